Context: an optimization exercise on an open-source flow, tuned for small area, a short achievable clock period and few clock cycles. The choices shown serve that exercise and are no tape-out recipe. At most, simulation tests tie the RTL to the original design; equivalence was not proved. Runs are listed by start time; runs that overlapped did not see each other's results, and the first one shown may already differ from the original design. Not every run is shown, and edits may drop behaviour that the tests do not exercise. For runs 2 to 5, 12, 14 to 16 and 19, only the layout was checked, not whether the RTL still works.

File: config.mk
export PLATFORM = sky130hd
export DESIGN_NAME = TPU
export DESIGN_NICKNAME = TPU
export VERILOG_FILES = /design/flow/design.v
export SDC_FILE = /design/flow/constraint.sdc
export NUM_CORES = 4
export LEC_CHECK = 0
export CAP_MARGIN = 20
export CORE_MARGIN = 2
export CORE_UTILIZATION = 40
export SLEW_MARGIN = 20
File: constraint.sdc
create_clock -name core_clock -period 10.0 [get_ports {clk}]
set_input_delay 2.0000 -clock core_clock [delete_from_list [all_inputs] [get_ports {clk}]]
set_output_delay 2.0000 -clock core_clock [all_outputs]
set_load 0.01 [all_outputs]
File: design.v
module block(inp_north, inp_west, clk, rst, outp_south, outp_east, result);
	input [7:0] inp_north, inp_west;
	output reg [7:0] outp_south, outp_east;
	input clk, rst;
	output reg [31:0] result;
	wire [31:0] multi;
	always @(posedge rst or posedge clk) begin
		if(rst) begin
			result <= 0;
			outp_east <= 0;
			outp_south <= 0;
		end
		else begin
			result <= result + multi;
			outp_east <= inp_west;
			outp_south <= inp_north;
		end
	end
	assign multi = inp_north*inp_west;
endmodule
module systolic_array
#(  parameter ADDR_BITS=16, 
	parameter DATA_BITS=32,
	parameter DATAC_BITS=128,
	parameter S0 = 3'b000,
	parameter S1 = 3'b001,
	parameter S2 = 3'b010,
	parameter S3 = 3'b011,
	parameter S4 = 3'b100,
	parameter S5 = 3'b101,
	parameter S6 = 3'b110
)
(
	input clk,
	input sa_rst_n,
	output  wire [2:0] 			 	    state_SA_o,
	input busy,
	output done,
	output [7:0] inp_north0_o,
	output [7:0] inp_north1_o,
	output [7:0] inp_north2_o,
	output [7:0] inp_north3_o,
	output [7:0] inp_west0_o, 
	output [7:0] inp_west4_o, 
	output [7:0] inp_west8_o, 
	output [7:0] inp_west12_o,
	output [31:0] result0_o,
	input [DATA_BITS-1:0] local_buffer_A0,
	input [DATA_BITS-1:0] local_buffer_A1,
	input [DATA_BITS-1:0] local_buffer_A2,
	input [DATA_BITS-1:0] local_buffer_A3,
	input [DATA_BITS-1:0] local_buffer_B0,
	input [DATA_BITS-1:0] local_buffer_B1,
	input [DATA_BITS-1:0] local_buffer_B2,
	input [DATA_BITS-1:0] local_buffer_B3,
	output [DATAC_BITS-1:0] local_buffer_C0,
	output [DATAC_BITS-1:0] local_buffer_C1,
	output [DATAC_BITS-1:0] local_buffer_C2,
	output [DATAC_BITS-1:0] local_buffer_C3
);
	reg [3:0] count;
	reg [2:0] 							state;
	reg	done_temp;
	assign state_SA_o = state;
	assign result0_o = result7;
	wire [7:0] inp_north0, inp_north1, inp_north2, inp_north3;
	wire [7:0] inp_west0, inp_west4, inp_west8, inp_west12;
	wire [7:0] outp_south0, outp_south1, outp_south2, outp_south3, outp_south4, outp_south5, outp_south6, outp_south7, outp_south8, outp_south9, outp_south10, outp_south11, outp_south12, outp_south13, outp_south14, outp_south15;
	wire [7:0] outp_east0, outp_east1, outp_east2, outp_east3, outp_east4, outp_east5, outp_east6, outp_east7, outp_east8, outp_east9, outp_east10, outp_east11, outp_east12, outp_east13, outp_east14, outp_east15;
	wire [31:0] result0, result1, result2, result3, result4, result5, result6, result7, result8, result9, result10, result11, result12, result13, result14, result15;
	assign inp_north0_o = inp_north0;
	assign inp_north1_o = inp_north1;
	assign inp_north2_o = inp_north2;
	assign inp_north3_o = inp_north3;
	assign inp_west0_o = inp_west0;
	assign inp_west4_o = inp_west4;
	assign inp_west8_o = inp_west8;
	assign inp_west12_o = inp_west12;
	wire rst;
	assign rst = ~sa_rst_n;
	block P0 (inp_north0, inp_west0, clk, rst, outp_south0, outp_east0, result0);
	block P1 (inp_north1, outp_east0, clk, rst, outp_south1, outp_east1, result1);
	block P2 (inp_north2, outp_east1, clk, rst, outp_south2, outp_east2, result2);
	block P3 (inp_north3, outp_east2, clk, rst, outp_south3, outp_east3, result3);
	block P4 (outp_south0, inp_west4, clk, rst, outp_south4, outp_east4, result4);
	block P5 (outp_south1, outp_east4, clk, rst, outp_south5, outp_east5, result5);
	block P6 (outp_south2, outp_east5, clk, rst, outp_south6, outp_east6, result6);
	block P7 (outp_south3, outp_east6, clk, rst, outp_south7, outp_east7, result7);
	block P8 (outp_south4, inp_west8, clk, rst, outp_south8, outp_east8, result8);
	block P9 (outp_south5, outp_east8, clk, rst, outp_south9, outp_east9, result9);
	block P10 (outp_south6, outp_east9, clk, rst, outp_south10, outp_east10, result10);
	block P11 (outp_south7, outp_east10, clk, rst, outp_south11, outp_east11, result11);
	block P12 (outp_south8, inp_west12, clk, rst, outp_south12, outp_east12, result12);
	block P13 (outp_south9, outp_east12, clk, rst, outp_south13, outp_east13, result13);
	block P14 (outp_south10, outp_east13, clk, rst, outp_south14, outp_east14, result14);
	block P15 (outp_south11, outp_east14, clk, rst, outp_south15, outp_east15, result15);
	always@(negedge clk) begin
		if (!sa_rst_n) begin
			state <= S0;
		end else begin
			case(state)
				S0: begin
					if (sa_rst_n) begin
						state <= S1;
					end
					else begin
						state <= S0;
					end
				end
				S1: begin
					if (count == (7+4)) begin
						state <= S2;
					end
					else begin
						state <= S1;
					end
				end
				S2: begin
					state <= S0;
				end
				default: begin 
					state <= S0;
				end
			endcase
		end
	end
integer addr_n0, addr_n1, addr_n2, addr_n3;
integer addr_w0, addr_w4, addr_w8, addr_w12;
	always @(posedge clk) begin
		case(state)
			S0: begin 
				addr_n0 <= 0;
				addr_n1 <= -1;
				addr_n2 <= -2;
				addr_n3 <= -3;
				addr_w0 <= 0;
				addr_w4 <= -1;
				addr_w8 <= -2;
				addr_w12 <= -3;
				count <= 0;
				done_temp <= 0;
				local_buffer_A[0] <= local_buffer_A0;
				local_buffer_A[1] <= local_buffer_A1;
				local_buffer_A[2] <= local_buffer_A2;
				local_buffer_A[3] <= local_buffer_A3;
				local_buffer_B[0] <= local_buffer_B0;
				local_buffer_B[1] <= local_buffer_B1;
				local_buffer_B[2] <= local_buffer_B2;
				local_buffer_B[3] <= local_buffer_B3;
			end
			S1: begin 
				addr_n0 <= addr_n0 + 1;
				addr_n1 <= addr_n1 + 1;
				addr_n2 <= addr_n2 + 1;
				addr_n3 <= addr_n3 + 1;
				addr_w0 <= addr_w0 + 1;
				addr_w4 <= addr_w4 + 1;
				addr_w8 <= addr_w8 + 1;
				addr_w12 <= addr_w12 + 1;
				count <= count + 1;
				done_temp <= 0;
			end
			S2: begin 
				count <= 0;
				done_temp <= 1;
				local_buffer_C[0] <= {result0, result1, result2, result3};
				local_buffer_C[1] <= {result4, result5, result6, result7};
				local_buffer_C[2] <= {result8, result9, result10, result11};
				local_buffer_C[3] <= {result12, result13, result14, result15};
            end
			default: begin 
				addr_n0 <= 0;
				addr_n1 <= -1;
				addr_n2 <= -2;
				addr_n3 <= -3;
				addr_w0 <= 0;
				addr_w4 <= -1;
				addr_w8 <= -2;
				addr_w12 <= -3;
				count <= 0;
				done_temp <= 0;
            end
		endcase
	end
    reg [31:0]local_buffer_A[3:0];
    reg [31:0]local_buffer_B[3:0];
	reg [127:0]local_buffer_C[3:0];
	assign local_buffer_C0 = local_buffer_C[0];
	assign local_buffer_C1 = local_buffer_C[1];
	assign local_buffer_C2 = local_buffer_C[2];
	assign local_buffer_C3 = local_buffer_C[3];
	reg [7:0] inp_north0_temp, inp_north1_temp, inp_north2_temp, inp_north3_temp;
	reg [7:0] inp_west0_temp, inp_west4_temp, inp_west8_temp, inp_west12_temp;
	always @(*) begin
		if(addr_n0 >= 0 && addr_n0 < 4) begin
			case (addr_n0)
				0: inp_north0_temp <= local_buffer_B[0][31:24];
				1: inp_north0_temp <= local_buffer_B[1][31:24];
				2: inp_north0_temp <= local_buffer_B[2][31:24];
				3: inp_north0_temp <= local_buffer_B[3][31:24];
				default: inp_north0_temp <= 8'b0;
			endcase
		end 
		else begin
			inp_north0_temp <= 8'b0;
		end 
		if(addr_n1 >= 0 && addr_n1 < 4) begin
			case (addr_n1)
				0: inp_north1_temp <= local_buffer_B[0][23:16];
				1: inp_north1_temp <= local_buffer_B[1][23:16];
				2: inp_north1_temp <= local_buffer_B[2][23:16];
				3: inp_north1_temp <= local_buffer_B[3][23:16];
				default: inp_north1_temp <= 8'b0;
			endcase
		end else begin
			inp_north1_temp <= 8'b0;
		end
		if(addr_n2 >= 0 && addr_n2 < 4) begin
			case (addr_n2)
				0: inp_north2_temp <= local_buffer_B[0][15:8];
				1: inp_north2_temp <= local_buffer_B[1][15:8];
				2: inp_north2_temp <= local_buffer_B[2][15:8];
				3: inp_north2_temp <= local_buffer_B[3][15:8];
				default: inp_north2_temp <= 8'b0;
			endcase
		end else begin
			inp_north2_temp <= 8'b0;
		end
		if(addr_n3 >= 0 && addr_n3 < 4) begin
			case(addr_n3)
				0: inp_north3_temp <= local_buffer_B[0][7:0];
				1: inp_north3_temp <= local_buffer_B[1][7:0];
				2: inp_north3_temp <= local_buffer_B[2][7:0];
				3: inp_north3_temp <= local_buffer_B[3][7:0];
				default: inp_north3_temp <= 8'b0;
			endcase
		end else begin
			inp_north3_temp <= 8'b0;
		end
		if(addr_w0 >= 0 && addr_w0 < 4) begin
			case (addr_w0)
				0: inp_west0_temp <= local_buffer_A[0][31:24];
				1: inp_west0_temp <= local_buffer_A[1][31:24];
				2: inp_west0_temp <= local_buffer_A[2][31:24];
				3: inp_west0_temp <= local_buffer_A[3][31:24];
				default: inp_west0_temp <= 8'b0;
			endcase
		end else begin
			inp_west0_temp <= 8'b0;
		end
		if(addr_w4 >= 0 && addr_w4 < 4) begin
			case (addr_w4)
				0: inp_west4_temp <= local_buffer_A[0][23:16];
				1: inp_west4_temp <= local_buffer_A[1][23:16];
				2: inp_west4_temp <= local_buffer_A[2][23:16];
				3: inp_west4_temp <= local_buffer_A[3][23:16];
				default: inp_west4_temp <= 8'b0;
			endcase
		end else begin
			inp_west4_temp <= 8'b0;
		end
		if(addr_w8 >= 0 && addr_w8 < 4) begin
			case (addr_w8)
				0: inp_west8_temp <= local_buffer_A[0][15:8];
				1: inp_west8_temp <= local_buffer_A[1][15:8];
				2: inp_west8_temp <= local_buffer_A[2][15:8];
				3: inp_west8_temp <= local_buffer_A[3][15:8];
				default: inp_west8_temp <= 8'b0;
			endcase
		end else begin
			inp_west8_temp <= 8'b0;
		end
		if(addr_w12 >= 0 && addr_w12 < 4) begin
			case (addr_w12)
				0: inp_west12_temp <= local_buffer_A[0][7:0];
				1: inp_west12_temp <= local_buffer_A[1][7:0];
				2: inp_west12_temp <= local_buffer_A[2][7:0];
				3: inp_west12_temp <= local_buffer_A[3][7:0];
				default: inp_west12_temp <= 8'b0;
			endcase
		end else begin
			inp_west12_temp <= 8'b0;
		end
	end
    assign inp_north0 = inp_north0_temp;
    assign inp_north1 = inp_north1_temp;
    assign inp_north2 = inp_north2_temp;
    assign inp_north3 = inp_north3_temp;
    assign inp_west0 = inp_west0_temp;
    assign inp_west4 = inp_west4_temp;
    assign inp_west8 = inp_west8_temp;
    assign inp_west12 = inp_west12_temp;
	assign done = done_temp;
endmodule
module TPU_fsm
#(  parameter ADDR_BITS=16, 
	parameter DATA_BITS=32,
	parameter DATAC_BITS=128,
	parameter S0 = 4'b0000,
	parameter S1 = 4'b0001,
	parameter S2 = 4'b0010,
	parameter S3 = 4'b0011,
	parameter S4 = 4'b0100,
	parameter S5 = 4'b0101,
	parameter S6 = 4'b0110,
	parameter S7 = 4'b0111,
	parameter S8 = 4'b1000,
	parameter S9 = 4'b1001
)
(
	input   wire                     	clk,
	input   wire                     	rst_n,
	output  wire [3:0] 			 	    state_TPU_o,
    input            					in_valid,
	input								done,
    input [7:0]      					K,
    input [7:0]     					M,
    input [7:0]      					N,
    output     							busy,
    output      						sa_rst_n,
	output      						A_wr_en,
	output [15:0]    					A_index,
	input  [31:0]    					A_data_out,
	output      						B_wr_en,
	output [15:0]    					B_index,
	input  [31:0]    					B_data_out,
	output      						C_wr_en,
    output  [ADDR_BITS-1:0]    			C_index,
    output  [DATAC_BITS-1:0]    		C_data_in,
	output [DATA_BITS-1:0] local_buffer_A0,
	output [DATA_BITS-1:0] local_buffer_A1,
	output [DATA_BITS-1:0] local_buffer_A2,
	output [DATA_BITS-1:0] local_buffer_A3,
	output [DATA_BITS-1:0] local_buffer_B0,
	output [DATA_BITS-1:0] local_buffer_B1,
	output [DATA_BITS-1:0] local_buffer_B2,
	output [DATA_BITS-1:0] local_buffer_B3,
	input [DATAC_BITS-1:0] local_buffer_C0,
	input [DATAC_BITS-1:0] local_buffer_C1,
	input [DATAC_BITS-1:0] local_buffer_C2,
	input [DATAC_BITS-1:0] local_buffer_C3
);
	reg [15:0]				 			i, j;
	integer								t;
	reg [3:0] 							state;
	assign state_TPU_o = state;
	reg A_wr_en_temp;
	reg B_wr_en_temp;
	reg C_wr_en_temp;
	reg busy_temp;
	reg sa_rst_n_temp;
	reg [DATAC_BITS-1:0] result[3:0];
	wire [DATAC_BITS-1:0] result_temp[3:0];
	assign result_temp[0] = local_buffer_C0;
	assign result_temp[1] = local_buffer_C1;
	assign result_temp[2] = local_buffer_C2;
	reg [7:0]    K_reg;
	reg [7:0]    M_reg;
	reg [7:0]    N_reg;
	assign result_temp[3] = local_buffer_C3;
	reg [5:0] check_Koffset_times;
	reg [5:0] check_Moffset_times;
	reg [5:0] check_Noffset_times;
	reg [5:0] Koffset_times;
	reg [5:0] Moffset_times;
	reg [5:0] Noffset_times;
	reg [7:0] Koffset;
	reg [7:0] Moffset;
	reg [7:0] Noffset;
	reg [ADDR_BITS-1:0] Moffset_index_o;
	reg [ADDR_BITS-1:0] Noffset_index_o;
always @(posedge clk) begin
		if(in_valid) begin
			K_reg <= K;
			M_reg <= M;
			N_reg <= N;
			check_Koffset_times <= (K==4) ? 0 : (K>>2);
			check_Moffset_times <= (M==4) ? 0 : (M>>2);
			check_Noffset_times <= (N==4) ? 0 : (N>>2);
		end
end
	assign A_wr_en = A_wr_en_temp;
	assign B_wr_en = B_wr_en_temp;
	assign C_wr_en = C_wr_en_temp;
	assign busy = busy_temp;	
	assign sa_rst_n = sa_rst_n_temp;
	reg [ADDR_BITS-1:0]    			A_index_temp;
	reg [ADDR_BITS-1:0]    			B_index_temp;
	reg [ADDR_BITS-1:0]    			C_index_temp;
	reg [DATAC_BITS-1:0]			C_data_in_temp;
	assign	A_index = A_index_temp;
	assign	B_index = B_index_temp;
	assign	C_index = C_index_temp;
	assign 	C_data_in = C_data_in_temp;
	reg [DATA_BITS-1:0]	local_buffer_A[3:0];
	reg [DATA_BITS-1:0]	local_buffer_B[3:0];
	assign local_buffer_A0 = local_buffer_A[0];
	assign local_buffer_A1 = local_buffer_A[1];
	assign local_buffer_A2 = local_buffer_A[2];
	assign local_buffer_A3 = local_buffer_A[3];
	assign local_buffer_B0 = local_buffer_B[0];
	assign local_buffer_B1 = local_buffer_B[1];
	assign local_buffer_B2 = local_buffer_B[2];
	assign local_buffer_B3 = local_buffer_B[3];
	always@(negedge clk) begin
		if (!rst_n) begin
			state <= S0;
		end else begin
			case(state)
				S0: begin
					if (in_valid) begin
						state <= S1;
					end
					else begin
						state <= S0;
					end
				end
				S1: begin
					if (i == 4) begin
						state <= S3;
					end
					else begin
						state <= S2;
					end
				end
				S2: begin
					state <= S1;
				end
				S3: begin
					if (done) begin
						state <= S6;
					end
					else begin
						state <= S3;
					end
				end
				S4: begin
					if (j == 4) begin
						if (Moffset_times == check_Moffset_times) begin
							if (Noffset_times == check_Noffset_times) begin
								state <= S0;
							end
							else begin
								state <= S9;
							end
						end	
						else begin
							state <= S8;
						end
					end
					else begin
						state <= S5;
					end
				end
				S5: begin
					state <= S4;
				end
				S6: begin
					if(Koffset_times == check_Koffset_times) begin
						state <= S4;
					end
					else begin
						state <= S7;
					end
				end
				S7: begin
					state <= S1;
				end
				S8: begin
					state <= S1;
				end
				S9: begin
					state <= S1;
				end
				default: begin 
					state <= S0;
				end
			endcase
		end
	end
	always @(posedge clk) begin
		case(state)
			S0: begin
				A_wr_en_temp <= 1'b0;
				B_wr_en_temp <= 1'b0;
				C_wr_en_temp <= 1'b0;
				busy_temp <= 1'b0;
				sa_rst_n_temp <= 1'b0;
				i=0;
				j=0;
				for (t = 0; t <4; t = t + 1)
					result[t] <= 128'b0;
				Koffset_times <= 0;
				Koffset <= 0;
				Moffset_times <= 0;
				Moffset <= 0;
				Moffset_index_o <= 0;
				Noffset_times <= 0;
				Noffset <= 0;
				Noffset_index_o <= 0;
			end
			S1: begin
				A_wr_en_temp <= 1'b0;
				B_wr_en_temp <= 1'b0;
				C_wr_en_temp <= 1'b0;
				busy_temp <= 1'b1;
				sa_rst_n_temp <= 1'b0;
				A_index_temp <= i + Koffset + Moffset;
				B_index_temp <= i + Koffset + Noffset;
			end
			S2: begin
				A_wr_en_temp <= 1'b0;
				B_wr_en_temp <= 1'b0;
				C_wr_en_temp <= 1'b0;
				busy_temp <= 1'b1;
				sa_rst_n_temp <= 1'b0;
				if ( A_index_temp < K_reg * (Moffset_times+1)) begin
					local_buffer_A[i] <= A_data_out;
					local_buffer_B[i] <= B_data_out;
				end
				else begin
					local_buffer_A[i] <= 32'b0;
					local_buffer_B[i] <= 32'b0;
				end
				i <= i + 1;
			end
			S3: begin
				A_wr_en_temp <= 1'b0;
				B_wr_en_temp <= 1'b0;
				C_wr_en_temp <= 1'b0;
				busy_temp <= 1'b1;
				sa_rst_n_temp <= 1'b1;
			end
			S4: begin
				A_wr_en_temp <= 1'b0;
				B_wr_en_temp <= 1'b0;
				C_wr_en_temp <= 1'b1;
				busy_temp <= 1'b1;
				sa_rst_n_temp <= 1'b1;
				C_index_temp = j + Moffset_index_o + Noffset_index_o;
			end
			S5: begin
				A_wr_en_temp <= 1'b0;
				B_wr_en_temp <= 1'b0;
				C_wr_en_temp <= 1'b1;
				busy_temp <= 1'b1;
				sa_rst_n_temp <= 1'b1;
				C_data_in_temp <= result[j];
				j <= j + 1;
			end
			S6: begin
				A_wr_en_temp <= 1'b0;
				B_wr_en_temp <= 1'b0;
				C_wr_en_temp <= 1'b0;
				busy_temp <= 1'b1;
				sa_rst_n_temp <= 1'b0;
				for (t = 0; t < 4; t = t + 1)
					result[t] <= result[t] + result_temp[t];
			end
			S7: begin
				A_wr_en_temp <= 1'b0;
				B_wr_en_temp <= 1'b0;
				C_wr_en_temp <= 1'b0;
				busy_temp <= 1'b1;
				sa_rst_n_temp <= 1'b0;
				Koffset_times <= Koffset_times + 1;
				Koffset <= Koffset + 4;
				i <= 0;
			end
			S8: begin
				A_wr_en_temp <= 1'b0;
				B_wr_en_temp <= 1'b0;
				C_wr_en_temp <= 1'b0;
				busy_temp <= 1'b1;
				sa_rst_n_temp <= 1'b0;
				i=0;
				j=0;
				for (t = 0; t <4; t = t + 1)
					result[t] <= 128'b0;
				Koffset_times <= 0;
				Koffset <= 0;
				Moffset_times <= Moffset_times + 1;
				Moffset <= Moffset + K_reg;
				Moffset_index_o <= Moffset_index_o + 4;
			end
			S9: begin
				A_wr_en_temp <= 1'b0;
				B_wr_en_temp <= 1'b0;
				C_wr_en_temp <= 1'b0;
				busy_temp <= 1'b1;
				sa_rst_n_temp <= 1'b0;
				i=0;
				j=0;
				for (t = 0; t <4; t = t + 1)
					result[t] <= 128'b0;
				Koffset_times <= 0;
				Koffset <= 0;
				Moffset_times <= 0;
				Moffset <= 0;
				Moffset_index_o <= 0;
				Noffset_times <= Noffset_times + 1;
				Noffset <= Noffset + K_reg;
				Noffset_index_o <= Noffset_index_o + M_reg;
			end
		endcase
	end
endmodule
module TPU
#(  parameter ADDR_BITS=16, 
	parameter DATA_BITS=32,
	parameter DATAC_BITS=128
)(
    clk,
    rst_n,
    in_valid,
    K,
    M,
    N,
    busy,
    A_index,
    A_data_out,
    B_index,
    B_data_out,
    C_wr_en,
    C_index,
    C_data_in
);
input clk;
input rst_n;
input            in_valid;
input [7:0]      K;
input [7:0]      M;
input [7:0]      N;
output           busy;
output [15:0]    A_index;
input  [31:0]    A_data_out;
output [15:0]    B_index;
input  [31:0]    B_data_out;
output           C_wr_en;
output [15:0]    C_index;
output [127:0]   C_data_in;
wire done;
wire sa_rst_n;
wire [DATA_BITS-1:0]	local_buffer_A0;
wire [DATA_BITS-1:0]	local_buffer_A1;
wire [DATA_BITS-1:0]	local_buffer_A2;
wire [DATA_BITS-1:0]	local_buffer_A3;
wire [DATA_BITS-1:0]	local_buffer_B0;
wire [DATA_BITS-1:0]	local_buffer_B1;
wire [DATA_BITS-1:0]	local_buffer_B2;
wire [DATA_BITS-1:0]	local_buffer_B3;
wire [DATAC_BITS-1:0]	local_buffer_C0;
wire [DATAC_BITS-1:0]	local_buffer_C1;
wire [DATAC_BITS-1:0]	local_buffer_C2;
wire [DATAC_BITS-1:0]	local_buffer_C3;
TPU_fsm TPU_fsm1(
    .clk(clk),
	.rst_n(rst_n),
	.state_TPU_o(),
    .in_valid(in_valid),
    .done(done),
    .K(K),
    .M(M),
    .N(N),
    .busy(busy),
    .sa_rst_n(sa_rst_n),
	.A_wr_en(),
	.A_index(A_index),
	.A_data_out(A_data_out),
	.B_wr_en(),
	.B_index(B_index),
	.B_data_out(B_data_out),
	.C_wr_en(C_wr_en),
    .C_index(C_index),
    .C_data_in(C_data_in),
	.local_buffer_A0(local_buffer_A0),
	.local_buffer_A1(local_buffer_A1),
	.local_buffer_A2(local_buffer_A2),
	.local_buffer_A3(local_buffer_A3),
	.local_buffer_B0(local_buffer_B0),
	.local_buffer_B1(local_buffer_B1),
	.local_buffer_B2(local_buffer_B2),
	.local_buffer_B3(local_buffer_B3),
	.local_buffer_C0(local_buffer_C0),
	.local_buffer_C1(local_buffer_C1),
	.local_buffer_C2(local_buffer_C2),
	.local_buffer_C3(local_buffer_C3)
);
systolic_array systolic_array1(
	.clk(clk),
	.sa_rst_n(sa_rst_n),
    .state_SA_o(),
    .busy(busy),
	.done(done),
	.inp_north0_o(),
	.inp_north1_o(),
	.inp_north2_o(),
	.inp_north3_o(),
	.inp_west0_o(), 
	.inp_west4_o(), 
	.inp_west8_o(), 
	.inp_west12_o(),
    .result0_o(),
	.local_buffer_A0(local_buffer_A0),
	.local_buffer_A1(local_buffer_A1),
	.local_buffer_A2(local_buffer_A2),
	.local_buffer_A3(local_buffer_A3),
	.local_buffer_B0(local_buffer_B0),
	.local_buffer_B1(local_buffer_B1),
	.local_buffer_B2(local_buffer_B2),
	.local_buffer_B3(local_buffer_B3),
	.local_buffer_C0(local_buffer_C0),
	.local_buffer_C1(local_buffer_C1),
	.local_buffer_C2(local_buffer_C2),
	.local_buffer_C3(local_buffer_C3)
);
endmodule
File: run.sh
#!/bin/bash
# synth_recipe.tcl (not shown) runs the flow's synth.tcl, then flattens the netlist and writes it again
# the make line also repeats each setting of config.mk as NAME=value (left out here)
make -C /OpenROAD-flow-scripts/flow DESIGN_CONFIG=/design/flow/config.mk WORK_HOME=/design/flow/orfs CLKGATE_MAP_FILE= SYNTH_SCRIPT=/design/flow/synth_recipe.tcl finish
==> results of run 1 <==
==> layout make-up <==
class | count | area [µm²] | area share
repair buffers | 409 | 3990 | 0.0200
flip-flops and latches | 2822 | 81100 | 0.406
clock inverters | 181 | 2040 | 0.0102
inverters | 1857 | 6990 | 0.0350
diodes | 45 | 113 | 0.000564
well taps | 5928 | 7420 | 0.0372
clock buffers | 427 | 9030 | 0.0453
multi-input cells | 11600 | 88900 | 0.445
==> metrics by stage <==
step	hold WS (ns)	utilization	area, µm²	worst slack, ns
2_1_floorplan	0.352	-	179000	-11.91
3_3_place_gp	0.285	0.424	188000	1.75
3_5_place_dp	0.286	0.424	188000	1.70
4_1_cts	0.289	0.448	199000	1.70
5_1_grt	0.329	0.449	200000	1.04
6_report	0.269	0.449	200000	1.70
==> cells in the final DEF, fill, tap and decap left out, drive strengths merged, types with 229 or more instances in the layout <==
cell | netlist | layout
nor2b | 231 | 231
o21bai | 229 | 229
nand4 | 329 | 329
a21o | 282 | 282
nand2 | 1440 | 1440
nand3 | 313 | 313
nor2 | 1391 | 1391
ha | 1323 | 1323
dfrtp | 704 | 704
xor2 | 453 | 453
xnor2 | 688 | 688
fa | 853 | 853
and2 | 549 | 549
clkdlybuf4s50 | 0 | 268
clkbuf | 446 | 429
edfxtp | 2107 | 2107
a21oi | 1040 | 1040
o21ai | 683 | 683
inv | 1858 | 1879
==> synth_stat cells (229+ instances only) <==
library cell	n
edfxtp_1	2107
ha_1	1323
a21oi_1	1037
nand3_1	313
nand4_1	329
fa_1	853
dfrtp_1	704
clkbuf_1	445
o21ai_0	667
o21bai_1	229
xnor2_1	688
nand2_1	1439
a21o_1	282
and2_1	549
nor2_1	1391
xor2_1	453
inv_1	1857
nor2b_1	231
==> path summary, 6_finish.rpt <==
| kind | to | slack [ns] | cells after the start |
|---|---|---|---|
| setup / recovery | systolic_array1.P12.result[31] | 1.70 | 27 |
| hold / removal | systolic_array1.P3.result[2] | 0.27 | 1 |
| setup reg to reg | systolic_array1.P12.result[31] | 1.70 | 27 |
| hold reg to reg | systolic_array1.P3.result[2] | 0.27 | 1 |
| max in group asynchronous | systolic_array1.P0.result[14] | 6.27 | 5 |
| min in group core_clock | systolic_array1.local_buffer_A[1][30] | 0.40 | 0 |
==> metal layers <==
layer	vias up	track usage	part of all wire
met4	2	0.0812	0.041
li1	58900	-	-
met1	61800	0.321	0.46
met5	-	0	0.000026
met2	3357	0.338	0.44
met3	720	0.0263	0.056
==> kinds of logic (layout without fill, tap and decap cells) <==
family | Yosys count | in the layout | share of synthesized area
AOI/OAI and AO/OA | 3079 | 3079 | 0.110
xor gates and xnor gates | 1141 | 1141 | 0.0560
adders and majority gates | 2176 | 2176 | 0.188
buffers and inverters | 2326 | 2874 | 0.0489
DFF | 2822 | 2822 | 0.454
muxes | 132 | 132 | 0.00740
other | 0 | 45 | 0
and+or+nand+nor | 5084 | 5084 | 0.136
==> critical path, stage by stage, from the launching register on <==
cell and delay [ns]:
edfxtp_1 0.49, nor4_1 0.40, nand4_1 0.17, nor2_1 0.41
and2_1 0.37, a22oi_1 0.15, nand2_1 0.46, nand2_1 0.15
fa_1 0.52, inv_1 0.05, fa_1 0.49, inv_1 0.05
fa_1 0.48, fa_1 0.49, inv_1 0.04, ha_1 0.31
o21ai_0 0.12, a21boi_0 0.15, o21ai_0 0.27, a21boi_0 0.17
o21ai_0 0.26, a21boi_0 0.16, o21ai_0 0.26, a21boi_0 0.32
o41a_1 0.44, a31oi_1 0.64, nor3b_1 0.14, xor2_1 0.18
==> impl_metrics.yaml, run 1 <==
status:
  status: "timing/DRC/antenna clean"
critical_path:
  critPathLaunchType: "flop"
  cp_data_arrival_time_ns: 9.11
  critPathKind: "flop to flop"
  endpoint_kind: "flop"
  crit_required_ns: 10.81
  path_max_fanout: 9
  crit_start: "systolic_array1.addr_w12[19]"
  reg2reg_from: "systolic_array1.addr_w12[19]"
logic_synthesis:
  ys_ff_latch: 2822
  synth_edf_count: 2107
  yosys-top-cells-area: "edfxtp_1 (35%), dfrtp_1 (9.9%), fa_1 (9.6%), ha_1 (9.3%), inv_1 (3.9%)"
  synth_seq_area_share: 0.454
  yosys_warnings: 7
  ys.flop_type: "edfxtp_1"
  netlist_instances: 16800
  synth_top_area_frac: 0.354
  syn_area_um2: 179000
  synth.distinct_cells: 98
  avgSynthCellArea_um2: 10.7
  synth_top_cell_by_area: "edfxtp_1"
  synthArstFlopShare: 0.249
sta:
  maxSlewHeadroom: 0.131
  fmax_mhz: 120
  fin_skew_ns: 0.0715
  rsz0062_at_grt: "false"
  final.setup.tns_ns: 0
  min_period_over_period: 0.830
  period_needed_ns: 8.30
  setup_viol: 0
  worstMarginPinSlew_ns: 1.27
  slew_violations: 0
  hold_violations: 0
place:
  gp_congestion: 0.987
  dpl.hpwl_mm: 395
  port_buffers: 268
  place_inst: 22600
grt:
  grt_usage: 0.220
  grt_pass1_vias: 124000
  grt_max_degree: 145
  grt_first_pass_wirelength_mm: 765
  grt_overflow: 0
  antenna_found_initial: 39
floorplanning:
  fp.dieW_um: 672
  die_area_um2: 452000
  coreArea_um2: 445000
  ioPinCount: 269
  die_y_um: 672
  initial_core_util: 0.402
  rows: 245
drt:
  drt_wl_total_mm: 506
  via_per_inst: 5.36
  drt-initial-drc-count: 11400
  vias: 125000
  drc_errors: 0
  dr.pass1.iters: 9
  wire_per_inst_um: 21.7
  final_antenna_net_count: 0
layout:
  top_regs: "TPU_fsm1.result (512), systolic_array1.local_buffer_C (512)"
  drive_gt1_frac: 0.0449
  nNetsFinal: 19300
  fin_cells: 23300
  area_growth_pct: 11.8
  fillers: 41500
clock_network:
  cts.path.max_buffers: 4
  clock-root-buffer: "clkbuf_16"
  clk_latency_ns: 0.98
  cts_resized: 0
  postCtsHoldBufs: 0
  postCtsSetupRepairBufs: 0
  clkSlewWorstSetupHoldPaths_ns: 0.06
  cts_tree: "yes"
  numCtsBuffers: 327
  cts_sinks: 2822
  htreeDepth: 5
flow_run:
  drv_cap: 0
hold_path:
  min_path_type: "flop to async pin"
Testbench counts, summed over its fixed seeds: cycles 150,754.
Power of run 1 is not shown: the default activity estimate is doubtful for this run.
==> run 2, diff against run 1 <==
==> design.v (replaced) <==
module block (
	input             clk,
	input      [7:0]  a,
	input      [7:0]  b,
	input             first,
	output reg [20:0] acc
);
	reg [15:0] p;
	always @(posedge clk) begin
		p   <= a * b;
		acc <= (first ? 21'd0 : acc) + {5'd0, p};
	end
endmodule
module systolic_array (
	input          clk,
	input  [31:0]  a_word,      
	input  [31:0]  b_word,      
	input  [3:0]   first,       
	output [83:0]  row0,
	output [83:0]  row1,
	output [83:0]  row2,
	output [83:0]  row3
);
	reg [31:0] b1, b2, b3;
	reg [7:0]  a1_0;
	reg [7:0]  a2_0, a2_1;
	reg [7:0]  a3_0, a3_1, a3_2;
	always @(posedge clk) begin
		b1 <= b_word;
		b2 <= b1;
		b3 <= b2;
		a1_0 <= a_word[23:16];
		a2_0 <= a_word[15:8];
		a2_1 <= a2_0;
		a3_0 <= a_word[7:0];
		a3_1 <= a3_0;
		a3_2 <= a3_1;
	end
	wire [7:0]  ar [0:3];
	wire [31:0] br [0:3];
	assign ar[0] = a_word[31:24];
	assign ar[1] = a1_0;
	assign ar[2] = a2_1;
	assign ar[3] = a3_2;
	assign br[0] = b_word;
	assign br[1] = b1;
	assign br[2] = b2;
	assign br[3] = b3;
	wire [83:0] rows [0:3];
	genvar r, c;
	generate
		for (r = 0; r < 4; r = r + 1) begin : g_row
			for (c = 0; c < 4; c = c + 1) begin : g_col
				block P (
					.clk(clk),
					.a(ar[r]),
					.b(br[r][31-8*c -: 8]),
					.first(first[r]),
					.acc(rows[r][83-21*c -: 21])
				);
			end
		end
	endgenerate
	assign row0 = rows[0];
	assign row1 = rows[1];
	assign row2 = rows[2];
	assign row3 = rows[3];
endmodule
module TPU_fsm (
	input             clk,
	input             rst_n,
	input             in_valid,
	input      [7:0]  K,
	input      [7:0]  M,
	input      [7:0]  N,
	output reg        busy,
	output reg [7:0]  A_idx,
	output reg [7:0]  B_idx,
	output reg        fetch_v,      
	output     [3:0]  first_row,    
	output     [3:0]  wr_row,       
	output reg [7:0]  C_idx
);
	reg        act;
	reg [4:0]  k, Km1, Kpm1;
	reg [2:0]  mb, nb, MBm1, NBm1;
	reg [5:0]  Kr, Mr;
	reg [7:0]  abase, bbase;
	reg [5:0]  first_c;    
	reg [6:0]  last_c;
	reg [7:0]  fin_c;
	wire start    = in_valid & ~busy;
	wire tile_end = (k == Kpm1);
	wire mb_end   = (mb == MBm1);
	wire nb_end   = (nb == NBm1);
	reg [4:0]  k_n;
	reg [2:0]  mb_n, nb_n;
	reg [7:0]  a_n, b_n, abase_n, bbase_n;
	always @(*) begin
		k_n = k + 5'd1;
		mb_n = mb;
		nb_n = nb;
		a_n = A_idx + 8'd1;
		b_n = B_idx + 8'd1;
		abase_n = abase;
		bbase_n = bbase;
		if (tile_end) begin
			k_n = 5'd0;
			if (!mb_end) begin
				mb_n = mb + 3'd1;
				abase_n = abase + {2'b0, Kr};
				a_n = abase_n;
				b_n = bbase;
			end else begin
				mb_n = 3'd0;
				nb_n = nb + 3'd1;
				abase_n = 8'd0;
				a_n = 8'd0;
				bbase_n = bbase + {2'b0, Kr};
				b_n = bbase_n;
			end
		end
	end
	wire last_n = (k_n == Km1);
	wire fin_n  = last_n & (mb_n == MBm1) & (nb_n == NBm1);
	wire [4:0] Kin_m1 = K[4:0] - 5'd1;
	always @(posedge clk) begin
		if (!rst_n) begin
			act <= 1'b0;
			busy <= 1'b0;
			fetch_v <= 1'b0;
			first_c[0] <= 1'b0;
			last_c[0] <= 1'b0;
			fin_c[0] <= 1'b0;
		end else if (start) begin
			act <= 1'b1;
			busy <= 1'b1;
			k <= 5'd0;
			mb <= 3'd0;
			nb <= 3'd0;
			Km1 <= Kin_m1;
			Kpm1 <= (K < 8'd4) ? 5'd3 : Kin_m1;
			MBm1 <= (M - 8'd1) >> 2;
			NBm1 <= (N - 8'd1) >> 2;
			Kr <= K[5:0];
			Mr <= M[5:0];
			abase <= 8'd0;
			bbase <= 8'd0;
			A_idx <= 8'd0;
			B_idx <= 8'd0;
			fetch_v <= 1'b1;
			first_c[0] <= 1'b1;
			last_c[0] <= (K == 8'd1);
			fin_c[0] <= (K == 8'd1) & (M <= 8'd4) & (N <= 8'd4);
		end else begin
			if (fin_c[7])
				busy <= 1'b0;
			if (act) begin
				if (tile_end & mb_end & nb_end) begin
					act <= 1'b0;
					fetch_v <= 1'b0;
					first_c[0] <= 1'b0;
					last_c[0] <= 1'b0;
					fin_c[0] <= 1'b0;
				end else begin
					k <= k_n;
					mb <= mb_n;
					nb <= nb_n;
					abase <= abase_n;
					bbase <= bbase_n;
					A_idx <= a_n;
					B_idx <= b_n;
					fetch_v <= (k_n <= Km1);
					first_c[0] <= (k_n == 5'd0);
					last_c[0] <= last_n;
					fin_c[0] <= fin_n;
				end
			end else begin
				fetch_v <= 1'b0;
				first_c[0] <= 1'b0;
				last_c[0] <= 1'b0;
				fin_c[0] <= 1'b0;
			end
		end
	end
	always @(posedge clk) begin
		if (!rst_n) begin
			last_c[6:1] <= 6'd0;
			fin_c[7:1] <= 7'd0;
		end else begin
			last_c[6:1] <= last_c[5:0];
			fin_c[7:1] <= fin_c[6:0];
		end
		first_c[5:1] <= first_c[4:0];
	end
	assign first_row = first_c[5:2];
	assign wr_row    = last_c[6:3];
	reg [7:0] cbn, cbnb;
	reg [2:0] wmb;
	always @(posedge clk) begin
		if (start) begin
			cbn <= 8'd0;
			cbnb <= 8'd0;
			wmb <= 3'd0;
		end else if (last_c[3]) begin
			if (wmb == MBm1) begin
				wmb <= 3'd0;
				cbnb <= cbnb + {2'b0, Mr};
				cbn <= cbnb + {2'b0, Mr};
			end else begin
				wmb <= wmb + 3'd1;
				cbn <= cbn + 8'd4;
			end
		end
		C_idx <= last_c[3] ? cbn : C_idx + 8'd1;
	end
endmodule
module TPU (
	clk,
	rst_n,
	in_valid,
	K,
	M,
	N,
	busy,
	A_index,
	A_data_out,
	B_index,
	B_data_out,
	C_wr_en,
	C_index,
	C_data_in
);
input            clk;
input            rst_n;
input            in_valid;
input  [7:0]     K;
input  [7:0]     M;
input  [7:0]     N;
output           busy;
output [15:0]    A_index;
input  [31:0]    A_data_out;
output [15:0]    B_index;
input  [31:0]    B_data_out;
output reg       C_wr_en;
output [15:0]    C_index;
output [127:0]   C_data_in;
wire [7:0] A_idx, B_idx, C_idx;
wire       fetch_v;
wire [3:0] first_row, wr_row;
TPU_fsm ctrl (
	.clk(clk),
	.rst_n(rst_n),
	.in_valid(in_valid),
	.K(K),
	.M(M),
	.N(N),
	.busy(busy),
	.A_idx(A_idx),
	.B_idx(B_idx),
	.fetch_v(fetch_v),
	.first_row(first_row),
	.wr_row(wr_row),
	.C_idx(C_idx)
);
assign A_index = {8'd0, A_idx};
assign B_index = {8'd0, B_idx};
assign C_index = {8'd0, C_idx};
reg [31:0] a_word, b_word;
always @(posedge clk) begin
	a_word <= fetch_v ? A_data_out : 32'd0;
	b_word <= B_data_out;
end
wire [83:0] row0, row1, row2, row3;
systolic_array sa (
	.clk(clk),
	.a_word(a_word),
	.b_word(b_word),
	.first(first_row),
	.row0(row0),
	.row1(row1),
	.row2(row2),
	.row3(row3)
);
reg [83:0] c_row;
always @(posedge clk) begin
	if (!rst_n)
		C_wr_en <= 1'b0;
	else
		C_wr_en <= |wr_row;
	c_row <= ({84{wr_row[0]}} & row0) | ({84{wr_row[1]}} & row1) |
	         ({84{wr_row[2]}} & row2) | ({84{wr_row[3]}} & row3);
end
assign C_data_in = {11'd0, c_row[83:63], 11'd0, c_row[62:42],
                    11'd0, c_row[41:21], 11'd0, c_row[20:0]};
endmodule
==> run 2 against run 1 <==
Cell count decreased by 55%. First-iteration DRC count down 72%. Critical path depth shrank 11. Sequential share of layout area down 15 points. Via count down 57%. Largest cell class unchanged.
==> impl_metrics.yaml, run 2 <==
status:
  status: "timing/DRC/antenna clean"
logic_synthesis:
  synth_edf_count: 71
  synth_top_area_frac: 0.253
  synth_simple_gate_area_share: 0.176
  synth_xor_area_frac: 0.0594
  syn_area_um2: 74000
  synth_compound_area_frac: 0.107
  netlist_instances: 7808
  ys.flop_type: "dfxtp_1"
  synthMuxAreaShare: 0.00240
  synth_top_family_by_area: "adder cells"
  synth_seq_area_share: 0.282
  ys_ff_latch: 1007
  synthMostInstantiatedCell: "inv_1"
  synth.distinct_cells: 86
  yosys_warnings: 4
  synthArstFlopShare: 0
  synthTopCellsByCount: "inv_1 (975), dfxtp_1 (936), and2_1 (893)"
  avgSynthCellArea_um2: 9.48
  synth_top_cell_by_area: "dfxtp_1"
  yosys-top-cells-area: "dfxtp_1 (25%), fa_1 (16%), ha_1 (15%), and2_1 (7.6%), inv_1 (4.9%)"
  synth_fa_ha_area_frac: 0.307
drt:
  final_antenna_net_count: 0
  drt-initial-drc-count: 3203
  dr.pass1.iters: 5
  wire_per_inst_um: 17.7
  drt_wl_total_mm: 187
  drc_errors: 0
  via_per_inst: 5.05
  vias: 53300
sta:
  worstMarginPinSlew_ns: 0.831
  setup_viol: 0
  fmax_mhz: 187
  min_period_over_period: 0.534
  maxSlewHeadroom: 0.446
  slew_violations: 0
  hold_violations: 0
  fin_ws_ns: 4.66
  period_needed_ns: 5.34
  rsz0062_at_grt: "false"
  fin_skew_ns: 0.0734
  final.setup.tns_ns: 0
clock_network:
  clkSlewWorstSetupHoldPaths_ns: 0.06
  cts_resized: 0
  clock-root-buffer: "clkbuf_16"
  postCtsSetupRepairBufs: 0
  cts_sinks: 1007
  numCtsBuffers: 117
  htreeDepth: 3
  cts.path.max_buffers: 3
  clk_latency_ns: 0.80
  postCtsHoldBufs: 0
  cts_tree: "yes"
critical_path:
  path_max_fanout: 17
  r2r_cells: 16
  crit_start: "sa.a1_0[5]"
  r2r_setup_slack_ns: 4.66
  critPathLaunchType: "flop"
  cp_data_arrival_time_ns: 6.03
  reg2reg_from: "sa.a1_0[5]"
  crit_required_ns: 10.69
  endpoint_kind: "flop"
  critPathKind: "flop to flop"
  r2r-end: "sa.g_row[1].g_col[3].P.p[15]"
layout:
  largest_reg_flops: 336
  drive_gt1_frac: 0.0398
  area_growth_pct: 11.9
  mostFrequentLayoutCells: "inv_1 (975), dfxtp_1 (925), and2_1 (893), ha_1 (865), fa_1 (595)"
  fillers: 17600
  layout_commonest_cell: "inv_1"
  top_regs: "sa.g_row.g_col.P.acc (336), sa.g_row.g_col.P.p (256), c_row (84)"
  fin_area_um2: 82800
  nNetsFinal: 9525
  top_register: "sa.g_row.g_col.P.acc"
grt:
  busiest_layer: "met2"
  grt_pass1_vias: 54500
  grt_usage: 0.200
  grt_first_pass_wirelength_mm: 298
  antenna_found_initial: 7
  grt.met2_usage: 0.329
  grt_max_degree: 66
  grt_overflow: 0
  use_met1: 0.274
  gr-usage-met3: 0.0240
place:
  place_ws_ns: 4.60
  placed_cell_area_um2: 78500
  port_buffers: 200
  gp_congestion: 0.876
  dpl.hpwl_mm: 143
hold_path:
  min_path_type: "flop to flop"
  holdPathStages: 0
  min_to: "sa.a2_0[5]"
  min_from: "a_word[13]"
floorplanning:
  ioPinCount: 269
  die_area_um2: 188000
  rows: 157
  fp.dieW_um: 434
  coreArea_um2: 183000
  die_y_um: 434
  initial_core_util: 0.403
flow_run:
  drv_cap: 0
==> run 2: how the worst max path moves through the flow <==
stage,endpoint,slack (ns),cells past startpoint
floorplan,sa.g_row[1].g_col[2].P.p[15],5.41,16
global placement,sa.g_row[2].g_col[1].P.p[15],4.70,16
detailed placement,sa.g_row[1].g_col[3].P.p[15],4.60,16
CTS,sa.g_row[1].g_col[3].P.p[15],4.61,16
global route,sa.g_row[1].g_col[3].P.p[15],4.34,16
finish,sa.g_row[1].g_col[3].P.p[15],4.66,16
==> run 2: cells by family after synthesis <==
logic type	Yosys count
flip-flops	1007
AND/OR/NAND/NOR	2385
buffers and inverters	1244
other	1
multiplexers	17
XOR/XNOR	502
adder cells (fa/ha/maj)	1460
AO/OA/AOI/OAI	1192
==> run 2: metal layers <==
layer	wire (µm)	vias up
li1	-	25800
met1	85600	26200
met2	86700	1090
met3	8860	242
met4	5810	0
met5	0	-
==> run 2: final cells by class <==
class,instances,area (µm²),share of cell area
clock buffers,171,3490,0.0421
flip-flops and latches,1007,20900,0.253
multi-input cells,5624,48400,0.585
repair buffers,248,2370,0.0286
clock inverters,49,800,0.00966
well taps,2464,3080,0.0372
diodes,7,17.5,0.000212
inverters,976,3660,0.0443
==> run 2: stage by stage <==
stage	hold WS [ns]	std cells	utilization
final	0.323	10500	0.451
after CTS	0.325	10500	0.451
after global routing	0.328	10500	0.451
after detailed placement	0.312	10300	0.428
after floorplan	0.310	7875	-
after global placement	0.313	10300	0.428
==> run 2: critical path, stage by stage (launching register included) <==
cell and delay [ns]:
dfxtp_1 0.76, buf_4 0.33, and2_1 0.19, fa_1 0.45
fa_1 0.53, fa_1 0.50, inv_1 0.05, fa_1 0.47
inv_1 0.04, ha_1 0.32, or3_1 0.37, o21ai_0 0.08
a21oi_1 0.07, and4_1 0.21, a2111oi_1 0.57, a21oi_1 0.16
xnor2_1 0.16
Power of run 2 is not shown: the default activity estimate is doubtful for this run.
==> run 3, diff against run 2 <==
--- a/design.v
+++ b/design.v
@@ -7,7 +7,236 @@
 );
-	reg [15:0] p;
-	always @(posedge clk) begin
-		p   <= a * b;
-		acc <= (first ? 21'd0 : acc) + {5'd0, p};
-	end
+	wire [63:0] pp;
+	wire [20:0] ai = first ? 21'd0 : acc;
+	genvar i;
+	generate for (i = 0; i < 64; i = i + 1) begin : g_pp
+		assign pp[i] = a[i / 8] & b[i % 8];
+	end endgenerate
+	wire s0;
+	wire c0;
+	wire s1;
+	wire c1;
+	wire s2;
+	wire c2;
+	wire s3;
+	wire c3;
+	wire s4;
+	wire c4;
+	wire s5;
+	wire c5;
+	wire s6;
+	wire c6;
+	wire s7;
+	wire c7;
+	wire s8;
+	wire c8;
+	wire s9;
+	wire c9;
+	wire s10;
+	wire c10;
+	wire s11;
+	wire c11;
+	wire s12;
+	wire c12;
+	wire s13;
+	wire c13;
+	wire s14;
+	wire c14;
+	wire s15;
+	wire c15;
+	wire s16;
+	wire c16;
+	wire s17;
+	wire c17;
+	wire s18;
+	wire c18;
+	wire s19;
+	wire c19;
+	wire s20;
+	wire c20;
+	wire s21;
+	wire c21;
+	wire s22;
+	wire c22;
+	wire s23;
+	wire c23;
+	wire s24;
+	wire c24;
+	wire s25;
+	wire c25;
+	wire s26;
+	wire c26;
+	wire s27;
+	wire c27;
+	wire s28;
+	wire c28;
+	wire s29;
+	wire c29;
+	wire s30;
+	wire c30;
+	wire s31;
+	wire c31;
+	wire s32;
+	wire c32;
+	wire s33;
+	wire c33;
+	wire s34;
+	wire c34;
+	wire s35;
+	wire c35;
+	wire s36;
+	wire c36;
+	wire s37;
+	wire c37;
+	wire s38;
+	wire c38;
+	wire s39;
+	wire c39;
+	wire s40;
+	wire c40;
+	wire s41;
+	wire c41;
+	wire s42;
+	wire c42;
+	wire s43;
+	wire c43;
+	wire s44;
+	wire c44;
+	wire s45;
+	wire c45;
+	wire s46;
+	wire c46;
+	wire s47;
+	wire c47;
+	wire s48;
+	wire c48;
+	wire s49;
+	wire c49;
+	wire s50;
+	wire c50;
+	wire s51;
+	wire c51;
+	wire s52;
+	wire c52;
+	wire s53;
+	wire c53;
+	wire s54;
+	wire c54;
+	wire s55;
+	wire c55;
+	assign s0 = pp[5] ^ pp[12];
+	assign c0 = pp[5] & pp[12];
+	assign s1 = pp[6] ^ pp[13] ^ pp[20];
+	assign c1 = (pp[6] & pp[13]) | (pp[6] & pp[20]) | (pp[13] & pp[20]);
+	assign s2 = pp[27] ^ pp[34];
+	assign c2 = pp[27] & pp[34];
+	assign s3 = pp[7] ^ pp[14] ^ pp[21];
+	assign c3 = (pp[7] & pp[14]) | (pp[7] & pp[21]) | (pp[14] & pp[21]);
+	assign s4 = pp[28] ^ pp[35] ^ pp[42];
+	assign c4 = (pp[28] & pp[35]) | (pp[28] & pp[42]) | (pp[35] & pp[42]);
+	assign s5 = pp[49] ^ pp[56];
+	assign c5 = pp[49] & pp[56];
+	assign s6 = pp[15] ^ pp[22] ^ pp[29];
+	assign c6 = (pp[15] & pp[22]) | (pp[15] & pp[29]) | (pp[22] & pp[29]);
+	assign s7 = pp[36] ^ pp[43] ^ pp[50];
+	assign c7 = (pp[36] & pp[43]) | (pp[36] & pp[50]) | (pp[43] & pp[50]);
+	assign s8 = pp[57] ^ ai[8];
+	assign c8 = pp[57] & ai[8];
+	assign s9 = pp[23] ^ pp[30] ^ pp[37];
+	assign c9 = (pp[23] & pp[30]) | (pp[23] & pp[37]) | (pp[30] & pp[37]);
+	assign s10 = pp[44] ^ pp[51] ^ pp[58];
+	assign c10 = (pp[44] & pp[51]) | (pp[44] & pp[58]) | (pp[51] & pp[58]);
+	assign s11 = pp[31] ^ pp[38] ^ pp[45];
+	assign c11 = (pp[31] & pp[38]) | (pp[31] & pp[45]) | (pp[38] & pp[45]);
+	assign s12 = pp[3] ^ pp[10];
+	assign c12 = pp[3] & pp[10];
+	assign s13 = pp[4] ^ pp[11] ^ pp[18];
+	assign c13 = (pp[4] & pp[11]) | (pp[4] & pp[18]) | (pp[11] & pp[18]);
+	assign s14 = pp[25] ^ pp[32];
+	assign c14 = pp[25] & pp[32];
+	assign s15 = pp[19] ^ pp[26] ^ pp[33];
+	assign c15 = (pp[19] & pp[26]) | (pp[19] & pp[33]) | (pp[26] & pp[33]);
+	assign s16 = pp[40] ^ ai[5] ^ s0;
+	assign c16 = (pp[40] & ai[5]) | (pp[40] & s0) | (ai[5] & s0);
+	assign s17 = pp[41] ^ pp[48] ^ ai[6];
+	assign c17 = (pp[41] & pp[48]) | (pp[41] & ai[6]) | (pp[48] & ai[6]);
+	assign s18 = s1 ^ s2 ^ c0;
+	assign c18 = (s1 & s2) | (s1 & c0) | (s2 & c0);
+	assign s19 = ai[7] ^ s3 ^ s4;
+	assign c19 = (ai[7] & s3) | (ai[7] & s4) | (s3 & s4);
+	assign s20 = s5 ^ c1 ^ c2;
+	assign c20 = (s5 & c1) | (s5 & c2) | (c1 & c2);
+	assign s21 = s6 ^ s7 ^ s8;
+	assign c21 = (s6 & s7) | (s6 & s8) | (s7 & s8);
+	assign s22 = c3 ^ c4 ^ c5;
+	assign c22 = (c3 & c4) | (c3 & c5) | (c4 & c5);
+	assign s23 = ai[9] ^ s9 ^ s10;
+	assign c23 = (ai[9] & s9) | (ai[9] & s10) | (s9 & s10);
+	assign s24 = c6 ^ c7 ^ c8;
+	assign c24 = (c6 & c7) | (c6 & c8) | (c7 & c8);
+	assign s25 = pp[52] ^ pp[59] ^ ai[10];
+	assign c25 = (pp[52] & pp[59]) | (pp[52] & ai[10]) | (pp[59] & ai[10]);
+	assign s26 = s11 ^ c9 ^ c10;
+	assign c26 = (s11 & c9) | (s11 & c10) | (c9 & c10);
+	assign s27 = pp[39] ^ pp[46] ^ pp[53];
+	assign c27 = (pp[39] & pp[46]) | (pp[39] & pp[53]) | (pp[46] & pp[53]);
+	assign s28 = pp[60] ^ ai[11] ^ c11;
+	assign c28 = (pp[60] & ai[11]) | (pp[60] & c11) | (ai[11] & c11);
+	assign s29 = pp[47] ^ pp[54] ^ pp[61];
+	assign c29 = (pp[47] & pp[54]) | (pp[47] & pp[61]) | (pp[54] & pp[61]);
+	assign s30 = pp[2] ^ pp[9];
+	assign c30 = pp[2] & pp[9];
+	assign s31 = pp[17] ^ pp[24] ^ ai[3];
+	assign c31 = (pp[17] & pp[24]) | (pp[17] & ai[3]) | (pp[24] & ai[3]);
+	assign s32 = ai[4] ^ s13 ^ s14;
+	assign c32 = (ai[4] & s13) | (ai[4] & s14) | (s13 & s14);
+	assign s33 = s15 ^ s16 ^ c13;
+	assign c33 = (s15 & s16) | (s15 & c13) | (s16 & c13);
+	assign s34 = s17 ^ s18 ^ c15;
+	assign c34 = (s17 & s18) | (s17 & c15) | (s18 & c15);
+	assign s35 = s19 ^ s20 ^ c17;
+	assign c35 = (s19 & s20) | (s19 & c17) | (s20 & c17);
+	assign s36 = s21 ^ s22 ^ c19;
+	assign c36 = (s21 & s22) | (s21 & c19) | (s22 & c19);
+	assign s37 = s23 ^ s24 ^ c21;
+	assign c37 = (s23 & s24) | (s23 & c21) | (s24 & c21);
+	assign s38 = s25 ^ s26 ^ c23;
+	assign c38 = (s25 & s26) | (s25 & c23) | (s26 & c23);
+	assign s39 = s27 ^ s28 ^ c25;
+	assign c39 = (s27 & s28) | (s27 & c25) | (s28 & c25);
+	assign s40 = ai[12] ^ s29 ^ c27;
+	assign c40 = (ai[12] & s29) | (ai[12] & c27) | (s29 & c27);
+	assign s41 = pp[55] ^ pp[62] ^ ai[13];
+	assign c41 = (pp[55] & pp[62]) | (pp[55] & ai[13]) | (pp[62] & ai[13]);
+	assign s42 = pp[1] ^ pp[8];
+	assign c42 = pp[1] & pp[8];
+	assign s43 = pp[16] ^ ai[2] ^ s30;
+	assign c43 = (pp[16] & ai[2]) | (pp[16] & s30) | (ai[2] & s30);
+	assign s44 = s12 ^ s31 ^ c30;
+	assign c44 = (s12 & s31) | (s12 & c30) | (s31 & c30);
+	assign s45 = c12 ^ s32 ^ c31;
+	assign c45 = (c12 & s32) | (c12 & c31) | (s32 & c31);
+	assign s46 = c14 ^ s33 ^ c32;
+	assign c46 = (c14 & s33) | (c14 & c32) | (s33 & c32);
+	assign s47 = c16 ^ s34 ^ c33;
+	assign c47 = (c16 & s34) | (c16 & c33) | (s34 & c33);
+	assign s48 = c18 ^ s35 ^ c34;
+	assign c48 = (c18 & s35) | (c18 & c34) | (s35 & c34);
+	assign s49 = c20 ^ s36 ^ c35;
+	assign c49 = (c20 & s36) | (c20 & c35) | (s36 & c35);
+	assign s50 = c22 ^ s37 ^ c36;
+	assign c50 = (c22 & s37) | (c22 & c36) | (s37 & c36);
+	assign s51 = c24 ^ s38 ^ c37;
+	assign c51 = (c24 & s38) | (c24 & c37) | (s38 & c37);
+	assign s52 = c26 ^ s39 ^ c38;
+	assign c52 = (c26 & s39) | (c26 & c38) | (s39 & c38);
+	assign s53 = c28 ^ s40 ^ c39;
+	assign c53 = (c28 & s40) | (c28 & c39) | (s40 & c39);
+	assign s54 = c29 ^ s41 ^ c40;
+	assign c54 = (c29 & s41) | (c29 & c40) | (s41 & c40);
+	assign s55 = pp[63] ^ ai[14] ^ c41;
+	assign c55 = (pp[63] & ai[14]) | (pp[63] & c41) | (ai[14] & c41);
+	wire [20:0] x = {ai[20], ai[19], ai[18], ai[17], ai[16], ai[15], s55, s54, s53, s52, s51, s50, s49, s48, s47, s46, s45, s44, s43, ai[1], pp[0]};
+	wire [20:0] y = {1'b0, 1'b0, 1'b0, 1'b0, 1'b0, c55, c54, c53, c52, c51, c50, c49, c48, c47, c46, c45, c44, c43, c42, s42, ai[0]};
+	always @(posedge clk)
+		acc <= x + y;
 endmodule
@@ -88,5 +317,5 @@
 	reg [7:0]  abase, bbase;
-	reg [5:0]  first_c;    
-	reg [6:0]  last_c;
-	reg [7:0]  fin_c;
+	reg [4:0]  first_c;    
+	reg [5:0]  last_c;
+	reg [6:0]  fin_c;
 	wire start    = in_valid & ~busy;
@@ -155,3 +384,3 @@
 		end else begin
-			if (fin_c[7])
+			if (fin_c[6])
 				busy <= 1'b0;
@@ -187,12 +416,12 @@
 		if (!rst_n) begin
-			last_c[6:1] <= 6'd0;
-			fin_c[7:1] <= 7'd0;
+			last_c[5:1] <= 5'd0;
+			fin_c[6:1] <= 6'd0;
 		end else begin
-			last_c[6:1] <= last_c[5:0];
-			fin_c[7:1] <= fin_c[6:0];
+			last_c[5:1] <= last_c[4:0];
+			fin_c[6:1] <= fin_c[5:0];
 		end
-		first_c[5:1] <= first_c[4:0];
+		first_c[4:1] <= first_c[3:0];
 	end
-	assign first_row = first_c[5:2];
-	assign wr_row    = last_c[6:3];
+	assign first_row = first_c[4:1];
+	assign wr_row    = last_c[5:2];
 	reg [7:0] cbn, cbnb;
@@ -204,3 +433,3 @@
 			wmb <= 3'd0;
-		end else if (last_c[3]) begin
+		end else if (last_c[2]) begin
 			if (wmb == MBm1) begin
@@ -214,3 +443,3 @@
 		end
-		C_idx <= last_c[3] ? cbn : C_idx + 8'd1;
+		C_idx <= last_c[2] ? cbn : C_idx + 8'd1;
 	end
--- a/config.mk
+++ b/config.mk
@@ -7,2 +7,3 @@
 export LEC_CHECK = 0
+export ABC_CLOCK_PERIOD_IN_PS = 3000
 export CAP_MARGIN = 20
@@ -10,2 +11,3 @@
 export CORE_UTILIZATION = 40
+export SETUP_SLACK_MARGIN = 5
 export SLEW_MARGIN = 20
==> run 3 against run 2 <==
Clock skew is 0.019 ns lower. Routed wire length is 11% lower. Register-to-register slack better by 0.52 ns. Final area is 17% lower. Clock-buffer cell count is 46 lower. Worst hold slack worse by 0.0099 ns. Cell count is 17% lower. Highest routed layer unchanged. Flip-flop and latch count is 259 lower. Synthesized area is 18% lower.
==> impl_metrics.yaml, run 3 <==
clock_network:
  cts_tree: "yes"
  htreeDepth: 3
  cts.path.max_buffers: 3
  clock-root-buffer: "clkbuf_16"
  clkSlewWorstSetupHoldPaths_ns: 0.06
  postCtsHoldBufs: 0
  numCtsBuffers: 91
  cts_sinks: 748
  clk_latency_ns: 0.74
grt:
  grt_usage: 0.212
  grt_first_pass_wirelength_mm: 260
  grt_max_degree: 67
  grt_overflow: 0
  antenna_found_initial: 6
  grt_pass1_vias: 46100
critical_path:
  crit_required_ns: 10.57
  cp_cell_sequence: "buf_12 -> and2_1 -> fa_1 -> fa_1 -> inv_1 -> fa_1 -> fa_1 -> inv_1 -> ha_1 -> and3_1 -> a31o_2 -> a221o_1 -> nand3_2 -> a21oi_1 -> mux2_4"
  path_max_fanout: 24
  critPathLaunchType: "flop"
  cp_data_arrival_time_ns: 5.40
  critPathKind: "flop to flop"
  crit_top_cell: "fa_1"
  worst_path_max_delay_cell: "fa_1"
  crit_path_max_incr_delay_ns: 0.55
  crit_family: "adder cells"
  cp.buffers_inverters: 3
  endpoint_kind: "flop"
sta:
  maxSlewHeadroom: 0.364
  hold_violations: 0
  fin_skew_ns: 0.0541
  worstMarginPinSlew_ns: 0.954
  fmax_mhz: 207
  setup_viol: 0
  slew_violations: 0
  min_period_over_period: 0.482
  period_needed_ns: 4.82
  rsz0062_at_grt: "true"
  final.setup.tns_ns: 0
layout:
  mostFrequentLayoutCells: "inv_1 (840), fa_1 (787), nand2_1 (728), dfxtp_1 (638), and2_1 (609)"
  top_regs: "sa.g_row.g_col.P.acc (336), c_row (84)"
  layout_commonest_cell: "inv_1"
  top_register: "sa.g_row.g_col.P.acc"
  fin_area_um2: 69000
  nNetsFinal: 7902
  largest_reg_flops: 336
  fillers: 14500
  area_growth_pct: 13.2
  drive_gt1_frac: 0.0475
place:
  placed_cell_area_um2: 64900
  dpl.hpwl_mm: 121
  port_buffers: 200
  gp_congestion: 0.862
drt:
  wire_per_inst_um: 19.0
  dr.pass1.iters: 5
  via_per_inst: 5.14
  drt_wl_total_mm: 166
  final_antenna_net_count: 0
  drt-initial-drc-count: 2772
  drc_errors: 0
  vias: 44800
floorplanning:
  rows: 143
  coreArea_um2: 152000
  die_y_um: 394
  ioPinCount: 269
  initial_core_util: 0.402
  fp.dieW_um: 394
  die_area_um2: 156000
logic_synthesis:
  synth_top_area_frac: 0.258
  yosys_warnings: 4
  synth_seq_area_share: 0.257
  synthArstFlopShare: 0
  synthMostInstantiatedCell: "inv_1"
  ys_ff_latch: 748
  ys.flop_type: "dfxtp_1"
  yosys-top-cells-area: "fa_1 (26%), dfxtp_1 (22%), ha_1 (8.6%), and2_1 (6.3%), inv_1 (5.2%)"
  synth_edf_count: 71
  synth.distinct_cells: 82
  synth_top_cell_by_area: "fa_1"
  avgSynthCellArea_um2: 9.45
  synthTopCellsByCount: "inv_1 (841), fa_1 (787), nand2_1 (728)"
  netlist_instances: 6451
  syn_area_um2: 61000
status:
  status: "timing/DRC/antenna clean"
flow_run:
  drv_cap: 0
hold_path:
  min_path_type: "flop to flop"
run 3: what timing repair did:
action / CTS / global route
pin swaps: 2 / 10
setup endpoints to repair: 85 / 81
buffers inserted: 1 / 7
cloned: 1 / 8
resized for setup: 58 / 113
run 3: final cells by class:
cell class                 count  area, µm²  area share
inverter                     842       3160      0.0458
timing repair buffer         264       3020      0.0438
antenna                        4       10.0    0.000145
tap                         2030       2540      0.0368
sequential                   748      15800       0.228
multi-input combinational   4660      41300       0.598
clock buffer                 125       2690      0.0390
clock inverter                41        522     0.00756
run 3: metal layers:
layer,wire (µm),GRT usage,part of all wire,vias up
li1,-,-,-,20800
met1,79700,0.316,0.48,22600
met2,71600,0.318,0.43,1181
met3,11100,0.0338,0.067,202
met4,3560,0.0508,0.021,0
met5,0,0,0,-
run 3: final timing paths:
check              from                              to  slack (ns)  cells after the start
max reg2reg  sa.a3_2[1]  sa.g_row[3].g_col[0].P.acc[20]        5.18                     15
max          sa.a3_2[1]  sa.g_row[3].g_col[0].P.acc[20]        5.18                     15
min          a_word[13]                      sa.a2_0[5]        0.31                      0
min reg2reg  a_word[13]                      sa.a2_0[5]        0.31                      0
run 3: cells by family after synthesis:
family	synth area share
buf+inv	0.0726
mux	0.00242
fa+ha+maj	0.344
compound gates	0.0978
simple gates	0.178
xor+xnor	0.0478
other cells	0.0000615
flops	0.257
run 3: metrics by stage:
stage | utilization | setup slack (ns) | std cells | hold WS, ns
after global placement | 0.428 | 4.50 | 8527 | 0.310
final | 0.455 | 5.18 | 8714 | 0.313
after global routing | 0.455 | 4.91 | 8710 | 0.330
after CTS | 0.451 | 4.96 | 8695 | 0.309
after floorplan | - | 5.08 | 6518 | 0.310
after detailed placement | 0.428 | 4.42 | 8527 | 0.312
Power of run 3 is not shown: the default activity estimate is doubtful for this run.
==> run 4, diff against run 3 <==
==> design.v (replaced) <==
module block (
	input             clk,
	input      [7:0]  a,
	input      [7:0]  b,
	input             first,
	output reg [20:0] s,
	output reg [20:0] c
);
	wire [63:0] pp;
	wire [20:0] si = first ? 21'd0 : s;
	wire [20:0] ci = first ? 21'd0 : c;
	genvar i;
	generate for (i = 0; i < 64; i = i + 1) begin : g_pp
		assign pp[i] = a[i / 8] & b[i % 8];
	end endgenerate
	wire ts0;
	wire tc0;
	wire ts1;
	wire tc1;
	wire ts2;
	wire tc2;
	wire ts3;
	wire tc3;
	wire ts4;
	wire tc4;
	wire ts5;
	wire tc5;
	wire ts6;
	wire tc6;
	wire ts7;
	wire tc7;
	wire ts8;
	wire tc8;
	wire ts9;
	wire tc9;
	wire ts10;
	wire tc10;
	wire ts11;
	wire tc11;
	wire ts12;
	wire tc12;
	wire ts13;
	wire tc13;
	wire ts14;
	wire tc14;
	wire ts15;
	wire tc15;
	wire ts16;
	wire tc16;
	wire ts17;
	wire tc17;
	wire ts18;
	wire tc18;
	wire ts19;
	wire tc19;
	wire ts20;
	wire tc20;
	wire ts21;
	wire tc21;
	wire ts22;
	wire tc22;
	wire ts23;
	wire tc23;
	wire ts24;
	wire tc24;
	wire ts25;
	wire tc25;
	wire ts26;
	wire tc26;
	wire ts27;
	wire tc27;
	wire ts28;
	wire tc28;
	wire ts29;
	wire tc29;
	wire ts30;
	wire tc30;
	wire ts31;
	wire tc31;
	wire ts32;
	wire tc32;
	wire ts33;
	wire tc33;
	wire ts34;
	wire tc34;
	wire ts35;
	wire tc35;
	wire ts36;
	wire tc36;
	wire ts37;
	wire tc37;
	wire ts38;
	wire tc38;
	wire ts39;
	wire tc39;
	wire ts40;
	wire tc40;
	wire ts41;
	wire tc41;
	wire ts42;
	wire tc42;
	wire ts43;
	wire tc43;
	wire ts44;
	wire tc44;
	wire ts45;
	wire tc45;
	wire ts46;
	wire tc46;
	wire ts47;
	wire tc47;
	wire ts48;
	wire tc48;
	wire ts49;
	wire tc49;
	wire ts50;
	wire tc50;
	wire ts51;
	wire tc51;
	wire ts52;
	wire tc52;
	wire ts53;
	wire tc53;
	wire ts54;
	wire tc54;
	wire ts55;
	wire tc55;
	wire ts56;
	wire tc56;
	wire ts57;
	wire tc57;
	wire ts58;
	wire tc58;
	wire ts59;
	wire tc59;
	wire ts60;
	wire tc60;
	wire ts61;
	wire tc61;
	wire ts62;
	wire tc62;
	wire ts63;
	wire tc63;
	wire ts64;
	wire tc64;
	wire ts65;
	wire tc65;
	wire ts66;
	wire tc66;
	wire ts67;
	wire tc67;
	wire ts68;
	wire tc68;
	wire ts69;
	wire tc69;
	wire ts70;
	wire tc70;
	wire ts71;
	wire tc71;
	wire ts72;
	wire tc72;
	wire ts73;
	wire tc73;
	wire ts74;
	wire tc74;
	wire ts75;
	wire tc75;
	wire ts76;
	wire tc76;
	assign ts0 = pp[7] ^ pp[14];
	assign tc0 = pp[7] & pp[14];
	assign ts1 = pp[15] ^ pp[22];
	assign tc1 = pp[15] & pp[22];
	assign ts2 = pp[4] ^ pp[11];
	assign tc2 = pp[4] & pp[11];
	assign ts3 = pp[5] ^ pp[12] ^ pp[19];
	assign tc3 = (pp[5] & pp[12]) | (pp[5] & pp[19]) | (pp[12] & pp[19]);
	assign ts4 = pp[26] ^ pp[33];
	assign tc4 = pp[26] & pp[33];
	assign ts5 = pp[6] ^ pp[13] ^ pp[20];
	assign tc5 = (pp[6] & pp[13]) | (pp[6] & pp[20]) | (pp[13] & pp[20]);
	assign ts6 = pp[27] ^ pp[34] ^ pp[41];
	assign tc6 = (pp[27] & pp[34]) | (pp[27] & pp[41]) | (pp[34] & pp[41]);
	assign ts7 = pp[48] ^ si[6];
	assign tc7 = pp[48] & si[6];
	assign ts8 = pp[21] ^ pp[28] ^ pp[35];
	assign tc8 = (pp[21] & pp[28]) | (pp[21] & pp[35]) | (pp[28] & pp[35]);
	assign ts9 = pp[42] ^ pp[49] ^ pp[56];
	assign tc9 = (pp[42] & pp[49]) | (pp[42] & pp[56]) | (pp[49] & pp[56]);
	assign ts10 = si[7] ^ ci[7] ^ ts0;
	assign tc10 = (si[7] & ci[7]) | (si[7] & ts0) | (ci[7] & ts0);
	assign ts11 = pp[29] ^ pp[36] ^ pp[43];
	assign tc11 = (pp[29] & pp[36]) | (pp[29] & pp[43]) | (pp[36] & pp[43]);
	assign ts12 = pp[50] ^ pp[57] ^ si[8];
	assign tc12 = (pp[50] & pp[57]) | (pp[50] & si[8]) | (pp[57] & si[8]);
	assign ts13 = ci[8] ^ ts1 ^ tc0;
	assign tc13 = (ci[8] & ts1) | (ci[8] & tc0) | (ts1 & tc0);
	assign ts14 = pp[23] ^ pp[30] ^ pp[37];
	assign tc14 = (pp[23] & pp[30]) | (pp[23] & pp[37]) | (pp[30] & pp[37]);
	assign ts15 = pp[44] ^ pp[51] ^ pp[58];
	assign tc15 = (pp[44] & pp[51]) | (pp[44] & pp[58]) | (pp[51] & pp[58]);
	assign ts16 = si[9] ^ ci[9] ^ tc1;
	assign tc16 = (si[9] & ci[9]) | (si[9] & tc1) | (ci[9] & tc1);
	assign ts17 = pp[31] ^ pp[38] ^ pp[45];
	assign tc17 = (pp[31] & pp[38]) | (pp[31] & pp[45]) | (pp[38] & pp[45]);
	assign ts18 = pp[52] ^ pp[59] ^ si[10];
	assign tc18 = (pp[52] & pp[59]) | (pp[52] & si[10]) | (pp[59] & si[10]);
	assign ts19 = pp[39] ^ pp[46] ^ pp[53];
	assign tc19 = (pp[39] & pp[46]) | (pp[39] & pp[53]) | (pp[46] & pp[53]);
	assign ts20 = pp[2] ^ pp[9];
	assign tc20 = pp[2] & pp[9];
	assign ts21 = pp[3] ^ pp[10] ^ pp[17];
	assign tc21 = (pp[3] & pp[10]) | (pp[3] & pp[17]) | (pp[10] & pp[17]);
	assign ts22 = pp[24] ^ si[3];
	assign tc22 = pp[24] & si[3];
	assign ts23 = pp[18] ^ pp[25] ^ pp[32];
	assign tc23 = (pp[18] & pp[25]) | (pp[18] & pp[32]) | (pp[25] & pp[32]);
	assign ts24 = si[4] ^ ci[4] ^ ts2;
	assign tc24 = (si[4] & ci[4]) | (si[4] & ts2) | (ci[4] & ts2);
	assign ts25 = pp[40] ^ si[5] ^ ci[5];
	assign tc25 = (pp[40] & si[5]) | (pp[40] & ci[5]) | (si[5] & ci[5]);
	assign ts26 = ts3 ^ ts4 ^ tc2;
	assign tc26 = (ts3 & ts4) | (ts3 & tc2) | (ts4 & tc2);
	assign ts27 = ci[6] ^ ts5 ^ ts6;
	assign tc27 = (ci[6] & ts5) | (ci[6] & ts6) | (ts5 & ts6);
	assign ts28 = ts7 ^ tc3 ^ tc4;
	assign tc28 = (ts7 & tc3) | (ts7 & tc4) | (tc3 & tc4);
	assign ts29 = ts8 ^ ts9 ^ ts10;
	assign tc29 = (ts8 & ts9) | (ts8 & ts10) | (ts9 & ts10);
	assign ts30 = tc5 ^ tc6 ^ tc7;
	assign tc30 = (tc5 & tc6) | (tc5 & tc7) | (tc6 & tc7);
	assign ts31 = ts11 ^ ts12 ^ ts13;
	assign tc31 = (ts11 & ts12) | (ts11 & ts13) | (ts12 & ts13);
	assign ts32 = tc8 ^ tc9 ^ tc10;
	assign tc32 = (tc8 & tc9) | (tc8 & tc10) | (tc9 & tc10);
	assign ts33 = ts14 ^ ts15 ^ ts16;
	assign tc33 = (ts14 & ts15) | (ts14 & ts16) | (ts15 & ts16);
	assign ts34 = tc11 ^ tc12 ^ tc13;
	assign tc34 = (tc11 & tc12) | (tc11 & tc13) | (tc12 & tc13);
	assign ts35 = ci[10] ^ ts17 ^ ts18;
	assign tc35 = (ci[10] & ts17) | (ci[10] & ts18) | (ts17 & ts18);
	assign ts36 = tc14 ^ tc15 ^ tc16;
	assign tc36 = (tc14 & tc15) | (tc14 & tc16) | (tc15 & tc16);
	assign ts37 = pp[60] ^ si[11] ^ ci[11];
	assign tc37 = (pp[60] & si[11]) | (pp[60] & ci[11]) | (si[11] & ci[11]);
	assign ts38 = ts19 ^ tc17 ^ tc18;
	assign tc38 = (ts19 & tc17) | (ts19 & tc18) | (tc17 & tc18);
	assign ts39 = pp[47] ^ pp[54] ^ pp[61];
	assign tc39 = (pp[47] & pp[54]) | (pp[47] & pp[61]) | (pp[54] & pp[61]);
	assign ts40 = si[12] ^ ci[12] ^ tc19;
	assign tc40 = (si[12] & ci[12]) | (si[12] & tc19) | (ci[12] & tc19);
	assign ts41 = pp[55] ^ pp[62] ^ si[13];
	assign tc41 = (pp[55] & pp[62]) | (pp[55] & si[13]) | (pp[62] & si[13]);
	assign ts42 = pp[1] ^ pp[8];
	assign tc42 = pp[1] & pp[8];
	assign ts43 = pp[16] ^ si[2] ^ ci[2];
	assign tc43 = (pp[16] & si[2]) | (pp[16] & ci[2]) | (si[2] & ci[2]);
	assign ts44 = ci[3] ^ ts21 ^ ts22;
	assign tc44 = (ci[3] & ts21) | (ci[3] & ts22) | (ts21 & ts22);
	assign ts45 = ts23 ^ ts24 ^ tc21;
	assign tc45 = (ts23 & ts24) | (ts23 & tc21) | (ts24 & tc21);
	assign ts46 = ts25 ^ ts26 ^ tc23;
	assign tc46 = (ts25 & ts26) | (ts25 & tc23) | (ts26 & tc23);
	assign ts47 = ts27 ^ ts28 ^ tc25;
	assign tc47 = (ts27 & ts28) | (ts27 & tc25) | (ts28 & tc25);
	assign ts48 = ts29 ^ ts30 ^ tc27;
	assign tc48 = (ts29 & ts30) | (ts29 & tc27) | (ts30 & tc27);
	assign ts49 = ts31 ^ ts32 ^ tc29;
	assign tc49 = (ts31 & ts32) | (ts31 & tc29) | (ts32 & tc29);
	assign ts50 = ts33 ^ ts34 ^ tc31;
	assign tc50 = (ts33 & ts34) | (ts33 & tc31) | (ts34 & tc31);
	assign ts51 = ts35 ^ ts36 ^ tc33;
	assign tc51 = (ts35 & ts36) | (ts35 & tc33) | (ts36 & tc33);
	assign ts52 = ts37 ^ ts38 ^ tc35;
	assign tc52 = (ts37 & ts38) | (ts37 & tc35) | (ts38 & tc35);
	assign ts53 = ts39 ^ ts40 ^ tc37;
	assign tc53 = (ts39 & ts40) | (ts39 & tc37) | (ts40 & tc37);
	assign ts54 = ci[13] ^ ts41 ^ tc39;
	assign tc54 = (ci[13] & ts41) | (ci[13] & tc39) | (ts41 & tc39);
	assign ts55 = pp[63] ^ si[14] ^ ci[14];
	assign tc55 = (pp[63] & si[14]) | (pp[63] & ci[14]) | (si[14] & ci[14]);
	assign ts56 = pp[0] ^ si[0];
	assign tc56 = pp[0] & si[0];
	assign ts57 = si[1] ^ ci[1] ^ ts42;
	assign tc57 = (si[1] & ci[1]) | (si[1] & ts42) | (ci[1] & ts42);
	assign ts58 = ts20 ^ ts43 ^ tc42;
	assign tc58 = (ts20 & ts43) | (ts20 & tc42) | (ts43 & tc42);
	assign ts59 = tc20 ^ ts44 ^ tc43;
	assign tc59 = (tc20 & ts44) | (tc20 & tc43) | (ts44 & tc43);
	assign ts60 = tc22 ^ ts45 ^ tc44;
	assign tc60 = (tc22 & ts45) | (tc22 & tc44) | (ts45 & tc44);
	assign ts61 = tc24 ^ ts46 ^ tc45;
	assign tc61 = (tc24 & ts46) | (tc24 & tc45) | (ts46 & tc45);
	assign ts62 = tc26 ^ ts47 ^ tc46;
	assign tc62 = (tc26 & ts47) | (tc26 & tc46) | (ts47 & tc46);
	assign ts63 = tc28 ^ ts48 ^ tc47;
	assign tc63 = (tc28 & ts48) | (tc28 & tc47) | (ts48 & tc47);
	assign ts64 = tc30 ^ ts49 ^ tc48;
	assign tc64 = (tc30 & ts49) | (tc30 & tc48) | (ts49 & tc48);
	assign ts65 = tc32 ^ ts50 ^ tc49;
	assign tc65 = (tc32 & ts50) | (tc32 & tc49) | (ts50 & tc49);
	assign ts66 = tc34 ^ ts51 ^ tc50;
	assign tc66 = (tc34 & ts51) | (tc34 & tc50) | (ts51 & tc50);
	assign ts67 = tc36 ^ ts52 ^ tc51;
	assign tc67 = (tc36 & ts52) | (tc36 & tc51) | (ts52 & tc51);
	assign ts68 = tc38 ^ ts53 ^ tc52;
	assign tc68 = (tc38 & ts53) | (tc38 & tc52) | (ts53 & tc52);
	assign ts69 = tc40 ^ ts54 ^ tc53;
	assign tc69 = (tc40 & ts54) | (tc40 & tc53) | (ts54 & tc53);
	assign ts70 = tc41 ^ ts55 ^ tc54;
	assign tc70 = (tc41 & ts55) | (tc41 & tc54) | (ts55 & tc54);
	assign ts71 = si[15] ^ ci[15] ^ tc55;
	assign tc71 = (si[15] & ci[15]) | (si[15] & tc55) | (ci[15] & tc55);
	assign ts72 = si[16] ^ ci[16];
	assign tc72 = si[16] & ci[16];
	assign ts73 = si[17] ^ ci[17];
	assign tc73 = si[17] & ci[17];
	assign ts74 = si[18] ^ ci[18];
	assign tc74 = si[18] & ci[18];
	assign ts75 = si[19] ^ ci[19];
	assign tc75 = si[19] & ci[19];
	assign ts76 = si[20] ^ ci[20];
	assign tc76 = si[20] & ci[20];
	always @(posedge clk) begin
		s <= {ts76, ts75, ts74, ts73, ts72, ts71, ts70, ts69, ts68, ts67, ts66, ts65, ts64, ts63, ts62, ts61, ts60, ts59, ts58, ts57, ci[0]};
		c <= {tc75, tc74, tc73, tc72, tc71, tc70, tc69, tc68, tc67, tc66, tc65, tc64, tc63, tc62, tc61, tc60, tc59, tc58, tc57, tc56, ts56};
	end
endmodule
module systolic_array (
	input          clk,
	input  [31:0]  a_word,      
	input  [31:0]  b_word,      
	input  [3:0]   first,       
	output [167:0] row0,        
	output [167:0] row1,
	output [167:0] row2,
	output [167:0] row3
);
	reg [31:0] b1, b2, b3;
	reg [7:0]  a1_0;
	reg [7:0]  a2_0, a2_1;
	reg [7:0]  a3_0, a3_1, a3_2;
	always @(posedge clk) begin
		b1 <= b_word;
		b2 <= b1;
		b3 <= b2;
		a1_0 <= a_word[23:16];
		a2_0 <= a_word[15:8];
		a2_1 <= a2_0;
		a3_0 <= a_word[7:0];
		a3_1 <= a3_0;
		a3_2 <= a3_1;
	end
	wire [7:0]  ar [0:3];
	wire [31:0] br [0:3];
	assign ar[0] = a_word[31:24];
	assign ar[1] = a1_0;
	assign ar[2] = a2_1;
	assign ar[3] = a3_2;
	assign br[0] = b_word;
	assign br[1] = b1;
	assign br[2] = b2;
	assign br[3] = b3;
	wire [83:0] rs [0:3];
	wire [83:0] rc [0:3];
	genvar r, c;
	generate
		for (r = 0; r < 4; r = r + 1) begin : g_row
			for (c = 0; c < 4; c = c + 1) begin : g_col
				block P (
					.clk(clk),
					.a(ar[r]),
					.b(br[r][31-8*c -: 8]),
					.first(first[r]),
					.s(rs[r][83-21*c -: 21]),
					.c(rc[r][83-21*c -: 21])
				);
			end
		end
	endgenerate
	assign row0 = {rs[0], rc[0]};
	assign row1 = {rs[1], rc[1]};
	assign row2 = {rs[2], rc[2]};
	assign row3 = {rs[3], rc[3]};
endmodule
module TPU_fsm (
	input             clk,
	input             rst_n,
	input             in_valid,
	input      [7:0]  K,
	input      [7:0]  M,
	input      [7:0]  N,
	output reg        busy,
	output reg [7:0]  A_idx,
	output reg [7:0]  B_idx,
	output reg        fetch_v,      
	output     [3:0]  first_row,    
	output     [3:0]  wr_row,       
	output reg [7:0]  C_idx
);
	reg        act;
	reg [4:0]  k, Km1, Kpm1;
	reg [2:0]  mb, nb, MBm1, NBm1;
	reg [5:0]  Kr, Mr;
	reg [7:0]  abase, bbase;
	reg [4:0]  first_c;    
	reg [5:0]  last_c;
	reg [6:0]  fin_c;
	wire start    = in_valid & ~busy;
	wire tile_end = (k == Kpm1);
	wire mb_end   = (mb == MBm1);
	wire nb_end   = (nb == NBm1);
	reg [4:0]  k_n;
	reg [2:0]  mb_n, nb_n;
	reg [7:0]  a_n, b_n, abase_n, bbase_n;
	always @(*) begin
		k_n = k + 5'd1;
		mb_n = mb;
		nb_n = nb;
		a_n = A_idx + 8'd1;
		b_n = B_idx + 8'd1;
		abase_n = abase;
		bbase_n = bbase;
		if (tile_end) begin
			k_n = 5'd0;
			if (!mb_end) begin
				mb_n = mb + 3'd1;
				abase_n = abase + {2'b0, Kr};
				a_n = abase_n;
				b_n = bbase;
			end else begin
				mb_n = 3'd0;
				nb_n = nb + 3'd1;
				abase_n = 8'd0;
				a_n = 8'd0;
				bbase_n = bbase + {2'b0, Kr};
				b_n = bbase_n;
			end
		end
	end
	wire last_n = (k_n == Km1);
	wire fin_n  = last_n & (mb_n == MBm1) & (nb_n == NBm1);
	wire [4:0] Kin_m1 = K[4:0] - 5'd1;
	always @(posedge clk) begin
		if (!rst_n) begin
			act <= 1'b0;
			busy <= 1'b0;
			fetch_v <= 1'b0;
			first_c[0] <= 1'b0;
			last_c[0] <= 1'b0;
			fin_c[0] <= 1'b0;
		end else if (start) begin
			act <= 1'b1;
			busy <= 1'b1;
			k <= 5'd0;
			mb <= 3'd0;
			nb <= 3'd0;
			Km1 <= Kin_m1;
			Kpm1 <= (K < 8'd4) ? 5'd3 : Kin_m1;
			MBm1 <= (M - 8'd1) >> 2;
			NBm1 <= (N - 8'd1) >> 2;
			Kr <= K[5:0];
			Mr <= M[5:0];
			abase <= 8'd0;
			bbase <= 8'd0;
			A_idx <= 8'd0;
			B_idx <= 8'd0;
			fetch_v <= 1'b1;
			first_c[0] <= 1'b1;
			last_c[0] <= (K == 8'd1);
			fin_c[0] <= (K == 8'd1) & (M <= 8'd4) & (N <= 8'd4);
		end else begin
			if (fin_c[6])
				busy <= 1'b0;
			if (act) begin
				if (tile_end & mb_end & nb_end) begin
					act <= 1'b0;
					fetch_v <= 1'b0;
					first_c[0] <= 1'b0;
					last_c[0] <= 1'b0;
					fin_c[0] <= 1'b0;
				end else begin
					k <= k_n;
					mb <= mb_n;
					nb <= nb_n;
					abase <= abase_n;
					bbase <= bbase_n;
					A_idx <= a_n;
					B_idx <= b_n;
					fetch_v <= (k_n <= Km1);
					first_c[0] <= (k_n == 5'd0);
					last_c[0] <= last_n;
					fin_c[0] <= fin_n;
				end
			end else begin
				fetch_v <= 1'b0;
				first_c[0] <= 1'b0;
				last_c[0] <= 1'b0;
				fin_c[0] <= 1'b0;
			end
		end
	end
	always @(posedge clk) begin
		if (!rst_n) begin
			last_c[5:1] <= 5'd0;
			fin_c[6:1] <= 6'd0;
		end else begin
			last_c[5:1] <= last_c[4:0];
			fin_c[6:1] <= fin_c[5:0];
		end
		first_c[4:1] <= first_c[3:0];
	end
	assign first_row = first_c[4:1];
	assign wr_row    = last_c[5:2];
	reg [7:0] cbn, cbnb;
	reg [2:0] wmb;
	always @(posedge clk) begin
		if (start) begin
			cbn <= 8'd0;
			cbnb <= 8'd0;
			wmb <= 3'd0;
		end else if (last_c[2]) begin
			if (wmb == MBm1) begin
				wmb <= 3'd0;
				cbnb <= cbnb + {2'b0, Mr};
				cbn <= cbnb + {2'b0, Mr};
			end else begin
				wmb <= wmb + 3'd1;
				cbn <= cbn + 8'd4;
			end
		end
		C_idx <= last_c[2] ? cbn : C_idx + 8'd1;
	end
endmodule
module TPU (
	clk,
	rst_n,
	in_valid,
	K,
	M,
	N,
	busy,
	A_index,
	A_data_out,
	B_index,
	B_data_out,
	C_wr_en,
	C_index,
	C_data_in
);
input            clk;
input            rst_n;
input            in_valid;
input  [7:0]     K;
input  [7:0]     M;
input  [7:0]     N;
output           busy;
output [15:0]    A_index;
input  [31:0]    A_data_out;
output [15:0]    B_index;
input  [31:0]    B_data_out;
output reg       C_wr_en;
output [15:0]    C_index;
output [127:0]   C_data_in;
wire [7:0] A_idx, B_idx, C_idx;
wire       fetch_v;
wire [3:0] first_row, wr_row;
TPU_fsm ctrl (
	.clk(clk),
	.rst_n(rst_n),
	.in_valid(in_valid),
	.K(K),
	.M(M),
	.N(N),
	.busy(busy),
	.A_idx(A_idx),
	.B_idx(B_idx),
	.fetch_v(fetch_v),
	.first_row(first_row),
	.wr_row(wr_row),
	.C_idx(C_idx)
);
assign A_index = {8'd0, A_idx};
assign B_index = {8'd0, B_idx};
assign C_index = {8'd0, C_idx};
reg [31:0] a_word, b_word;
always @(posedge clk) begin
	a_word <= fetch_v ? A_data_out : 32'd0;
	b_word <= B_data_out;
end
wire [167:0] row0, row1, row2, row3;
systolic_array sa (
	.clk(clk),
	.a_word(a_word),
	.b_word(b_word),
	.first(first_row),
	.row0(row0),
	.row1(row1),
	.row2(row2),
	.row3(row3)
);
wire [167:0] sel = ({168{wr_row[0]}} & row0) | ({168{wr_row[1]}} & row1) |
                   ({168{wr_row[2]}} & row2) | ({168{wr_row[3]}} & row3);
reg [83:0] c_row;
always @(posedge clk) begin
	if (!rst_n)
		C_wr_en <= 1'b0;
	else
		C_wr_en <= |wr_row;
	c_row[83:63] <= sel[167:147] + sel[83:63];
	c_row[62:42] <= sel[146:126] + sel[62:42];
	c_row[41:21] <= sel[125:105] + sel[41:21];
	c_row[20:0]  <= sel[104:84]  + sel[20:0];
end
assign C_data_in = {11'd0, c_row[83:63], 11'd0, c_row[62:42],
                    11'd0, c_row[41:21], 11'd0, c_row[20:0]};
endmodule
==> run 4 against run 3 <==
Still clean on timing, DRC and antenna. Sequential share of layout area rose by 5.7 points. Register-to-register slack improved by 0.09 ns. Non-clock buffer count fell by 11. Maximum frequency rose by 1.9%. Via count rose by 3.6%. Clock-buffer cell count rose by 47. Worst hold slack improved by 0.0032 ns. Worst setup slack improved by 0.088 ns. Critical path depth did not move. Synthesized area rose by 15%. Flip-flop and latch count rose by 336. Critical endpoint is now c_row[62].
==> impl_metrics.yaml, run 4 <==
grt:
  grt_overflow: 0
  grt_first_pass_wirelength_mm: 296
  grt_pass1_vias: 50000
  antenna_found_initial: 19
  grt_usage: 0.215
  grt_max_degree: 89
logic_synthesis:
  synthMostInstantiatedCell: "inv_1"
  synth_seq_area_share: 0.320
  ys.flop_type: "dfxtp_1"
  yosys_warnings: 4
  yosys-top-cells-area: "fa_1 (29%), dfxtp_1 (29%), and2_1 (6.5%), inv_1 (5.8%), ha_1 (5.7%)"
  synth_edf_count: 71
  synth_top_cell_by_area: "fa_1"
  syn_area_um2: 70100
  ys_ff_latch: 1084
  synthTopCellsByCount: "inv_1 (1,076), fa_1 (1,015), dfxtp_1 (1,013)"
  synth.distinct_cells: 66
  avgSynthCellArea_um2: 10.3
  synthArstFlopShare: 0
  netlist_instances: 6800
  synth_top_area_frac: 0.290
layout:
  fillers: 16300
  top_regs: "sa.g_row.g_col.P.c (336), sa.g_row.g_col.P.s (336), c_row (84)"
  area_growth_pct: 12.4
  layout_commonest_cell: "inv_1"
  nNetsFinal: 8343
  post-route-util: 0.453
  mostFrequentLayoutCells: "inv_1 (1,076), fa_1 (1,015), dfxtp_1 (993), and2_1 (730), nand2_1 (558)"
  drive_gt1_frac: 0.0430
  fin_cells: 9346
drt:
  wire_per_inst_um: 20.2
  dr.pass1.iters: 6
  drt-initial-drc-count: 3120
  via_per_inst: 4.96
  drc_errors: 0
  vias: 46400
  final_antenna_net_count: 0
  drt_wl_total_mm: 189
critical_path:
  path_max_fanout: 83
  crit_required_ns: 10.70
  worst_path_max_delay_cell: "buf_4"
  critPathKind: "flop to flop"
  critPathLaunchType: "flop"
  cp_cell_sequence: "buf_12 -> buf_4 -> a22oi_1 -> nand2_1 -> ha_1 -> inv_1 -> fa_1 -> nor2b_1 -> o21ai_0 -> a21boi_0 -> o211ai_1 -> a2111o_1 -> nand4_1 -> a2111oi_0 -> a211oi_1"
  endpoint_kind: "flop"
  reg2reg_from: "ctrl.last_c[3]"
  r2r_setup_slack_ns: 5.27
  r2r_cells: 15
  r2r-end: "c_row[62]"
  cp_data_arrival_time_ns: 5.43
  crit_path_max_incr_delay_ns: 0.78
clock_network:
  postCtsHoldBufs: 0
  cts.path.max_buffers: 3
  postCtsSetupRepairBufs: 0
  cts_resized: 0
  clock-root-buffer: "clkbuf_16"
  numCtsBuffers: 131
  htreeDepth: 4
  cts_sinks: 1084
  clk_latency_ns: 0.80
  cts_tree: "yes"
  clkSlewWorstSetupHoldPaths_ns: 0.06
hold_path:
  min_path_type: "flop to flop"
  min_from: "a_word[8]"
  holdPathStages: 0
  min_to: "sa.a2_0[0]"
sta:
  maxSlewHeadroom: 0.235
  fin_skew_ns: 0.0393
  hold_ws_ns: 0.317
  min_period_over_period: 0.473
  final.setup.tns_ns: 0
  setup_viol: 0
  hold_violations: 0
  period_needed_ns: 4.73
  rsz0062_at_grt: "false"
  fmax_mhz: 211
  worstMarginPinSlew_ns: 1.15
  slew_violations: 0
floorplanning:
  ioPinCount: 269
  fp.dieW_um: 423
  coreArea_um2: 174000
  die_area_um2: 179000
  rows: 153
  die_y_um: 423
  initial_core_util: 0.403
flow_run:
  drv_cap: 0
place:
  dpl.hpwl_mm: 136
  gp_congestion: 0.877
  place_inst: 9106
  port_buffers: 200
status:
  status: "timing/DRC/antenna clean"
run 4: final cells by class:
| type | count | area [µm²] | share of cell area |
|---|---|---|---|
| Antenna cell | 5 | 12.5 | 0.000159 |
| Clock buffer | 172 | 3660 | 0.0465 |
| Clock inverter | 61 | 913 | 0.0116 |
| Inverter | 1076 | 4040 | 0.0513 |
| Multi-Input combinational cell | 4370 | 42400 | 0.538 |
| Sequential cell | 1084 | 22500 | 0.285 |
| Tap cell | 2325 | 2910 | 0.0369 |
| Timing Repair Buffer | 253 | 2420 | 0.0308 |
run 4: layer usage:
| metal | vias up | track usage | routed length [µm] |
|---|---|---|---|
| li1 | 21000 | - | - |
| met1 | 23800 | 0.294 | 84100 |
| met2 | 1302 | 0.348 | 88000 |
| met3 | 290 | 0.0343 | 11000 |
| met4 | 8 | 0.0724 | 5820 |
| met5 | - | 0 | 60 |
run 4: how the worst max path moves through the flow:
stage                     cells past startpoint       endpoint           start  slack [ns]
final                                        15      c_row[62]  ctrl.last_c[3]        5.27
after global routing                         15      c_row[62]  ctrl.last_c[3]        5.01
after CTS                                    14      c_row[62]  ctrl.last_c[3]        5.10
after detailed placement                     14      c_row[62]  ctrl.last_c[3]        5.16
after global placement                       14      c_row[62]  ctrl.last_c[3]        5.14
after floorplan                               2  ctrl.abase[0]           rst_n        6.27
run 4: worst max-delay path: cells and delay by family (launching register included):
family,cells,cell delay [ns]
simple gates,3,0.41
compound gates,7,1.67
fa+ha+maj,2,0.59
buf+inv,3,1.17
flops,1,0.70
run 4: kinds of logic after synthesis:
kind of cell | Yosys count | share of synthesized area
and+or+nand+nor | 2191 | 0.171
xor gates and xnor gates | 153 | 0.0191
DFF | 1084 | 0.320
buffers and inverters | 1413 | 0.0794
muxes | 14 | 0.00204
AOI/OAI and AO/OA | 608 | 0.0619
other | 1 | 0.0000535
adders and majority gates | 1336 | 0.347
run 4: metrics by stage:
stage | instance area, µm² | setup slack, ns
3_3_place_gp | 74200 | 5.14
4_1_cts | 78700 | 5.10
5_1_grt | 78800 | 5.01
2_1_floorplan | 70300 | 6.27
6_report | 78800 | 5.27
3_5_place_dp | 74200 | 5.16
Power of run 4 is not shown: the default activity estimate is doubtful for this run.
==> run 5, diff against run 4 <==
--- a/design.v
+++ b/design.v
@@ -169,156 +169,79 @@
 	wire tc76;
-	assign ts0 = pp[7] ^ pp[14];
-	assign tc0 = pp[7] & pp[14];
-	assign ts1 = pp[15] ^ pp[22];
-	assign tc1 = pp[15] & pp[22];
-	assign ts2 = pp[4] ^ pp[11];
-	assign tc2 = pp[4] & pp[11];
-	assign ts3 = pp[5] ^ pp[12] ^ pp[19];
-	assign tc3 = (pp[5] & pp[12]) | (pp[5] & pp[19]) | (pp[12] & pp[19]);
-	assign ts4 = pp[26] ^ pp[33];
-	assign tc4 = pp[26] & pp[33];
-	assign ts5 = pp[6] ^ pp[13] ^ pp[20];
-	assign tc5 = (pp[6] & pp[13]) | (pp[6] & pp[20]) | (pp[13] & pp[20]);
-	assign ts6 = pp[27] ^ pp[34] ^ pp[41];
-	assign tc6 = (pp[27] & pp[34]) | (pp[27] & pp[41]) | (pp[34] & pp[41]);
-	assign ts7 = pp[48] ^ si[6];
-	assign tc7 = pp[48] & si[6];
-	assign ts8 = pp[21] ^ pp[28] ^ pp[35];
-	assign tc8 = (pp[21] & pp[28]) | (pp[21] & pp[35]) | (pp[28] & pp[35]);
-	assign ts9 = pp[42] ^ pp[49] ^ pp[56];
-	assign tc9 = (pp[42] & pp[49]) | (pp[42] & pp[56]) | (pp[49] & pp[56]);
-	assign ts10 = si[7] ^ ci[7] ^ ts0;
-	assign tc10 = (si[7] & ci[7]) | (si[7] & ts0) | (ci[7] & ts0);
-	assign ts11 = pp[29] ^ pp[36] ^ pp[43];
-	assign tc11 = (pp[29] & pp[36]) | (pp[29] & pp[43]) | (pp[36] & pp[43]);
-	assign ts12 = pp[50] ^ pp[57] ^ si[8];
-	assign tc12 = (pp[50] & pp[57]) | (pp[50] & si[8]) | (pp[57] & si[8]);
-	assign ts13 = ci[8] ^ ts1 ^ tc0;
-	assign tc13 = (ci[8] & ts1) | (ci[8] & tc0) | (ts1 & tc0);
-	assign ts14 = pp[23] ^ pp[30] ^ pp[37];
-	assign tc14 = (pp[23] & pp[30]) | (pp[23] & pp[37]) | (pp[30] & pp[37]);
-	assign ts15 = pp[44] ^ pp[51] ^ pp[58];
-	assign tc15 = (pp[44] & pp[51]) | (pp[44] & pp[58]) | (pp[51] & pp[58]);
-	assign ts16 = si[9] ^ ci[9] ^ tc1;
-	assign tc16 = (si[9] & ci[9]) | (si[9] & tc1) | (ci[9] & tc1);
-	assign ts17 = pp[31] ^ pp[38] ^ pp[45];
-	assign tc17 = (pp[31] & pp[38]) | (pp[31] & pp[45]) | (pp[38] & pp[45]);
-	assign ts18 = pp[52] ^ pp[59] ^ si[10];
-	assign tc18 = (pp[52] & pp[59]) | (pp[52] & si[10]) | (pp[59] & si[10]);
-	assign ts19 = pp[39] ^ pp[46] ^ pp[53];
-	assign tc19 = (pp[39] & pp[46]) | (pp[39] & pp[53]) | (pp[46] & pp[53]);
-	assign ts20 = pp[2] ^ pp[9];
-	assign tc20 = pp[2] & pp[9];
-	assign ts21 = pp[3] ^ pp[10] ^ pp[17];
-	assign tc21 = (pp[3] & pp[10]) | (pp[3] & pp[17]) | (pp[10] & pp[17]);
-	assign ts22 = pp[24] ^ si[3];
-	assign tc22 = pp[24] & si[3];
-	assign ts23 = pp[18] ^ pp[25] ^ pp[32];
-	assign tc23 = (pp[18] & pp[25]) | (pp[18] & pp[32]) | (pp[25] & pp[32]);
-	assign ts24 = si[4] ^ ci[4] ^ ts2;
-	assign tc24 = (si[4] & ci[4]) | (si[4] & ts2) | (ci[4] & ts2);
-	assign ts25 = pp[40] ^ si[5] ^ ci[5];
-	assign tc25 = (pp[40] & si[5]) | (pp[40] & ci[5]) | (si[5] & ci[5]);
-	assign ts26 = ts3 ^ ts4 ^ tc2;
-	assign tc26 = (ts3 & ts4) | (ts3 & tc2) | (ts4 & tc2);
-	assign ts27 = ci[6] ^ ts5 ^ ts6;
-	assign tc27 = (ci[6] & ts5) | (ci[6] & ts6) | (ts5 & ts6);
-	assign ts28 = ts7 ^ tc3 ^ tc4;
-	assign tc28 = (ts7 & tc3) | (ts7 & tc4) | (tc3 & tc4);
-	assign ts29 = ts8 ^ ts9 ^ ts10;
-	assign tc29 = (ts8 & ts9) | (ts8 & ts10) | (ts9 & ts10);
-	assign ts30 = tc5 ^ tc6 ^ tc7;
-	assign tc30 = (tc5 & tc6) | (tc5 & tc7) | (tc6 & tc7);
-	assign ts31 = ts11 ^ ts12 ^ ts13;
-	assign tc31 = (ts11 & ts12) | (ts11 & ts13) | (ts12 & ts13);
-	assign ts32 = tc8 ^ tc9 ^ tc10;
-	assign tc32 = (tc8 & tc9) | (tc8 & tc10) | (tc9 & tc10);
-	assign ts33 = ts14 ^ ts15 ^ ts16;
-	assign tc33 = (ts14 & ts15) | (ts14 & ts16) | (ts15 & ts16);
-	assign ts34 = tc11 ^ tc12 ^ tc13;
-	assign tc34 = (tc11 & tc12) | (tc11 & tc13) | (tc12 & tc13);
-	assign ts35 = ci[10] ^ ts17 ^ ts18;
-	assign tc35 = (ci[10] & ts17) | (ci[10] & ts18) | (ts17 & ts18);
-	assign ts36 = tc14 ^ tc15 ^ tc16;
-	assign tc36 = (tc14 & tc15) | (tc14 & tc16) | (tc15 & tc16);
-	assign ts37 = pp[60] ^ si[11] ^ ci[11];
-	assign tc37 = (pp[60] & si[11]) | (pp[60] & ci[11]) | (si[11] & ci[11]);
-	assign ts38 = ts19 ^ tc17 ^ tc18;
-	assign tc38 = (ts19 & tc17) | (ts19 & tc18) | (tc17 & tc18);
-	assign ts39 = pp[47] ^ pp[54] ^ pp[61];
-	assign tc39 = (pp[47] & pp[54]) | (pp[47] & pp[61]) | (pp[54] & pp[61]);
-	assign ts40 = si[12] ^ ci[12] ^ tc19;
-	assign tc40 = (si[12] & ci[12]) | (si[12] & tc19) | (ci[12] & tc19);
-	assign ts41 = pp[55] ^ pp[62] ^ si[13];
-	assign tc41 = (pp[55] & pp[62]) | (pp[55] & si[13]) | (pp[62] & si[13]);
-	assign ts42 = pp[1] ^ pp[8];
-	assign tc42 = pp[1] & pp[8];
-	assign ts43 = pp[16] ^ si[2] ^ ci[2];
-	assign tc43 = (pp[16] & si[2]) | (pp[16] & ci[2]) | (si[2] & ci[2]);
-	assign ts44 = ci[3] ^ ts21 ^ ts22;
-	assign tc44 = (ci[3] & ts21) | (ci[3] & ts22) | (ts21 & ts22);
-	assign ts45 = ts23 ^ ts24 ^ tc21;
-	assign tc45 = (ts23 & ts24) | (ts23 & tc21) | (ts24 & tc21);
-	assign ts46 = ts25 ^ ts26 ^ tc23;
-	assign tc46 = (ts25 & ts26) | (ts25 & tc23) | (ts26 & tc23);
-	assign ts47 = ts27 ^ ts28 ^ tc25;
-	assign tc47 = (ts27 & ts28) | (ts27 & tc25) | (ts28 & tc25);
-	assign ts48 = ts29 ^ ts30 ^ tc27;
-	assign tc48 = (ts29 & ts30) | (ts29 & tc27) | (ts30 & tc27);
-	assign ts49 = ts31 ^ ts32 ^ tc29;
-	assign tc49 = (ts31 & ts32) | (ts31 & tc29) | (ts32 & tc29);
-	assign ts50 = ts33 ^ ts34 ^ tc31;
-	assign tc50 = (ts33 & ts34) | (ts33 & tc31) | (ts34 & tc31);
-	assign ts51 = ts35 ^ ts36 ^ tc33;
-	assign tc51 = (ts35 & ts36) | (ts35 & tc33) | (ts36 & tc33);
-	assign ts52 = ts37 ^ ts38 ^ tc35;
-	assign tc52 = (ts37 & ts38) | (ts37 & tc35) | (ts38 & tc35);
-	assign ts53 = ts39 ^ ts40 ^ tc37;
-	assign tc53 = (ts39 & ts40) | (ts39 & tc37) | (ts40 & tc37);
-	assign ts54 = ci[13] ^ ts41 ^ tc39;
-	assign tc54 = (ci[13] & ts41) | (ci[13] & tc39) | (ts41 & tc39);
-	assign ts55 = pp[63] ^ si[14] ^ ci[14];
-	assign tc55 = (pp[63] & si[14]) | (pp[63] & ci[14]) | (si[14] & ci[14]);
-	assign ts56 = pp[0] ^ si[0];
-	assign tc56 = pp[0] & si[0];
-	assign ts57 = si[1] ^ ci[1] ^ ts42;
-	assign tc57 = (si[1] & ci[1]) | (si[1] & ts42) | (ci[1] & ts42);
-	assign ts58 = ts20 ^ ts43 ^ tc42;
-	assign tc58 = (ts20 & ts43) | (ts20 & tc42) | (ts43 & tc42);
-	assign ts59 = tc20 ^ ts44 ^ tc43;
-	assign tc59 = (tc20 & ts44) | (tc20 & tc43) | (ts44 & tc43);
-	assign ts60 = tc22 ^ ts45 ^ tc44;
-	assign tc60 = (tc22 & ts45) | (tc22 & tc44) | (ts45 & tc44);
-	assign ts61 = tc24 ^ ts46 ^ tc45;
-	assign tc61 = (tc24 & ts46) | (tc24 & tc45) | (ts46 & tc45);
-	assign ts62 = tc26 ^ ts47 ^ tc46;
-	assign tc62 = (tc26 & ts47) | (tc26 & tc46) | (ts47 & tc46);
-	assign ts63 = tc28 ^ ts48 ^ tc47;
-	assign tc63 = (tc28 & ts48) | (tc28 & tc47) | (ts48 & tc47);
-	assign ts64 = tc30 ^ ts49 ^ tc48;
-	assign tc64 = (tc30 & ts49) | (tc30 & tc48) | (ts49 & tc48);
-	assign ts65 = tc32 ^ ts50 ^ tc49;
-	assign tc65 = (tc32 & ts50) | (tc32 & tc49) | (ts50 & tc49);
-	assign ts66 = tc34 ^ ts51 ^ tc50;
-	assign tc66 = (tc34 & ts51) | (tc34 & tc50) | (ts51 & tc50);
-	assign ts67 = tc36 ^ ts52 ^ tc51;
-	assign tc67 = (tc36 & ts52) | (tc36 & tc51) | (ts52 & tc51);
-	assign ts68 = tc38 ^ ts53 ^ tc52;
-	assign tc68 = (tc38 & ts53) | (tc38 & tc52) | (ts53 & tc52);
-	assign ts69 = tc40 ^ ts54 ^ tc53;
-	assign tc69 = (tc40 & ts54) | (tc40 & tc53) | (ts54 & tc53);
-	assign ts70 = tc41 ^ ts55 ^ tc54;
-	assign tc70 = (tc41 & ts55) | (tc41 & tc54) | (ts55 & tc54);
-	assign ts71 = si[15] ^ ci[15] ^ tc55;
-	assign tc71 = (si[15] & ci[15]) | (si[15] & tc55) | (ci[15] & tc55);
-	assign ts72 = si[16] ^ ci[16];
-	assign tc72 = si[16] & ci[16];
-	assign ts73 = si[17] ^ ci[17];
-	assign tc73 = si[17] & ci[17];
-	assign ts74 = si[18] ^ ci[18];
-	assign tc74 = si[18] & ci[18];
-	assign ts75 = si[19] ^ ci[19];
-	assign tc75 = si[19] & ci[19];
-	assign ts76 = si[20] ^ ci[20];
-	assign tc76 = si[20] & ci[20];
+	ha hts0 (pp[7], pp[14], ts0, tc0);
+	ha hts1 (pp[15], pp[22], ts1, tc1);
+	ha hts2 (pp[4], pp[11], ts2, tc2);
+	fa fts3 (pp[5], pp[12], pp[19], ts3, tc3);
+	ha hts4 (pp[26], pp[33], ts4, tc4);
+	fa fts5 (pp[6], pp[13], pp[20], ts5, tc5);
+	fa fts6 (pp[27], pp[34], pp[41], ts6, tc6);
+	ha hts7 (pp[48], si[6], ts7, tc7);
+	fa fts8 (pp[21], pp[28], pp[35], ts8, tc8);
+	fa fts9 (pp[42], pp[49], pp[56], ts9, tc9);
+	fa fts10 (si[7], ci[7], ts0, ts10, tc10);
+	fa fts11 (pp[29], pp[36], pp[43], ts11, tc11);
+	fa fts12 (pp[50], pp[57], si[8], ts12, tc12);
+	fa fts13 (ci[8], ts1, tc0, ts13, tc13);
+	fa fts14 (pp[23], pp[30], pp[37], ts14, tc14);
+	fa fts15 (pp[44], pp[51], pp[58], ts15, tc15);
+	fa fts16 (si[9], ci[9], tc1, ts16, tc16);
+	fa fts17 (pp[31], pp[38], pp[45], ts17, tc17);
+	fa fts18 (pp[52], pp[59], si[10], ts18, tc18);
+	fa fts19 (pp[39], pp[46], pp[53], ts19, tc19);
+	ha hts20 (pp[2], pp[9], ts20, tc20);
+	fa fts21 (pp[3], pp[10], pp[17], ts21, tc21);
+	ha hts22 (pp[24], si[3], ts22, tc22);
+	fa fts23 (pp[18], pp[25], pp[32], ts23, tc23);
+	fa fts24 (si[4], ci[4], ts2, ts24, tc24);
+	fa fts25 (pp[40], si[5], ci[5], ts25, tc25);
+	fa fts26 (ts3, ts4, tc2, ts26, tc26);
+	fa fts27 (ci[6], ts5, ts6, ts27, tc27);
+	fa fts28 (ts7, tc3, tc4, ts28, tc28);
+	fa fts29 (ts8, ts9, ts10, ts29, tc29);
+	fa fts30 (tc5, tc6, tc7, ts30, tc30);
+	fa fts31 (ts11, ts12, ts13, ts31, tc31);
+	fa fts32 (tc8, tc9, tc10, ts32, tc32);
+	fa fts33 (ts14, ts15, ts16, ts33, tc33);
+	fa fts34 (tc11, tc12, tc13, ts34, tc34);
+	fa fts35 (ci[10], ts17, ts18, ts35, tc35);
+	fa fts36 (tc14, tc15, tc16, ts36, tc36);
+	fa fts37 (pp[60], si[11], ci[11], ts37, tc37);
+	fa fts38 (ts19, tc17, tc18, ts38, tc38);
+	fa fts39 (pp[47], pp[54], pp[61], ts39, tc39);
+	fa fts40 (si[12], ci[12], tc19, ts40, tc40);
+	fa fts41 (pp[55], pp[62], si[13], ts41, tc41);
+	ha hts42 (pp[1], pp[8], ts42, tc42);
+	fa fts43 (pp[16], si[2], ci[2], ts43, tc43);
+	fa fts44 (ci[3], ts21, ts22, ts44, tc44);
+	fa fts45 (ts23, ts24, tc21, ts45, tc45);
+	fa fts46 (ts25, ts26, tc23, ts46, tc46);
+	fa fts47 (ts27, ts28, tc25, ts47, tc47);
+	fa fts48 (ts29, ts30, tc27, ts48, tc48);
+	fa fts49 (ts31, ts32, tc29, ts49, tc49);
+	fa fts50 (ts33, ts34, tc31, ts50, tc50);
+	fa fts51 (ts35, ts36, tc33, ts51, tc51);
+	fa fts52 (ts37, ts38, tc35, ts52, tc52);
+	fa fts53 (ts39, ts40, tc37, ts53, tc53);
+	fa fts54 (ci[13], ts41, tc39, ts54, tc54);
+	fa fts55 (pp[63], si[14], ci[14], ts55, tc55);
+	ha hts56 (pp[0], si[0], ts56, tc56);
+	fa fts57 (si[1], ci[1], ts42, ts57, tc57);
+	fa fts58 (ts20, ts43, tc42, ts58, tc58);
+	fa fts59 (tc20, ts44, tc43, ts59, tc59);
+	fa fts60 (tc22, ts45, tc44, ts60, tc60);
+	fa fts61 (tc24, ts46, tc45, ts61, tc61);
+	fa fts62 (tc26, ts47, tc46, ts62, tc62);
+	fa fts63 (tc28, ts48, tc47, ts63, tc63);
+	fa fts64 (tc30, ts49, tc48, ts64, tc64);
+	fa fts65 (tc32, ts50, tc49, ts65, tc65);
+	fa fts66 (tc34, ts51, tc50, ts66, tc66);
+	fa fts67 (tc36, ts52, tc51, ts67, tc67);
+	fa fts68 (tc38, ts53, tc52, ts68, tc68);
+	fa fts69 (tc40, ts54, tc53, ts69, tc69);
+	fa fts70 (tc41, ts55, tc54, ts70, tc70);
+	fa fts71 (si[15], ci[15], tc55, ts71, tc71);
+	ha hts72 (si[16], ci[16], ts72, tc72);
+	ha hts73 (si[17], ci[17], ts73, tc73);
+	ha hts74 (si[18], ci[18], ts74, tc74);
+	ha hts75 (si[19], ci[19], ts75, tc75);
+	ha hts76 (si[20], ci[20], ts76, tc76);
 	always @(posedge clk) begin
@@ -328,2 +251,10 @@
 endmodule
+module fa (input a, input b, input c, output s, output co);
+	assign s = a ^ b ^ c;
+	assign co = (a & b) | (a & c) | (b & c);
+endmodule
+module ha (input a, input b, output s, output co);
+	assign s = a ^ b;
+	assign co = a & b;
+endmodule
 module systolic_array (
--- a/config.mk
+++ b/config.mk
@@ -13 +13,3 @@
 export SLEW_MARGIN = 20
+export SYNTH_HIERARCHICAL = 1
+export SYNTH_MINIMUM_KEEP_SIZE = 0
==> run 5 against run 4 <==
Non-clock buffer count unchanged. Worst hold slack better by 0.0065 ns. Final area down 3.2%.
==> impl_metrics.yaml, run 5 <==
status:
  status: "timing/DRC/antenna clean"
place:
  dpl.hpwl_mm: 127
  gp_congestion: 0.864
  port_buffers: 200
layout:
  top_regs: "sa.g_row.g_col.P.c (336), sa.g_row.g_col.P.s (336), c_row (84)"
  drive_gt1_frac: 0.0539
  layout_commonest_cell: "and2_1"
  area_growth_pct: 12.8
  mostFrequentLayoutCells: "and2_1 (1,074), fa_1 (1,015), dfxtp_1 (1,002), nor2b_1 (681), ha_1 (337)"
  nNetsFinal: 7406
logic_synthesis:
  synthArstFlopShare: 0
  synth_top_family_by_area: "adder cells"
  synth.distinct_cells: 84
  synth_fa_ha_area_frac: 0.363
  ys_ff_latch: 1084
  ys.flop_type: "dfxtp_1"
  yosys_warnings: 10
  synth_top_area_frac: 0.301
  synth_top_cell_by_area: "fa_1"
  synthTopCellsByCount: "and2_1 (1,074), fa_1 (1,015), dfxtp_1 (1,013)"
  syn_area_um2: 67600
  synthMuxAreaShare: 0.00122
  synthMostInstantiatedCell: "and2_1"
  synth_simple_gate_area_share: 0.193
  synth_seq_area_share: 0.332
  yosys-top-cells-area: "fa_1 (30%), dfxtp_1 (30%), and2_1 (9.9%), nor2b_1 (6.3%), ha_1 (6.2%)"
  netlist_instances: 5762
  synth_compound_area_frac: 0.0707
  synth_xor_area_frac: 0.0176
  synth_edf_count: 71
  avgSynthCellArea_um2: 11.7
critical_path:
  critPathKind: "flop to flop"
  endpoint_kind: "flop"
  path_max_fanout: 84
  critPathLaunchType: "flop"
  crit_required_ns: 10.64
  cp_data_arrival_time_ns: 5.13
floorplanning:
  ioPinCount: 269
  fp.dieW_um: 415
  die_area_um2: 172000
  coreArea_um2: 167000
  rows: 150
  initial_core_util: 0.404
  die_y_um: 415
sta:
  worstMarginPinSlew_ns: 1.16
  fmax_mhz: 223
  rsz0062_at_grt: "false"
  period_needed_ns: 4.49
  hold_violations: 0
  maxSlewHeadroom: 0.224
  setup_viol: 0
  slew_violations: 0
  min_period_over_period: 0.449
  final.setup.tns_ns: 0
  fin_skew_ns: 0.0349
grt:
  grt_first_pass_wirelength_mm: 282
  grt_pass1_vias: 47400
  grt_overflow: 0
  grt_max_degree: 87
  antenna_found_initial: 7
  grt_usage: 0.211
clock_network:
  cts_tree: "yes"
  clock-root-buffer: "clkbuf_16"
  postCtsSetupRepairBufs: 0
  cts_sinks: 1084
  clk_latency_ns: 0.79
  numCtsBuffers: 131
  cts_resized: 0
  cts.path.max_buffers: 3
  clkSlewWorstSetupHoldPaths_ns: 0.06
  postCtsHoldBufs: 0
  htreeDepth: 4
drt:
  drc_errors: 0
  final_antenna_net_count: 0
  wire_per_inst_um: 21.6
  dr.pass1.iters: 5
  via_per_inst: 5.13
  drt-initial-drc-count: 2543
  vias: 42400
  drt_wl_total_mm: 179
flow_run:
  drv_cap: 0
hold_path:
  min_path_type: "flop to flop"
==> run 5: metrics by stage <==
stage          cell area, µm²  instances  utilization  setup WS (ns)  hold WS, ns
2_1_floorplan           67800       5829            -           6.10        0.310
3_3_place_gp            71700       8033        0.428           5.39        0.310
3_5_place_dp            71700       8033        0.428           5.33        0.312
4_1_cts                 76200       8267        0.455           5.50        0.324
5_1_grt                 76200       8269        0.455           5.22        0.326
6_report                76200       8277        0.455           5.51        0.323
==> run 5: worst max-delay path: stages, from the launching register on <==
cell,delay [ns]
dfxtp_4,0.60
buf_4,0.57
buf_4,0.83
nor2b_1,0.16
fa_1,0.59
fa_1,0.45
fa_1,0.59
fa_1,0.43
==> run 5: final cells by class <==
cell class	count	area [µm²]
sequential	1084	22400
inverter	47	176
fill	15400	91200
multi-input combinational	4446	43900
antenna	9	22.5
clock buffer	176	3850
timing repair buffer	253	2430
tap	2204	2760
clock inverter	58	644
==> run 5: worst paths after layout <==
path	startpoint	depth (start not counted)	end	slack (ns)
worst max-delay path	ctrl.first_c[2]	7	sa.g_row[1].g_col[2].P.s[9]	5.51
worst min-delay path	a_word[7]	0	sa.a3_0[7]	0.32
worst max register to register	ctrl.first_c[2]	7	sa.g_row[1].g_col[2].P.s[9]	5.51
worst min register to register	a_word[7]	0	sa.a3_0[7]	0.32
==> run 5: cell families after synthesis <==
| kind of cell | after synthesis |
|---|---|
| simple gates | 2219 |
| mux | 8 |
| xor+xnor | 136 |
| compound gates | 663 |
| flops | 1084 |
| other cells | 1 |
| buf+inv | 299 |
| fa+ha+maj | 1352 |
==> run 5: Yosys stat by module (local to each module, per instance) <==
module          times used  flip-flops and latches
fa                    1008                       0
TPU                      1                     149
block                   16                      42
TPU_fsm                  1                     119
ha                     224                       0
systolic_array           1                     144
==> run 5: metal layers <==
| metal | track usage | wire (µm) | up-vias |
|---|---|---|---|
| met1 | 0.282 | 79000 | 22000 |
| met3 | 0.0302 | 7700 | 242 |
| met5 | 0 | 0 | - |
| li1 | - | - | 19200 |
| met2 | 0.352 | 86700 | 970 |
| met4 | 0.0734 | 5630 | 0 |
Power of run 5 is not shown: the default activity estimate is doubtful for this run.
==> run 6, diff against run 5 <==
--- a/design.v
+++ b/design.v
@@ -4,3 +4,3 @@
 	input      [7:0]  b,
-	input             first,
+	input             first_in,   
 	output reg [20:0] s,
@@ -8,2 +8,5 @@
 );
+	reg first;   
+	always @(posedge clk)
+		first <= first_in;
 	wire [63:0] pp;
@@ -304,3 +307,3 @@
 					.b(br[r][31-8*c -: 8]),
-					.first(first[r]),
+					.first_in(first[r]),
 					.s(rs[r][83-21*c -: 21]),
@@ -336,3 +339,3 @@
 	reg [7:0]  abase, bbase;
-	reg [4:0]  first_c;    
+	reg [3:0]  first_c;    
 	reg [5:0]  last_c;
@@ -441,5 +444,5 @@
 		end
-		first_c[4:1] <= first_c[3:0];
+		first_c[3:1] <= first_c[2:0];
 	end
-	assign first_row = first_c[4:1];
+	assign first_row = first_c[3:0];
 	assign wr_row    = last_c[5:2];
==> flow/run.sh (new file) <==
#!/bin/bash
set -euo pipefail
MARGIN=$(cat flow/margin.txt)
bash standard.sh SETUP_SLACK_MARGIN=$MARGIN finish > standard.log 2>&1
==> flow/margin.txt (new file) <==
7.0
==> standard.sh (new file) <==
#!/bin/bash
# synth_recipe.tcl (not shown) runs the flow's synth.tcl, then flattens the netlist and writes it again
# the make line also repeats each setting of config.mk as NAME=value (left out here)
make -C /OpenROAD-flow-scripts/flow DESIGN_CONFIG=/design/flow/config.mk WORK_HOME=/design/flow/orfs CLKGATE_MAP_FILE= SYNTH_SCRIPT=/design/flow/synth_recipe.tcl "${@:-finish}"
--- a/config.mk
+++ b/config.mk
@@ -7,3 +7,2 @@
 export LEC_CHECK = 0
-export ABC_CLOCK_PERIOD_IN_PS = 3000
 export CAP_MARGIN = 20
@@ -11,3 +10,2 @@
 export CORE_UTILIZATION = 40
-export SETUP_SLACK_MARGIN = 5
 export SLEW_MARGIN = 20
removed: run.sh
==> run 6 against run 5 <==
Worst hold slack worse by 0.0027 ns. Clock skew is 0.00076 ns lower. Flip-flop and latch count up 15. Non-clock buffer count is 234 higher. Cell count increased by 3.3%. Clock-buffer cell count unchanged. Maximum frequency up 31%. Critical path depth decreased by 6. Routed wire length is 18% higher. Synthesized cell count about the same. Global-route usage rose by 2.2 points. Critical path type is now flop to primary output. Highest routed layer unchanged.
==> impl_metrics.yaml, run 6 <==
status:
  status: "timing/DRC/antenna clean"
drt:
  drt_wl_total_mm: 212
  dr.pass1.iters: 5
  drc_errors: 0
  via_per_inst: 5.29
  drt-initial-drc-count: 3376
  wire_per_inst_um: 24.8
  vias: 45200
  final_antenna_net_count: 0
floorplanning:
  coreArea_um2: 169000
  die_y_um: 416
  die_area_um2: 173000
  rows: 151
  ioPinCount: 269
  initial_core_util: 0.402
  fp.dieW_um: 416
sta:
  maxSlewHeadroom: 0.382
  hold_ws_ns: 0.320
  fin_skew_ns: 0.0342
  rsz0062_at_grt: "true"
  worstMarginPinSlew_ns: 0.926
  fmax_mhz: 291
  hold_violations: 0
  slew_violations: 0
  min_period_over_period: 0.344
  setup_viol: 0
  period_needed_ns: 3.44
  final.setup.tns_ns: 0
logic_synthesis:
  synthTopCellsByCount: "and2_1 (1,073), dfxtp_1 (1,028), fa_1 (1,015)"
  synth_top_cell_by_area: "dfxtp_1"
  synth_top_area_frac: 0.303
  ys.flop_type: "dfxtp_1"
  avgSynthCellArea_um2: 11.8
  synthMostInstantiatedCell: "and2_1"
  syn_area_um2: 67900
  yosys-top-cells-area: "dfxtp_1 (30%), fa_1 (30%), and2_1 (9.9%), nor2b_1 (6.3%), ha_1 (6.2%)"
  yosys_warnings: 10
  synth_simple_gate_area_share: 0.192
  ys_ff_latch: 1099
  synth_compound_area_frac: 0.0709
  synth.distinct_cells: 91
  synth_seq_area_share: 0.335
  synth_top_family_by_area: "adder cells"
  netlist_instances: 5760
  synth_fa_ha_area_frac: 0.362
  synth_xor_area_frac: 0.0180
  synthArstFlopShare: 0
  synthMuxAreaShare: 0.00120
  synth_edf_count: 71
place:
  gp_congestion: 0.872
  dpl.hpwl_mm: 130
  port_buffers: 200
  place_inst: 8055
clock_network:
  numCtsBuffers: 132
  clkSlewWorstSetupHoldPaths_ns: 0.06
  clock-root-buffer: "clkbuf_16"
  htreeDepth: 4
  cts_sinks: 1099
  cts_tree: "yes"
  cts.path.max_buffers: 3
  clk_latency_ns: 0.80
critical_path:
  endpoint_kind: "primary output"
  crit_required_ns: 8.00
  cp.buffers_inverters: 1
  cp_cell_sequence: "buf_2"
  critPathLaunchType: "flop"
  crit_family: "flip-flops"
  crit_path_max_incr_delay_ns: 0.47
  worst_path_max_delay_cell: "edfxtp_1"
  path_max_fanout: 3
  cp_data_arrival_time_ns: 1.44
  reg2reg_from: "a_word[26]"
  crit_start: "ctrl.A_idx[6]"
  critPathKind: "flop to primary output"
grt:
  grt_first_pass_wirelength_mm: 304
  antenna_found_initial: 22
  grt_max_degree: 47
  grt_overflow: 0
  grt_pass1_vias: 48300
  grt_usage: 0.234
hold_path:
  min_from: "a_word[21]"
  min_path_type: "flop to flop"
flow_run:
  drv_cap: 0
layout:
  area_growth_pct: 21.6
  layout_commonest_cell: "and2_1"
  mostFrequentLayoutCells: "and2_1 (1,002), fa_1 (933), dfxtp_1 (895), nor2b_1 (683), ha_1 (267)"
  fin_cells: 8552
  drive_gt1_frac: 0.187
  top_regs: "sa.g_row.g_col.P.c (336), sa.g_row.g_col.P.s (336), c_row (84)"
  nNetsFinal: 7648
[run 6: path summary, 6_finish.rpt]
check	end	slack, ns	cells past startpoint
hold reg to reg	sa.a1_0[5]	0.32	0
setup / recovery	A_index[6]	6.56	1
hold / removal	sa.a1_0[5]	0.32	0
setup reg to reg	sa.g_row[0].g_col[2].P.s[8]	6.84	8
[run 6: area by class of cell]
class / count / area, µm²
timing repair inverter: 2 / 15.0
clock buffer: 176 / 3790
timing repair buffer: 487 / 6130
multi-input combinational: 4437 / 45800
tap: 2218 / 2780
fill: 14900 / 86400
clock inverter: 62 / 739
antenna: 25 / 62.6
inverter: 46 / 180
sequential: 1099 / 23000
[run 6: per-layer routing]
metal  global-route usage  vias up  part of all wire
met5                    0        -                 0
li1                     -    19800                 -
met1                0.311    23400              0.41
met2                0.379     1694              0.47
met4               0.0894        0             0.040
met3               0.0428      366             0.075
[run 6: cell families (layout without fill, tap and decap cells)]
logic type / Yosys count / count (layout)
adders and majority gates: 1352 / 1352
muxes: 8 / 8
DFF: 1099 / 1099
other: 1 / 93
xor gates and xnor gates: 138 / 138
buffers and inverters: 291 / 773
AOI/OAI and AO/OA: 662 / 662
and+or+nand+nor: 2209 / 2209
[run 6: through the flow]
step / util / setup WS, ns / area, µm²
2_1_floorplan: - / 6.84 / 68300
3_3_place_gp: 0.427 / 5.68 / 72100
3_5_place_dp: 0.427 / 5.58 / 72100
4_1_cts: 0.473 / 6.49 / 80000
5_1_grt: 0.488 / 6.53 / 82400
6_report: 0.488 / 6.56 / 82500
[run 6: modules after synthesis, one instance, submodules excluded]
module | cells | times used
TPU | 1341 | 1
TPU_fsm | 595 | 1
block | 153 | 16
fa | 1 | 1008
ha | 1 | 224
systolic_array | 144 | 1
[run 6: what timing repair did]
action	in CTS	in global routing
gates cloned	25	15
endpoints found under the setup margin	479	354
hold buffers	0	0
pin swaps	218	262
buffers inserted	121	73
gates resized for setup	899	372
Testbench counts for the RTL of run 6, summed over its fixed seeds: cycles 19,071.
Power of run 6 is not shown: the default activity estimate is doubtful for this run.
==> run 7, diff against run 6 <==
==> flow/margin.txt (replaced) <==
6.5
==> run 7 against run 6 <==
Still clean. Worst setup slack got worse by 0.00081 ns. Critical path depth unchanged. Global-route usage shrank 2.1 points. Cell count fell by 2.5%. Flip-flop and latch count stayed put. Worst hold slack got worse by 0.0071 ns. Core utilization decreased by 3.3 points. Largest cell class unchanged.
==> impl_metrics.yaml, run 7 <==
clock_network:
  cts_tree: "yes"
  cts_sinks: 1099
  clk_latency_ns: 0.78
  cts.path.max_buffers: 3
  numCtsBuffers: 133
  clkSlewWorstSetupHoldPaths_ns: 0.06
  clock-root-buffer: "clkbuf_16"
  htreeDepth: 4
drt:
  wire_per_inst_um: 21.8
  vias: 43100
  drt_wl_total_mm: 182
  final_antenna_net_count: 0
  dr.pass1.iters: 7
  via_per_inst: 5.17
  drt-initial-drc-count: 2804
  drc_errors: 0
grt:
  antenna_found_initial: 17
  grt_overflow: 0
  grt_first_pass_wirelength_mm: 283
  grt_usage: 0.213
  grt_max_degree: 97
  grt_pass1_vias: 47700
critical_path:
  critPathLaunchType: "flop"
  crit_family: "flip-flops"
  endpoint_kind: "primary output"
  r2r-end: "sa.g_row[3].g_col[1].P.s[10]"
  cp_data_arrival_time_ns: 1.44
  crit_start: "ctrl.A_idx[0]"
  path_max_fanout: 4
  crit_required_ns: 8.00
  r2r_setup_slack_ns: 6.57
  r2r_cells: 5
  worst_path_max_delay_cell: "edfxtp_1"
  reg2reg_from: "sa.a3_2[4]"
  cp_cell_sequence: "buf_2"
  cp.buffers_inverters: 1
  critPathKind: "flop to primary output"
  crit_path_max_incr_delay_ns: 0.48
logic_synthesis:
  synth_edf_count: 71
  synth_xor_area_frac: 0.0180
  syn_area_um2: 67900
  synth_top_family_by_area: "adder cells"
  ys_ff_latch: 1099
  synthArstFlopShare: 0
  synthMuxAreaShare: 0.00120
  netlist_instances: 5760
  synth_simple_gate_area_share: 0.192
  synth_fa_ha_area_frac: 0.362
  synth_seq_area_share: 0.335
  synthMostInstantiatedCell: "and2_1"
  synth_compound_area_frac: 0.0709
  synth_top_area_frac: 0.303
  synth_top_cell_by_area: "dfxtp_1"
  avgSynthCellArea_um2: 11.8
  yosys-top-cells-area: "dfxtp_1 (30%), fa_1 (30%), and2_1 (9.9%), nor2b_1 (6.3%), ha_1 (6.2%)"
  synthTopCellsByCount: "and2_1 (1,073), dfxtp_1 (1,028), fa_1 (1,015)"
  synth.distinct_cells: 91
  yosys_warnings: 10
  ys.flop_type: "dfxtp_1"
sta:
  rsz0062_at_grt: "true"
  setup_viol: 0
  final.setup.tns_ns: 0
  min_period_over_period: 0.344
  fmax_mhz: 291
  fin_skew_ns: 0.0306
  maxSlewHeadroom: 0.337
  fin_ws_ns: 6.56
  slew_violations: 0
  worstMarginPinSlew_ns: 0.995
  hold_violations: 0
  period_needed_ns: 3.44
hold_path:
  min_path_type: "flop to flop"
  min_to: "sa.a2_1[6]"
  min_from: "sa.a2_0[6]"
  holdPathStages: 0
flow_run:
  drv_cap: 0
floorplanning:
  die_area_um2: 173000
  initial_core_util: 0.402
  fp.dieW_um: 416
  ioPinCount: 269
  die_y_um: 416
  coreArea_um2: 169000
  rows: 151
layout:
  drive_gt1_frac: 0.0665
  mostFrequentLayoutCells: "and2_1 (1,073), fa_1 (1,013), dfxtp_1 (1,010), nor2b_1 (683), ha_1 (337)"
  area_growth_pct: 13.4
  layout_commonest_cell: "and2_1"
  top_regs: "sa.g_row.g_col.P.c (336), sa.g_row.g_col.P.s (336), c_row (84)"
  nNetsFinal: 7448
place:
  place_ws_ns: 5.00
  gp_congestion: 0.867
  port_buffers: 200
  dpl.hpwl_mm: 128
status:
  status: "timing/DRC/antenna clean"
[run 7: cell counts after synthesis]
No cell type changed its count.
[run 7: per-stage QoR]
stage / instance area [µm²] / instances / util / hold WS [ns]
after detailed placement: 72000 / 8056 / 0.426 / 0.312
after global routing: 76900 / 8325 / 0.456 / 0.321
after global placement: 72000 / 8056 / 0.426 / 0.310
after CTS: 76700 / 8313 / 0.454 / 0.309
after floorplan: 68100 / 5827 / - / 0.310
final: 77000 / 8334 / 0.456 / 0.313
[run 7: kinds of logic (layout without fill, tap and decap cells)]
logic type	Yosys count	in the layout
and+or+nand+nor	2209	2211
adders and majority gates	1352	1352
DFF	1099	1099
AOI/OAI and AO/OA	662	662
buffers and inverters	291	569
xor gates and xnor gates	138	138
muxes	8	8
other	1	77
[run 7: worst max-delay path by stage]
stage,end,cells past startpoint
4_1_cts,ctrl.Kpm1[2],4
6_report,A_index[0],1
2_1_floorplan,ctrl.abase[0],3
5_1_grt,c_row[81],13
3_5_place_dp,ctrl.Kr[5],4
3_3_place_gp,ctrl.Kr[4],4
[run 7: area by class of cell]
type                       count  area (µm²)
tap                         2218        2780
antenna                        9        22.5
sequential                  1099       22800
timing repair inverter         1        7.51
fill                       15600       91900
inverter                      46         180
clock buffer                 179        3810
clock inverter                58         777
timing repair buffer         285        2630
multi-input combinational   4439       44000
[run 7: what timing repair did]
action                     4_1_cts  5_1_grt
setup endpoints to repair      262       76
pin swaps                        1        5
gates resized for setup        221       22
cloned                           2        2
hold buffers                     0        0
setup buffers                   18       10
[run 7: modules after synthesis (local to each module, per instance)]
| module | cell area (µm²) | flip-flops and latches | cells | copies in the design |
|---|---|---|---|---|
| block | 1540 | 43 | 153 | 16 |
| fa | 20.0 | 0 | 1 | 1008 |
| TPU_fsm | 6170 | 118 | 595 | 1 |
| TPU | 11100 | 149 | 1341 | 1 |
| systolic_array | 2880 | 144 | 144 | 1 |
| ha | 12.5 | 0 | 1 | 224 |
[run 7: worst register-to-register path, cell delays in order, from the launching register on]
cell	delay [ns]
dfxtp_2	0.96
and2_1	0.31
fa_1	0.45
fa_1	0.51
fa_1	0.63
fa_1	0.45
[run 7: layer usage]
layer  vias to the layer above  wire length, µm  track usage
met5                         -                0            0
met4                         0             5500       0.0692
met3                       285             9600       0.0317
met2                      1236            87200        0.352
met1                     22200            79400        0.287
li1                      19300                -            -
Power of run 7 is not shown: the default activity estimate is doubtful for this run.
==> run 8, diff against run 7 <==
--- a/design.v
+++ b/design.v
@@ -12,7 +12,7 @@
 	wire [63:0] pp;
-	wire [20:0] si = first ? 21'd0 : s;
-	wire [20:0] ci = first ? 21'd0 : c;
+	wire [20:0] si = first ? 21'h1fffff : s;
+	wire [20:0] ci = first ? 21'h1fffff : c;
 	genvar i;
 	generate for (i = 0; i < 64; i = i + 1) begin : g_pp
-		assign pp[i] = a[i / 8] & b[i % 8];
+		assign pp[i] = ~(a[i / 8] & b[i % 8]);
 	end endgenerate
@@ -172,10 +172,10 @@
 	wire tc76;
-	ha hts0 (pp[7], pp[14], ts0, tc0);
-	ha hts1 (pp[15], pp[22], ts1, tc1);
-	ha hts2 (pp[4], pp[11], ts2, tc2);
+	half_adder_n hts0 (pp[7], pp[14], ts0, tc0);
+	half_adder_n hts1 (pp[15], pp[22], ts1, tc1);
+	half_adder_n hts2 (pp[4], pp[11], ts2, tc2);
 	fa fts3 (pp[5], pp[12], pp[19], ts3, tc3);
-	ha hts4 (pp[26], pp[33], ts4, tc4);
+	half_adder_n hts4 (pp[26], pp[33], ts4, tc4);
 	fa fts5 (pp[6], pp[13], pp[20], ts5, tc5);
 	fa fts6 (pp[27], pp[34], pp[41], ts6, tc6);
-	ha hts7 (pp[48], si[6], ts7, tc7);
+	half_adder_n hts7 (pp[48], si[6], ts7, tc7);
 	fa fts8 (pp[21], pp[28], pp[35], ts8, tc8);
@@ -192,5 +192,5 @@
 	fa fts19 (pp[39], pp[46], pp[53], ts19, tc19);
-	ha hts20 (pp[2], pp[9], ts20, tc20);
+	half_adder_n hts20 (pp[2], pp[9], ts20, tc20);
 	fa fts21 (pp[3], pp[10], pp[17], ts21, tc21);
-	ha hts22 (pp[24], si[3], ts22, tc22);
+	half_adder_n hts22 (pp[24], si[3], ts22, tc22);
 	fa fts23 (pp[18], pp[25], pp[32], ts23, tc23);
@@ -214,3 +214,3 @@
 	fa fts41 (pp[55], pp[62], si[13], ts41, tc41);
-	ha hts42 (pp[1], pp[8], ts42, tc42);
+	half_adder_n hts42 (pp[1], pp[8], ts42, tc42);
 	fa fts43 (pp[16], si[2], ci[2], ts43, tc43);
@@ -228,3 +228,3 @@
 	fa fts55 (pp[63], si[14], ci[14], ts55, tc55);
-	ha hts56 (pp[0], si[0], ts56, tc56);
+	half_adder_n hts56 (pp[0], si[0], ts56, tc56);
 	fa fts57 (si[1], ci[1], ts42, ts57, tc57);
@@ -244,7 +244,7 @@
 	fa fts71 (si[15], ci[15], tc55, ts71, tc71);
-	ha hts72 (si[16], ci[16], ts72, tc72);
-	ha hts73 (si[17], ci[17], ts73, tc73);
-	ha hts74 (si[18], ci[18], ts74, tc74);
-	ha hts75 (si[19], ci[19], ts75, tc75);
-	ha hts76 (si[20], ci[20], ts76, tc76);
+	half_adder_n hts72 (si[16], ci[16], ts72, tc72);
+	half_adder_n hts73 (si[17], ci[17], ts73, tc73);
+	half_adder_n hts74 (si[18], ci[18], ts74, tc74);
+	half_adder_n hts75 (si[19], ci[19], ts75, tc75);
+	half_adder_n hts76 (si[20], ci[20], ts76, tc76);
 	always @(posedge clk) begin
@@ -258,5 +258,11 @@
 endmodule
-module ha (input a, input b, output s, output co);
-	assign s = a ^ b;
-	assign co = a & b;
+module half_adder_n (input a, input b, output s, output co);
+	gate_xnor gx (a, b, s);
+	gate_or go (a, b, co);
+endmodule
+module gate_xnor (input a, input b, output y);
+	assign y = ~(a ^ b);
+endmodule
+module gate_or (input a, input b, output y);
+	assign y = a | b;
 endmodule
@@ -377,2 +383,3 @@
 	wire [4:0] Kin_m1 = K[4:0] - 5'd1;
+	wire final_fetch = tile_end & mb_end & nb_end;
 	always @(posedge clk) begin
@@ -385,5 +392,29 @@
 			fin_c[0] <= 1'b0;
-		end else if (start) begin
-			act <= 1'b1;
-			busy <= 1'b1;
+		end else begin
+			if (start)
+				busy <= 1'b1;
+			else if (fin_c[6])
+				busy <= 1'b0;
+			if (start) begin
+				act <= 1'b1;
+				fetch_v <= 1'b1;
+				first_c[0] <= 1'b1;
+				last_c[0] <= (K == 8'd1);
+				fin_c[0] <= (K == 8'd1) & (M <= 8'd4) & (N <= 8'd4);
+			end else if (act & ~final_fetch) begin
+				fetch_v <= (k_n <= Km1);
+				first_c[0] <= (k_n == 5'd0);
+				last_c[0] <= last_n;
+				fin_c[0] <= fin_n;
+			end else begin
+				act <= 1'b0;
+				fetch_v <= 1'b0;
+				first_c[0] <= 1'b0;
+				last_c[0] <= 1'b0;
+				fin_c[0] <= 1'b0;
+			end
+		end
+	end
+	always @(posedge clk) begin
+		if (!busy) begin
 			k <= 5'd0;
@@ -391,2 +422,6 @@
 			nb <= 3'd0;
+			abase <= 8'd0;
+			bbase <= 8'd0;
+			A_idx <= 8'd0;
+			B_idx <= 8'd0;
 			Km1 <= Kin_m1;
@@ -397,39 +432,10 @@
 			Mr <= M[5:0];
-			abase <= 8'd0;
-			bbase <= 8'd0;
-			A_idx <= 8'd0;
-			B_idx <= 8'd0;
-			fetch_v <= 1'b1;
-			first_c[0] <= 1'b1;
-			last_c[0] <= (K == 8'd1);
-			fin_c[0] <= (K == 8'd1) & (M <= 8'd4) & (N <= 8'd4);
-		end else begin
-			if (fin_c[6])
-				busy <= 1'b0;
-			if (act) begin
-				if (tile_end & mb_end & nb_end) begin
-					act <= 1'b0;
-					fetch_v <= 1'b0;
-					first_c[0] <= 1'b0;
-					last_c[0] <= 1'b0;
-					fin_c[0] <= 1'b0;
-				end else begin
-					k <= k_n;
-					mb <= mb_n;
-					nb <= nb_n;
-					abase <= abase_n;
-					bbase <= bbase_n;
-					A_idx <= a_n;
-					B_idx <= b_n;
-					fetch_v <= (k_n <= Km1);
-					first_c[0] <= (k_n == 5'd0);
-					last_c[0] <= last_n;
-					fin_c[0] <= fin_n;
-				end
-			end else begin
-				fetch_v <= 1'b0;
-				first_c[0] <= 1'b0;
-				last_c[0] <= 1'b0;
-				fin_c[0] <= 1'b0;
-			end
+		end else if (act & ~final_fetch) begin
+			k <= k_n;
+			mb <= mb_n;
+			nb <= nb_n;
+			abase <= abase_n;
+			bbase <= bbase_n;
+			A_idx <= a_n;
+			B_idx <= b_n;
 		end
@@ -451,3 +457,3 @@
 	always @(posedge clk) begin
-		if (start) begin
+		if (!busy) begin
 			cbn <= 8'd0;
@@ -543,6 +549,6 @@
 		C_wr_en <= |wr_row;
-	c_row[83:63] <= sel[167:147] + sel[83:63];
-	c_row[62:42] <= sel[146:126] + sel[62:42];
-	c_row[41:21] <= sel[125:105] + sel[41:21];
-	c_row[20:0]  <= sel[104:84]  + sel[20:0];
+	c_row[83:63] <= ~sel[167:147] + ~sel[83:63];
+	c_row[62:42] <= ~sel[146:126] + ~sel[62:42];
+	c_row[41:21] <= ~sel[125:105] + ~sel[41:21];
+	c_row[20:0]  <= ~sel[104:84]  + ~sel[20:0];
 end
==> flow/margin.txt (replaced) <==
6.2
--- a/config.mk
+++ b/config.mk
@@ -10,2 +10,4 @@
 export CORE_UTILIZATION = 40
+export CTS_CLUSTER_DIAMETER = 100
+export CTS_CLUSTER_SIZE = 20
 export SLEW_MARGIN = 20
==> run 8 against run 7 <==
Register-to-register slack lost 0.20 ns. Synthesized cell count grew 6.1%. Non-clock buffer count shrank 19. Routed wire length shrank 2.3%. Die area shrank 1.9%. Cell count shrank 1.2%. Synthesized area shrank 1.9%. Clock-buffer cell count shrank 101. Sequential share of layout area grew 1.6 points.
==> impl_metrics.yaml, run 8 <==
layout:
  area_growth_pct: 7.70
  nNetsFinal: 7232
  layout_commonest_cell: "nand2_1"
  fillers: 15500
  top_regs: "sa.g_row.g_col.P.c (336), sa.g_row.g_col.P.s (336), c_row (84)"
  mostFrequentLayoutCells: "nand2_1 (1,136), dfxtp_1 (1,039), fa_1 (1,015), or2_1 (881), xnor2_1 (300)"
  post-route-util: 0.434
  drive_gt1_frac: 0.0363
logic_synthesis:
  yosys_warnings: 10
  netlist_instances: 6113
  avgSynthCellArea_um2: 10.9
  syn_area_um2: 66500
hold_path:
  min_path_type: "flop to flop"
critical_path:
  crit_path_max_incr_delay_ns: 0.71
  cp_data_arrival_time_ns: 1.75
  worst_path_max_delay_cell: "clkdlybuf4s50_1"
  critPathKind: "flop to primary output"
  cp.buffers_inverters: 1
  critPathLaunchType: "flop"
  endpoint_kind: "primary output"
  path_max_fanout: 1
  crit_family: "buffers and inverters"
  crit_required_ns: 8.00
  cp_cell_sequence: "clkdlybuf4s50_1"
sta:
  fmax_mhz: 267
  fin_skew_ns: 0.0428
  slew_violations: 0
  period_needed_ns: 3.75
  min_period_over_period: 0.375
  hold_violations: 0
  maxSlewHeadroom: 0.191
  final.setup.tns_ns: 0
  hold_ws_ns: 0.314
  setup_viol: 0
  rsz0062_at_grt: "true"
  fin_ws_ns: 6.25
  worstMarginPinSlew_ns: 1.21
clock_network:
  cts_sinks: 1099
  clkSlewWorstSetupHoldPaths_ns: 0.09
  numCtsBuffers: 69
  cts.path.max_buffers: 3
  htreeDepth: 3
  clock-root-buffer: "clkbuf_16"
  clk_latency_ns: 0.72
  postCtsHoldBufs: 0
  cts_tree: "yes"
place:
  gp_congestion: 0.878
  place_ws_ns: 5.50
  dpl.hpwl_mm: 127
  port_buffers: 200
grt:
  grt_overflow: 0
  grt_first_pass_wirelength_mm: 275
  grt_usage: 0.211
  antenna_found_initial: 12
  grt_pass1_vias: 46300
  grt_max_degree: 96
drt:
  drt-initial-drc-count: 2972
  drc_errors: 0
  drt_wl_total_mm: 177
  final_antenna_net_count: 0
  vias: 43100
  dr.pass1.iters: 7
  wire_per_inst_um: 21.6
  via_per_inst: 5.24
floorplanning:
  ioPinCount: 269
  fp.dieW_um: 412
  rows: 149
  coreArea_um2: 165000
  initial_core_util: 0.403
  die_y_um: 412
  die_area_um2: 170000
flow_run:
  drv_cap: 0
status:
  status: "timing/DRC/antenna clean"
-- run 8: worst paths after layout --
| path | from | to | slack [ns] | cells after the start |
|---|---|---|---|---|
| hold reg to reg | a_word[16] | sa.a1_0[0] | 0.31 | 0 |
| hold / removal | a_word[16] | sa.a1_0[0] | 0.31 | 0 |
| setup / recovery | c_row[24] | C_data_in[35] | 6.25 | 1 |
| setup reg to reg | ctrl.last_c[5] | c_row[83] | 6.37 | 10 |
-- run 8: final cells by class --
| cell class | instances | area (µm²) | area share |
|---|---|---|---|
| tap | 2189 | 2740 | 0.0382 |
| clock inverter | 17 | 244 | 0.00341 |
| multi-input combinational | 4536 | 41700 | 0.582 |
| clock buffer | 78 | 1790 | 0.0250 |
| timing repair buffer | 266 | 2690 | 0.0375 |
| antenna | 5 | 12.5 | 0.000175 |
| sequential | 1099 | 22300 | 0.312 |
| inverter | 41 | 154 | 0.00215 |
-- run 8: timing repair --
item,CTS,global route
resized for setup,28,18
cloned,0,1
pin swaps,0,1
buffers inserted,4,4
setup endpoints to repair,63,28
-- run 8: routing by layer --
layer / vias to the layer above / wire length [µm] / global-route usage
li1: 19300 / - / -
met2: 1384 / 81100 / 0.333
met1: 22100 / 79400 / 0.293
met5: - / 72 / 0
met3: 259 / 12000 / 0.0437
met4: 10 / 4810 / 0.0575
-- run 8: through the flow --
step / std cells / instance area [µm²]
after floorplan: 6180 / 66800
after global placement: 8122 / 69300
after detailed placement: 8122 / 69300
after CTS: 8221 / 71500
after global routing: 8227 / 71600
final: 8231 / 71700
Testbench counts for the RTL of run 8, summed over its fixed seeds: cycles 19,071.
Power of run 8 is not shown: the default activity estimate is doubtful for this run.
==> run 9, diff against run 8 <==
==> flow/margin.txt (replaced) <==
6.5
==> run 9 against run 8 <==
Core utilization is 0.079 points higher. Synthesized cell count unchanged. Clock-buffer cell count up 1. Still clean on timing, DRC and antenna. First-iteration DRC count up 3.7%. Largest cell class unchanged. Critical path type unchanged. Cell count about the same.
==> impl_metrics.yaml, run 9 <==
status:
  status: "timing/DRC/antenna clean"
place:
  gp_congestion: 0.871
  dpl.hpwl_mm: 126
  port_buffers: 200
layout:
  top_regs: "sa.g_row.g_col.P.c (336), sa.g_row.g_col.P.s (336), c_row (84)"
  drive_gt1_frac: 0.0430
  area_growth_pct: 7.89
  post-route-util: 0.435
  fillers: 15500
  mostFrequentLayoutCells: "nand2_1 (1,136), dfxtp_1 (1,021), fa_1 (1,015), or2_1 (881), xnor2_1 (300)"
  layout_commonest_cell: "nand2_1"
  nNetsFinal: 7244
sta:
  rsz0062_at_grt: "false"
  hold_violations: 0
  min_period_over_period: 0.345
  slew_violations: 0
  setup_viol: 0
  period_needed_ns: 3.45
  fmax_mhz: 290
  maxSlewHeadroom: 0.342
  fin_skew_ns: 0.0373
  final.setup.tns_ns: 0
  worstMarginPinSlew_ns: 0.984
logic_synthesis:
  netlist_instances: 6113
  yosys_warnings: 10
  avgSynthCellArea_um2: 10.9
  syn_area_um2: 66500
hold_path:
  min_path_type: "flop to flop"
grt:
  grt.met2_usage: 0.335
  grt_usage: 0.211
  grt_overflow: 0
  grt_max_degree: 58
  grt_pass1_vias: 46300
  busiest_layer: "met2"
  grt_first_pass_wirelength_mm: 276
  use_met1: 0.294
  gr-usage-met3: 0.0459
  antenna_found_initial: 7
critical_path:
  endpoint: "C_data_in[33]"
  worst_path_max_delay_cell: "dlygate4sd2_1"
  critPathLaunchType: "flop"
  r2r-end: "sa.g_row[1].g_col[3].P.s[9]"
  crit_path_max_incr_delay_ns: 0.43
  r2r_cells: 7
  endpoint_kind: "primary output"
  cp_cell_sequence: "dlygate4sd2_1"
  crit_family: "buffers and inverters"
  crit_required_ns: 8.00
  cp.buffers_inverters: 1
  crit_start: "c_row[22]"
  path_max_fanout: 1
  cp_data_arrival_time_ns: 1.45
  reg2reg_from: "sa.a1_0[2]"
  critPathKind: "flop to primary output"
  path_depth: 1
  r2r_setup_slack_ns: 6.61
drt:
  dr.pass1.iters: 6
  drc_errors: 0
  final_antenna_net_count: 0
  vias: 43200
  wire_per_inst_um: 21.5
  via_per_inst: 5.25
  drt-initial-drc-count: 3082
  drt_wl_total_mm: 177
flow_run:
  drv_cap: 0
floorplanning:
  ioPinCount: 269
  initial_core_util: 0.403
  fp.dieW_um: 412
  rows: 149
  coreArea_um2: 165000
  die_area_um2: 170000
  die_y_um: 412
clock_network:
  clk_latency_ns: 0.71
  cts.path.max_buffers: 3
  clkSlewWorstSetupHoldPaths_ns: 0.09
  cts_sinks: 1099
  clock-root-buffer: "clkbuf_16"
  numCtsBuffers: 69
  cts_tree: "yes"
  htreeDepth: 3
run 9: stage by stage:
stage               setup WS (ns)  hold slack [ns]  instance area, µm²  instances
floorplan                    6.49            0.310               66800       6180
global placement             5.48            0.310               69300       8121
detailed placement           5.49            0.312               69300       8121
CTS                          6.48            0.315               71600       8227
global route                 6.50            0.306               71800       8234
finish                       6.55            0.313               71800       8237
run 9: worst min-delay path by stage:
| stage | slack (ns) | from | endpoint | cells after the start |
|---|---|---|---|---|
| 2_1_floorplan | 0.31 | a_word[16] | sa.a1_0[0] | 0 |
| 3_3_place_gp | 0.31 | sa.a3_1[6] | sa.a3_2[6] | 0 |
| 3_5_place_dp | 0.31 | a_word[20] | sa.a1_0[4] | 0 |
| 4_1_cts | 0.32 | sa.a2_0[7] | sa.a2_1[7] | 0 |
| 5_1_grt | 0.31 | sa.a2_0[7] | sa.a2_1[7] | 0 |
| 6_report | 0.31 | sa.a2_0[7] | sa.a2_1[7] | 0 |
run 9: worst reg2reg max path: cells and delay by family (launching register included):
kind          cells  cell delay [ns]
fa+ha+maj         4             1.93
buf+inv           1             0.51
flops             1             0.32
simple gates      2             0.54
run 9: cell type report:
class,count,area (µm²),area share
diodes,3,7.51,0.000105
clock buffers,79,1850,0.0258
clock inverters,12,153,0.00213
inverters,41,154,0.00214
multi-input cells,4536,41700,0.581
flip-flops and latches,1099,22400,0.312
well taps,2189,2740,0.0382
repair buffers,278,2780,0.0388
run 9: repair_timing:
action	CTS	global route
gates resized for setup	183	26
hold buffers	0	0
setup endpoints to repair	190	41
setup buffers	11	5
cloned	4	2
pin swaps	0	2
run 9: routing by layer:
layer / routed length, µm / share of wire
met3: 12400 / 0.070
met4: 3710 / 0.021
met1: 79400 / 0.45
met5: 77 / 0.00043
met2: 81800 / 0.46
Power of run 9 is not shown: the default activity estimate is doubtful for this run.
==> run 10, diff against run 9 <==
==> flow/run.sh (replaced) <==
#!/bin/bash
set -euo pipefail
MARGIN=$(cat flow/margin.txt)
bash standard.sh SETUP_SLACK_MARGIN=$MARGIN \
  "BUFFER_PORTS_ARGS=-inputs -outputs -buffer_cell sky130_fd_sc_hd__buf_2" \
  finish > standard.log 2>&1
==> flow/margin.txt (replaced) <==
7.0
==> run 10 against run 9 <==
Still clean. Synthesized area did not move. Die area did not move. Global-route usage rose by 1.9 points. Non-clock buffer count rose by 298. Cell count rose by 3.7%. Critical path depth did not move. Core utilization rose by 3.5 points. Critical path type unchanged. Highest routed layer unchanged.
==> impl_metrics.yaml, run 10 <==
sta:
  hold_violations: 0
  final.setup.tns_ns: 0
  rsz0062_at_grt: "true"
  period_needed_ns: 3.26
  maxSlewHeadroom: 0.414
  setup_viol: 0
  fin_ws_ns: 6.74
  fmax_mhz: 307
  fin_skew_ns: 0.0441
  slew_violations: 0
  worstMarginPinSlew_ns: 0.879
  min_period_over_period: 0.326
critical_path:
  path_max_fanout: 1
  critPathKind: "flop to primary output"
  cp_data_arrival_time_ns: 1.26
  crit_family: "flip-flops"
  crit_required_ns: 8.00
  critPathLaunchType: "flop"
  endpoint_kind: "primary output"
  cp_cell_sequence: "buf_6"
  worst_path_max_delay_cell: "dfxtp_4"
  cp.buffers_inverters: 1
  crit_path_max_incr_delay_ns: 0.44
flow_run:
  drv_cap: 0
place:
  place_ws_ns: 5.49
  place_inst: 8116
  port_buffers: 200
  dpl.hpwl_mm: 125
  placed_cell_area_um2: 68300
  gp_congestion: 0.861
layout:
  fin_cells: 8544
  area_growth_pct: 16.6
  top_regs: "sa.g_row.g_col.P.c (336), sa.g_row.g_col.P.s (336), c_row (84)"
  drive_gt1_frac: 0.183
  nNetsFinal: 7541
  fillers: 14800
  mostFrequentLayoutCells: "nand2_1 (1,080), fa_1 (972), dfxtp_1 (895), or2_1 (869), xnor2_1 (270)"
  layout_commonest_cell: "nand2_1"
  fin_area_um2: 77600
floorplanning:
  coreArea_um2: 165000
  initial_core_util: 0.403
  die_area_um2: 170000
  fp.dieW_um: 412
  die_y_um: 412
  ioPinCount: 269
  rows: 149
logic_synthesis:
  syn_area_um2: 66500
  avgSynthCellArea_um2: 10.9
  yosys_warnings: 10
  netlist_instances: 6113
grt:
  grt_usage: 0.230
  grt_pass1_vias: 47500
  grt_max_degree: 75
  grt_first_pass_wirelength_mm: 295
  grt_overflow: 0
  antenna_found_initial: 12
hold_path:
  min_path_type: "flop to flop"
clock_network:
  clkSlewWorstSetupHoldPaths_ns: 0.09
  numCtsBuffers: 68
  cts_sinks: 1099
  postCtsHoldBufs: 0
  cts_tree: "yes"
  cts.path.max_buffers: 3
  clk_latency_ns: 0.71
  htreeDepth: 3
  clock-root-buffer: "clkbuf_16"
drt:
  dr.pass1.iters: 6
  drc_errors: 0
  drt-initial-drc-count: 3820
  final_antenna_net_count: 0
  via_per_inst: 5.40
  drt_wl_total_mm: 210
  vias: 46100
  wire_per_inst_um: 24.6
status:
  status: "timing/DRC/antenna clean"
[run 10: changes by cell type in the layout (fill, tap and decap cells not counted), sizes merged, moves of 3 or more]
cell	previous run	this run
clkdlybuf4s15	4	0
bufinv	0	3
buf	73	542
diode	3	7
dlygate4sd2	100	0
bufbuf	4	10
clkbuf	85	107
clkdlybuf4s50	90	0
[run 10: layout make-up]
type,count,area [µm²],area share
Timing Repair Buffer,576,6710,0.0864
Antenna cell,7,17.5,0.000226
Inverter,41,154,0.00198
Clock inverter,13,198,0.00255
Sequential cell,1099,22600,0.292
Clock buffer,83,1850,0.0239
Tap cell,2189,2740,0.0353
Multi-Input combinational cell,4536,43300,0.558
[run 10: through the flow]
stage / hold slack (ns) / util
after floorplan: 0.310 / -
after global placement: 0.310 / 0.414
after detailed placement: 0.312 / 0.414
after CTS: 0.328 / 0.451
after global routing: 0.332 / 0.470
final: 0.327 / 0.470
[run 10: worst reg2reg max path: stages, from the launching register on]
cell and delay [ns]:
dfxtp_4 0.41, buf_12 0.17, clkbuf_16 0.18, a22o_1 0.23, a221oi_2 0.25, ha_2 0.34
and3_4 0.23, nand3_1 0.12, o21ai_4 0.24, o41ai_4 0.10, buf_4 0.16, or2_1 0.25
a311oi_2 0.27, xor2_1 0.16
[run 10: path summary, 6_finish.rpt]
check                 start            end  slack [ns]  cells past startpoint
max               c_row[27]  C_data_in[38]        6.74                      1
min               a_word[3]     sa.a3_0[3]        0.33                      0
max reg2reg  ctrl.last_c[2]      c_row[16]        6.85                     13
min reg2reg       a_word[3]     sa.a3_0[3]        0.33                      0
[run 10: metal layers]
metal,global-route usage,part of all wire,up-vias
met5,0,0.00042,-
met4,0.0752,0.043,14
met3,0.0617,0.099,426
met2,0.362,0.45,2012
met1,0.309,0.41,23700
li1,-,-,20000
[run 10: what timing repair did]
action / CTS / global route
setup endpoints to repair: 478 / 297
buffers inserted: 148 / 126
hold endpoints to repair: 0 / 0
pin swaps: 129 / 354
resized for setup: 482 / 339
gates cloned: 25 / 26
Power of run 10 is not shown: the default activity estimate is doubtful for this run.
==> run 11, diff against run 10 <==
==> flow/margin.txt (replaced) <==
6.65
==> run 11 against run 10 <==
Still clean on timing, DRC and antenna. Maximum frequency shrank 2.4%. Clock skew shrank 0.0079 ns. First-iteration DRC count shrank 17%. Critical endpoint is now c_row[20]. Synthesized area is the same.
==> impl_metrics.yaml, run 11 <==
status:
  status: "timing/DRC/antenna clean"
grt:
  grt_max_degree: 80
  grt_first_pass_wirelength_mm: 276
  antenna_found_initial: 11
  grt_overflow: 0
  grt_pass1_vias: 46000
  grt_usage: 0.212
sta:
  final.setup.tns_ns: 0
  rsz0062_at_grt: "true"
  hold_violations: 0
  period_needed_ns: 3.34
  worstMarginPinSlew_ns: 0.946
  hold_ws_ns: 0.325
  maxSlewHeadroom: 0.368
  fmax_mhz: 299
  slew_violations: 0
  min_period_over_period: 0.334
  setup_viol: 0
  fin_skew_ns: 0.0362
layout:
  top_regs: "sa.g_row.g_col.P.c (336), sa.g_row.g_col.P.s (336), c_row (84)"
  drive_gt1_frac: 0.0749
  nNetsFinal: 7259
  post-route-util: 0.431
  fin_cells: 8254
  layout_commonest_cell: "nand2_1"
  area_growth_pct: 6.81
  mostFrequentLayoutCells: "nand2_1 (1,136), dfxtp_1 (1,031), fa_1 (1,014), or2_1 (881), xnor2_1 (300)"
drt:
  drt_wl_total_mm: 180
  drc_errors: 0
  dr.pass1.iters: 6
  vias: 43400
  wl_met1_mm: 78.8
  highest-signal-layer: "met5"
  wire_per_inst_um: 21.8
  wl_met3_mm: 13.0
  drt-initial-drc-count: 3189
  via_per_inst: 5.26
  met2WireLength_mm: 82.6
  final_antenna_net_count: 0
hold_path:
  min_path_type: "flop to flop"
  min_from: "sa.a2_0[6]"
  holdPathStages: 0
  min_to: "sa.a2_1[6]"
clock_network:
  postCtsHoldBufs: 0
  clkSlewWorstSetupHoldPaths_ns: 0.09
  cts.path.max_buffers: 3
  clk_latency_ns: 0.72
  htreeDepth: 3
  cts_tree: "yes"
  numCtsBuffers: 68
  cts_sinks: 1099
  clock-root-buffer: "clkbuf_16"
floorplanning:
  coreArea_um2: 165000
  ioPinCount: 269
  die_y_um: 412
  initial_core_util: 0.403
  fp.dieW_um: 412
  rows: 149
  die_area_um2: 170000
critical_path:
  reg2reg_from: "ctrl.last_c[2]"
  critPathKind: "flop to flop"
  r2r-end: "c_row[20]"
  crit_path_max_incr_delay_ns: 0.48
  r2r_cells: 13
  cp_data_arrival_time_ns: 3.90
  critPathLaunchType: "flop"
  r2r_setup_slack_ns: 6.66
  path_max_fanout: 17
  cp_cell_sequence: "buf_12 -> buf_16 -> a22o_1 -> a221oi_1 -> ha_1 -> fa_2 -> a21oi_2 -> a2bb2oi_4 -> o21ai_2 -> o41ai_4 -> o31ai_2 -> nor4_1 -> nor4bb_2"
  worst_path_max_delay_cell: "dfxtp_4"
  crit_required_ns: 10.56
  endpoint_kind: "flop"
logic_synthesis:
  yosys_warnings: 10
  avgSynthCellArea_um2: 10.9
  syn_area_um2: 66500
  netlist_instances: 6113
place:
  gp_congestion: 0.876
  dpl.hpwl_mm: 126
  port_buffers: 200
  place_inst: 8123
flow_run:
  drv_cap: 0
run 11: stage by stage:
| stage | cell area [µm²] | setup WS, ns |
|---|---|---|
| floorplan | 66800 | 6.64 |
| global placement | 68300 | 5.68 |
| detailed placement | 68300 | 5.62 |
| CTS | 70700 | 6.63 |
| finish | 71100 | 6.66 |
| global route | 71100 | 6.56 |
run 11: cell type report:
type                    count  area, µm²
diodes                      3       7.51
clock buffers              77       1760
clock inverters            15        161
fillers                 15500      93900
inverters                  41        154
multi-input cells        4536      41700
flip-flops and latches   1099      22400
well taps                2189       2740
repair buffers            294       2160
run 11: metal layers:
layer | vias to the layer above | track usage
li1 | 19300 | -
met1 | 22400 | 0.291
met2 | 1417 | 0.334
met3 | 291 | 0.0458
met4 | 16 | 0.0633
met5 | - | 0
run 11: worst max-delay path by stage:
stage                               from   endpoint  slack (ns)
after floorplan           ctrl.last_c[2]  c_row[39]        6.64
after global placement    ctrl.last_c[3]  c_row[16]        5.68
after detailed placement  ctrl.last_c[3]  c_row[20]        5.62
after CTS                 ctrl.last_c[2]  c_row[20]        6.63
after global routing      ctrl.last_c[2]  c_row[20]        6.56
final                     ctrl.last_c[2]  c_row[20]        6.66
run 11: repair_timing:
item | 4_1_cts | 5_1_grt
setup buffers | 17 | 10
pin swaps | 0 | 6
setup endpoints to repair | 151 | 94
cloned | 3 | 6
gates resized for setup | 55 | 29
run 11: critical path, delay by kind of cell, from the launching register on:
| family | cells | cell delay (ns) |
|---|---|---|
| DFF | 1 | 0.48 |
| and+or+nand+nor | 2 | 0.40 |
| AOI/OAI and AO/OA | 7 | 1.32 |
| buffers and inverters | 2 | 0.30 |
| adders and majority gates | 2 | 0.67 |
Power of run 11 is not shown: the default activity estimate is doubtful for this run.
==> run 12, diff against run 11 <==
--- a/design.v
+++ b/design.v
@@ -5,4 +5,4 @@
 	input             first_in,   
-	output reg [20:0] s,
-	output reg [20:0] c
+	output reg [20:0] acc,        
+	output reg [2:0]  cr          
 );
@@ -12,4 +12,4 @@
 	wire [63:0] pp;
-	wire [20:0] si = first ? 21'h1fffff : s;
-	wire [20:0] ci = first ? 21'h1fffff : c;
+	wire [20:0] ai = first ? 21'h1fffff : acc;
+	wire [2:0]  ri = first ? 3'h7 : cr;
 	genvar i;
@@ -144,110 +144,79 @@
 	wire tc62;
-	wire ts63;
-	wire tc63;
-	wire ts64;
-	wire tc64;
-	wire ts65;
-	wire tc65;
-	wire ts66;
-	wire tc66;
-	wire ts67;
-	wire tc67;
-	wire ts68;
-	wire tc68;
-	wire ts69;
-	wire tc69;
-	wire ts70;
-	wire tc70;
-	wire ts71;
-	wire tc71;
-	wire ts72;
-	wire tc72;
-	wire ts73;
-	wire tc73;
-	wire ts74;
-	wire tc74;
-	wire ts75;
-	wire tc75;
-	wire ts76;
-	wire tc76;
-	half_adder_n hts0 (pp[7], pp[14], ts0, tc0);
-	half_adder_n hts1 (pp[15], pp[22], ts1, tc1);
-	half_adder_n hts2 (pp[4], pp[11], ts2, tc2);
-	fa fts3 (pp[5], pp[12], pp[19], ts3, tc3);
-	half_adder_n hts4 (pp[26], pp[33], ts4, tc4);
-	fa fts5 (pp[6], pp[13], pp[20], ts5, tc5);
-	fa fts6 (pp[27], pp[34], pp[41], ts6, tc6);
-	half_adder_n hts7 (pp[48], si[6], ts7, tc7);
-	fa fts8 (pp[21], pp[28], pp[35], ts8, tc8);
-	fa fts9 (pp[42], pp[49], pp[56], ts9, tc9);
-	fa fts10 (si[7], ci[7], ts0, ts10, tc10);
-	fa fts11 (pp[29], pp[36], pp[43], ts11, tc11);
-	fa fts12 (pp[50], pp[57], si[8], ts12, tc12);
-	fa fts13 (ci[8], ts1, tc0, ts13, tc13);
-	fa fts14 (pp[23], pp[30], pp[37], ts14, tc14);
-	fa fts15 (pp[44], pp[51], pp[58], ts15, tc15);
-	fa fts16 (si[9], ci[9], tc1, ts16, tc16);
-	fa fts17 (pp[31], pp[38], pp[45], ts17, tc17);
-	fa fts18 (pp[52], pp[59], si[10], ts18, tc18);
-	fa fts19 (pp[39], pp[46], pp[53], ts19, tc19);
-	half_adder_n hts20 (pp[2], pp[9], ts20, tc20);
-	fa fts21 (pp[3], pp[10], pp[17], ts21, tc21);
-	half_adder_n hts22 (pp[24], si[3], ts22, tc22);
-	fa fts23 (pp[18], pp[25], pp[32], ts23, tc23);
-	fa fts24 (si[4], ci[4], ts2, ts24, tc24);
-	fa fts25 (pp[40], si[5], ci[5], ts25, tc25);
-	fa fts26 (ts3, ts4, tc2, ts26, tc26);
-	fa fts27 (ci[6], ts5, ts6, ts27, tc27);
-	fa fts28 (ts7, tc3, tc4, ts28, tc28);
-	fa fts29 (ts8, ts9, ts10, ts29, tc29);
-	fa fts30 (tc5, tc6, tc7, ts30, tc30);
-	fa fts31 (ts11, ts12, ts13, ts31, tc31);
-	fa fts32 (tc8, tc9, tc10, ts32, tc32);
-	fa fts33 (ts14, ts15, ts16, ts33, tc33);
-	fa fts34 (tc11, tc12, tc13, ts34, tc34);
-	fa fts35 (ci[10], ts17, ts18, ts35, tc35);
-	fa fts36 (tc14, tc15, tc16, ts36, tc36);
-	fa fts37 (pp[60], si[11], ci[11], ts37, tc37);
-	fa fts38 (ts19, tc17, tc18, ts38, tc38);
-	fa fts39 (pp[47], pp[54], pp[61], ts39, tc39);
-	fa fts40 (si[12], ci[12], tc19, ts40, tc40);
-	fa fts41 (pp[55], pp[62], si[13], ts41, tc41);
-	half_adder_n hts42 (pp[1], pp[8], ts42, tc42);
-	fa fts43 (pp[16], si[2], ci[2], ts43, tc43);
-	fa fts44 (ci[3], ts21, ts22, ts44, tc44);
-	fa fts45 (ts23, ts24, tc21, ts45, tc45);
-	fa fts46 (ts25, ts26, tc23, ts46, tc46);
-	fa fts47 (ts27, ts28, tc25, ts47, tc47);
-	fa fts48 (ts29, ts30, tc27, ts48, tc48);
-	fa fts49 (ts31, ts32, tc29, ts49, tc49);
-	fa fts50 (ts33, ts34, tc31, ts50, tc50);
-	fa fts51 (ts35, ts36, tc33, ts51, tc51);
-	fa fts52 (ts37, ts38, tc35, ts52, tc52);
-	fa fts53 (ts39, ts40, tc37, ts53, tc53);
-	fa fts54 (ci[13], ts41, tc39, ts54, tc54);
-	fa fts55 (pp[63], si[14], ci[14], ts55, tc55);
-	half_adder_n hts56 (pp[0], si[0], ts56, tc56);
-	fa fts57 (si[1], ci[1], ts42, ts57, tc57);
-	fa fts58 (ts20, ts43, tc42, ts58, tc58);
-	fa fts59 (tc20, ts44, tc43, ts59, tc59);
-	fa fts60 (tc22, ts45, tc44, ts60, tc60);
-	fa fts61 (tc24, ts46, tc45, ts61, tc61);
-	fa fts62 (tc26, ts47, tc46, ts62, tc62);
-	fa fts63 (tc28, ts48, tc47, ts63, tc63);
-	fa fts64 (tc30, ts49, tc48, ts64, tc64);
-	fa fts65 (tc32, ts50, tc49, ts65, tc65);
-	fa fts66 (tc34, ts51, tc50, ts66, tc66);
-	fa fts67 (tc36, ts52, tc51, ts67, tc67);
-	fa fts68 (tc38, ts53, tc52, ts68, tc68);
-	fa fts69 (tc40, ts54, tc53, ts69, tc69);
-	fa fts70 (tc41, ts55, tc54, ts70, tc70);
-	fa fts71 (si[15], ci[15], tc55, ts71, tc71);
-	half_adder_n hts72 (si[16], ci[16], ts72, tc72);
-	half_adder_n hts73 (si[17], ci[17], ts73, tc73);
-	half_adder_n hts74 (si[18], ci[18], ts74, tc74);
-	half_adder_n hts75 (si[19], ci[19], ts75, tc75);
-	half_adder_n hts76 (si[20], ci[20], ts76, tc76);
+	half_adder_n hts0 (pp[4], pp[11], ts0, tc0);
+	fa fts1 (pp[5], pp[12], pp[19], ts1, tc1);
+	fa fts2 (pp[6], pp[13], pp[20], ts2, tc2);
+	half_adder_n hts3 (pp[27], pp[34], ts3, tc3);
+	fa fts4 (pp[7], pp[14], pp[21], ts4, tc4);
+	fa fts5 (pp[28], pp[35], pp[42], ts5, tc5);
+	half_adder_n hts6 (pp[49], pp[56], ts6, tc6);
+	fa fts7 (pp[15], pp[22], pp[29], ts7, tc7);
+	fa fts8 (pp[36], pp[43], pp[50], ts8, tc8);
+	half_adder_n hts9 (pp[57], ai[8], ts9, tc9);
+	fa fts10 (pp[23], pp[30], pp[37], ts10, tc10);
+	fa fts11 (pp[44], pp[51], pp[58], ts11, tc11);
+	fa fts12 (pp[31], pp[38], pp[45], ts12, tc12);
+	half_adder_n hts13 (pp[39], pp[46], ts13, tc13);
+	half_adder_n hts14 (pp[3], pp[10], ts14, tc14);
+	fa fts15 (pp[18], pp[25], pp[32], ts15, tc15);
+	half_adder_n hts16 (ai[4], ri[0], ts16, tc16);
+	fa fts17 (pp[26], pp[33], pp[40], ts17, tc17);
+	fa fts18 (ai[5], ts1, tc0, ts18, tc18);
+	fa fts19 (pp[41], pp[48], ai[6], ts19, tc19);
+	fa fts20 (ts2, ts3, tc1, ts20, tc20);
+	fa fts21 (ai[7], ts4, ts5, ts21, tc21);
+	fa fts22 (ts6, tc2, tc3, ts22, tc22);
+	fa fts23 (ts7, ts8, ts9, ts23, tc23);
+	fa fts24 (tc4, tc5, tc6, ts24, tc24);
+	fa fts25 (ai[9], ts10, ts11, ts25, tc25);
+	fa fts26 (tc7, tc8, tc9, ts26, tc26);
+	fa fts27 (pp[52], pp[59], ai[10], ts27, tc27);
+	fa fts28 (ts12, tc10, tc11, ts28, tc28);
+	fa fts29 (pp[53], pp[60], ai[11], ts29, tc29);
+	fa fts30 (ri[1], ts13, tc12, ts30, tc30);
+	fa fts31 (pp[47], pp[54], pp[61], ts31, tc31);
+	half_adder_n hts32 (ai[12], tc13, ts32, tc32);
+	half_adder_n hts33 (pp[55], pp[62], ts33, tc33);
+	half_adder_n hts34 (pp[2], pp[9], ts34, tc34);
+	fa fts35 (pp[17], pp[24], ai[3], ts35, tc35);
+	fa fts36 (ts0, ts15, ts16, ts36, tc36);
+	fa fts37 (ts17, ts18, tc15, ts37, tc37);
+	fa fts38 (ts19, ts20, tc17, ts38, tc38);
+	fa fts39 (ts21, ts22, tc19, ts39, tc39);
+	fa fts40 (ts23, ts24, tc21, ts40, tc40);
+	fa fts41 (ts25, ts26, tc23, ts41, tc41);
+	fa fts42 (ts27, ts28, tc25, ts42, tc42);
+	fa fts43 (ts29, ts30, tc27, ts43, tc43);
+	fa fts44 (ts31, ts32, tc29, ts44, tc44);
+	fa fts45 (ai[13], ts33, tc31, ts45, tc45);
+	half_adder_n hts46 (pp[63], ai[14], ts46, tc46);
+	half_adder_n hts47 (pp[1], pp[8], ts47, tc47);
+	fa fts48 (pp[16], ai[2], ts34, ts48, tc48);
+	fa fts49 (ts14, ts35, tc34, ts49, tc49);
+	fa fts50 (tc14, ts36, tc35, ts50, tc50);
+	fa fts51 (tc16, ts37, tc36, ts51, tc51);
+	fa fts52 (tc18, ts38, tc37, ts52, tc52);
+	fa fts53 (tc20, ts39, tc38, ts53, tc53);
+	fa fts54 (tc22, ts40, tc39, ts54, tc54);
+	fa fts55 (tc24, ts41, tc40, ts55, tc55);
+	fa fts56 (tc26, ts42, tc41, ts56, tc56);
+	fa fts57 (tc28, ts43, tc42, ts57, tc57);
+	fa fts58 (tc30, ts44, tc43, ts58, tc58);
+	fa fts59 (tc32, ts45, tc44, ts59, tc59);
+	fa fts60 (tc33, ts46, tc45, ts60, tc60);
+	half_adder_n hts61 (ai[15], tc46, ts61, tc61);
+	half_adder_n hts62 (ai[16], ri[2], ts62, tc62);
+	wire [20:0] xn = {ai[20], ai[19], ai[18], ai[17], ts62, ts61, ts60, ts59, ts58, ts57, ts56, ts55, ts54, ts53, ts52, ts51, ts50, ts49, ts48, ai[1], pp[0]};
+	wire [20:0] yn = {1'b1, 1'b1, 1'b1, tc62, tc61, tc60, tc59, tc58, tc57, tc56, tc55, tc54, tc53, tc52, tc51, tc50, tc49, tc48, tc47, ts47, ai[0]};
+	wire [4:0] sg0 = {1'b0, xn[3:0]} + {1'b0, yn[3:0]} + 5'd1;
+	wire [7:0] sg1 = {1'b0, xn[10:4]} + {1'b0, yn[10:4]} + 8'd1;
+	wire [5:0] sg2 = {1'b0, xn[15:11]} + {1'b0, yn[15:11]} + 6'd1;
+	wire [5:0] sg3 = {1'b0, xn[20:16]} + {1'b0, yn[20:16]} + 6'd1;
 	always @(posedge clk) begin
-		s <= {ts76, ts75, ts74, ts73, ts72, ts71, ts70, ts69, ts68, ts67, ts66, ts65, ts64, ts63, ts62, ts61, ts60, ts59, ts58, ts57, ci[0]};
-		c <= {tc75, tc74, tc73, tc72, tc71, tc70, tc69, tc68, tc67, tc66, tc65, tc64, tc63, tc62, tc61, tc60, tc59, tc58, tc57, tc56, ts56};
+		acc[3:0] <= sg0[3:0];
+		cr[0] <= sg0[4];
+		acc[10:4] <= sg1[6:0];
+		cr[1] <= sg1[7];
+		acc[15:11] <= sg2[4:0];
+		cr[2] <= sg2[5];
+		acc[20:16] <= sg3[4:0];
 	end
@@ -273,6 +242,6 @@
 	input  [3:0]   first,       
-	output [167:0] row0,        
-	output [167:0] row1,
-	output [167:0] row2,
-	output [167:0] row3
+	output [95:0]  row0,        
+	output [95:0]  row1,
+	output [95:0]  row2,
+	output [95:0]  row3
 );
@@ -303,4 +272,3 @@
 	assign br[3] = b3;
-	wire [83:0] rs [0:3];
-	wire [83:0] rc [0:3];
+	wire [95:0] rs [0:3];
 	genvar r, c;
@@ -314,4 +282,4 @@
 					.first_in(first[r]),
-					.s(rs[r][83-21*c -: 21]),
-					.c(rc[r][83-21*c -: 21])
+					.acc(rs[r][95-24*c -: 21]),
+					.cr(rs[r][74-24*c -: 3])
 				);
@@ -320,6 +288,6 @@
 	endgenerate
-	assign row0 = {rs[0], rc[0]};
-	assign row1 = {rs[1], rc[1]};
-	assign row2 = {rs[2], rc[2]};
-	assign row3 = {rs[3], rc[3]};
+	assign row0 = rs[0];
+	assign row1 = rs[1];
+	assign row2 = rs[2];
+	assign row3 = rs[3];
 endmodule
@@ -530,3 +498,3 @@
 end
-wire [167:0] row0, row1, row2, row3;
+wire [95:0] row0, row1, row2, row3;
 systolic_array sa (
@@ -541,4 +509,4 @@
 );
-wire [167:0] sel = ({168{wr_row[0]}} & row0) | ({168{wr_row[1]}} & row1) |
-                   ({168{wr_row[2]}} & row2) | ({168{wr_row[3]}} & row3);
+wire [95:0] sel = ({96{wr_row[0]}} & row0) | ({96{wr_row[1]}} & row1) |
+                  ({96{wr_row[2]}} & row2) | ({96{wr_row[3]}} & row3);
 reg [83:0] c_row;
@@ -549,7 +517,12 @@
 		C_wr_en <= |wr_row;
-	c_row[83:63] <= ~sel[167:147] + ~sel[83:63];
-	c_row[62:42] <= ~sel[146:126] + ~sel[62:42];
-	c_row[41:21] <= ~sel[125:105] + ~sel[41:21];
-	c_row[20:0]  <= ~sel[104:84]  + ~sel[20:0];
 end
+genvar c;
+generate
+	for (c = 0; c < 4; c = c + 1) begin : g_out
+		wire [20:0] acc = ~sel[95-24*c -: 21];
+		wire [2:0]  cr  = ~sel[74-24*c -: 3];
+		always @(posedge clk)
+			c_row[83-21*c -: 21] <= acc + {4'd0, cr[2], 4'd0, cr[1], 6'd0, cr[0], 4'd0};
+	end
+endgenerate
 assign C_data_in = {11'd0, c_row[83:63], 11'd0, c_row[62:42],
==> flow/margin.txt (replaced) <==
6.8
==> run 12 against run 11 <==
Sequential share of layout area shrank 8.9 points. Synthesized area shrank 6.6%. Via count grew 5.0%. Global-route usage grew 1.8 points. Final area grew 5.9%. Clock skew shrank 0.0063 ns. Worst hold slack gained 0.0025 ns. Clock-buffer cell count shrank 15. Cell count grew 6.1%. Synthesized cell count grew 3.6%. Register-to-register slack lost 0.46 ns. Critical path type unchanged. Critical endpoint is now sa.g_row[2].g_col[0].P.acc[10].
==> impl_metrics.yaml, run 12 <==
status:
  status: "timing/DRC/antenna clean"
floorplanning:
  die_y_um: 398
  ioPinCount: 269
  initial_core_util: 0.403
  coreArea_um2: 154000
  fp.dieW_um: 398
  rows: 144
  die_area_um2: 159000
critical_path:
  crit_path_max_incr_delay_ns: 0.58
  path_max_fanout: 6
  endpoint_kind: "flop"
  critPathKind: "flop to flop"
  critPathLaunchType: "flop"
  worst_path_max_delay_cell: "fa_1"
  crit_required_ns: 10.59
  crit_top_cell: "fa_1"
  cp_data_arrival_time_ns: 4.39
  r2r_cells: 12
  cp_cell_sequence: "buf_12 -> nand2_4 -> fa_1 -> fa_1 -> fa_1 -> fa_1 -> inv_2 -> fa_2 -> nor2b_4 -> o31a_1 -> mux2i_1 -> nand2_1"
hold_path:
  holdPathStages: 0
  min_path_type: "flop to flop"
layout:
  top_regs: "sa.g_row.g_col.P.acc (336), c_row (84), sa.g_row.g_col.P.cr (48)"
  area_growth_pct: 21.1
  layout_commonest_cell: "nand2_1"
  largest_reg_flops: 336
  mostFrequentLayoutCells: "nand2_1 (1,007), fa_1 (670), dfxtp_1 (598), xnor2_1 (363), inv_1 (333)"
  drive_gt1_frac: 0.290
  nNetsFinal: 7968
  post-route-util: 0.488
  top_register: "sa.g_row.g_col.P.acc"
  fillers: 14000
place:
  port_buffers: 200
  gp_congestion: 0.873
  dpl.hpwl_mm: 123
logic_synthesis:
  yosys_warnings: 10
  avgSynthCellArea_um2: 9.81
  synth_seq_area_share: 0.266
  synthTopCellsByCount: "nand2_1 (1,177), fa_1 (851), dfxtp_1 (783)"
  ys_ff_latch: 811
  synth_edf_count: 28
  syn_area_um2: 62100
  synth.distinct_cells: 76
  synthArstFlopShare: 0
  ys.flop_type: "dfxtp_1"
  yosys-top-cells-area: "fa_1 (27%), dfxtp_1 (25%), nand2_1 (7.1%), ha_1 (6.8%), xnor2_1 (5.7%)"
  synth_top_cell_by_area: "fa_1"
  netlist_instances: 6336
  synthMostInstantiatedCell: "nand2_1"
  synth_top_area_frac: 0.274
sta:
  hold_ws_ns: 0.328
  setup_viol: 0
  period_needed_ns: 3.80
  slew_violations: 0
  final.setup.tns_ns: 0
  min_period_over_period: 0.380
  fin_skew_ns: 0.0299
  rsz0062_at_grt: "true"
  maxSlewHeadroom: 0.464
  hold_violations: 0
  fmax_mhz: 263
  worstMarginPinSlew_ns: 0.803
clock_network:
  htreeDepth: 2
  clock-root-buffer: "clkbuf_16"
  numCtsBuffers: 51
  postCtsHoldBufs: 0
  cts_sinks: 811
  cts_tree: "yes"
  clkSlewWorstSetupHoldPaths_ns: 0.10
  clk_latency_ns: 0.71
  cts.path.max_buffers: 3
grt:
  antenna_found_initial: 7
  grt_pass1_vias: 47000
  grt_usage: 0.230
  grt_first_pass_wirelength_mm: 279
  grt_max_degree: 77
  grt_overflow: 0
drt:
  dr.pass1.iters: 6
  vias: 45600
  final_antenna_net_count: 0
  drt-initial-drc-count: 3098
  via_per_inst: 5.21
  wire_per_inst_um: 21.3
  drc_errors: 0
  drt_wl_total_mm: 186
flow_run:
  drv_cap: 0
-- run 12: modules after synthesis, one instance, submodules excluded, excerpt --
module	flip-flops and latches	times used
TPU_fsm	118	1
block	25	16
fa	0	784
systolic_array	144	1
gate_xnor	0	224
TPU	149	1
gate_or	0	224
-- run 12: layout make-up --
class	instances	area (µm²)	share of cell area
inverter	395	1480	0.0197
clock inverter	13	185	0.00246
timing repair buffer	637	6880	0.0914
antenna	3	7.51	0.0000998
sequential	811	17000	0.225
tap	2044	2560	0.0340
clock buffer	62	1330	0.0176
multi-input combinational	4793	45900	0.609
-- run 12: worst max-delay path, delay by kind of cell, from the launching register on --
family	cells	cell delay [ns]
adders and majority gates	5	2.46
DFF	1	0.42
and+or+nand+nor	3	0.26
buffers and inverters	2	0.21
muxes	1	0.20
AOI/OAI and AO/OA	1	0.16
-- run 12: metal layers --
layer | vias up | track usage | share of wire
met3 | 270 | 0.0439 | 0.068
met5 | - | 0 | 0.00033
met4 | 10 | 0.0663 | 0.033
met2 | 1436 | 0.365 | 0.46
met1 | 23100 | 0.318 | 0.44
li1 | 20800 | - | -
-- run 12: logic make-up after synthesis --
family	count (synthesis)	share of synthesized area
simple gates	2274	0.176
fa+ha+maj	1188	0.342
flops	811	0.266
buf+inv	799	0.0553
compound gates	738	0.0862
xor+xnor	494	0.0696
mux	31	0.00507
other cells	1	0.0000604
-- run 12: path summary, 6_finish.rpt --
kind / from / to / slack (ns)
max: sa.a2_1[0] / sa.g_row[2].g_col[0].P.acc[10] / 6.20
min: a_word[22] / sa.a1_0[6] / 0.33
max reg2reg: sa.a2_1[0] / sa.g_row[2].g_col[0].P.acc[10] / 6.20
min reg2reg: a_word[22] / sa.a1_0[6] / 0.33
-- run 12: repair_timing --
| item | 4_1_cts | 5_1_grt |
|---|---|---|
| gates cloned | 16 | 5 |
| buffers inserted | 303 | 95 |
| gates resized for setup | 679 | 287 |
| pin swaps | 325 | 229 |
| setup endpoints to repair | 289 | 245 |
| endpoints found under the hold margin | 0 | 0 |
-- run 12: per-stage QoR --
stage	area, µm²	setup WS, ns	instances
final	75300	6.20	8758
after detailed placement	65300	5.69	8261
after floorplan	64600	6.37	6403
after CTS	73100	6.23	8655
after global placement	65300	5.73	8261
after global routing	75300	6.08	8755
Power of run 12 is not shown: the default activity estimate is doubtful for this run.
==> run 13, diff against run 12 <==
==> design.v: back to that of run 8 <==
==> run 13 against run 12 <==
Worst setup slack improved by 0.51 ns. Synthesized area rose by 7.1%. Cell count decreased by 4.7%. Clock skew increased by 0.021 ns. Final area down 2.0%. Non-clock buffer count shrank 253. Clock-buffer cell count is 15 higher. Via count decreased by 2.6%. Critical path type is now flop to primary output.
==> impl_metrics.yaml, run 13 <==
floorplanning:
  die_area_um2: 170000
  die_y_um: 412
  ioPinCount: 269
  coreArea_um2: 165000
  fp.dieW_um: 412
  rows: 149
  initial_core_util: 0.403
layout:
  mostFrequentLayoutCells: "nand2_1 (1,135), fa_1 (1,012), dfxtp_1 (939), or2_1 (880), xnor2_1 (291)"
  nNetsFinal: 7348
  top_regs: "sa.g_row.g_col.P.c (336), sa.g_row.g_col.P.s (336), c_row (84)"
  area_growth_pct: 10.8
  fillers: 15300
  layout_commonest_cell: "nand2_1"
  drive_gt1_frac: 0.112
  post-route-util: 0.447
  fin_cells: 8343
drt:
  drt-initial-drc-count: 3350
  vias: 44400
  drc_errors: 0
  via_per_inst: 5.32
  wire_per_inst_um: 23.1
  drt_wl_total_mm: 192
  dr.pass1.iters: 6
  final_antenna_net_count: 0
critical_path:
  crit_path_max_incr_delay_ns: 0.41
  crit_family: "flip-flops"
  endpoint_kind: "primary output"
  cp.buffers_inverters: 1
  worst_path_max_delay_cell: "dfxtp_4"
  cp_cell_sequence: "buf_6"
  crit_required_ns: 8.00
  path_max_fanout: 1
  critPathLaunchType: "flop"
  critPathKind: "flop to primary output"
  cp_data_arrival_time_ns: 1.29
sta:
  worstMarginPinSlew_ns: 0.968
  maxSlewHeadroom: 0.353
  rsz0062_at_grt: "true"
  hold_violations: 0
  fin_skew_ns: 0.0505
  min_period_over_period: 0.329
  setup_viol: 0
  fmax_mhz: 304
  fin_ws_ns: 6.71
  slew_violations: 0
  final.setup.tns_ns: 0
  period_needed_ns: 3.29
logic_synthesis:
  netlist_instances: 6113
  syn_area_um2: 66500
  avgSynthCellArea_um2: 10.9
  yosys_warnings: 10
clock_network:
  cts_tree: "yes"
  postCtsHoldBufs: 0
  numCtsBuffers: 67
  htreeDepth: 3
  cts.path.max_buffers: 3
  clock-root-buffer: "clkbuf_16"
  clkSlewWorstSetupHoldPaths_ns: 0.08
  clk_latency_ns: 0.75
  cts_sinks: 1099
place:
  place_ws_ns: 5.35
  dpl.hpwl_mm: 128
  gp_congestion: 0.883
  port_buffers: 200
  place_inst: 8121
grt:
  antenna_found_initial: 15
  grt_overflow: 0
  grt_pass1_vias: 46800
  grt_first_pass_wirelength_mm: 283
  grt_usage: 0.218
  grt_max_degree: 71
flow_run:
  drv_cap: 0
hold_path:
  min_path_type: "flop to flop"
status:
  status: "timing/DRC/antenna clean"
[run 13: cell count changes in the layout (fill, tap and decap cells not counted), moves of 90 or more]
cell      change
a221oi_1     +90
a22o_1      +113
buf_4       -110
dfxtp_1     +341
fa_1        +342
fa_2        -178
ha_1        -136
inv_1       -293
nand2_1     +128
nand2_4      -99
or2_1       +656
or2_2       -323
[run 13: through the flow]
stage | cell area (µm²) | hold slack (ns)
6_report | 73700 | 0.316
5_1_grt | 73700 | 0.328
4_1_cts | 72300 | 0.323
3_5_place_dp | 68300 | 0.312
3_3_place_gp | 68300 | 0.311
2_1_floorplan | 66800 | 0.310
[run 13: final timing paths]
kind                       start       endpoint  slack, ns  cells past startpoint
hold reg to reg       sa.a2_0[3]     sa.a2_1[3]       0.32                      0
hold / removal        sa.a2_0[3]     sa.a2_1[3]       0.32                      0
setup reg to reg  ctrl.last_c[2]      c_row[20]       6.82                     13
setup / recovery       c_row[41]  C_data_in[52]       6.71                      1
[run 13: area by class of cell]
type	count	area, µm²	share of cell area
clock inverters	15	210	0.00285
clock buffers	77	1720	0.0234
inverters	41	154	0.00209
well taps	2189	2740	0.0372
multi-input cells	4536	42100	0.571
flip-flops and latches	1099	22600	0.306
repair buffers	384	4260	0.0577
diodes	2	5.00	0.0000679
[run 13: repair_timing]
| item | in CTS | in global routing |
|---|---|---|
| cloned | 8 | 16 |
| setup buffers | 53 | 51 |
| endpoints found under the setup margin | 388 | 200 |
| pin swaps | 6 | 25 |
| gates resized for setup | 331 | 104 |
[run 13: metal layers]
layer | vias up | share of wire | track usage
li1 | 19600 | - | -
met1 | 23000 | 0.44 | 0.305
met2 | 1569 | 0.46 | 0.350
met3 | 296 | 0.071 | 0.0375
met4 | 12 | 0.032 | 0.0583
met5 | - | 0.00038 | 0
[run 13: worst reg2reg max path, cell delays in order (launching register included)]
cell,delay (ns)
dfxtp_4,0.42
buf_4,0.19
bufbuf_16,0.28
a22o_1,0.23
a221oi_2,0.19
ha_1,0.30
and2_1,0.16
o211ai_1,0.19
o21ai_2,0.12
o41ai_4,0.34
buf_4,0.20
o31ai_4,0.07
nand4_1,0.10
nor4bb_2,0.28
Testbench counts for the RTL of run 13, summed over its fixed seeds: cycles 19,071.
Power of run 13 is not shown: the default activity estimate is doubtful for this run.
==> run 14, diff against run 13 <==
--- a/design.v
+++ b/design.v
@@ -4,2 +4,4 @@
 	input      [7:0]  b,
+	input      [7:0]  a_nx,       
+	input      [7:0]  b_nx,
 	input             first_in,   
@@ -11,2 +13,9 @@
 		first <= first_in;
+	reg [1:0] ep_s, ep_c;   
+	always @(posedge clk) begin
+		ep_s[0] <= ~((a_nx[0] & b_nx[7]) ^ (a_nx[7] & b_nx[0]));
+		ep_c[0] <= ~((a_nx[0] & b_nx[7]) & (a_nx[7] & b_nx[0]));
+		ep_s[1] <= ~((a_nx[1] & b_nx[7]) ^ (a_nx[7] & b_nx[1]));
+		ep_c[1] <= ~((a_nx[1] & b_nx[7]) & (a_nx[7] & b_nx[1]));
+	end
 	wire [63:0] pp;
@@ -168,86 +177,80 @@
 	wire tc74;
-	wire ts75;
-	wire tc75;
-	wire ts76;
-	wire tc76;
-	half_adder_n hts0 (pp[7], pp[14], ts0, tc0);
-	half_adder_n hts1 (pp[15], pp[22], ts1, tc1);
-	half_adder_n hts2 (pp[4], pp[11], ts2, tc2);
-	fa fts3 (pp[5], pp[12], pp[19], ts3, tc3);
-	half_adder_n hts4 (pp[26], pp[33], ts4, tc4);
-	fa fts5 (pp[6], pp[13], pp[20], ts5, tc5);
-	fa fts6 (pp[27], pp[34], pp[41], ts6, tc6);
-	half_adder_n hts7 (pp[48], si[6], ts7, tc7);
-	fa fts8 (pp[21], pp[28], pp[35], ts8, tc8);
-	fa fts9 (pp[42], pp[49], pp[56], ts9, tc9);
-	fa fts10 (si[7], ci[7], ts0, ts10, tc10);
-	fa fts11 (pp[29], pp[36], pp[43], ts11, tc11);
-	fa fts12 (pp[50], pp[57], si[8], ts12, tc12);
-	fa fts13 (ci[8], ts1, tc0, ts13, tc13);
-	fa fts14 (pp[23], pp[30], pp[37], ts14, tc14);
-	fa fts15 (pp[44], pp[51], pp[58], ts15, tc15);
-	fa fts16 (si[9], ci[9], tc1, ts16, tc16);
-	fa fts17 (pp[31], pp[38], pp[45], ts17, tc17);
-	fa fts18 (pp[52], pp[59], si[10], ts18, tc18);
-	fa fts19 (pp[39], pp[46], pp[53], ts19, tc19);
-	half_adder_n hts20 (pp[2], pp[9], ts20, tc20);
-	fa fts21 (pp[3], pp[10], pp[17], ts21, tc21);
-	half_adder_n hts22 (pp[24], si[3], ts22, tc22);
-	fa fts23 (pp[18], pp[25], pp[32], ts23, tc23);
-	fa fts24 (si[4], ci[4], ts2, ts24, tc24);
-	fa fts25 (pp[40], si[5], ci[5], ts25, tc25);
-	fa fts26 (ts3, ts4, tc2, ts26, tc26);
-	fa fts27 (ci[6], ts5, ts6, ts27, tc27);
-	fa fts28 (ts7, tc3, tc4, ts28, tc28);
-	fa fts29 (ts8, ts9, ts10, ts29, tc29);
-	fa fts30 (tc5, tc6, tc7, ts30, tc30);
-	fa fts31 (ts11, ts12, ts13, ts31, tc31);
-	fa fts32 (tc8, tc9, tc10, ts32, tc32);
-	fa fts33 (ts14, ts15, ts16, ts33, tc33);
-	fa fts34 (tc11, tc12, tc13, ts34, tc34);
-	fa fts35 (ci[10], ts17, ts18, ts35, tc35);
-	fa fts36 (tc14, tc15, tc16, ts36, tc36);
-	fa fts37 (pp[60], si[11], ci[11], ts37, tc37);
-	fa fts38 (ts19, tc17, tc18, ts38, tc38);
-	fa fts39 (pp[47], pp[54], pp[61], ts39, tc39);
-	fa fts40 (si[12], ci[12], tc19, ts40, tc40);
-	fa fts41 (pp[55], pp[62], si[13], ts41, tc41);
-	half_adder_n hts42 (pp[1], pp[8], ts42, tc42);
-	fa fts43 (pp[16], si[2], ci[2], ts43, tc43);
-	fa fts44 (ci[3], ts21, ts22, ts44, tc44);
-	fa fts45 (ts23, ts24, tc21, ts45, tc45);
-	fa fts46 (ts25, ts26, tc23, ts46, tc46);
-	fa fts47 (ts27, ts28, tc25, ts47, tc47);
-	fa fts48 (ts29, ts30, tc27, ts48, tc48);
-	fa fts49 (ts31, ts32, tc29, ts49, tc49);
-	fa fts50 (ts33, ts34, tc31, ts50, tc50);
-	fa fts51 (ts35, ts36, tc33, ts51, tc51);
-	fa fts52 (ts37, ts38, tc35, ts52, tc52);
-	fa fts53 (ts39, ts40, tc37, ts53, tc53);
-	fa fts54 (ci[13], ts41, tc39, ts54, tc54);
-	fa fts55 (pp[63], si[14], ci[14], ts55, tc55);
-	half_adder_n hts56 (pp[0], si[0], ts56, tc56);
-	fa fts57 (si[1], ci[1], ts42, ts57, tc57);
-	fa fts58 (ts20, ts43, tc42, ts58, tc58);
-	fa fts59 (tc20, ts44, tc43, ts59, tc59);
-	fa fts60 (tc22, ts45, tc44, ts60, tc60);
-	fa fts61 (tc24, ts46, tc45, ts61, tc61);
-	fa fts62 (tc26, ts47, tc46, ts62, tc62);
-	fa fts63 (tc28, ts48, tc47, ts63, tc63);
-	fa fts64 (tc30, ts49, tc48, ts64, tc64);
-	fa fts65 (tc32, ts50, tc49, ts65, tc65);
-	fa fts66 (tc34, ts51, tc50, ts66, tc66);
-	fa fts67 (tc36, ts52, tc51, ts67, tc67);
-	fa fts68 (tc38, ts53, tc52, ts68, tc68);
-	fa fts69 (tc40, ts54, tc53, ts69, tc69);
-	fa fts70 (tc41, ts55, tc54, ts70, tc70);
-	fa fts71 (si[15], ci[15], tc55, ts71, tc71);
-	half_adder_n hts72 (si[16], ci[16], ts72, tc72);
-	half_adder_n hts73 (si[17], ci[17], ts73, tc73);
-	half_adder_n hts74 (si[18], ci[18], ts74, tc74);
-	half_adder_n hts75 (si[19], ci[19], ts75, tc75);
-	half_adder_n hts76 (si[20], ci[20], ts76, tc76);
+	half_adder_n hts0 (pp[4], pp[11], ts0, tc0);
+	fa fts1 (pp[5], pp[12], pp[19], ts1, tc1);
+	half_adder_n hts2 (pp[26], pp[33], ts2, tc2);
+	fa fts3 (pp[6], pp[13], pp[20], ts3, tc3);
+	fa fts4 (pp[27], pp[34], pp[41], ts4, tc4);
+	half_adder_n hts5 (pp[48], si[6], ts5, tc5);
+	fa fts6 (pp[14], pp[21], pp[28], ts6, tc6);
+	fa fts7 (pp[35], pp[42], pp[49], ts7, tc7);
+	fa fts8 (ep_s[0], si[7], ci[7], ts8, tc8);
+	fa fts9 (pp[22], pp[29], pp[36], ts9, tc9);
+	fa fts10 (pp[43], pp[50], ep_c[0], ts10, tc10);
+	fa fts11 (ep_s[1], si[8], ci[8], ts11, tc11);
+	fa fts12 (pp[23], pp[30], pp[37], ts12, tc12);
+	fa fts13 (pp[44], pp[51], pp[58], ts13, tc13);
+	fa fts14 (ep_c[1], si[9], ci[9], ts14, tc14);
+	fa fts15 (pp[31], pp[38], pp[45], ts15, tc15);
+	fa fts16 (pp[52], pp[59], si[10], ts16, tc16);
+	fa fts17 (pp[39], pp[46], pp[53], ts17, tc17);
+	half_adder_n hts18 (pp[2], pp[9], ts18, tc18);
+	fa fts19 (pp[3], pp[10], pp[17], ts19, tc19);
+	half_adder_n hts20 (pp[24], si[3], ts20, tc20);
+	fa fts21 (pp[18], pp[25], pp[32], ts21, tc21);
+	fa fts22 (si[4], ci[4], ts0, ts22, tc22);
+	fa fts23 (pp[40], si[5], ci[5], ts23, tc23);
+	fa fts24 (ts1, ts2, tc0, ts24, tc24);
+	fa fts25 (ci[6], ts3, ts4, ts25, tc25);
+	fa fts26 (ts5, tc1, tc2, ts26, tc26);
+	fa fts27 (ts6, ts7, ts8, ts27, tc27);
+	fa fts28 (tc3, tc4, tc5, ts28, tc28);
+	fa fts29 (ts9, ts10, ts11, ts29, tc29);
+	fa fts30 (tc6, tc7, tc8, ts30, tc30);
+	fa fts31 (ts12, ts13, ts14, ts31, tc31);
+	fa fts32 (tc9, tc10, tc11, ts32, tc32);
+	fa fts33 (ci[10], ts15, ts16, ts33, tc33);
+	fa fts34 (tc12, tc13, tc14, ts34, tc34);
+	fa fts35 (pp[60], si[11], ci[11], ts35, tc35);
+	fa fts36 (ts17, tc15, tc16, ts36, tc36);
+	fa fts37 (pp[47], pp[54], pp[61], ts37, tc37);
+	fa fts38 (si[12], ci[12], tc17, ts38, tc38);
+	fa fts39 (pp[55], pp[62], si[13], ts39, tc39);
+	half_adder_n hts40 (pp[1], pp[8], ts40, tc40);
+	fa fts41 (pp[16], si[2], ci[2], ts41, tc41);
+	fa fts42 (ci[3], ts19, ts20, ts42, tc42);
+	fa fts43 (ts21, ts22, tc19, ts43, tc43);
+	fa fts44 (ts23, ts24, tc21, ts44, tc44);
+	fa fts45 (ts25, ts26, tc23, ts45, tc45);
+	fa fts46 (ts27, ts28, tc25, ts46, tc46);
+	fa fts47 (ts29, ts30, tc27, ts47, tc47);
+	fa fts48 (ts31, ts32, tc29, ts48, tc48);
+	fa fts49 (ts33, ts34, tc31, ts49, tc49);
+	fa fts50 (ts35, ts36, tc33, ts50, tc50);
+	fa fts51 (ts37, ts38, tc35, ts51, tc51);
+	fa fts52 (ci[13], ts39, tc37, ts52, tc52);
+	fa fts53 (pp[63], si[14], ci[14], ts53, tc53);
+	half_adder_n hts54 (pp[0], si[0], ts54, tc54);
+	fa fts55 (si[1], ci[1], ts40, ts55, tc55);
+	fa fts56 (ts18, ts41, tc40, ts56, tc56);
+	fa fts57 (tc18, ts42, tc41, ts57, tc57);
+	fa fts58 (tc20, ts43, tc42, ts58, tc58);
+	fa fts59 (tc22, ts44, tc43, ts59, tc59);
+	fa fts60 (tc24, ts45, tc44, ts60, tc60);
+	fa fts61 (tc26, ts46, tc45, ts61, tc61);
+	fa fts62 (tc28, ts47, tc46, ts62, tc62);
+	fa fts63 (tc30, ts48, tc47, ts63, tc63);
+	fa fts64 (tc32, ts49, tc48, ts64, tc64);
+	fa fts65 (tc34, ts50, tc49, ts65, tc65);
+	fa fts66 (tc36, ts51, tc50, ts66, tc66);
+	fa fts67 (tc38, ts52, tc51, ts67, tc67);
+	fa fts68 (tc39, ts53, tc52, ts68, tc68);
+	fa fts69 (si[15], ci[15], tc53, ts69, tc69);
+	half_adder_n hts70 (si[16], ci[16], ts70, tc70);
+	half_adder_n hts71 (si[17], ci[17], ts71, tc71);
+	half_adder_n hts72 (si[18], ci[18], ts72, tc72);
+	half_adder_n hts73 (si[19], ci[19], ts73, tc73);
+	half_adder_n hts74 (si[20], ci[20], ts74, tc74);
 	always @(posedge clk) begin
-		s <= {ts76, ts75, ts74, ts73, ts72, ts71, ts70, ts69, ts68, ts67, ts66, ts65, ts64, ts63, ts62, ts61, ts60, ts59, ts58, ts57, ci[0]};
-		c <= {tc75, tc74, tc73, tc72, tc71, tc70, tc69, tc68, tc67, tc66, tc65, tc64, tc63, tc62, tc61, tc60, tc59, tc58, tc57, tc56, ts56};
+		s <= {ts74, ts73, ts72, ts71, ts70, ts69, ts68, ts67, ts66, ts65, ts64, ts63, ts62, ts61, ts60, ts59, ts58, ts57, ts56, ts55, ci[0]};
+		c <= {tc73, tc72, tc71, tc70, tc69, tc68, tc67, tc66, tc65, tc64, tc63, tc62, tc61, tc60, tc59, tc58, tc57, tc56, tc55, tc54, ts54};
 	end
@@ -272,2 +275,4 @@
 	input  [31:0]  b_word,      
+	input  [31:0]  a_word_nx,   
+	input  [31:0]  b_word_nx,
 	input  [3:0]   first,       
@@ -293,2 +298,12 @@
 	end
+	wire [7:0]  an [0:3];
+	wire [31:0] bn [0:3];
+	assign an[0] = a_word_nx[31:24];
+	assign an[1] = a_word[23:16];
+	assign an[2] = a2_0;
+	assign an[3] = a3_1;
+	assign bn[0] = b_word_nx;
+	assign bn[1] = b_word;
+	assign bn[2] = b1;
+	assign bn[3] = b2;
 	wire [7:0]  ar [0:3];
@@ -313,2 +328,4 @@
 					.b(br[r][31-8*c -: 8]),
+					.a_nx(an[r]),
+					.b_nx(bn[r][31-8*c -: 8]),
 					.first_in(first[r]),
@@ -526,4 +543,5 @@
 reg [31:0] a_word, b_word;
+wire [31:0] a_word_nx = fetch_v ? A_data_out : 32'd0;
 always @(posedge clk) begin
-	a_word <= fetch_v ? A_data_out : 32'd0;
+	a_word <= a_word_nx;
 	b_word <= B_data_out;
@@ -535,2 +553,4 @@
 	.b_word(b_word),
+	.a_word_nx(a_word_nx),
+	.b_word_nx(B_data_out),
 	.first(first_row),
==> run 14 against run 13 <==
Worst setup slack lost 0.0048 ns. Worst hold slack gained 0.0080 ns. Critical path depth up 1. Maximum frequency is 0.15% lower. Cell count rose by 1.1%. Sequential share of layout area grew 1.4 points. Critical path type unchanged. Clock-buffer cell count rose by 9. Flip-flop and latch count increased by 64. Highest routed layer unchanged.
==> impl_metrics.yaml, run 14 <==
layout:
  mostFrequentLayoutCells: "nand2_1 (1,059), dfxtp_1 (1,021), fa_1 (1,013), or2_1 (849), xnor2_1 (266)"
  area_growth_pct: 9.72
  nNetsFinal: 7437
  layout_commonest_cell: "nand2_1"
  fin_cells: 8433
  top_regs: "sa.g_row.g_col.P.c (336), sa.g_row.g_col.P.s (336), c_row (84)"
  drive_gt1_frac: 0.0994
sta:
  fmax_mhz: 303
  setup_viol: 0
  worstMarginPinSlew_ns: 1.02
  maxSlewHeadroom: 0.320
  rsz0062_at_grt: "true"
  slew_violations: 0
  final.setup.tns_ns: 0
  fin_ws_ns: 6.70
  period_needed_ns: 3.30
  min_period_over_period: 0.330
  fin_skew_ns: 0.0374
  hold_violations: 0
hold_path:
  min_to: "sa.a3_1[0]"
  holdPathStages: 0
  min_from: "sa.a3_0[0]"
  min_path_type: "flop to flop"
drt:
  drt_wl_total_mm: 193
  via_per_inst: 5.29
  drc_errors: 0
  drt-initial-drc-count: 3025
  wire_per_inst_um: 22.9
  vias: 44600
  dr.pass1.iters: 6
  final_antenna_net_count: 0
floorplanning:
  coreArea_um2: 169000
  initial_core_util: 0.402
  fp.dieW_um: 416
  ioPinCount: 269
  die_area_um2: 173000
  rows: 151
  die_y_um: 416
critical_path:
  cp_cell_sequence: "buf_12 -> buf_6"
  crit_required_ns: 8.00
  cp.buffers_inverters: 2
  crit_family: "flip-flops"
  crit_path_max_incr_delay_ns: 0.36
  path_max_fanout: 2
  r2r_cells: 6
  critPathKind: "flop to primary output"
  critPathLaunchType: "flop"
  r2r-end: "sa.g_row[2].g_col[2].P.s[9]"
  endpoint_kind: "primary output"
  reg2reg_from: "sa.a2_1[5]"
  worst_path_max_delay_cell: "dfxtp_4"
  r2r_setup_slack_ns: 6.84
  cp_data_arrival_time_ns: 1.30
grt:
  antenna_found_initial: 20
  grt_max_degree: 75
  grt_usage: 0.221
  grt_first_pass_wirelength_mm: 292
  grt_overflow: 0
  grt_pass1_vias: 47700
clock_network:
  clk_latency_ns: 0.72
  numCtsBuffers: 70
  htreeDepth: 3
  cts.path.max_buffers: 3
  cts_tree: "yes"
  clock-root-buffer: "clkbuf_16"
  clkSlewWorstSetupHoldPaths_ns: 0.09
  cts_sinks: 1163
place:
  place_ws_ns: 5.69
  port_buffers: 200
  gp_congestion: 0.895
  dpl.hpwl_mm: 136
  place_inst: 8256
logic_synthesis:
  avgSynthCellArea_um2: 11.1
  syn_area_um2: 67800
  yosys_warnings: 10
  netlist_instances: 6122
flow_run:
  drv_cap: 0
status:
  status: "timing/DRC/antenna clean"
## run 14: cell type report
| cell class | count | area [µm²] |
|---|---|---|
| multi-input combinational | 4504 | 42100 |
| clock inverter | 9 | 125 |
| tap | 2218 | 2780 |
| fill | 15900 | 94500 |
| inverter | 110 | 413 |
| antenna | 6 | 15.0 |
| timing repair buffer | 337 | 3300 |
| clock buffer | 86 | 1920 |
| sequential | 1163 | 23800 |
## run 14: how the worst max path moves through the flow
stage              startpoint         to  slack (ns)  depth (start not counted)
4_1_cts             ctrl.busy       busy        6.66                          2
3_3_place_gp   ctrl.last_c[2]  c_row[83]        5.78                         11
6_report            ctrl.busy       busy        6.70                          2
3_5_place_dp   ctrl.last_c[2]  c_row[81]        5.69                         13
2_1_floorplan  ctrl.last_c[4]  c_row[39]        6.80                         15
5_1_grt             ctrl.busy       busy        6.66                          2
## run 14: worst reg2reg max path, cell delays in order, from the launching register on
cell,delay [ns]
dfxtp_1,0.33
buf_6,0.38
nand2_1,0.18
fa_1,0.60
fa_1,0.46
fa_1,0.65
fa_1,0.45
## run 14: repair_timing
action | CTS | global route
endpoints found under the setup margin | 332 | 178
resized for setup | 292 | 74
buffers inserted | 40 | 24
gates cloned | 9 | 3
pin swaps | 5 | 27
hold buffers | 0 | 0
## run 14: metrics by stage
step	util	hold slack [ns]	instance area [µm²]
after floorplan	-	0.310	68200
after global placement	0.415	0.312	70000
after detailed placement	0.415	0.312	70000
after CTS	0.437	0.324	73700
after global routing	0.441	0.330	74400
final	0.441	0.324	74400
## run 14: routing by layer
layer  share of wire  wire length [µm]  track usage
met5         0.00087               168            0
met4           0.035              6820       0.0719
met3           0.065             12500       0.0378
met2            0.49             93800        0.373
met1            0.41             79800        0.289
Power of run 14 is not shown: the default activity estimate is doubtful for this run.
==> run 15, diff against run 14 <==
--- a/design.v
+++ b/design.v
@@ -365,3 +365,4 @@
 	reg [6:0]  fin_c;
-	wire start    = in_valid & ~busy;
+	reg        idle;
+	wire start    = in_valid & idle;
 	wire tile_end = (k == Kpm1);
@@ -405,2 +406,3 @@
 			busy <= 1'b0;
+			idle <= 1'b1;
 			fetch_v <= 1'b0;
@@ -410,6 +412,9 @@
 		end else begin
-			if (start)
+			if (start) begin
 				busy <= 1'b1;
-			else if (fin_c[6])
+				idle <= 1'b0;
+			end else if (fin_c[6]) begin
 				busy <= 1'b0;
+				idle <= 1'b1;
+			end
 			if (start) begin
@@ -435,3 +440,3 @@
 	always @(posedge clk) begin
-		if (!busy) begin
+		if (idle) begin
 			k <= 5'd0;
@@ -474,3 +479,3 @@
 	always @(posedge clk) begin
-		if (!busy) begin
+		if (idle) begin
 			cbn <= 8'd0;
==> flow/margin.txt (replaced) <==
6.95
==> run 15 against run 14 <==
Register-to-register slack improved by 0.04 ns. Worst setup slack improved by 0.096 ns. Non-clock buffer count rose by 109. Final area rose by 3.1%. Core utilization rose by 1.3 points. Critical path type unchanged. Critical endpoint is now C_data_in[72].
==> impl_metrics.yaml, run 15 <==
status:
  status: "timing/DRC/antenna clean"
hold_path:
  min_path_type: "flop to flop"
layout:
  nNetsFinal: 7535
  drive_gt1_frac: 0.139
  top_regs: "sa.g_row.g_col.P.c (336), sa.g_row.g_col.P.s (336), c_row (84)"
  post-route-util: 0.454
  layout_commonest_cell: "nand2_1"
  mostFrequentLayoutCells: "nand2_1 (1,055), fa_1 (1,011), dfxtp_1 (977), or2_1 (849), xnor2_1 (260)"
  fin_area_um2: 76800
  fillers: 15500
  area_growth_pct: 12.9
grt:
  grt_usage: 0.224
  grt_max_degree: 95
  grt_overflow: 0
  grt_pass1_vias: 48100
  grt_first_pass_wirelength_mm: 295
  antenna_found_initial: 20
drt:
  drt-initial-drc-count: 3590
  via_per_inst: 5.37
  vias: 45800
  wl_met3_mm: 16.1
  wire_per_inst_um: 24.4
  drc_errors: 0
  drt_wl_total_mm: 208
  final_antenna_net_count: 0
  met2WireLength_mm: 99.0
  highest-signal-layer: "met5"
  wl_met1_mm: 83.2
  dr.pass1.iters: 8
floorplanning:
  fp.dieW_um: 416
  coreArea_um2: 169000
  initial_core_util: 0.402
  rows: 151
  ioPinCount: 269
  die_y_um: 416
  die_area_um2: 173000
place:
  dpl.hpwl_mm: 135
  placed_cell_area_um2: 70100
  port_buffers: 200
  gp_congestion: 0.889
sta:
  slew_violations: 0
  min_period_over_period: 0.320
  fmax_mhz: 312
  fin_skew_ns: 0.0361
  hold_violations: 0
  worstMarginPinSlew_ns: 1.09
  final.setup.tns_ns: 0
  rsz0062_at_grt: "true"
  setup_viol: 0
  period_needed_ns: 3.20
  maxSlewHeadroom: 0.274
logic_synthesis:
  netlist_instances: 6112
  avgSynthCellArea_um2: 11.1
  syn_area_um2: 68000
  yosys_warnings: 10
critical_path:
  path_max_fanout: 1
  endpoint_kind: "primary output"
  crit_path_max_incr_delay_ns: 0.38
  cp_data_arrival_time_ns: 1.20
  critPathLaunchType: "flop"
  worst_path_max_delay_cell: "dfxtp_2"
  cp.buffers_inverters: 1
  critPathKind: "flop to primary output"
  crit_family: "flip-flops"
  crit_required_ns: 8.00
  cp_cell_sequence: "buf_6"
clock_network:
  postCtsHoldBufs: 0
  clk_latency_ns: 0.72
  htreeDepth: 3
  numCtsBuffers: 68
  cts.path.max_buffers: 3
  clock-root-buffer: "clkbuf_16"
  cts_tree: "yes"
  cts_sinks: 1164
  clkSlewWorstSetupHoldPaths_ns: 0.09
flow_run:
  drv_cap: 0
## run 15: stage by stage
step	hold WS, ns	setup slack, ns	std cells
floorplan	0.310	6.96	6179
global placement	0.313	5.39	8244
detailed placement	0.312	5.28	8244
CTS	0.327	6.74	8418
global route	0.328	6.76	8518
finish	0.325	6.80	8527
## run 15: cell type report
cell class	instances	area (µm²)	share of cell area
Antenna cell	9	22.5	0.000293
Timing Repair Buffer	446	4940	0.0644
Tap cell	2218	2780	0.0361
Multi-Input combinational cell	4498	42900	0.558
Inverter	106	398	0.00518
Clock inverter	7	68.8	0.000896
Sequential cell	1164	23900	0.311
Clock buffer	79	1810	0.0235
## run 15: worst paths after layout
path	from	slack (ns)	endpoint	cells after the start
worst max-delay path	c_row[50]	6.80	C_data_in[72]	1
worst min-delay path	sa.a3_1[5]	0.32	sa.a3_2[5]	0
worst max register to register	ctrl.last_c[4]	6.88	c_row[39]	10
worst min register to register	sa.a3_1[5]	0.32	sa.a3_2[5]	0
## run 15: what timing repair did
action,in CTS,in global routing
resized for setup,396,244
endpoints found under the setup margin,459,263
gates cloned,11,26
setup buffers,77,74
endpoints found under the hold margin,0,0
pin swaps,35,101
## run 15: metal layers
| layer | up-vias | track usage |
|---|---|---|
| li1 | 20000 | - |
| met3 | 426 | 0.0365 |
| met5 | - | 0 |
| met2 | 1844 | 0.382 |
| met1 | 23600 | 0.291 |
| met4 | 14 | 0.0736 |
Power of run 15 is not shown: the default activity estimate is doubtful for this run.
==> run 16, diff against run 15 <==
==> flow/margin.txt (replaced) <==
6.8
==> run 16 against run 15 <==
Synthesized cell count unchanged. Critical path depth unchanged. Synthesized area unchanged. Worst hold slack about the same. Routed wire length down 6.5%. First-iteration DRC count down 8.4%. Clock-buffer cell count down 1. Core utilization down 1.2 points. Flip-flop and latch count unchanged. Sequential share of layout area up 0.75 points. Worst setup slack worse by 0.12 ns. Non-clock buffer count down 83. Critical path type unchanged.
==> impl_metrics.yaml, run 16 <==
status:
  status: "timing/DRC/antenna clean"
drt:
  final_antenna_net_count: 0
  drt_wl_total_mm: 194
  drt-initial-drc-count: 3287
  dr.pass1.iters: 6
  drc_errors: 0
  via_per_inst: 5.28
  vias: 44600
  wire_per_inst_um: 23.0
layout:
  mostFrequentLayoutCells: "nand2_1 (1,056), dfxtp_1 (1,021), fa_1 (1,013), or2_1 (850), xnor2_1 (260)"
  area_growth_pct: 9.92
  top_regs: "sa.g_row.g_col.P.c (336), sa.g_row.g_col.P.s (336), c_row (84)"
  nNetsFinal: 7454
  drive_gt1_frac: 0.106
  fin_area_um2: 74700
  layout_commonest_cell: "nand2_1"
sta:
  min_period_over_period: 0.332
  worstMarginPinSlew_ns: 0.944
  fmax_mhz: 301
  period_needed_ns: 3.32
  slew_violations: 0
  hold_violations: 0
  rsz0062_at_grt: "true"
  fin_skew_ns: 0.0387
  maxSlewHeadroom: 0.371
  final.setup.tns_ns: 0
  setup_viol: 0
floorplanning:
  initial_core_util: 0.402
  rows: 151
  die_y_um: 416
  coreArea_um2: 169000
  die_area_um2: 173000
  fp.dieW_um: 416
  ioPinCount: 269
grt:
  grt_max_degree: 66
  grt_overflow: 0
  antenna_found_initial: 27
  grt_pass1_vias: 47300
  grt_first_pass_wirelength_mm: 294
  grt_usage: 0.223
place:
  port_buffers: 200
  dpl.hpwl_mm: 136
  placed_cell_area_um2: 70100
  gp_congestion: 0.912
critical_path:
  critPathLaunchType: "flop"
  reg2reg_from: "ctrl.last_c[3]"
  r2r_cells: 11
  path_depth: 1
  worst_path_max_delay_cell: "dfxtp_4"
  endpoint_kind: "primary output"
  crit_required_ns: 8.00
  path_max_fanout: 1
  r2r-end: "c_row[62]"
  crit_path_max_incr_delay_ns: 0.47
  critPathKind: "flop to primary output"
  endpoint: "C_data_in[82]"
  crit_start: "c_row[60]"
  cp.buffers_inverters: 1
  r2r_setup_slack_ns: 6.87
  cp_data_arrival_time_ns: 1.32
  crit_family: "flip-flops"
  cp_cell_sequence: "buf_6"
clock_network:
  numCtsBuffers: 70
  htreeDepth: 3
  clock-root-buffer: "clkbuf_16"
  cts_sinks: 1164
  clk_latency_ns: 0.72
  clkSlewWorstSetupHoldPaths_ns: 0.09
  postCtsHoldBufs: 0
  cts.path.max_buffers: 3
  cts_tree: "yes"
logic_synthesis:
  avgSynthCellArea_um2: 11.1
  syn_area_um2: 68000
  netlist_instances: 6112
  yosys_warnings: 10
hold_path:
  min_from: "sa.a2_0[2]"
  min_path_type: "flop to flop"
flow_run:
  drv_cap: 0
==> run 16: changes by cell type in the layout (fill, tap and decap cells not counted), sizes merged <==
cell and change:
clkinv +1, bufbuf +3, diode -5, clkbuf -16, inv +3, buf -71
==> run 16: layout make-up <==
class	count	area, µm²
fill	15500	94400
timing repair buffer	363	3500
sequential	1164	23800
clock inverter	11	106
antenna	4	10.0
inverter	106	398
clock buffer	78	1850
multi-input combinational	4498	42300
tap	2218	2780
==> run 16: metrics by stage <==
stage                     utilization  cells  hold WS (ns)  setup slack, ns
final                           0.442   8442         0.325             6.68
after detailed placement        0.415   8243         0.312             5.78
after global routing            0.442   8438         0.332             6.66
after CTS                       0.436   8386         0.322             6.65
after global placement          0.415   8243         0.310             5.84
after floorplan                     -   6179         0.310             6.81
==> run 16: layer usage <==
metal,up-vias,track usage,part of all wire
met5,-,0,0.00051
met1,23000,0.294,0.42
met2,1456,0.369,0.48
met3,362,0.0375,0.061
li1,19800,-,-
met4,18,0.0820,0.040
==> run 16: how the worst min path moves through the flow <==
stage	slack, ns	to	cells past startpoint
floorplan	0.31	sa.a1_0[2]	0
global placement	0.31	sa.a1_0[5]	0
detailed placement	0.31	sa.a3_1[4]	0
CTS	0.32	sa.a2_1[2]	0
global route	0.33	sa.a2_1[2]	0
finish	0.32	sa.a2_1[2]	0
==> run 16: timing repair <==
item | 4_1_cts | 5_1_grt
resized for setup | 276 | 99
pin swaps | 11 | 40
endpoints found under the setup margin | 295 | 162
setup buffers | 47 | 46
gates cloned | 7 | 6
Power of run 16 is not shown: the default activity estimate is doubtful for this run.
==> run 17, diff against run 16 <==
==> design.v: back to that of run 8 <==
==> flow/margin.txt (replaced) <==
6.9
--- a/config.mk
+++ b/config.mk
@@ -15 +15,2 @@
 export SYNTH_MINIMUM_KEEP_SIZE = 0
+export TNS_END_PERCENT = 50
==> run 17 against run 16 <==
First-iteration DRC count grew 11%. Global-route usage up 0.53 points. Routed wire length up 0.61%. Die area decreased by 2.1%. Clock skew is 0.00095 ns higher. Core utilization is 1.1 points higher. Worst hold slack got worse by 0.013 ns. Register-to-register slack worse by 0.04 ns. Non-clock buffer count up 84.
==> impl_metrics.yaml, run 17 <==
grt:
  grt_usage: 0.228
  grt_first_pass_wirelength_mm: 293
  grt_max_degree: 71
  antenna_found_initial: 9
  grt_overflow: 0
  grt_pass1_vias: 47000
logic_synthesis:
  netlist_instances: 6113
  yosys_warnings: 10
  avgSynthCellArea_um2: 10.9
  syn_area_um2: 66500
critical_path:
  critPathLaunchType: "flop"
  worst_path_max_delay_cell: "dfxtp_4"
  crit_path_max_incr_delay_ns: 0.44
  cp_cell_sequence: "buf_6"
  cp.buffers_inverters: 1
  path_max_fanout: 1
  crit_family: "flip-flops"
  crit_required_ns: 8.00
  endpoint_kind: "primary output"
  cp_data_arrival_time_ns: 1.29
  critPathKind: "flop to primary output"
clock_network:
  clkSlewWorstSetupHoldPaths_ns: 0.10
  cts.path.max_buffers: 3
  numCtsBuffers: 67
  cts_sinks: 1099
  cts_tree: "yes"
  clock-root-buffer: "clkbuf_16"
  htreeDepth: 3
  clk_latency_ns: 0.74
sta:
  fin_skew_ns: 0.0397
  worstMarginPinSlew_ns: 0.836
  fmax_mhz: 304
  min_period_over_period: 0.329
  maxSlewHeadroom: 0.443
  setup_viol: 0
  period_needed_ns: 3.29
  slew_violations: 0
  rsz0062_at_grt: "true"
  final.setup.tns_ns: 0
  hold_violations: 0
floorplanning:
  ioPinCount: 269
  die_area_um2: 170000
  die_y_um: 412
  initial_core_util: 0.403
  rows: 149
  fp.dieW_um: 412
  coreArea_um2: 165000
drt:
  wire_per_inst_um: 23.3
  drt-initial-drc-count: 3646
  via_per_inst: 5.31
  drt_wl_total_mm: 195
  dr.pass1.iters: 6
  final_antenna_net_count: 0
  vias: 44600
  drc_errors: 0
layout:
  mostFrequentLayoutCells: "nand2_1 (1,132), fa_1 (1,011), dfxtp_1 (938), or2_1 (880), xnor2_1 (294)"
  nNetsFinal: 7411
  area_growth_pct: 12.2
  drive_gt1_frac: 0.132
  top_regs: "sa.g_row.g_col.P.c (336), sa.g_row.g_col.P.s (336), c_row (84)"
  layout_commonest_cell: "nand2_1"
status:
  status: "timing/DRC/antenna clean"
place:
  port_buffers: 200
  dpl.hpwl_mm: 126
  gp_congestion: 0.866
hold_path:
  min_path_type: "flop to flop"
flow_run:
  drv_cap: 0
-- run 17: worst paths after layout --
kind | cells past startpoint | to | startpoint | slack [ns]
max | 1 | C_data_in[38] | c_row[27] | 6.71
min | 0 | sa.a2_0[2] | a_word[10] | 0.31
max reg2reg | 5 | sa.g_row[2].g_col[0].P.s[7] | sa.b2[29] | 6.83
min reg2reg | 0 | sa.a2_0[2] | a_word[10] | 0.31
-- run 17: metrics by stage --
step           setup WS [ns]   util  instances  instance area (µm²)  hold WS [ns]
6_report                6.71  0.453       8404                74700         0.312
5_1_grt                 6.67  0.452       8401                74700         0.322
4_1_cts                 6.65  0.441       8321                72700         0.312
3_5_place_dp            5.62  0.414       8122                68300         0.312
3_3_place_gp            5.68  0.414       8122                68300         0.311
2_1_floorplan           6.90      -       6180                66900         0.310
-- run 17: final cells by class --
cell class / instances / area [µm²]
Fill cell: 15200 / 90300
Multi-Input combinational cell: 4536 / 42500
Sequential cell: 1099 / 22600
Timing Repair Buffer: 447 / 4800
Tap cell: 2189 / 2740
Clock buffer: 74 / 1700
Clock inverter: 15 / 211
Inverter: 41 / 154
Antenna cell: 3 / 7.51
-- run 17: metal layers --
layer | wire, µm | vias up | global-route usage
li1 | - | 19700 | -
met1 | 84200 | 23000 | 0.317
met2 | 89200 | 1658 | 0.357
met3 | 16000 | 291 | 0.0494
met4 | 5960 | 10 | 0.0693
met5 | 63 | - | 0
-- run 17: timing repair --
item	4_1_cts	5_1_grt
hold buffers	0	0
cloned	18	11
setup endpoints to repair	424	253
pin swaps	27	81
gates resized for setup	236	280
setup buffers	92	69
Testbench counts for the RTL of run 17, summed over its fixed seeds: cycles 19,071.
Power of run 17 is not shown: the default activity estimate is doubtful for this run.
==> run 18, diff against run 17 <==
==> flow/margin.txt (replaced) <==
6.8
--- a/config.mk
+++ b/config.mk
@@ -9,3 +9,3 @@
 export CORE_MARGIN = 2
-export CORE_UTILIZATION = 40
+export CORE_UTILIZATION = 60
 export CTS_CLUSTER_DIAMETER = 100
@@ -15,2 +15 @@
 export SYNTH_MINIMUM_KEEP_SIZE = 0
-export TNS_END_PERCENT = 50
==> run 18 against run 17 <==
Still clean on timing, DRC and antenna. Maximum frequency decreased by 0.30%. Synthesized area unchanged. Via count decreased by 1.3%. Clock-buffer cell count decreased by 2. Routed wire length decreased by 4.4%. Sequential share of layout area increased by 0.98 points. Register-to-register slack about the same.
==> impl_metrics.yaml, run 18 <==
status:
  status: "timing/DRC/antenna clean"
floorplanning:
  fp.dieW_um: 337
  rows: 122
  initial_core_util: 0.603
  ioPinCount: 269
  die_area_um2: 114000
  coreArea_um2: 110000
  die_y_um: 337
drt:
  dr.pass1.iters: 14
  drc_errors: 0
  wire_per_inst_um: 24.5
  vias: 44000
  drt_wl_total_mm: 187
  final_antenna_net_count: 0
  via_per_inst: 5.78
  drt-initial-drc-count: 3156
critical_path:
  cp_data_arrival_time_ns: 1.30
  cp.buffers_inverters: 1
  cp_cell_sequence: "buf_6"
  endpoint_kind: "primary output"
  r2r_setup_slack_ns: 6.82
  crit_family: "flip-flops"
  worst_path_max_delay_cell: "dfxtp_4"
  r2r_cells: 12
  path_max_fanout: 1
  crit_start: "c_row[41]"
  critPathLaunchType: "flop"
  path_depth: 1
  crit_path_max_incr_delay_ns: 0.45
  crit_required_ns: 8.00
  reg2reg_from: "ctrl.last_c[2]"
  critPathKind: "flop to primary output"
hold_path:
  min_from: "sa.a3_1[1]"
  holdPathStages: 0
  min_path_type: "flop to flop"
logic_synthesis:
  syn_area_um2: 66500
  avgSynthCellArea_um2: 10.9
  netlist_instances: 6113
  yosys_warnings: 10
clock_network:
  clk_latency_ns: 0.73
  clock-root-buffer: "clkbuf_16"
  cts.path.max_buffers: 3
  cts_sinks: 1099
  clkSlewWorstSetupHoldPaths_ns: 0.09
  cts_tree: "yes"
  htreeDepth: 2
  numCtsBuffers: 61
place:
  dpl.hpwl_mm: 125
  port_buffers: 200
  gp_congestion: 0.869
layout:
  nNetsFinal: 7337
  top_regs: "sa.g_row.g_col.P.c (336), sa.g_row.g_col.P.s (336), c_row (84)"
  drive_gt1_frac: 0.108
  mostFrequentLayoutCells: "nand2_1 (1,136), fa_1 (1,013), dfxtp_1 (938), or2_1 (881), xnor2_1 (294)"
  fillers: 8757
  area_growth_pct: 8.61
  seq_area_um2: 22600
  multi_input_area_um2: 42000
  layout_commonest_cell: "nand2_1"
sta:
  fin_skew_ns: 0.0314
  maxSlewHeadroom: 0.368
  worstMarginPinSlew_ns: 0.941
  period_needed_ns: 3.30
  hold_violations: 0
  min_period_over_period: 0.330
  rsz0062_at_grt: "true"
  fmax_mhz: 303
  final.setup.tns_ns: 0
  setup_viol: 0
  slew_violations: 0
grt:
  grt_max_degree: 80
  antenna_found_initial: 9
  grt_pass1_vias: 46300
  grt_usage: 0.320
  grt_first_pass_wirelength_mm: 275
  grt_overflow: 0
flow_run:
  drv_cap: 0
## run 18: final cells by class
| class | count | share of cell area |
|---|---|---|
| antenna | 1 | 0.0000346 |
| clock buffer | 72 | 0.0224 |
| timing repair buffer | 379 | 0.0552 |
| sequential | 1099 | 0.312 |
| inverter | 41 | 0.00213 |
| multi-input combinational | 4536 | 0.582 |
| tap | 1488 | 0.0258 |
| clock inverter | 5 | 0.000468 |
## run 18: path summary, 6_finish.rpt
| kind | endpoint |
|---|---|
| hold reg to reg | sa.a3_2[1] |
| setup reg to reg | c_row[16] |
| setup / recovery | C_data_in[52] |
| hold / removal | sa.a3_2[1] |
## run 18: worst register-to-register path, cell delays in order (launching register included)
cell	delay (ns)
dfxtp_4	0.40
buf_4	0.17
buf_12	0.15
a22o_1	0.24
a221oi_1	0.27
ha_2	0.41
and3_4	0.22
o211ai_1	0.14
o21ai_4	0.13
o41ai_4	0.45
or2_1	0.21
a311oi_2	0.11
xor2_1	0.19
## run 18: timing repair
action | 4_1_cts | 5_1_grt
endpoints found under the setup margin | 388 | 188
buffers inserted | 53 | 51
hold buffers | 0 | 0
gates resized for setup | 290 | 112
gates cloned | 12 | 7
pin swaps | 6 | 32
## run 18: per-stage QoR
stage / worst slack (ns) / hold WS, ns / cell area [µm²] / utilization / cells
2_1_floorplan: 6.80 / 0.310 / 66800 / - / 6180
3_3_place_gp: 5.76 / 0.310 / 67400 / 0.611 / 7420
4_1_cts: 6.66 / 0.320 / 71000 / 0.644 / 7562
5_1_grt: 6.67 / 0.333 / 72300 / 0.655 / 7620
3_5_place_dp: 5.68 / 0.312 / 67400 / 0.611 / 7420
6_report: 6.70 / 0.320 / 72300 / 0.655 / 7621
## run 18: metal layers
metal | vias to the layer above | part of all wire | track usage
met5 | - | 0.00024 | 0
met4 | 6 | 0.038 | 0.0950
met3 | 335 | 0.075 | 0.0568
met2 | 1621 | 0.47 | 0.518
met1 | 22500 | 0.42 | 0.442
li1 | 19500 | - | -
Power of run 18 is not shown: the default activity estimate is doubtful for this run.
==> run 19, diff against run 18 <==
==> design.v: back to that of run 15 <==
--- a/config.mk
+++ b/config.mk
@@ -9,3 +9,3 @@
 export CORE_MARGIN = 2
-export CORE_UTILIZATION = 60
+export CORE_UTILIZATION = 50
 export CTS_CLUSTER_DIAMETER = 100
==> run 19 against run 18 <==
Cell count rose by 5.0%. Still clean on timing, DRC and antenna. Final area is 2.2% higher. Maximum frequency is 2.7% higher. Critical path depth is the same. Register-to-register slack worse by 0.02 ns. Highest routed layer unchanged. Worst hold slack improved by 0.0084 ns. Non-clock buffer count down 22. Largest cell class unchanged.
==> impl_metrics.yaml, run 19 <==
status:
  status: "timing/DRC/antenna clean"
critical_path:
  critPathKind: "flop to primary output"
  path_max_fanout: 7
  critPathLaunchType: "flop"
  cp.buffers_inverters: 1
  worst_path_max_delay_cell: "dfxtp_4"
  crit_family: "flip-flops"
  endpoint_kind: "primary output"
  cp_data_arrival_time_ns: 1.21
  cp_cell_sequence: "buf_6"
  crit_path_max_incr_delay_ns: 0.40
  r2r_cells: 11
  crit_required_ns: 8.00
  path_depth: 1
sta:
  worstMarginPinSlew_ns: 0.990
  period_needed_ns: 3.21
  maxSlewHeadroom: 0.340
  setup_viol: 0
  hold_violations: 0
  fin_skew_ns: 0.0326
  final.setup.tns_ns: 0
  slew_violations: 0
  rsz0062_at_grt: "true"
  min_period_over_period: 0.321
  fmax_mhz: 311
drt:
  drt_wl_total_mm: 188
  drt-initial-drc-count: 3332
  final_antenna_net_count: 0
  drc_errors: 0
  dr.pass1.iters: 6
  vias: 44600
  via_per_inst: 5.57
  wire_per_inst_um: 23.5
grt:
  grt_usage: 0.265
  grt_first_pass_wirelength_mm: 283
  antenna_found_initial: 12
  grt_overflow: 0
  grt_pass1_vias: 46900
  grt_max_degree: 88
floorplanning:
  ioPinCount: 269
  die_y_um: 373
  rows: 135
  coreArea_um2: 135000
  die_area_um2: 139000
  initial_core_util: 0.503
  fp.dieW_um: 373
clock_network:
  cts_tree: "yes"
  htreeDepth: 3
  cts_sinks: 1164
  cts.path.max_buffers: 3
  clkSlewWorstSetupHoldPaths_ns: 0.09
  numCtsBuffers: 69
  clk_latency_ns: 0.70
  clock-root-buffer: "clkbuf_16"
  postCtsHoldBufs: 0
logic_synthesis:
  yosys_warnings: 10
  syn_area_um2: 68000
  netlist_instances: 6112
  avgSynthCellArea_um2: 11.1
hold_path:
  min_path_type: "flop to flop"
  holdPathStages: 0
layout:
  top_regs: "sa.g_row.g_col.P.c (336), sa.g_row.g_col.P.s (336), c_row (84)"
  drive_gt1_frac: 0.101
  post-route-util: 0.547
  area_growth_pct: 8.65
  layout_commonest_cell: "nand2_1"
  nNetsFinal: 7447
  mostFrequentLayoutCells: "nand2_1 (1,055), dfxtp_1 (1,032), fa_1 (1,013), or2_1 (851), xnor2_1 (260)"
place:
  gp_congestion: 0.868
  port_buffers: 200
  dpl.hpwl_mm: 127
flow_run:
  drv_cap: 0
-- run 19: stage by stage --
step / worst slack, ns / hold slack (ns) / cells / area (µm²)
2_1_floorplan: 6.81 / 0.310 / 6179 / 68300
3_3_place_gp: 5.39 / 0.312 / 7803 / 69500
3_5_place_dp: 5.25 / 0.312 / 7803 / 69500
4_1_cts: 6.73 / 0.329 / 7941 / 72800
5_1_grt: 6.69 / 0.332 / 7995 / 73800
6_report: 6.79 / 0.328 / 8003 / 73900
-- run 19: area by class of cell --
cell class	instances	area, µm²
sequential	1164	23800
clock inverter	9	83.8
multi-input combinational	4498	42200
fill	11700	61300
timing repair buffer	357	3300
clock buffer	80	1820
antenna	8	20.0
inverter	106	398
tap	1781	2230
-- run 19: metal layers --
| layer | global-route usage | wire length (µm) | up-vias |
|---|---|---|---|
| li1 | - | - | 19800 |
| met1 | 0.385 | 84900 | 23100 |
| met2 | 0.412 | 84600 | 1450 |
| met3 | 0.0449 | 13200 | 282 |
| met4 | 0.0691 | 5470 | 4 |
| met5 | 0 | 21 | - |
-- run 19: timing repair --
| item | CTS | global route |
|---|---|---|
| buffers inserted | 43 | 50 |
| endpoints found under the hold margin | 0 | 0 |
| gates resized for setup | 225 | 83 |
| pin swaps | 3 | 22 |
| endpoints found under the setup margin | 359 | 162 |
| cloned | 6 | 4 |
-- run 19: final timing paths --
path | from | endpoint | slack, ns
setup / recovery | ctrl.A_idx[0] | A_index[0] | 6.79
hold reg to reg | sa.a3_1[6] | sa.a3_2[6] | 0.33
setup reg to reg | ctrl.last_c[4] | c_row[20] | 6.80
hold / removal | sa.a3_1[6] | sa.a3_2[6] | 0.33
Power of run 19 is not shown: the default activity estimate is doubtful for this run.
==> run 20, diff against run 19 <==
==> design.v: back to that of run 8 <==
==> run 20 against run 19 <==
Maximum frequency grew 0.20%. Final area shrank 2.3%. Highest routed layer unchanged. Worst setup slack improved by 0.0066 ns. Sequential share of layout area decreased by 1.0 points. Via count down 1.7%. Clock-buffer cell count did not move.
==> impl_metrics.yaml, run 20 <==
critical_path:
  r2r_cells: 13
  crit_start: "ctrl.last_c[2]"
  crit_required_ns: 10.58
  path_max_fanout: 15
  r2r_setup_slack_ns: 6.79
  reg2reg_from: "ctrl.last_c[2]"
  critPathKind: "flop to flop"
  endpoint_kind: "flop"
  critPathLaunchType: "flop"
  cp_data_arrival_time_ns: 3.79
  endpoint: "c_row[40]"
  r2r-end: "c_row[40]"
clock_network:
  clk_latency_ns: 0.69
  postCtsHoldBufs: 0
  cts_tree: "yes"
  cts.path.max_buffers: 3
  cts_sinks: 1099
  htreeDepth: 3
  clock-root-buffer: "clkbuf_16"
  numCtsBuffers: 66
  clkSlewWorstSetupHoldPaths_ns: 0.10
drt:
  dr.pass1.iters: 6
  wire_per_inst_um: 23.4
  via_per_inst: 5.56
  vias: 43800
  final_antenna_net_count: 0
  drt-initial-drc-count: 3227
  drc_errors: 0
  drt_wl_total_mm: 184
layout:
  multi_input_area_um2: 42000
  fin_area_um2: 72100
  seq_area_um2: 22500
  fillers: 11400
  mostFrequentLayoutCells: "nand2_1 (1,135), fa_1 (1,014), dfxtp_1 (959), or2_1 (881), xnor2_1 (295)"
  nNetsFinal: 7318
  top_regs: "sa.g_row.g_col.P.c (336), sa.g_row.g_col.P.s (336), c_row (84)"
  area_growth_pct: 8.44
  drive_gt1_frac: 0.101
  layout_commonest_cell: "nand2_1"
sta:
  maxSlewHeadroom: 0.340
  period_needed_ns: 3.21
  fin_skew_ns: 0.0257
  min_period_over_period: 0.321
  hold_ws_ns: 0.312
  final.setup.tns_ns: 0
  worstMarginPinSlew_ns: 0.987
  fin_ws_ns: 6.79
  hold_violations: 0
  rsz0062_at_grt: "true"
  setup_viol: 0
  fmax_mhz: 312
  slew_violations: 0
grt:
  grt_usage: 0.262
  grt_pass1_vias: 46000
  grt_first_pass_wirelength_mm: 273
  grt_max_degree: 68
  antenna_found_initial: 12
  grt_overflow: 0
place:
  port_buffers: 200
  placed_cell_area_um2: 67800
  gp_congestion: 0.863
  dpl.hpwl_mm: 124
  place_ws_ns: 5.76
floorplanning:
  ioPinCount: 269
  die_area_um2: 136000
  fp.dieW_um: 369
  die_y_um: 369
  initial_core_util: 0.505
  coreArea_um2: 132000
  rows: 133
hold_path:
  min_path_type: "flop to flop"
logic_synthesis:
  syn_area_um2: 66500
  netlist_instances: 6113
  yosys_warnings: 10
  avgSynthCellArea_um2: 10.9
flow_run:
  drv_cap: 0
status:
  status: "timing/DRC/antenna clean"
-- run 20: routing by layer --
layer  global-route usage  wire length [µm]  vias up
met5                    0                79        -
met2                0.417             84300     1452
met4               0.0618              5170       14
met1                0.373             81700    22600
met3               0.0454             12800      249
li1                     -                 -    19500
-- run 20: cell type report --
class | count | area share
multi-input cells | 4536 | 0.581
flip-flops and latches | 1099 | 0.312
repair buffers | 355 | 0.0473
well taps | 1755 | 0.0304
clock buffers | 80 | 0.0254
inverters | 41 | 0.00213
clock inverters | 8 | 0.00118
diodes | 1 | 0.0000347
-- run 20: worst min path at each step --
| stage | endpoint | cells after the start | from | slack (ns) |
|---|---|---|---|---|
| finish | sa.a2_0[6] | 0 | a_word[14] | 0.31 |
| detailed placement | sa.a2_1[2] | 0 | sa.a2_0[2] | 0.31 |
| global placement | sa.a3_1[5] | 0 | sa.a3_0[5] | 0.31 |
| floorplan | sa.a1_0[0] | 0 | a_word[16] | 0.31 |
| global route | sa.a2_1[7] | 0 | sa.a2_0[7] | 0.33 |
| CTS | sa.a2_1[7] | 0 | sa.a2_0[7] | 0.32 |
-- run 20: repair_timing --
item	4_1_cts	5_1_grt
pin swaps	7	9
setup buffers	39	41
gates resized for setup	210	115
endpoints found under the setup margin	324	164
hold endpoints to repair	0	0
cloned	5	12
-- run 20: worst max-delay path, stage by stage (launching register included) --
cell and delay, ns:
dfxtp_4 0.41, buf_4 0.17, bufbuf_16 0.29, a22o_1 0.26
a221oi_1 0.24, ha_1 0.32, a21oi_1 0.16, o31a_1 0.31
o2111a_1 0.24, o21ai_2 0.08, o41ai_2 0.30, buf_4 0.18
nand3_1 0.07, o311ai_1 0.09
-- run 20: through the flow --
stage          std cells   util
2_1_floorplan       6180      -
3_3_place_gp        7688  0.514
3_5_place_dp        7689  0.514
4_1_cts             7821  0.538
5_1_grt             7875  0.547
6_report            7875  0.547
Testbench counts for the RTL of run 20, summed over its fixed seeds: cycles 19,071.
Power of run 20 is not shown: the default activity estimate is doubtful for this run.
==> run 21, diff against run 20 <==
==> flow/margin.txt (replaced) <==
6.9
==> run 21 against run 20 <==
Critical path depth fell by 12. Worst setup slack worse by 0.022 ns. Via count grew 2.6%. Global-route usage increased by 1.8 points. Final area up 2.5%. Synthesized cell count unchanged. Die area unchanged. Clock-buffer cell count is 6 higher. Still clean. Non-clock buffer count increased by 73. Critical endpoint is now C_data_in[36].
==> impl_metrics.yaml, run 21 <==
status:
  status: "timing/DRC/antenna clean"
grt:
  grt_max_degree: 56
  grt_pass1_vias: 46500
  antenna_found_initial: 16
  grt_first_pass_wirelength_mm: 288
  grt_overflow: 0
  grt_usage: 0.280
clock_network:
  htreeDepth: 3
  clkSlewWorstSetupHoldPaths_ns: 0.09
  clock-root-buffer: "clkbuf_16"
  numCtsBuffers: 66
  cts_tree: "yes"
  cts_sinks: 1099
  cts.path.max_buffers: 3
  clk_latency_ns: 0.72
sta:
  hold_violations: 0
  final.setup.tns_ns: 0
  slew_violations: 0
  period_needed_ns: 3.23
  fin_skew_ns: 0.0402
  rsz0062_at_grt: "true"
  setup_viol: 0
  fmax_mhz: 310
  worstMarginPinSlew_ns: 0.887
  maxSlewHeadroom: 0.404
  min_period_over_period: 0.323
  fin_ws_ns: 6.77
logic_synthesis:
  netlist_instances: 6113
  avgSynthCellArea_um2: 10.9
  yosys_warnings: 10
  syn_area_um2: 66500
drt:
  dr.pass1.iters: 7
  via_per_inst: 5.64
  drc_errors: 0
  drt-initial-drc-count: 3975
  drt_wl_total_mm: 197
  vias: 44900
  final_antenna_net_count: 0
  wire_per_inst_um: 24.7
layout:
  multi_input_area_um2: 42100
  post-route-util: 0.561
  seq_area_um2: 22600
  fin_area_um2: 74000
  nNetsFinal: 7391
  top_regs: "sa.g_row.g_col.P.c (336), sa.g_row.g_col.P.s (336), c_row (84)"
  drive_gt1_frac: 0.125
  layout_commonest_cell: "nand2_1"
  fillers: 11300
  mostFrequentLayoutCells: "nand2_1 (1,129), fa_1 (1,010), dfxtp_1 (918), or2_1 (881), xnor2_1 (289)"
  area_growth_pct: 11.2
place:
  placed_cell_area_um2: 67800
  dpl.hpwl_mm: 125
  gp_congestion: 0.887
  place_ws_ns: 5.66
  port_buffers: 200
critical_path:
  worst_path_max_delay_cell: "dfxtp_4"
  r2r_cells: 12
  path_max_fanout: 1
  critPathLaunchType: "flop"
  r2r_setup_slack_ns: 6.84
  crit_family: "flip-flops"
  cp_data_arrival_time_ns: 1.23
  cp_cell_sequence: "buf_6"
  crit_required_ns: 8.00
  reg2reg_from: "ctrl.last_c[2]"
  crit_path_max_incr_delay_ns: 0.41
  r2r-end: "c_row[20]"
  critPathKind: "flop to primary output"
  endpoint_kind: "primary output"
  cp.buffers_inverters: 1
floorplanning:
  initial_core_util: 0.505
  coreArea_um2: 132000
  fp.dieW_um: 369
  rows: 133
  die_y_um: 369
  ioPinCount: 269
  die_area_um2: 136000
flow_run:
  drv_cap: 0
hold_path:
  min_path_type: "flop to flop"
  holdPathStages: 0
  min_from: "a_word[1]"
  min_to: "sa.a3_0[1]"
[run 21: changes by cell type in the layout (fill, tap and decap cells not counted), sizes merged]
cell / delta
buf: +59
bufbuf: +12
clkbuf: +8
clkinv: +2
clkinvlp: -3
diode: +8
[run 21: per-layer routing]
layer  routed length (µm)  vias up  global-route usage
met4                 6230       22              0.0828
met2                89700     1784               0.438
met1                84200    23100               0.393
met3                16700      316              0.0572
met5                  207        -                   0
li1                     -    19700                   -
[run 21: worst max path at each step]
| stage | depth (start not counted) | slack (ns) | to | from |
|---|---|---|---|---|
| 6_report | 1 | 6.77 | C_data_in[36] | c_row[25] |
| 5_1_grt | 1 | 6.70 | C_data_in[36] | c_row[25] |
| 4_1_cts | 1 | 6.72 | C_data_in[36] | c_row[25] |
| 3_5_place_dp | 13 | 5.66 | c_row[20] | ctrl.last_c[3] |
| 3_3_place_gp | 11 | 5.74 | c_row[39] | ctrl.last_c[4] |
| 2_1_floorplan | 15 | 6.90 | c_row[39] | ctrl.last_c[4] |
[run 21: what timing repair did]
action / 4_1_cts / 5_1_grt
gates resized for setup: 323 / 189
setup endpoints to repair: 411 / 263
endpoints found under the hold margin: 0 / 0
pin swaps: 10 / 72
gates cloned: 22 / 12
hold buffers: 0 / 0
buffers inserted: 84 / 52
[run 21: area by class of cell]
type                    instances  share of cell area
diodes                          9            0.000305
inverters                      41             0.00208
clock inverters                 7             0.00105
flip-flops and latches       1099               0.305
multi-input cells            4536               0.570
clock buffers                  86              0.0252
well taps                    1755              0.0297
repair buffers                428              0.0669
[run 21: stage by stage]
step / cells / hold slack (ns)
after global routing: 7952 / 0.325
after floorplan: 6180 / 0.310
final: 7961 / 0.319
after detailed placement: 7689 / 0.312
after CTS: 7888 / 0.314
after global placement: 7689 / 0.310
[run 21: worst reg2reg max path: cells and delay by family (launching register included)]
| family | cells | cell delay, ns |
|---|---|---|
| flops | 1 | 0.41 |
| simple gates | 2 | 0.38 |
| buf+inv | 3 | 0.61 |
| compound gates | 6 | 1.29 |
| fa+ha+maj | 1 | 0.38 |
Power of run 21 is not shown: the default activity estimate is doubtful for this run.
==> run 22, diff against run 21 <==
--- a/design.v
+++ b/design.v
@@ -343,4 +343,5 @@
 	reg [2:0]  mb, nb, MBm1, NBm1;
-	reg [5:0]  Kr, Mr;
-	reg [7:0]  abase, bbase;
+	reg [1:0]  Kpad;       
+	reg [1:0]  Mpad;       
+	reg [7:0]  bbase;
 	reg [3:0]  first_c;    
@@ -354,3 +355,7 @@
 	reg [2:0]  mb_n, nb_n;
-	reg [7:0]  a_n, b_n, abase_n, bbase_n;
+	wire [7:0] inc   = tile_end ? 8'd1 - {6'd0, Kpad} : 8'd1;
+	wire [7:0] a_sum = A_idx + inc;
+	wire [7:0] b_sum = B_idx + inc;
+	wire [7:0] a_n   = (tile_end & mb_end) ? 8'd0 : a_sum;
+	wire [7:0] b_n   = (tile_end & ~mb_end) ? bbase : b_sum;
 	always @(*) begin
@@ -359,6 +364,2 @@
 		nb_n = nb;
-		a_n = A_idx + 8'd1;
-		b_n = B_idx + 8'd1;
-		abase_n = abase;
-		bbase_n = bbase;
 		if (tile_end) begin
@@ -367,5 +368,2 @@
 				mb_n = mb + 3'd1;
-				abase_n = abase + {2'b0, Kr};
-				a_n = abase_n;
-				b_n = bbase;
 			end else begin
@@ -373,6 +371,2 @@
 				nb_n = nb + 3'd1;
-				abase_n = 8'd0;
-				a_n = 8'd0;
-				bbase_n = bbase + {2'b0, Kr};
-				b_n = bbase_n;
 			end
@@ -422,3 +416,2 @@
 			nb <= 3'd0;
-			abase <= 8'd0;
 			bbase <= 8'd0;
@@ -430,4 +423,4 @@
 			NBm1 <= (N - 8'd1) >> 2;
-			Kr <= K[5:0];
-			Mr <= M[5:0];
+			Kpad <= (K < 8'd4) ? 2'd0 - K[1:0] : 2'd0;
+			Mpad <= 2'd0 - M[1:0];
 		end else if (act & ~final_fetch) begin
@@ -436,4 +429,4 @@
 			nb <= nb_n;
-			abase <= abase_n;
-			bbase <= bbase_n;
+			if (tile_end & mb_end)
+				bbase <= b_sum;
 			A_idx <= a_n;
@@ -454,3 +447,3 @@
 	assign wr_row    = last_c[5:2];
-	reg [7:0] cbn, cbnb;
+	reg [7:0] cbn;
 	reg [2:0] wmb;
@@ -459,3 +452,2 @@
 			cbn <= 8'd0;
-			cbnb <= 8'd0;
 			wmb <= 3'd0;
@@ -464,4 +456,3 @@
 				wmb <= 3'd0;
-				cbnb <= cbnb + {2'b0, Mr};
-				cbn <= cbnb + {2'b0, Mr};
+				cbn <= cbn + 8'd4 - {6'd0, Mpad};
 			end else begin
==> flow/margin.txt (replaced) <==
6.8
==> run 22 against run 21 <==
Still clean on timing, DRC and antenna. Die area shrank 1.3%. Critical path type unchanged. Routed wire length shrank 6.1%. Largest cell class unchanged. Critical endpoint unchanged. Clock-buffer cell count shrank 14.
==> impl_metrics.yaml, run 22 <==
sta:
  period_needed_ns: 3.26
  rsz0062_at_grt: "true"
  fmax_mhz: 306
  maxSlewHeadroom: 0.366
  worstMarginPinSlew_ns: 0.951
  setup_viol: 0
  fin_skew_ns: 0.0461
  hold_violations: 0
  min_period_over_period: 0.326
  final.setup.tns_ns: 0
  slew_violations: 0
floorplanning:
  coreArea_um2: 130000
  die_y_um: 366
  initial_core_util: 0.505
  die_area_um2: 134000
  rows: 132
  ioPinCount: 269
  fp.dieW_um: 366
drt:
  met2WireLength_mm: 82.6
  dr.pass1.iters: 6
  highest-signal-layer: "met5"
  vias: 43400
  wl_met1_mm: 81.2
  drc_errors: 0
  drt-initial-drc-count: 3286
  final_antenna_net_count: 0
  drt_wl_total_mm: 185
  wl_met3_mm: 15.7
  via_per_inst: 5.58
  wire_per_inst_um: 23.8
critical_path:
  endpoint: "C_data_in[36]"
  crit_family: "flip-flops"
  cp.buffers_inverters: 1
  critPathKind: "flop to primary output"
  crit_path_max_incr_delay_ns: 0.41
  worst_path_max_delay_cell: "dfxtp_4"
  cp_cell_sequence: "buf_6"
  r2r_setup_slack_ns: 6.86
  cp_data_arrival_time_ns: 1.26
  critPathLaunchType: "flop"
  crit_start: "c_row[25]"
  path_max_fanout: 1
  endpoint_kind: "primary output"
  path_depth: 1
  r2r-end: "sa.g_row[0].g_col[2].P.s[6]"
  crit_required_ns: 8.00
  reg2reg_from: "a_word[25]"
  r2r_cells: 8
layout:
  drive_gt1_frac: 0.112
  area_growth_pct: 9.02
  mostFrequentLayoutCells: "nand2_1 (1,127), fa_1 (1,010), dfxtp_1 (912), or2_1 (881), xnor2_1 (282)"
  top_regs: "sa.g_row.g_col.P.c (336), sa.g_row.g_col.P.s (336), c_row (84)"
  layout_commonest_cell: "nand2_1"
  fillers: 11200
  nNetsFinal: 7215
place:
  port_buffers: 200
  gp_congestion: 0.874
  dpl.hpwl_mm: 124
flow_run:
  drv_cap: 0
clock_network:
  clk_latency_ns: 0.74
  clock-root-buffer: "clkbuf_16"
  cts_sinks: 1075
  cts.path.max_buffers: 3
  numCtsBuffers: 61
  clkSlewWorstSetupHoldPaths_ns: 0.10
  cts_tree: "yes"
  htreeDepth: 2
logic_synthesis:
  avgSynthCellArea_um2: 10.9
  yosys_warnings: 10
  syn_area_um2: 65700
  netlist_instances: 6020
grt:
  antenna_found_initial: 20
  grt_max_degree: 67
  grt_usage: 0.264
  grt_overflow: 0
  grt_pass1_vias: 45700
  grt_first_pass_wirelength_mm: 275
hold_path:
  holdPathStages: 0
  min_path_type: "flop to flop"
status:
  status: "timing/DRC/antenna clean"
[run 22: cell types whose count changed in the layout (fill, tap and decap cells not counted), sizes merged, moves of 6 or more]
cell | previous run | this run
buf | 397 | 348
nor2 | 86 | 62
clkbuf | 100 | 84
dfxtp | 1071 | 1055
a21oi | 110 | 96
bufbuf | 17 | 5
o21ai | 78 | 66
xnor2 | 300 | 290
ha | 113 | 104
or3 | 12 | 3
edfxtp | 28 | 20
nand2b | 14 | 21
nor4 | 4 | 11
nand2 | 1136 | 1130
[run 22: worst min path at each step]
stage | startpoint | to | slack, ns
6_report | sa.a2_0[7] | sa.a2_1[7] | 0.31
5_1_grt | a_word[21] | sa.a1_0[5] | 0.33
4_1_cts | sa.a2_0[7] | sa.a2_1[7] | 0.32
3_5_place_dp | sa.a3_0[3] | sa.a3_1[3] | 0.31
3_3_place_gp | sa.a3_1[1] | sa.a3_2[1] | 0.31
2_1_floorplan | a_word[16] | sa.a1_0[0] | 0.31
[run 22: repair_timing]
action,CTS,global route
gates resized for setup,298,132
gates cloned,5,11
pin swaps,5,17
hold buffers,0,0
setup endpoints to repair,357,166
buffers inserted,43,46
[run 22: layout make-up]
type	instances	area [µm²]	area share
clock inverters	7	63.8	0.000891
clock buffers	72	1620	0.0226
diodes	4	10.0	0.000140
inverters	35	131	0.00183
multi-input cells	4469	41800	0.583
repair buffers	365	3840	0.0536
flip-flops and latches	1075	22000	0.307
well taps	1742	2180	0.0304
[run 22: routing by layer]
layer / GRT usage / up-vias
met1: 0.381 / 22400
met4: 0.0660 / 18
li1: - / 19200
met3: 0.0464 / 252
met2: 0.414 / 1571
met5: 0 / -
[run 22: worst reg2reg max path: cells and delay by family (launching register included)]
family	cells	cell delay, ns
fa+ha+maj	4	2.02
buf+inv	3	0.53
flops	1	0.37
simple gates	1	0.07
[run 22: metrics by stage]
step | hold WS, ns | setup WS, ns | util | instances | cell area, µm²
finish | 0.306 | 6.74 | 0.551 | 7769 | 71600
global route | 0.327 | 6.72 | 0.551 | 7767 | 71600
CTS | 0.319 | 6.71 | 0.540 | 7708 | 70300
detailed placement | 0.312 | 5.59 | 0.515 | 7581 | 66900
global placement | 0.311 | 5.69 | 0.515 | 7581 | 66900
floorplan | 0.310 | 6.78 | - | 6087 | 66000
Testbench counts for the RTL of run 22, summed over its fixed seeds: cycles 19,071.
Power of run 22 is not shown: the default activity estimate is doubtful for this run.
==> run 23, diff against run 22 <==
==> flow/margin.txt (replaced) <==
6.9
==> run 23 against run 22 <==
Global-route usage is 0.89 points higher. Via count rose by 1.4%. Largest cell class unchanged. Worst setup slack got worse by 0.0057 ns. Still clean. Synthesized cell count unchanged. Worst hold slack better by 0.012 ns. Critical path type unchanged.
==> impl_metrics.yaml, run 23 <==
sta:
  hold_violations: 0
  rsz0062_at_grt: "true"
  min_period_over_period: 0.327
  fin_skew_ns: 0.0426
  maxSlewHeadroom: 0.384
  final.setup.tns_ns: 0
  slew_violations: 0
  fmax_mhz: 306
  period_needed_ns: 3.27
  worstMarginPinSlew_ns: 0.924
  setup_viol: 0
critical_path:
  cp_data_arrival_time_ns: 1.27
  cp.buffers_inverters: 1
  critPathLaunchType: "flop"
  critPathKind: "flop to primary output"
  crit_family: "flip-flops"
  crit_required_ns: 8.00
  crit_path_max_incr_delay_ns: 0.42
  endpoint_kind: "primary output"
  cp_cell_sequence: "buf_6"
  worst_path_max_delay_cell: "dfxtp_4"
  path_max_fanout: 1
grt:
  grt_max_degree: 67
  use_met1: 0.393
  busiest_layer: "met2"
  grt_pass1_vias: 46100
  grt_usage: 0.273
  grt_overflow: 0
  gr-usage-met3: 0.0442
  antenna_found_initial: 10
  grt.met2_usage: 0.426
  grt_first_pass_wirelength_mm: 282
drt:
  final_antenna_net_count: 0
  wire_per_inst_um: 24.2
  drc_errors: 0
  vias: 44000
  drt-initial-drc-count: 3626
  via_per_inst: 5.61
  dr.pass1.iters: 5
  drt_wl_total_mm: 189
clock_network:
  cts_tree: "yes"
  numCtsBuffers: 61
  postCtsHoldBufs: 0
  htreeDepth: 2
  cts.path.max_buffers: 3
  cts_sinks: 1075
  clk_latency_ns: 0.74
  clkSlewWorstSetupHoldPaths_ns: 0.09
  clock-root-buffer: "clkbuf_16"
layout:
  post-route-util: 0.561
  nNetsFinal: 7280
  mostFrequentLayoutCells: "nand2_1 (1,115), fa_1 (999), dfxtp_1 (900), or2_1 (877), xnor2_1 (274)"
  layout_commonest_cell: "nand2_1"
  area_growth_pct: 11.0
  drive_gt1_frac: 0.134
  top_regs: "sa.g_row.g_col.P.c (336), sa.g_row.g_col.P.s (336), c_row (84)"
floorplanning:
  die_y_um: 366
  die_area_um2: 134000
  initial_core_util: 0.505
  ioPinCount: 269
  coreArea_um2: 130000
  rows: 132
  fp.dieW_um: 366
place:
  gp_congestion: 0.869
  port_buffers: 200
  dpl.hpwl_mm: 123
logic_synthesis:
  avgSynthCellArea_um2: 10.9
  netlist_instances: 6020
  yosys_warnings: 10
  syn_area_um2: 65700
flow_run:
  drv_cap: 0
status:
  status: "timing/DRC/antenna clean"
hold_path:
  min_path_type: "flop to flop"
[run 23: repair_timing]
item / 4_1_cts / 5_1_grt
setup buffers: 84 / 65
gates resized for setup: 337 / 206
pin swaps: 18 / 108
setup endpoints to repair: 424 / 257
cloned: 10 / 12
[run 23: path summary, 6_finish.rpt]
kind | startpoint | slack, ns | to | cells after the start
hold reg to reg | sa.a3_0[2] | 0.32 | sa.a3_1[2] | 0
hold / removal | sa.a3_0[2] | 0.32 | sa.a3_1[2] | 0
setup / recovery | c_row[24] | 6.73 | C_data_in[35] | 1
setup reg to reg | a_word[25] | 6.79 | sa.g_row[0].g_col[1].P.s[8] | 9
[run 23: routing by layer]
layer	up-vias	routed length (µm)
li1	19300	-
met2	1674	85300
met5	-	88
met4	14	6210
met3	274	15100
met1	22700	82600
[run 23: area by class of cell]
class                           instances  area [µm²]
Antenna cell                            4        10.0
Clock buffer                           71        1590
Clock inverter                         10         191
Fill cell                           11100       57100
Inverter                               35         131
Multi-Input combinational cell       4469       42000
Sequential cell                      1075       22000
Tap cell                             1742        2180
Timing Repair Buffer                  430        4740
[run 23: per-stage QoR]
| stage | cell area (µm²) | setup slack [ns] | hold slack, ns | instances |
|---|---|---|---|---|
| floorplan | 66100 | 6.78 | 0.310 | 6087 |
| global placement | 66900 | 5.72 | 0.311 | 7580 |
| detailed placement | 66900 | 5.63 | 0.312 | 7580 |
| CTS | 71200 | 6.71 | 0.324 | 7755 |
| global route | 72900 | 6.72 | 0.331 | 7832 |
| finish | 72900 | 6.73 | 0.319 | 7836 |
Power of run 23 is not shown: the default activity estimate is doubtful for this run.
==> run 24, diff against run 23 <==
==> flow/margin.txt (replaced) <==
6.7
==> run 24 against run 23 <==
Synthesized area is the same. Final area shrank 4.4%. Synthesized cell count is the same. Non-clock buffer count shrank 136. Cell count shrank 1.7%. Clock-buffer cell count grew 6. Critical path depth is the same. Clock skew shrank 0.020 ns. Core utilization shrank 2.4 points. Worst setup slack gained 0.0095 ns. Register-to-register slack is essentially flat.
==> impl_metrics.yaml, run 24 <==
clock_network:
  clkSlewWorstSetupHoldPaths_ns: 0.09
  cts.path.max_buffers: 3
  cts_sinks: 1075
  numCtsBuffers: 66
  cts_tree: "yes"
  clock-root-buffer: "clkbuf_16"
  clk_latency_ns: 0.70
  htreeDepth: 3
  postCtsHoldBufs: 0
grt:
  antenna_found_initial: 18
  grt_max_degree: 65
  grt_pass1_vias: 44700
  grt.met2_usage: 0.415
  grt_usage: 0.259
  grt_first_pass_wirelength_mm: 268
  grt_overflow: 0
  busiest_layer: "met2"
  use_met1: 0.361
  gr-usage-met3: 0.0499
flow_run:
  drv_cap: 0
layout:
  mostFrequentLayoutCells: "nand2_1 (1,128), fa_1 (1,012), dfxtp_1 (989), or2_1 (881), xnor2_1 (285)"
  area_growth_pct: 6.19
  fin_area_um2: 69700
  fillers: 11500
  top_regs: "sa.g_row.g_col.P.c (336), sa.g_row.g_col.P.s (336), c_row (84)"
  fin_cells: 7706
  layout_commonest_cell: "nand2_1"
  nNetsFinal: 7149
  drive_gt1_frac: 0.0852
critical_path:
  cp_data_arrival_time_ns: 1.26
  r2r_setup_slack_ns: 6.78
  critPathLaunchType: "flop"
  crit_path_max_incr_delay_ns: 0.41
  crit_family: "flip-flops"
  cp.buffers_inverters: 1
  worst_path_max_delay_cell: "dfxtp_1"
  endpoint_kind: "primary output"
  path_max_fanout: 1
  crit_required_ns: 8.00
  critPathKind: "flop to primary output"
  cp_cell_sequence: "buf_4"
hold_path:
  min_path_type: "flop to flop"
place:
  place_inst: 7571
  gp_congestion: 0.881
  port_buffers: 200
  placed_cell_area_um2: 66800
  dpl.hpwl_mm: 122
sta:
  final.setup.tns_ns: 0
  worstMarginPinSlew_ns: 0.968
  slew_violations: 0
  min_period_over_period: 0.326
  hold_violations: 0
  period_needed_ns: 3.26
  rsz0062_at_grt: "true"
  maxSlewHeadroom: 0.354
  fmax_mhz: 307
  fin_skew_ns: 0.0230
  setup_viol: 0
floorplanning:
  rows: 132
  initial_core_util: 0.505
  coreArea_um2: 130000
  fp.dieW_um: 366
  ioPinCount: 269
  die_area_um2: 134000
  die_y_um: 366
drt:
  drt_wl_total_mm: 174
  wire_per_inst_um: 22.6
  drc_errors: 0
  dr.pass1.iters: 5
  final_antenna_net_count: 0
  via_per_inst: 5.52
  drt-initial-drc-count: 3112
  vias: 42500
logic_synthesis:
  netlist_instances: 6020
  yosys_warnings: 10
  avgSynthCellArea_um2: 10.9
  syn_area_um2: 65700
status:
  status: "timing/DRC/antenna clean"
[run 24: path summary, 6_finish.rpt]
path | from | endpoint | cells past startpoint
max | c_row[59] | C_data_in[81] | 1
max reg2reg | a_word[24] | sa.g_row[0].g_col[0].P.s[8] | 7
min | a_word[13] | sa.a2_0[5] | 0
min reg2reg | a_word[13] | sa.a2_0[5] | 0
[run 24: timing repair]
action                                  in CTS  in global routing
pin swaps                                    1                 12
buffers inserted                            23                 16
cloned                                       2                  3
gates resized for setup                     96                 60
endpoints found under the hold margin        0                  0
endpoints found under the setup margin     277                 76
[run 24: layout make-up]
cell class	count	area, µm²	area share
diodes	1	2.50	0.0000359
clock buffers	77	1760	0.0252
clock inverters	13	105	0.00151
inverters	35	131	0.00188
multi-input cells	4469	41500	0.596
flip-flops and latches	1075	21900	0.314
well taps	1742	2180	0.0313
repair buffers	294	2150	0.0309
[run 24: metal layers]
metal | share of wire | vias up
li1 | - | 19100
met1 | 0.44 | 21800
met2 | 0.47 | 1351
met3 | 0.066 | 270
met4 | 0.027 | 30
met5 | 0.0011 | -
[run 24: metrics by stage]
step | utilization | setup slack [ns] | hold WS (ns)
after global placement | 0.514 | 5.51 | 0.310
after detailed placement | 0.514 | 5.43 | 0.312
after floorplan | - | 6.70 | 0.310
after global routing | 0.537 | 6.60 | 0.328
final | 0.537 | 6.74 | 0.319
after CTS | 0.533 | 6.70 | 0.318
Power of run 24 is not shown: the default activity estimate is doubtful for this run.
==> run 25, diff against run 24 <==
==> flow/margin.txt (replaced) <==
6.6
==> run 25 against run 24 <==
Routed wire length grew 0.27%. Maximum frequency fell by 2.2%. Synthesized cell count unchanged. Largest cell class unchanged.
==> impl_metrics.yaml, run 25 <==
status:
  status: "timing/DRC/antenna clean"
place:
  place_inst: 7578
  placed_cell_area_um2: 66900
  dpl.hpwl_mm: 122
  gp_congestion: 0.868
  port_buffers: 200
layout:
  fin_area_um2: 69300
  mostFrequentLayoutCells: "nand2_1 (1,128), fa_1 (1,013), dfxtp_1 (1,012), or2_1 (881), xnor2_1 (285)"
  drive_gt1_frac: 0.0755
  nNetsFinal: 7139
  fillers: 11500
  area_growth_pct: 5.51
  layout_commonest_cell: "nand2_1"
  top_regs: "sa.g_row.g_col.P.c (336), sa.g_row.g_col.P.s (336), c_row (84)"
  fin_cells: 7690
hold_path:
  min_from: "sa.a3_1[2]"
  min_path_type: "flop to flop"
  min_to: "sa.a3_2[2]"
  holdPathStages: 0
floorplanning:
  ioPinCount: 269
  fp.dieW_um: 366
  rows: 132
  coreArea_um2: 130000
  initial_core_util: 0.505
  die_y_um: 366
  die_area_um2: 134000
drt:
  drc_errors: 0
  dr.pass1.iters: 5
  drt-initial-drc-count: 2853
  wire_per_inst_um: 22.7
  via_per_inst: 5.55
  final_antenna_net_count: 0
  vias: 42700
  drt_wl_total_mm: 174
clock_network:
  cts_tree: "yes"
  clkSlewWorstSetupHoldPaths_ns: 0.10
  htreeDepth: 2
  postCtsHoldBufs: 0
  clock-root-buffer: "clkbuf_16"
  clk_latency_ns: 0.72
  cts.path.max_buffers: 3
  cts_sinks: 1075
  numCtsBuffers: 60
critical_path:
  path_max_fanout: 10
  endpoint_kind: "primary output"
  path_depth: 1
  reg2reg_from: "ctrl.last_c[2]"
  crit_family: "flip-flops"
  cp_cell_sequence: "buf_2"
  cp_data_arrival_time_ns: 1.33
  r2r_cells: 12
  crit_path_max_incr_delay_ns: 0.45
  worst_path_max_delay_cell: "dfxtp_2"
  critPathLaunchType: "flop"
  cp.buffers_inverters: 1
  r2r_setup_slack_ns: 6.68
  crit_required_ns: 8.00
  critPathKind: "flop to primary output"
  r2r-end: "c_row[20]"
sta:
  hold_ws_ns: 0.325
  slew_violations: 0
  worstMarginPinSlew_ns: 0.922
  period_needed_ns: 3.33
  final.setup.tns_ns: 0
  min_period_over_period: 0.333
  fmax_mhz: 300
  rsz0062_at_grt: "true"
  maxSlewHeadroom: 0.386
  fin_skew_ns: 0.0289
  setup_viol: 0
  hold_violations: 0
logic_synthesis:
  avgSynthCellArea_um2: 10.9
  netlist_instances: 6020
  yosys_warnings: 10
  syn_area_um2: 65700
grt:
  grt_first_pass_wirelength_mm: 270
  grt_pass1_vias: 45300
  grt_usage: 0.259
  grt_overflow: 0
  antenna_found_initial: 19
  grt_max_degree: 73
flow_run:
  drv_cap: 0
[run 25: timing repair]
| item | in CTS | in global routing |
|---|---|---|
| pin swaps | 0 | 2 |
| endpoints found under the setup margin | 163 | 89 |
| buffers inserted | 11 | 18 |
| cloned | 2 | 2 |
| gates resized for setup | 43 | 31 |
[run 25: final cells by class]
cell class,instances,area (µm²),area share
inverter,35,131,0.00190
clock inverter,6,68.8,0.000993
sequential,1075,21800,0.315
tap,1742,2180,0.0315
multi-input combinational,4469,41400,0.598
clock buffer,72,1590,0.0229
antenna,1,2.50,0.0000361
timing repair buffer,290,2070,0.0298
[run 25: layer usage]
metal | wire length, µm | GRT usage | vias up
met3 | 12900 | 0.0558 | 242
met4 | 4190 | 0.0653 | 22
met2 | 79000 | 0.403 | 1389
met5 | 125 | 0 | -
li1 | - | - | 19000
met1 | 78100 | 0.368 | 22000
[run 25: how the worst max path moves through the flow]
stage,slack [ns],to,startpoint
after floorplan,6.60,c_row[39],ctrl.last_c[3]
after global placement,5.83,c_row[39],ctrl.last_c[2]
after detailed placement,5.77,c_row[39],ctrl.last_c[2]
after CTS,6.59,c_row[39],ctrl.last_c[2]
after global routing,6.50,ctrl.A_idx[6],ctrl.k[1]
final,6.67,B_index[2],ctrl.B_idx[2]
[run 25: worst register-to-register path, stage by stage, from the launching register on]
cell and delay (ns):
dfxtp_4 0.45, buf_6 0.21, a22o_1 0.20, a221oi_1 0.06, ha_1 0.26, fa_1 0.48
a21oi_2 0.24, a2bb2oi_4 0.21, o21ai_2 0.12, o41ai_4 0.45, o31ai_2 0.14, nand4_1 0.11
nor4bb_1 0.29
[run 25: stage by stage]
step / worst slack [ns] / util
4_1_cts: 6.59 / 0.530
6_report: 6.67 / 0.533
2_1_floorplan: 6.60 / -
3_3_place_gp: 5.83 / 0.514
3_5_place_dp: 5.77 / 0.514
5_1_grt: 6.50 / 0.533
Power of run 25 is not shown: the default activity estimate is doubtful for this run.

what the ideal ports hide:
The flow's constraints put no driver on any port. The routed layouts listed below were extracted and timed again, unchanged, in two steps.
Step 1 (the two cells are an assumption about what drives the block):
set clk [get_ports {clk}]
set_driving_cell -lib_cell sky130_fd_sc_hd__clkbuf_16 $clk
set_driving_cell -lib_cell sky130_fd_sc_hd__buf_2 [delete_from_list [all_inputs] $clk]
Step 2, shift: input delay + t, output delay - t, t = (earliest + latest rising clock arrival at the registers) / 2. This alone moves slack from input paths to output paths.
a / b / c = ideal / step 1 / step 2; a / b = the first two.
run | shift t [ns] | setup WS [ns] | hold WS [ns] | worst setup path at the end | clock arrival spread, ns
run 2 | 0.849 | 4.656 / 4.656 / 4.656 | 0.323 / 0.323 / 0.323 | register to register | 0.077 / 0.077
run 3 | 0.790 | 5.178 / 5.178 / 5.178 | 0.313 / 0.313 / 0.313 | register to register | 0.056 / 0.056
run 4 | 0.867 | 5.266 / 5.266 / 5.266 | 0.317 / 0.317 / 0.317 | register to register | 0.041 / 0.041
run 5 | 0.855 | 5.512 / 5.512 / 5.458 | 0.323 / 0.323 / 0.323 | input to register | 0.035 / 0.035
run 6 | 0.860 | 6.562 / 6.480 / 6.251 | 0.320 / 0.320 / 0.320 | input to register | 0.037 / 0.038
run 7 | 0.845 | 6.562 / 6.482 / 5.812 | 0.313 / 0.313 / 0.313 | input to register | 0.036 / 0.036
run 8 | 0.776 | 6.251 / 6.173 / 6.161 | 0.314 / 0.314 / 0.314 | input to register | 0.043 / 0.043
run 9 | 0.779 | 6.547 / 6.465 / 6.090 | 0.313 / 0.313 / 0.313 | input to register | 0.048 / 0.048
run 10 | 0.778 | 6.740 / 6.656 / 6.567 | 0.327 / 0.327 / 0.327 | input to register | 0.050 / 0.050
run 11 | 0.776 | 6.661 / 6.623 / 6.661 | 0.325 / 0.325 / 0.325 | register to register | 0.041 / 0.040
run 12 | 0.772 | 6.201 / 6.201 / 6.201 | 0.328 / 0.328 / 0.328 | register to register | 0.036 / 0.036
run 13 | 0.802 | 6.706 / 6.625 / 6.631 | 0.316 / 0.316 / 0.316 | input to register | 0.060 / 0.060
run 14 | 0.787 | 6.701 / 6.612 / 6.337 | 0.324 / 0.324 / 0.324 | input to register | 0.050 / 0.050
run 15 | 0.790 | 6.797 / 6.708 / 6.417 | 0.325 / 0.325 / 0.325 | input to register | 0.037 / 0.036
run 16 | 0.774 | 6.675 / 6.600 / 6.452 | 0.325 / 0.325 / 0.325 | input to register | 0.048 / 0.047
run 17 | 0.794 | 6.711 / 6.626 / 6.692 | 0.311 / 0.311 / 0.311 | input to register | 0.054 / 0.054
run 18 | 0.792 | 6.701 / 6.620 / 6.665 | 0.320 / 0.320 / 0.320 | input to register | 0.031 / 0.032
run 19 | 0.764 | 6.788 / 6.710 / 6.427 | 0.328 / 0.328 / 0.328 | input to register | 0.033 / 0.033
run 20 | 0.754 | 6.795 / 6.721 / 6.710 | 0.312 / 0.312 / 0.312 | input to register | 0.026 / 0.026
run 21 | 0.780 | 6.773 / 6.690 / 6.608 | 0.319 / 0.319 / 0.319 | input to register | 0.040 / 0.040
run 22 | 0.794 | 6.735 / 6.655 / 6.331 | 0.306 / 0.306 / 0.306 | input to register | 0.051 / 0.050
run 23 | 0.800 | 6.730 / 6.645 / 6.312 | 0.319 / 0.319 / 0.319 | input to register | 0.043 / 0.043
run 24 | 0.768 | 6.739 / 6.660 / 6.292 | 0.319 / 0.319 / 0.319 | input to register | 0.029 / 0.029
run 25 | 0.788 | 6.665 / 6.585 / 6.195 | 0.325 / 0.325 / 0.325 | input to register | 0.029 / 0.029
After both steps setup and hold are still met in every run listed. For run 7, which loses most, drivers alone change the setup slack by -0.080 ns; drivers and shift together by -0.750 ns.
